From an optimization exercise on the open Yosys and OpenROAD flow, aimed at small area; shortcuts taken in it are not production practice. Where RTL was checked, it was by simulation tests only, not by an equivalence proof against the original. Runs are listed by start time; runs that overlapped did not see each other's results, and the first one shown may already differ from the original design. Not every run is shown, and edits may drop behaviour that the tests do not exercise. For runs 2 to 4, 9, 10 and 19, only the layout was checked, not whether the RTL still works. No activity file was given, so power comes from the tool's default toggle rates.

==> flow/design.v <==
`default_nettype none
`timescale 1ns/1ns
module alu (
    input wire clk,
    input wire rst,
    input wire enable,
    input wire [7:0] operation,
    input wire [7:0] op1,
    input wire [7:0] op2,
	input wire cpu_carry,
    output wire [7:0] result_l,
    output wire [7:0] result_h,
    output wire carry,
    output wire zero,
    output wire sign
);
	reg [7:0] res_h;
	reg [7:0] res_l;
	reg ca;
	reg ze;
	reg si;
	assign carry = ca;
	assign zero = ze;
	assign sign = si;
	assign result_l = res_l;
	assign result_h = res_h;
	always @(posedge clk or posedge rst) begin
	    if (rst) begin
			res_h <= 0;
	        res_l <= 0;
	        ca <= 0;
	        ze <= 0;
	        si <= 0;
	    end else begin
			if (enable) begin
				res_h <= 0;
				case (operation[7])
					1'b1: begin  
						case (operation[6:1])
							6'b00_0100: begin  
								if ((op1 + op2 + cpu_carry) > 255) ca <= 1;
                        		res_l <= (op1 + op2 + cpu_carry);
							end
							6'b00_0101: begin  
								if ((op1 + op2 + cpu_carry) > 255) ca <= 1;
                        		res_l <= (op1 + op2 + cpu_carry);
							end
							6'b00_0110: begin  
								if ((op1 - op2) == 0) ze <= 1;
								if (op1 < op2) begin
									si <= 1;
									res_l <= (op2 - op1);
								end else begin
									res_l <= (op1 - op2);
								end
							end
							6'b00_0111: begin  
								if ((op1 - op2) == 0) ze <= 1;
								if (op1 < op2) begin
									si <= 1;
									res_l <= (op2 - op1);
								end else begin
									res_l <= (op1 - op2);
								end
							end
							6'b00_1000: begin  
								if ((op1 == 0) | (op2 == 0)) ze <= 1;
								{ res_h, res_l } <= (op1 * op2);
							end
							6'b00_1001: begin  
								if ((op1 == 0) | (op2 == 0)) ze <= 1;
								{ res_h, res_l } <= (op1 * op2);
							end
							6'b00_1010: begin  
								if ((op1 & op2) == 0) ze <= 1;
                        		res_l <= (op1 & op2);
							end
							6'b00_1011: begin  
								if ((op1 & op2) == 0) ze <= 1;
                        		res_l <= (op1 & op2);
							end
							6'b00_1100: begin  
								if ((op1 | op2) == 0) ze <= 1;
                        		res_l <= (op1 | op2);
							end
							6'b00_1101: begin  
								if ((op1 | op2) == 0) ze <= 1;
                        		res_l <= (op1 | op2);
							end
							6'b00_1110: begin  
								if ((op1 ^ op2) == 0) ze <= 1;
                        		res_l <= (op1 ^ op2);
							end
							6'b00_1111: begin  
								if ((op1 ^ op2) == 0) ze <= 1;
                        		res_l <= (op1 ^ op2);
							end
						endcase
					end
					1'b0: begin  
						if (operation[6:3] == 4'b1100) begin  
							res_l <= op1 | (8'b00000001 << operation[2:0]);
						end else if (operation[6:3] == 4'b1101) begin   
							if ((op1 & ~(8'b00000001 << operation[2:0])) == 8'b0000_0000) ze <= 1;
							res_l <= op1 & ~(8'b00000001 << operation[2:0]);
						end else begin
							case (operation)
								8'b0000_0001: begin  
									if (op1 == 8'h01) ze <= 1;
									if (op1 < 8'h01) begin
										si <= 1;
										res_l <= 8'h01;
									end else begin
										res_l <= (op1 - 1'b1);
									end
								end
								8'b0000_0010: begin  
									if (op1 == 8'hFF) begin
										ca <= 1;
										ze <= 1;
									end
									res_l <= (op1 + 1'b1);
								end
								8'b0000_0011: begin  
									if ((~op1) == 8'h00) ze <= 1;
									res_l <= ~op1;
								end
								8'b0000_0100: begin  
									ca <= 1;
								end
								8'b0000_0101: begin  
									ca <= 0;
								end
								8'b0000_0110: begin  
									if (op1 == 0) ze <= 1;
									res_l <= { op1[6:0], op1[7] };
								end
								8'b0000_0111: begin  
									if (op1 == 0) ze <= 1;
									res_l <= { op1[0], op1[7:1] };
								end
								8'b0000_1000: begin  
									if ({ op1[6:0], cpu_carry } == 0) ze <= 1;
									res_l <= { op1[6:0], cpu_carry };
									ca <= op1[7];
								end
								8'b0000_1001: begin  
									if ({ cpu_carry, op1[7:1] } == 0) ze <= 1;
									res_l <= { cpu_carry, op1[7:1] };
									ca <= op1[0];
								end
								8'b0000_1010: begin  
									if (op1 == 0) ze <= 1;
									res_l <= { op1[3:0], op1[7:4] };
								end
							endcase
						end
					end
            	endcase
			end
	    end
	end
endmodule
==> flow/run.sh <==
#!/bin/bash
# synth_recipe.tcl (not shown) runs the flow's synth.tcl, then flattens the netlist and writes it again
# the make line also repeats each setting of config.mk as NAME=value (left out here)
make -C /OpenROAD-flow-scripts/flow DESIGN_CONFIG=/design/flow/config.mk WORK_HOME=/design/flow/orfs CLKGATE_MAP_FILE= SYNTH_SCRIPT=/design/flow/synth_recipe.tcl finish
==> flow/config.mk <==
export PLATFORM = sky130hd
export DESIGN_NAME = alu
export DESIGN_NICKNAME = alu
export VERILOG_FILES = /design/flow/design.v
export SDC_FILE = /design/flow/constraint.sdc
export NUM_CORES = 4
export LEC_CHECK = 0
export CAP_MARGIN = 20
export CORE_MARGIN = 2
export CORE_UTILIZATION = 40
export SLEW_MARGIN = 20
==> flow/constraint.sdc <==
create_clock -name core_clock -period 7.0 [get_ports {clk}]
set_input_delay 1.4000 -clock core_clock [delete_from_list [all_inputs] [get_ports {clk}]]
set_output_delay 1.4000 -clock core_clock [all_outputs]
set_load 0.01 [all_outputs]
==> reports/metrics.cfg, run 1 <==
[routing]
drt_iter0_markers=729
dr_total_vias=5870
dr.pass1.iters=8
ant_nets=0
finalWirelength_um=20700
avgRoutedWirePerCell_um=21.9
post-route-drc-count=0
viasPerCell=6.20

[timing]
fmax_mhz=161
whs_ns=0.471
drv_slew=0
tightest_slew_ns=0.852
hold_viol_final=0
post-route-period-util_pct=88.6
setup-violations-final=0
min_period_ns=6.21
slew_headroom_pct=42.8
rsz0062_at_grt=false
clock_skew_ns=0
setup_tns_ns=0

[setup_path]
reg2reg_depth=2
crit_path_max_fanout=11
crit_start=op1[2]
endpoint_kind=flop
required_ns=7.13
r2r-end=ca
path_delay_family=adder cells
cp_num_cells=15
critical_path_arrival_ns=6.33
critPathMostFrequentCell=fa_1
max_stage_delay_ns=0.54
crit_chain=clkdlybuf4s50_1, clkinv_1, nor2_1, fa_1, fa_1, fa_1, inv_1, fa_1, inv_1, ha_1, or3_1, a211oi_1, o31ai_1, xnor2_1, o2bb2ai_1
worst-r2r-setup-slack_ns=6.15
cp_num_buf_inv=4
reg2reg_from=ca
critPathLaunchType=input pin
cp_slowest_cell=fa_1
path_class=input pin to flop

[finish]
seq_area_um2=475
area_growth_pct=12.9
final_util_pct=46.1
fillers=1345
most-common-layout-cells=nor2_1 (91), inv_1 (83), ha_1 (71)
mostFrequentLayoutCell=nor2_1
diodes=0
drive_above_1_share_pct=5.22
fin_nets=907
final_area_um2=6370
multi_input_area_um2=4670

[synth]
ys.flop_type=dfrtp_1
avgSynthCellArea_um2=7.68
synth_area_um2=5650
synthArstFlopShare_pct=100
synthCells=735
synth_edf_count=0
synth_warnings=1
synth-seq-cells=19
ys_types=77
yosysSeqAreaShare_pct=8.42

[clock_tree]
clock_latency_ns=0.26
numCtsBuffers=3
root_buffer=clkbuf_16
cts_resized=0
clkSlewWorstSetupHoldPaths_ns=0.05
postCtsHoldBufs=0
clock-sinks=19
tritoncts=done
cts_buffer_depth=2
htree_levels=1
post_cts_buffers=0

[power_and_ir_drop]
p_leak_nw=2.72
p_total_mw=1.02
vdd_drop_max_mv=0.179
p_per_area_nw_per_um2=161

[hold_path]
hp-start=si
min_path_type=flop to flop
hold-path-endpoint=si
hold_depth=1

[outcome]
status=no timing/DRC/antenna violations

[floorplan]
die_y_um=123
io_pins=47
dieArea_um2=15100
start_util_pct=40.8
core_area_um2=13800
die_w_um=123
placementRows=43

[placement]
place.gp.congestion=1.02
port_buffers=46
dpl_cell_area_um2=6300
hpwl_um=16300

[global_route]
grt_start_max_net_pins=43
overflow=0
antenna_found_initial=1
grt_pass1_wl_um=33100
grt_usage_pct=28.7
grt_pass1_vias=5948

[run]
maxCapViolations=0

[worst max path at each step]
stage | to | slack [ns]
after detailed placement | res_h[7] | 0.57
after global routing | res_h[7] | 0.54
after floorplan | res_h[7] | 1.27
final | res_h[4] | 0.79
after global placement | res_h[7] | 0.60
after CTS | res_h[7] | 0.82
[Yosys cell counts (all sizes together), types with 13 or more instances]
master / n / share of area [%]
a21oi: 36 / 3.3
o21ai: 32 / 2.8
nand3: 18 / 1.7
xnor2: 21 / 3.3
fa: 40 / 14
clkbuf: 19 / 1.3
nor2: 91 / 6.0
inv: 87 / 5.8
dfrtp: 19 / 8.4
a31oi: 14 / 1.6
ha: 71 / 16
nor4: 13 / 1.4
nand2: 53 / 3.6
buf: 14 / 1.4
nor3: 18 / 1.7
a211oi: 14 / 1.9
[state kept, by name, indices dropped and copies added (netlist names)]
signal / count
ca: 1
res_h: 8
res_l: 8
si: 1
ze: 1
[report_power, final]
group	leakage (nW)	total [mW]	switching (mW)	internal (mW)
logic	2.44	0.767	0.456	0.311
clock network	0.0382	0.124	0.0467	0.0778
registers	0.241	0.133	0.00916	0.124
total	2.72	1.02	0.512	0.513
[logic make-up after synthesis]
logic type / Yosys count / share of synthesized area, %
mux: 10 / 3.10
buf+inv: 126 / 8.82
simple gates: 247 / 21.0
flops: 19 / 8.42
compound gates: 196 / 24.7
fa+ha+maj: 111 / 29.9
xor+xnor: 26 / 4.03
[metrics by stage]
stage          worst slack, ns  cells
2_1_floorplan             1.27    735
3_3_place_gp             0.595    943
3_5_place_dp             0.572    943
4_1_cts                  0.824    947
5_1_grt                  0.544    947
6_report                 0.795    947
[worst register-to-register path, stage by stage, from the launching register on]
cell and delay [ns]:
dfrtp_1 0.39, nor2_1 0.06, a221oi_1 0.29
[layout make-up]
type | count | area share (%)
flip-flops and latches | 19 | 7.46
clock buffers | 4 | 1.24
well taps | 180 | 3.53
multi-input cells | 590 | 73.3
inverters | 93 | 5.48
repair buffers | 61 | 8.99
[per-layer routing]
layer | global-route usage, % | wire length, um
met1 | 38.6 | 8650
met2 | 45.3 | 9390
met3 | 6.92 | 1930
met4 | 8.98 | 731
met5 | 0 | 0
==> run 2: changes to the inputs <==
==> flow/design.v (replaced) <==
`default_nettype none
`timescale 1ns/1ns
module alu (
    input wire clk,
    input wire rst,
    input wire enable,
    input wire [7:0] operation,
    input wire [7:0] op1,
    input wire [7:0] op2,
	input wire cpu_carry,
    output wire [7:0] result_l,
    output wire [7:0] result_h,
    output wire carry,
    output wire zero,
    output wire sign
);
	reg [7:0] res_h;
	reg [7:0] res_l;
	reg ca;
	reg ze;
	reg si;
	assign carry = ca;
	assign zero = ze;
	assign sign = si;
	assign result_l = res_l;
	assign result_h = res_h;
	wire [7:0] op = operation;
	wire [7:0] a = op1;
	wire [7:0] b = op2;
	wire c = cpu_carry;
    wire [7:0] pp [0:7];
    genvar gi;
    generate for (gi = 0; gi < 8; gi = gi + 1) begin : g_pp
        assign pp[gi] = op1 & {8{op2[gi]}};
    end endgenerate
    wire mhs0 = pp[0][6] ^ pp[1][5];
    wire mhc0 = pp[0][6] & pp[1][5];
    wire mfs0 = pp[0][7] ^ pp[1][6] ^ pp[2][5];
    wire mfc0 = (pp[0][7] & pp[1][6]) | (pp[0][7] & pp[2][5]) | (pp[1][6] & pp[2][5]);
    wire mhs1 = pp[3][4] ^ pp[4][3];
    wire mhc1 = pp[3][4] & pp[4][3];
    wire mfs1 = pp[1][7] ^ pp[2][6] ^ pp[3][5];
    wire mfc1 = (pp[1][7] & pp[2][6]) | (pp[1][7] & pp[3][5]) | (pp[2][6] & pp[3][5]);
    wire mhs2 = pp[4][4] ^ pp[5][3];
    wire mhc2 = pp[4][4] & pp[5][3];
    wire mfs2 = pp[2][7] ^ pp[3][6] ^ pp[4][5];
    wire mfc2 = (pp[2][7] & pp[3][6]) | (pp[2][7] & pp[4][5]) | (pp[3][6] & pp[4][5]);
    wire mhs3 = pp[0][4] ^ pp[1][3];
    wire mhc3 = pp[0][4] & pp[1][3];
    wire mfs3 = pp[0][5] ^ pp[1][4] ^ pp[2][3];
    wire mfc3 = (pp[0][5] & pp[1][4]) | (pp[0][5] & pp[2][3]) | (pp[1][4] & pp[2][3]);
    wire mhs4 = pp[3][2] ^ pp[4][1];
    wire mhc4 = pp[3][2] & pp[4][1];
    wire mfs4 = pp[2][4] ^ pp[3][3] ^ pp[4][2];
    wire mfc4 = (pp[2][4] & pp[3][3]) | (pp[2][4] & pp[4][2]) | (pp[3][3] & pp[4][2]);
    wire mfs5 = pp[5][1] ^ pp[6][0] ^ mhs0;
    wire mfc5 = (pp[5][1] & pp[6][0]) | (pp[5][1] & mhs0) | (pp[6][0] & mhs0);
    wire mfs6 = pp[5][2] ^ pp[6][1] ^ pp[7][0];
    wire mfc6 = (pp[5][2] & pp[6][1]) | (pp[5][2] & pp[7][0]) | (pp[6][1] & pp[7][0]);
    wire mfs7 = mhc0 ^ mfs0 ^ mhs1;
    wire mfc7 = (mhc0 & mfs0) | (mhc0 & mhs1) | (mfs0 & mhs1);
    wire mfs8 = pp[6][2] ^ pp[7][1] ^ mfc0;
    wire mfc8 = (pp[6][2] & pp[7][1]) | (pp[6][2] & mfc0) | (pp[7][1] & mfc0);
    wire mfs9 = mhc1 ^ mfs1 ^ mhs2;
    wire mfc9 = (mhc1 & mfs1) | (mhc1 & mhs2) | (mfs1 & mhs2);
    wire mfs10 = pp[5][4] ^ pp[6][3] ^ pp[7][2];
    wire mfc10 = (pp[5][4] & pp[6][3]) | (pp[5][4] & pp[7][2]) | (pp[6][3] & pp[7][2]);
    wire mfs11 = mfc1 ^ mhc2 ^ mfs2;
    wire mfc11 = (mfc1 & mhc2) | (mfc1 & mfs2) | (mhc2 & mfs2);
    wire mfs12 = pp[3][7] ^ pp[4][6] ^ pp[5][5];
    wire mfc12 = (pp[3][7] & pp[4][6]) | (pp[3][7] & pp[5][5]) | (pp[4][6] & pp[5][5]);
    wire mfs13 = pp[6][4] ^ pp[7][3] ^ mfc2;
    wire mfc13 = (pp[6][4] & pp[7][3]) | (pp[6][4] & mfc2) | (pp[7][3] & mfc2);
    wire mfs14 = pp[4][7] ^ pp[5][6] ^ pp[6][5];
    wire mfc14 = (pp[4][7] & pp[5][6]) | (pp[4][7] & pp[6][5]) | (pp[5][6] & pp[6][5]);
    wire mhs5 = pp[0][3] ^ pp[1][2];
    wire mhc5 = pp[0][3] & pp[1][2];
    wire mfs15 = pp[2][2] ^ pp[3][1] ^ pp[4][0];
    wire mfc15 = (pp[2][2] & pp[3][1]) | (pp[2][2] & pp[4][0]) | (pp[3][1] & pp[4][0]);
    wire mfs16 = pp[5][0] ^ mhc3 ^ mfs3;
    wire mfc16 = (pp[5][0] & mhc3) | (pp[5][0] & mfs3) | (mhc3 & mfs3);
    wire mfs17 = mfc3 ^ mhc4 ^ mfs4;
    wire mfc17 = (mfc3 & mhc4) | (mfc3 & mfs4) | (mhc4 & mfs4);
    wire mfs18 = mfc4 ^ mfc5 ^ mfs6;
    wire mfc18 = (mfc4 & mfc5) | (mfc4 & mfs6) | (mfc5 & mfs6);
    wire mfs19 = mfc6 ^ mfc7 ^ mfs8;
    wire mfc19 = (mfc6 & mfc7) | (mfc6 & mfs8) | (mfc7 & mfs8);
    wire mfs20 = mfc8 ^ mfc9 ^ mfs10;
    wire mfc20 = (mfc8 & mfc9) | (mfc8 & mfs10) | (mfc9 & mfs10);
    wire mfs21 = mfc10 ^ mfc11 ^ mfs12;
    wire mfc21 = (mfc10 & mfc11) | (mfc10 & mfs12) | (mfc11 & mfs12);
    wire mfs22 = pp[7][4] ^ mfc12 ^ mfc13;
    wire mfc22 = (pp[7][4] & mfc12) | (pp[7][4] & mfc13) | (mfc12 & mfc13);
    wire mfs23 = pp[5][7] ^ pp[6][6] ^ pp[7][5];
    wire mfc23 = (pp[5][7] & pp[6][6]) | (pp[5][7] & pp[7][5]) | (pp[6][6] & pp[7][5]);
    wire mhs6 = pp[0][2] ^ pp[1][1];
    wire mhc6 = pp[0][2] & pp[1][1];
    wire mfs24 = pp[2][1] ^ pp[3][0] ^ mhs5;
    wire mfc24 = (pp[2][1] & pp[3][0]) | (pp[2][1] & mhs5) | (pp[3][0] & mhs5);
    wire mfs25 = mhs3 ^ mhc5 ^ mfs15;
    wire mfc25 = (mhs3 & mhc5) | (mhs3 & mfs15) | (mhc5 & mfs15);
    wire mfs26 = mhs4 ^ mfc15 ^ mfs16;
    wire mfc26 = (mhs4 & mfc15) | (mhs4 & mfs16) | (mfc15 & mfs16);
    wire mfs27 = mfs5 ^ mfc16 ^ mfs17;
    wire mfc27 = (mfs5 & mfc16) | (mfs5 & mfs17) | (mfc16 & mfs17);
    wire mfs28 = mfs7 ^ mfc17 ^ mfs18;
    wire mfc28 = (mfs7 & mfc17) | (mfs7 & mfs18) | (mfc17 & mfs18);
    wire mfs29 = mfs9 ^ mfc18 ^ mfs19;
    wire mfc29 = (mfs9 & mfc18) | (mfs9 & mfs19) | (mfc18 & mfs19);
    wire mfs30 = mfs11 ^ mfc19 ^ mfs20;
    wire mfc30 = (mfs11 & mfc19) | (mfs11 & mfs20) | (mfc19 & mfs20);
    wire mfs31 = mfs13 ^ mfc20 ^ mfs21;
    wire mfc31 = (mfs13 & mfc20) | (mfs13 & mfs21) | (mfc20 & mfs21);
    wire mfs32 = mfs14 ^ mfc21 ^ mfs22;
    wire mfc32 = (mfs14 & mfc21) | (mfs14 & mfs22) | (mfc21 & mfs22);
    wire mfs33 = mfc14 ^ mfc22 ^ mfs23;
    wire mfc33 = (mfc14 & mfc22) | (mfc14 & mfs23) | (mfc22 & mfs23);
    wire mfs34 = pp[6][7] ^ pp[7][6] ^ mfc23;
    wire mfc34 = (pp[6][7] & pp[7][6]) | (pp[6][7] & mfc23) | (pp[7][6] & mfc23);
    wire mhs7 = pp[0][1] ^ pp[1][0];
    wire mhc7 = pp[0][1] & pp[1][0];
    wire mfs35 = pp[2][0] ^ mhs6 ^ mhc7;
    wire mfc35 = (pp[2][0] & mhs6) | (pp[2][0] & mhc7) | (mhs6 & mhc7);
    wire mfs36 = mhc6 ^ mfs24 ^ mfc35;
    wire mfc36 = (mhc6 & mfs24) | (mhc6 & mfc35) | (mfs24 & mfc35);
    wire mfs37 = mfc24 ^ mfs25 ^ mfc36;
    wire mfc37 = (mfc24 & mfs25) | (mfc24 & mfc36) | (mfs25 & mfc36);
    wire mfs38 = mfc25 ^ mfs26 ^ mfc37;
    wire mfc38 = (mfc25 & mfs26) | (mfc25 & mfc37) | (mfs26 & mfc37);
    wire mfs39 = mfc26 ^ mfs27 ^ mfc38;
    wire mfc39 = (mfc26 & mfs27) | (mfc26 & mfc38) | (mfs27 & mfc38);
    wire mfs40 = mfc27 ^ mfs28 ^ mfc39;
    wire mfc40 = (mfc27 & mfs28) | (mfc27 & mfc39) | (mfs28 & mfc39);
    wire mfs41 = mfc28 ^ mfs29 ^ mfc40;
    wire mfc41 = (mfc28 & mfs29) | (mfc28 & mfc40) | (mfs29 & mfc40);
    wire mfs42 = mfc29 ^ mfs30 ^ mfc41;
    wire mfc42 = (mfc29 & mfs30) | (mfc29 & mfc41) | (mfs30 & mfc41);
    wire mfs43 = mfc30 ^ mfs31 ^ mfc42;
    wire mfc43 = (mfc30 & mfs31) | (mfc30 & mfc42) | (mfs31 & mfc42);
    wire mfs44 = mfc31 ^ mfs32 ^ mfc43;
    wire mfc44 = (mfc31 & mfs32) | (mfc31 & mfc43) | (mfs32 & mfc43);
    wire mfs45 = mfc32 ^ mfs33 ^ mfc44;
    wire mfc45 = (mfc32 & mfs33) | (mfc32 & mfc44) | (mfs33 & mfc44);
    wire mfs46 = mfc33 ^ mfs34 ^ mfc45;
    wire mfc46 = (mfc33 & mfs34) | (mfc33 & mfc45) | (mfs34 & mfc45);
    wire mfs47 = pp[7][7] ^ mfc34 ^ mfc46;
    wire mfc47 = (pp[7][7] & mfc34) | (pp[7][7] & mfc46) | (mfc34 & mfc46);
    wire [15:0] prod = {mfc47, mfs47, mfs46, mfs45, mfs44, mfs43, mfs42, mfs41, mfs40, mfs39, mfs38, mfs37, mfs36, mfs35, mhs7, pp[0][0]};
	wire two    = op[7];
	wire is_add = two & (op[6:2] == 5'd2);
	wire is_sub = two & (op[6:2] == 5'd3);
	wire is_mul = two & (op[6:2] == 5'd4);
	wire is_and = two & (op[6:2] == 5'd5);
	wire is_or  = two & (op[6:2] == 5'd6);
	wire is_xor = two & (op[6:2] == 5'd7);
	wire is_setb = (op[7:3] == 5'b01100);
	wire is_clrb = (op[7:3] == 5'b01101);
	wire is_dec  = (op == 8'h01);
	wire is_inc  = (op == 8'h02);
	wire is_not  = (op == 8'h03);
	wire is_setc = (op == 8'h04);
	wire is_clrc = (op == 8'h05);
	wire is_rl   = (op == 8'h06);
	wire is_rr   = (op == 8'h07);
	wire is_rlc  = (op == 8'h08);
	wire is_rrc  = (op == 8'h09);
	wire is_swap = (op == 8'h0A);
	wire diff = is_sub | is_dec;
	wire [7:0] ycmp = is_dec ? 8'd1 : b;
	wire [8:0] bw;
	assign bw[0] = 1'b0;
	genvar k;
	generate for (k = 0; k < 8; k = k + 1) begin : g_cmp
		assign bw[k+1] = (~a[k] & ycmp[k]) | (~a[k] & bw[k]) | (ycmp[k] & bw[k]);
	end endgenerate
	wire lt = bw[8];
	wire [7:0] y = ({8{is_add}} & b) | ({8{diff}} & ~ycmp);
	wire [8:0] cc;
	assign cc[0] = (is_add & c) | (diff & ~lt) | is_inc;
	wire [7:0] s;
	generate for (k = 0; k < 8; k = k + 1) begin : g_add
		assign s[k] = a[k] ^ y[k] ^ cc[k];
		assign cc[k+1] = (a[k] & y[k]) | (a[k] & cc[k]) | (y[k] & cc[k]);
	end endgenerate
	wire inv = diff & lt;
	wire [7:0] mask = 8'd1 << op[2:0];
	wire [7:0] lg = ({8{is_and}} & a & b) | ({8{is_or}} & (a | b)) | ({8{is_xor}} & (a ^ b))
	              | ({8{is_not}} & ~a) | ({8{is_setb}} & (a | mask)) | ({8{is_clrb}} & a & ~mask);
	wire [7:0] rot = ({8{is_rl}} & {a[6:0], a[7]}) | ({8{is_rr}} & {a[0], a[7:1]})
	               | ({8{is_rlc}} & {a[6:0], c}) | ({8{is_rrc}} & {c, a[7:1]})
	               | ({8{is_swap}} & {a[3:0], a[7:4]});
	wire arith_op = is_add | diff | is_inc;
	wire [7:0] vnm = ({8{arith_op & ~inv}} & s) | ({8{inv}} & ~s) | lg | rot;
	wire [7:0] val = vnm | ({8{is_mul}} & prod[7:0]);
	wire wl = arith_op | is_mul | is_and | is_or | is_xor | is_not | is_setb | is_clrb
	        | is_rl | is_rr | is_rlc | is_rrc | is_swap;
	wire zop = wl & ~is_add & ~is_setb & ~is_mul;
	wire az = (a == 8'd0);
	wire bz = (b == 8'd0);
	wire zset = (zop & (vnm == 8'd0)) | (is_mul & (az | bz));
	wire ca_set = ((is_add | is_inc) & cc[8]) | is_setc;
	always @(posedge clk or posedge rst) begin
		if (rst) begin
			res_h <= 0;
			res_l <= 0;
			ca <= 0;
			ze <= 0;
			si <= 0;
		end else if (enable) begin
			res_h <= {8{is_mul}} & prod[15:8];
			if (wl) res_l <= val;
			if (zset) ze <= 1'b1;
			if (inv) si <= 1'b1;
			if (is_clrc) ca <= 1'b0;
			else if (is_rlc) ca <= a[7];
			else if (is_rrc) ca <= a[0];
			else if (ca_set) ca <= 1'b1;
		end
	end
endmodule
==> run 2 against run 1 <==
  * Utilization grew 8.1 points
  * Register-to-register slack gained 0.11 ns
  * Worst hold slack gained 0.0014 ns
  * Count of clock-buffer cells in the layout shrank 1
  * Final area shrank 12%
  * Power shrank 30%
  * Synthesized area shrank 24%
  * Clock power shrank 29%
  * Synthesized cell count shrank 25%
  * Flip-flop and latch count is the same
  * Fmax shrank 8.0%
  * Largest cell class unchanged
==> reports/metrics.cfg, run 2 <==
[clock_tree]
root_buffer=clkbuf_8
clock-sinks=19
numCtsBuffers=3
htree_levels=1
clock_latency_ns=0.28
postCtsHoldBufs=0
tritoncts=done
clkSlewWorstSetupHoldPaths_ns=0.08
cts_buffer_depth=2

[setup_path]
reg2reg_from=ca
endpoint_kind=flop
crit_path_max_fanout=4
reg2reg_depth=2
worst-r2r-setup-slack_ns=6.26
path_class=input pin to flop
required_ns=7.20
r2r-end=ca
critPathLaunchType=input pin
critical_path_arrival_ns=6.94

[synth]
synth_top_area_cell=fa_1
yosysSeqAreaShare_pct=11.1
synthTopCellsByCount=nor2_1 (73), inv_1 (72), fa_1 (56), nand2_1 (51), o21ai_0 (38)
ys_types=62
avgSynthCellArea_um2=7.82
ys.flop_type=dfrtp_1
synth_warnings=1
synthCells=550
synth_area_leaders=fa_1 (26%), dfrtp_1 (11%), ha_1 (7.0%), nor2_1 (6.4%), inv_1 (6.3%)
synth-seq-cells=19
synth_area_um2=4300
synthArstFlopShare_pct=100
synth_edf_count=0
synth_top_area_share_pct=26.1
synth.most_common_cell=nor2_1

[global_route]
grt_pass1_vias=4523
antenna_found_initial=0
grt_start_max_net_pins=41
grt_pass1_wl_um=24700
grt_usage_pct=28.0
overflow=0

[floorplan]
dieArea_um2=11600
io_pins=47
die_w_um=108
die_y_um=108
start_util_pct=41.5
placementRows=37
core_area_um2=10400

[power_and_ir_drop]
p_seq_share_pct=19.7
p_sw_mw=0.321
p_leak_nw=2.59
cellInternalPower_mw=0.393
clkPwrFrac_pct=12.4
p_per_area_nw_per_um2=127
switching_share_pct=45.0
p_comb_share_pct=67.9
vdd_drop_max_mv=0.0973

[timing]
rsz0062_at_grt=false
setup-violations-final=0
slew_headroom_pct=39.6
fmax_mhz=148
min_period_ns=6.75
setup_tns_ns=0
clock_skew_ns=0
hold_viol_final=0
setup_ws_ns=0.255
post-route-period-util_pct=96.4
drv_slew=0
tightest_slew_ns=0.899

[hold_path]
hold_depth=1
hp-start=si
min_path_type=flop to flop
hold-path-endpoint=si

[finish]
diodes=0
most-common-layout-cells=buf_4 (92), nor2_1 (72), inv_1 (67)
top_regs=res_h: 8 flops, res_l: 8 flops
mostFrequentLayoutCell=buf_4
drive_above_1_share_pct=21.8
fin_nets=769
area_growth_pct=30.7

[run]
maxCapViolations=0

[placement]
dpl_worst_slack_ns=-0.690
place.gp.congestion=0.979
hpwl_um=12500
port_buffers=46

[outcome]
status=no timing/DRC/antenna violations

[routing]
post-route-drc-count=0
finalWirelength_um=15800
drt_iter0_markers=450
dr.pass1.iters=6
avgRoutedWirePerCell_um=19.9
viasPerCell=5.71
ant_nets=0
dr_total_vias=4544

## run 2: worst max path at each step
stage / from / endpoint / slack [ns] / cells past startpoint
5_1_grt: operation[0] / ze / 0.0007 / 21
2_1_floorplan: op1[3] / res_h[6] / 0.002 / 24
3_3_place_gp: op1[3] / res_h[6] / -0.62 / 23
6_report: operation[0] / ze / 0.25 / 21
3_5_place_dp: op1[3] / res_h[6] / -0.69 / 23
4_1_cts: op1[4] / res_h[6] / 0.002 / 24
## run 2: metal layers
layer | GRT usage, % | wire length, um | vias to the layer above
met3 | 3.09 | 942 | 23
li1 | - | - | 2090
met1 | 38.6 | 7100 | 2248
met4 | 6.78 | 312 | 0
met2 | 47.1 | 7470 | 183
met5 | 0 | 0 | -
## run 2: worst max-delay path, stage by stage
cell             delay, ns
clkdlybuf4s50_1       0.43
or4b_4                0.25
o21ai_1               0.10
o22ai_2               0.23
a21oi_1               0.10
o211a_1               0.24
nor2_1                0.11
nor3_1                0.06
a211o_1               0.35
fa_2                  0.39
fa_2                  0.38
fa_2                  0.38
fa_2                  0.38
fa_2                  0.37
fa_2                  0.38
fa_2                  0.37
fa_1                  0.54
o21ai_0               0.09
o21ai_1               0.14
nand4_1               0.10
o21ai_1               0.14
## run 2: layout make-up
cell class	count	area, um^2
clock buffers	3	41.3
flip-flops and latches	19	475
well taps	136	170
repair buffers	142	1200
multi-input cells	415	3420
inverters	80	309
fillers	1010	4750
clock inverters	1	5.00
## run 2: power groups by stage
stage	Clock [mW]	Combinational [mW]	Sequential, mW
after floorplan	0	0.280	0.151
after global placement	0	0.473	0.142
after detailed placement	0	0.477	0.143
after CTS	0.0913	0.482	0.141
after global routing	0.0956	0.553	0.143
final	0.0886	0.485	0.141
## run 2: timing repair
| item | CTS | global route |
|---|---|---|
| endpoints found under the setup margin | 7 | 6 |
| setup buffers | 5 | 8 |
| pin swaps | 8 | 15 |
| resized for setup | 21 | 23 |
## run 2: kinds of logic after synthesis
logic type,share of synthesized area [%]
and+or+nand+nor,21.0
buffers and inverters,10.8
adders and majority gates,33.1
muxes,0.233
DFF,11.1
xor gates and xnor gates,1.63
AOI/OAI and AO/OA,22.2
## run 2: stage by stage
stage	instances	power [mW]	util [%]	hold slack, ns	cell area (um^2)
final	796	0.714	54.2	0.472	5620
after global routing	796	0.791	54.2	0.490	5620
after CTS	788	0.715	53.0	0.470	5500
after detailed placement	779	0.620	52.2	0.447	5410
after global placement	779	0.616	52.2	0.439	5410
after floorplan	550	0.431	-	0.493	4330
==> run 3: changes to the inputs <==
--- a/flow/design.v
+++ b/flow/design.v
@@ -135,17 +135,23 @@
     wire mfc41 = (mfc28 & mfs29) | (mfc28 & mfc40) | (mfs29 & mfc40);
     wire mfs42 = mfc29 ^ mfs30 ^ mfc41;
     wire mfc42 = (mfc29 & mfs30) | (mfc29 & mfc41) | (mfs30 & mfc41);
-    wire mfs43 = mfc30 ^ mfs31 ^ mfc42;
-    wire mfc43 = (mfc30 & mfs31) | (mfc30 & mfc42) | (mfs31 & mfc42);
-    wire mfs44 = mfc31 ^ mfs32 ^ mfc43;
-    wire mfc44 = (mfc31 & mfs32) | (mfc31 & mfc43) | (mfs32 & mfc43);
-    wire mfs45 = mfc32 ^ mfs33 ^ mfc44;
-    wire mfc45 = (mfc32 & mfs33) | (mfc32 & mfc44) | (mfs33 & mfc44);
-    wire mfs46 = mfc33 ^ mfs34 ^ mfc45;
-    wire mfc46 = (mfc33 & mfs34) | (mfc33 & mfc45) | (mfs34 & mfc45);
-    wire mfs47 = pp[7][7] ^ mfc34 ^ mfc46;
-    wire mfc47 = (pp[7][7] & mfc34) | (pp[7][7] & mfc46) | (mfc34 & mfc46);
-    wire [15:0] prod = {mfc47, mfs47, mfs46, mfs45, mfs44, mfs43, mfs42, mfs41, mfs40, mfs39, mfs38, mfs37, mfs36, mfs35, mhs7, pp[0][0]};
+    wire mhs8 = mfc30 ^ mfs31;
+    wire mhc8 = mfc30 & mfs31;
+    wire mfs43 = mfc31 ^ mfs32 ^ mhc8;
+    wire mfc43 = (mfc31 & mfs32) | (mfc31 & mhc8) | (mfs32 & mhc8);
+    wire mfs44 = mfc32 ^ mfs33 ^ mfc43;
+    wire mfc44 = (mfc32 & mfs33) | (mfc32 & mfc43) | (mfs33 & mfc43);
+    wire mfs45 = mfc33 ^ mfs34 ^ mfc44;
+    wire mfc45 = (mfc33 & mfs34) | (mfc33 & mfc44) | (mfs34 & mfc44);
+    wire mfs46 = pp[7][7] ^ mfc34 ^ mfc45;
+    wire mfc46 = (pp[7][7] & mfc34) | (pp[7][7] & mfc45) | (mfc34 & mfc45);
+    wire inc0 = mfc42 & mhs8;
+    wire inc1 = inc0 & mfs43;
+    wire inc2 = inc1 & mfs44;
+    wire inc3 = inc2 & mfs45;
+    wire inc4 = inc3 & mfs46;
+    wire inc5 = inc4 & mfc46;
+    wire [15:0] prod = {(mfc46 ^ inc4), (mfs46 ^ inc3), (mfs45 ^ inc2), (mfs44 ^ inc1), (mfs43 ^ inc0), (mhs8 ^ mfc42), mfs42, mfs41, mfs40, mfs39, mfs38, mfs37, mfs36, mfs35, mhs7, pp[0][0]};
 	wire two    = op[7];
 	wire is_add = two & (op[6:2] == 5'd2);
 	wire is_sub = two & (op[6:2] == 5'd3);
@@ -166,23 +172,22 @@
 	wire is_rrc  = (op == 8'h09);
 	wire is_swap = (op == 8'h0A);
 	wire diff = is_sub | is_dec;
-	wire [7:0] ycmp = is_dec ? 8'd1 : b;
-	wire [8:0] bw;
-	assign bw[0] = 1'b0;
+	wire [7:0] y = two ? (b ^ {8{op[2]}}) : {{7{op[0]}}, 1'b0};
+	wire [8:0] cc;
+	assign cc[0] = ~two | op[2] | c;
+	wire [7:0] s;
 	genvar k;
-	generate for (k = 0; k < 8; k = k + 1) begin : g_cmp
-		assign bw[k+1] = (~a[k] & ycmp[k]) | (~a[k] & bw[k]) | (ycmp[k] & bw[k]);
-	end endgenerate
-	wire lt = bw[8];
-	wire [7:0] y = ({8{is_add}} & b) | ({8{diff}} & ~ycmp);
-	wire [8:0] cc;
-	assign cc[0] = (is_add & c) | (diff & ~lt) | is_inc;
-	wire [7:0] s;
 	generate for (k = 0; k < 8; k = k + 1) begin : g_add
 		assign s[k] = a[k] ^ y[k] ^ cc[k];
 		assign cc[k+1] = (a[k] & y[k]) | (a[k] & cc[k]) | (y[k] & cc[k]);
 	end endgenerate
-	wire inv = diff & lt;
+	wire [8:0] orp;
+	assign orp[0] = 1'b0;
+	generate for (k = 0; k < 8; k = k + 1) begin : g_orp
+		assign orp[k+1] = orp[k] | s[k];
+	end endgenerate
+	wire inv = diff & ~cc[8];
+	wire [7:0] arith = s ^ ({8{inv}} & orp[7:0]);
 	wire [7:0] mask = 8'd1 << op[2:0];
 	wire [7:0] lg = ({8{is_and}} & a & b) | ({8{is_or}} & (a | b)) | ({8{is_xor}} & (a ^ b))
 	              | ({8{is_not}} & ~a) | ({8{is_setb}} & (a | mask)) | ({8{is_clrb}} & a & ~mask);
@@ -190,14 +195,15 @@
 	               | ({8{is_rlc}} & {a[6:0], c}) | ({8{is_rrc}} & {c, a[7:1]})
 	               | ({8{is_swap}} & {a[3:0], a[7:4]});
 	wire arith_op = is_add | diff | is_inc;
-	wire [7:0] vnm = ({8{arith_op & ~inv}} & s) | ({8{inv}} & ~s) | lg | rot;
+	wire [7:0] lr = lg | rot;
+	wire [7:0] vnm = ({8{arith_op}} & arith) | lr;
 	wire [7:0] val = vnm | ({8{is_mul}} & prod[7:0]);
 	wire wl = arith_op | is_mul | is_and | is_or | is_xor | is_not | is_setb | is_clrb
 	        | is_rl | is_rr | is_rlc | is_rrc | is_swap;
 	wire zop = wl & ~is_add & ~is_setb & ~is_mul;
 	wire az = (a == 8'd0);
 	wire bz = (b == 8'd0);
-	wire zset = (zop & (vnm == 8'd0)) | (is_mul & (az | bz));
+	wire zset = (zop & ~arith_op & (lr == 8'd0)) | ((diff | is_inc) & ~orp[8]) | (is_mul & (az | bz));
 	wire ca_set = ((is_add | is_inc) & cc[8]) | is_setc;
 	always @(posedge clk or posedge rst) begin
 		if (rst) begin
--- a/flow/config.mk
+++ b/flow/config.mk
@@ -7,5 +7,6 @@
 export LEC_CHECK = 0
 export CAP_MARGIN = 20
 export CORE_MARGIN = 2
-export CORE_UTILIZATION = 40
+export CORE_UTILIZATION = 60
+export CTS_BUF_LIST = sky130_fd_sc_hd__clkbuf_4
 export SLEW_MARGIN = 20
==> run 3 against run 2 <==
  * Global-route usage increased by 4.0 points
  * Clock power down 36%
  * Cell count down 15%
  * Fmax is 0.20% lower
  * Synthesized cell count decreased by 4.0%
  * Critical path type unchanged
  * Critical endpoint is now res_h[7]
==> reports/metrics.cfg, run 3 <==
[global_route]
grt_pass1_wl_um=19300
grt_pass1_vias=3803
use_met1_pct=45.8
grt_util_met3_pct=5.82
top_usage_layer=met2
grt_usage_pct=32.0
overflow=0
antenna_found_initial=0
grt_start_max_net_pins=36
met2_usage_pct=48.9

[synth]
synth_area_leaders=fa_1 (25%), dfrtp_1 (11%), ha_1 (8.6%), inv_1 (7.2%), nor2_1 (5.0%)
avgSynthCellArea_um2=8.25
synthTopCellsByCount=inv_1 (84), nor2_1 (58), fa_1 (55), nand2_1 (41), ha_1 (30)
synth_warnings=1
synth_top_area_cell=fa_1
synth-seq-cells=19
synth_edf_count=0
synth.most_common_cell=inv_1
synthArstFlopShare_pct=100
synthCells=528
synth_area_um2=4360
synth_top_area_share_pct=25.3
ys_types=74
yosysSeqAreaShare_pct=10.9
ys.flop_type=dfrtp_1

[setup_path]
path_class=input pin to flop
critPathLaunchType=input pin
endpoint_kind=flop
required_ns=7.15
crit_path_max_fanout=4
critical_path_arrival_ns=6.91

[clock_tree]
htree_levels=1
postCtsHoldBufs=0
numCtsBuffers=3
clock_latency_ns=0.28
clock-sinks=19
tritoncts=done
root_buffer=clkbuf_4
clkSlewWorstSetupHoldPaths_ns=0.10
cts_buffer_depth=2

[placement]
hpwl_um=9840
place_inst=673
dpl_cell_area_um2=5030
port_buffers=46
place.gp.congestion=0.948
dpl_worst_slack_ns=-0.214

[timing]
hold_viol_final=0
setup_tns_ns=0
setup-violations-final=0
fmax_mhz=148
min_period_ns=6.76
drv_slew=0
setup_ws_ns=0.241
clock_skew_ns=0
rsz0062_at_grt=false
post-route-period-util_pct=96.6
slew_headroom_pct=35.1
tightest_slew_ns=0.968

[floorplan]
io_pins=47
die_y_um=89.2
start_util_pct=61.0
die_w_um=89.2
dieArea_um2=7960
placementRows=31
core_area_um2=7140

[finish]
final_area_um2=5080
final_util_pct=71.1
fin_nets=694
drive_above_1_share_pct=12.9
mostFrequentLayoutCell=inv_1
diodes=0
top_regs=res_h: 8 flops, res_l: 8 flops
stdcell_count=679
most-common-layout-cells=inv_1 (83), nor2_1 (58), fa_1 (54)
area_growth_pct=16.5

[routing]
viasPerCell=5.85
avgRoutedWirePerCell_um=18.0
ant_nets=0
dr_total_vias=3974
dr.pass1.iters=5
post-route-drc-count=0
finalWirelength_um=12200
drt_iter0_markers=306

[power_and_ir_drop]
p_per_area_nw_per_um2=128
p_leak_nw=2.32
vdd_drop_max_mv=0.0693

[outcome]
status=no timing/DRC/antenna violations

[hold_path]
min_path_type=flop to flop

[run]
maxCapViolations=0

## run 3: cell families after synthesis
logic type	after synthesis	share of synthesized area, %
flip-flops	19	10.9
buffers and inverters	125	11.8
AND/OR/NAND/NOR	170	20.2
XOR/XNOR	17	3.42
adder cells (fa/ha/maj)	85	33.9
AO/OA/AOI/OAI	99	16.6
multiplexers	13	3.10
## run 3: final timing paths
kind / start / end / slack [ns] / cells after the start
max in group asynchronous: rst / res_l[6] / 5.06 / 2
min in group asynchronous: rst / res_h[2] / 1.50 / 2
setup reg to reg: res_l[3] / res_l[3] / 6.22 / 1
hold / removal: si / si / 0.46 / 1
hold reg to reg: si / si / 0.46 / 1
setup / recovery: op2[1] / res_h[7] / 0.24 / 23
## run 3: what timing repair did
action	4_1_cts	5_1_grt
buffers inserted	0	2
resized for setup	0	5
endpoints found under the setup margin	0	2
## run 3: final cells by class
class / count / area (um^2)
multi-input combinational: 384 / 3370
fill: 636 / 2060
timing repair buffer: 83 / 741
sequential: 19 / 475
inverter: 90 / 338
tap: 99 / 124
clock buffer: 4 / 30.0
## run 3: report_power, final
| part | switching, mW | total, mW | internal (mW) |
|---|---|---|---|
| clock | 0.0310 | 0.0570 | 0.0260 |
| sequential | 0.00597 | 0.127 | 0.121 |
| combinational | 0.259 | 0.464 | 0.205 |
## run 3: per-layer routing
metal / wire [um] / share of wire [%]
met1: 5340 / 44
met2: 5380 / 44
met3: 1210 / 9.9
met4: 287 / 2.3
met5: 0 / 0
## run 3: stage by stage
stage               power, mW  hold slack (ns)
floorplan               0.435            0.493
CTS                     0.649            0.468
detailed placement      0.588            0.447
global route            0.724            0.499
global placement        0.583            0.442
finish                  0.648            0.462
## run 3: critical path, cell delays in order
cell,delay (ns)
clkdlybuf4s50_1,0.46
inv_2,0.12
nor2_1,0.06
fa_1,0.49
inv_1,0.05
fa_1,0.50
fa_1,0.54
inv_1,0.05
fa_1,0.42
fa_2,0.41
fa_1,0.45
fa_1,0.42
inv_1,0.08
fa_1,0.17
inv_1,0.04
ha_1,0.17
ha_1,0.18
ha_1,0.18
ha_1,0.18
ha_1,0.20
xor2_1,0.14
nand3_1,0.07
o21ai_0,0.10
==> run 4: changes to the inputs <==
--- a/flow/config.mk
+++ b/flow/config.mk
@@ -7,6 +7,5 @@
 export LEC_CHECK = 0
 export CAP_MARGIN = 20
 export CORE_MARGIN = 2
-export CORE_UTILIZATION = 60
-export CTS_BUF_LIST = sky130_fd_sc_hd__clkbuf_4
+export CORE_UTILIZATION = 40
 export SLEW_MARGIN = 20
==> run 4 against run 3 <==
  * Utilization decreased by 23 points
  * Fmax increased by 0.81%
  * Worst hold slack is essentially flat
  * First-iteration DRC count is 34% lower
  * Register-to-register slack about the same
  * Sequential power hardly changed
  * Still clean
  * Highest routed layer unchanged
  * Synthesized area unchanged
  * Routed wire length up 8.9%
==> reports/metrics.cfg, run 4 <==
[synth]
synthTopCellsByCount=inv_1 (84), nor2_1 (58), fa_1 (55), nand2_1 (41), ha_1 (30)
synth_top_area_cell=fa_1
synth_area_um2=4360
synth_warnings=1
synthArstFlopShare_pct=100
synth_top_area_share_pct=25.3
ys_types=74
synth-seq-cells=19
avgSynthCellArea_um2=8.25
synth_edf_count=0
synth.most_common_cell=inv_1
synth_area_leaders=fa_1 (25%), dfrtp_1 (11%), ha_1 (8.6%), inv_1 (7.2%), nor2_1 (5.0%)
yosysSeqAreaShare_pct=10.9
ys.flop_type=dfrtp_1
synthCells=528

[power_and_ir_drop]
switching_share_pct=46.2
p_sw_mw=0.315
cellInternalPower_mw=0.367
p_per_area_nw_per_um2=133
p_seq_share_pct=18.7
p_total_mw=0.683
clkPwrFrac_pct=12.2
p_comb_share_pct=69.1
p_leak_nw=2.31
vdd_drop_max_mv=0.0703

[timing]
min_period_ns=6.70
setup-violations-final=0
clock_skew_ns=0
tightest_slew_ns=0.938
drv_slew=0
fmax_mhz=149
post-route-period-util_pct=95.8
setup_tns_ns=0
rsz0062_at_grt=false
whs_ns=0.462
hold_viol_final=0
slew_headroom_pct=37.3

[routing]
viasPerCell=5.41
dr_total_vias=3882
ant_nets=0
finalWirelength_um=13300
post-route-drc-count=0
avgRoutedWirePerCell_um=18.6
wl_met3_um=779
drt_iter0_markers=203
routed-wl-met2_um=6110
highest_layer=met4
dr.pass1.iters=5
m1WireLength_um=6300

[clock_tree]
tritoncts=done
clkSlewWorstSetupHoldPaths_ns=0.09
htree_levels=1
clock-sinks=19
post_cts_buffers=0
numCtsBuffers=3
clock_latency_ns=0.26
root_buffer=clkbuf_8
cts_buffer_depth=2
postCtsHoldBufs=0

[setup_path]
crit_start=op1[3]
endpoint_kind=flop
crit_path_max_fanout=10
critical_path_arrival_ns=6.81
worst-r2r-setup-slack_ns=6.21
path_class=input pin to flop
critPathLaunchType=input pin
r2r-end=res_l[3]
required_ns=7.10
reg2reg_from=res_l[3]
reg2reg_depth=1

[finish]
area_growth_pct=18.0
drive_above_1_share_pct=13.2
mostFrequentLayoutCell=inv_1
final_util_pct=47.8
stdcell_count=717
top_regs=res_h: 8 flops, res_l: 8 flops
fin_nets=691
fillers=1075
diodes=0
most-common-layout-cells=inv_1 (83), nor2_1 (56), fa_1 (52)

[global_route]
grt_pass1_vias=4025
grt_start_max_net_pins=42
overflow=0
grt_pass1_wl_um=21500
grt_usage_pct=23.8
antenna_found_initial=0

[hold_path]
hold-path-endpoint=si
min_path_type=flop to flop
hp-start=si
hold_depth=1

[outcome]
status=no timing/DRC/antenna violations

[placement]
place.gp.congestion=0.934
port_buffers=46
hpwl_um=10800
place_inst=713

[floorplan]
die_w_um=108
start_util_pct=40.5
placementRows=38
core_area_um2=10700
die_y_um=108
io_pins=47
dieArea_um2=11700

[run]
maxCapViolations=0

## run 4: cell count changes in the layout (fill, tap and decap cells not counted)
| cell | before | now |
|---|---|---|
| buf_4 | 37 | 34 |
| clkbuf_4 | 4 | 0 |
| clkbuf_8 | 0 | 3 |
| clkinv_2 | 0 | 1 |
| fa_1 | 54 | 52 |
| fa_2 | 1 | 3 |
| nor2_1 | 58 | 56 |
| nor2_2 | 0 | 2 |
| o31ai_2 | 1 | 0 |
| o31ai_4 | 0 | 1 |
## run 4: cell type report
| class | instances | area (um^2) | area share, % |
|---|---|---|---|
| multi-input cells | 384 | 3390 | 65.9 |
| flip-flops and latches | 19 | 475 | 9.25 |
| well taps | 140 | 175 | 3.41 |
| repair buffers | 80 | 718 | 14.0 |
| clock buffers | 3 | 41.3 | 0.803 |
| inverters | 90 | 338 | 6.57 |
| clock inverters | 1 | 5.00 | 0.0974 |
## run 4: power groups by stage
stage	Sequential, mW	Clock [mW]	Combinational (mW)
2_1_floorplan	0.135	0	0.301
3_3_place_gp	0.130	0	0.461
3_5_place_dp	0.130	0	0.469
4_1_cts	0.128	0.0837	0.473
5_1_grt	0.129	0.0890	0.540
6_report	0.128	0.0833	0.472
## run 4: how the worst max path moves through the flow
stage,slack (ns),to
after floorplan,0.27,res_h[7]
after detailed placement,-0.32,res_h[7]
after global routing,0.04,res_h[7]
after global placement,-0.17,res_h[7]
final,0.30,res_h[7]
after CTS,0.01,res_h[7]
## run 4: cells by family (layout without fill, tap and decap cells)
family	Yosys count	after routing	synth area share, %
AOI/OAI and AO/OA	99	99	16.6
xor gates and xnor gates	17	17	3.42
adders and majority gates	85	85	33.9
buffers and inverters	125	174	11.8
DFF	19	19	10.9
muxes	13	13	3.10
and+or+nand+nor	170	170	20.2
## run 4: per-stage QoR
step                      instance area, um^2  setup WS [ns]
after CTS                                5120         0.0140
after floorplan                          4360          0.267
after global placement                   5070         -0.166
final                                    5140          0.295
after detailed placement                 5070         -0.316
after global routing                     5140         0.0414
## run 4: repair_timing
item,CTS,global route
endpoints found under the hold margin,0,0
pin swaps,0,1
endpoints found under the setup margin,1,3
gates resized for setup,1,8
## run 4: metal layers
metal / vias to the layer above / GRT usage [%]
met5: - / 0
met4: 0 / 4.58
met3: 8 / 2.17
met2: 125 / 37.8
met1: 1919 / 35.5
li1: 1830 / -
## run 4: worst max-delay path, stage by stage
cell and delay [ns]:
clkdlybuf4s50_1 0.54, buf_4 0.23, ha_1 0.18, inv_1 0.06
fa_1 0.49, inv_1 0.05, fa_1 0.53, inv_1 0.06
fa_1 0.53, inv_1 0.06, fa_2 0.36, fa_2 0.40
fa_1 0.41, inv_1 0.08, fa_1 0.17, inv_1 0.04
ha_1 0.17, ha_1 0.18, ha_1 0.18, ha_1 0.18
ha_1 0.20, xor2_1 0.14, nand3_1 0.07, o21ai_0 0.10
==> run 5: changes to the inputs <==
==> flow/design.v (replaced) <==
`default_nettype none
`timescale 1ns/1ns
module alu (
    input wire clk,
    input wire rst,
    input wire enable,
    input wire [7:0] operation,
    input wire [7:0] op1,
    input wire [7:0] op2,
	input wire cpu_carry,
    output wire [7:0] result_l,
    output wire [7:0] result_h,
    output wire carry,
    output wire zero,
    output wire sign
);
	reg [7:0] res_h;
	reg [7:0] res_l;
	reg ca;
	reg ze;
	reg si;
	assign carry = ca;
	assign zero = ze;
	assign sign = si;
	assign result_l = res_l;
	assign result_h = res_h;
	wire [7:0] op = operation;
	wire [7:0] a = op1;
	wire [7:0] b = op2;
	wire c = cpu_carry;
    wire [7:0] npp [0:7];
    genvar gi;
    generate for (gi = 0; gi < 8; gi = gi + 1) begin : g_pp
        assign npp[gi] = ~(op1 & {8{op2[gi]}});
    end endgenerate
    wire mhs0, mhc0;
    alu_nha u_mha0 (.a(npp[0][6]), .b(npp[1][5]), .s(mhs0), .co(mhc0));
    wire mfs0, mfc0;
    alu_fa u_mfa0 (.a(npp[0][7]), .b(npp[1][6]), .c(npp[2][5]), .s(mfs0), .co(mfc0));
    wire mhs1, mhc1;
    alu_nha u_mha1 (.a(npp[3][4]), .b(npp[4][3]), .s(mhs1), .co(mhc1));
    wire mfs1, mfc1;
    alu_fa u_mfa1 (.a(npp[1][7]), .b(npp[2][6]), .c(npp[3][5]), .s(mfs1), .co(mfc1));
    wire mhs2, mhc2;
    alu_nha u_mha2 (.a(npp[4][4]), .b(npp[5][3]), .s(mhs2), .co(mhc2));
    wire mfs2, mfc2;
    alu_fa u_mfa2 (.a(npp[2][7]), .b(npp[3][6]), .c(npp[4][5]), .s(mfs2), .co(mfc2));
    wire mhs3, mhc3;
    alu_nha u_mha3 (.a(npp[0][4]), .b(npp[1][3]), .s(mhs3), .co(mhc3));
    wire mfs3, mfc3;
    alu_fa u_mfa3 (.a(npp[0][5]), .b(npp[1][4]), .c(npp[2][3]), .s(mfs3), .co(mfc3));
    wire mhs4, mhc4;
    alu_nha u_mha4 (.a(npp[3][2]), .b(npp[4][1]), .s(mhs4), .co(mhc4));
    wire mfs4, mfc4;
    alu_fa u_mfa4 (.a(npp[2][4]), .b(npp[3][3]), .c(npp[4][2]), .s(mfs4), .co(mfc4));
    wire mfs5, mfc5;
    alu_fa u_mfa5 (.a(npp[5][1]), .b(npp[6][0]), .c(mhs0), .s(mfs5), .co(mfc5));
    wire mfs6, mfc6;
    alu_fa u_mfa6 (.a(npp[5][2]), .b(npp[6][1]), .c(npp[7][0]), .s(mfs6), .co(mfc6));
    wire mfs7, mfc7;
    alu_fa u_mfa7 (.a(mhc0), .b(mfs0), .c(mhs1), .s(mfs7), .co(mfc7));
    wire mfs8, mfc8;
    alu_fa u_mfa8 (.a(npp[6][2]), .b(npp[7][1]), .c(mfc0), .s(mfs8), .co(mfc8));
    wire mfs9, mfc9;
    alu_fa u_mfa9 (.a(mhc1), .b(mfs1), .c(mhs2), .s(mfs9), .co(mfc9));
    wire mfs10, mfc10;
    alu_fa u_mfa10 (.a(npp[5][4]), .b(npp[6][3]), .c(npp[7][2]), .s(mfs10), .co(mfc10));
    wire mfs11, mfc11;
    alu_fa u_mfa11 (.a(mfc1), .b(mhc2), .c(mfs2), .s(mfs11), .co(mfc11));
    wire mfs12, mfc12;
    alu_fa u_mfa12 (.a(npp[3][7]), .b(npp[4][6]), .c(npp[5][5]), .s(mfs12), .co(mfc12));
    wire mfs13, mfc13;
    alu_fa u_mfa13 (.a(npp[6][4]), .b(npp[7][3]), .c(mfc2), .s(mfs13), .co(mfc13));
    wire mfs14, mfc14;
    alu_fa u_mfa14 (.a(npp[4][7]), .b(npp[5][6]), .c(npp[6][5]), .s(mfs14), .co(mfc14));
    wire mhs5, mhc5;
    alu_nha u_mha5 (.a(npp[0][3]), .b(npp[1][2]), .s(mhs5), .co(mhc5));
    wire mfs15, mfc15;
    alu_fa u_mfa15 (.a(npp[2][2]), .b(npp[3][1]), .c(npp[4][0]), .s(mfs15), .co(mfc15));
    wire mfs16, mfc16;
    alu_fa u_mfa16 (.a(npp[5][0]), .b(mhc3), .c(mfs3), .s(mfs16), .co(mfc16));
    wire mfs17, mfc17;
    alu_fa u_mfa17 (.a(mfc3), .b(mhc4), .c(mfs4), .s(mfs17), .co(mfc17));
    wire mfs18, mfc18;
    alu_fa u_mfa18 (.a(mfc4), .b(mfc5), .c(mfs6), .s(mfs18), .co(mfc18));
    wire mfs19, mfc19;
    alu_fa u_mfa19 (.a(mfc6), .b(mfc7), .c(mfs8), .s(mfs19), .co(mfc19));
    wire mfs20, mfc20;
    alu_fa u_mfa20 (.a(mfc8), .b(mfc9), .c(mfs10), .s(mfs20), .co(mfc20));
    wire mfs21, mfc21;
    alu_fa u_mfa21 (.a(mfc10), .b(mfc11), .c(mfs12), .s(mfs21), .co(mfc21));
    wire mfs22, mfc22;
    alu_fa u_mfa22 (.a(npp[7][4]), .b(mfc12), .c(mfc13), .s(mfs22), .co(mfc22));
    wire mfs23, mfc23;
    alu_fa u_mfa23 (.a(npp[5][7]), .b(npp[6][6]), .c(npp[7][5]), .s(mfs23), .co(mfc23));
    wire mhs6, mhc6;
    alu_nha u_mha6 (.a(npp[0][2]), .b(npp[1][1]), .s(mhs6), .co(mhc6));
    wire mfs24, mfc24;
    alu_fa u_mfa24 (.a(npp[2][1]), .b(npp[3][0]), .c(mhs5), .s(mfs24), .co(mfc24));
    wire mfs25, mfc25;
    alu_fa u_mfa25 (.a(mhs3), .b(mhc5), .c(mfs15), .s(mfs25), .co(mfc25));
    wire mfs26, mfc26;
    alu_fa u_mfa26 (.a(mhs4), .b(mfc15), .c(mfs16), .s(mfs26), .co(mfc26));
    wire mfs27, mfc27;
    alu_fa u_mfa27 (.a(mfs5), .b(mfc16), .c(mfs17), .s(mfs27), .co(mfc27));
    wire mfs28, mfc28;
    alu_fa u_mfa28 (.a(mfs7), .b(mfc17), .c(mfs18), .s(mfs28), .co(mfc28));
    wire mfs29, mfc29;
    alu_fa u_mfa29 (.a(mfs9), .b(mfc18), .c(mfs19), .s(mfs29), .co(mfc29));
    wire mfs30, mfc30;
    alu_fa u_mfa30 (.a(mfs11), .b(mfc19), .c(mfs20), .s(mfs30), .co(mfc30));
    wire mfs31, mfc31;
    alu_fa u_mfa31 (.a(mfs13), .b(mfc20), .c(mfs21), .s(mfs31), .co(mfc31));
    wire mfs32, mfc32;
    alu_fa u_mfa32 (.a(mfs14), .b(mfc21), .c(mfs22), .s(mfs32), .co(mfc32));
    wire mfs33, mfc33;
    alu_fa u_mfa33 (.a(mfc14), .b(mfc22), .c(mfs23), .s(mfs33), .co(mfc33));
    wire mfs34, mfc34;
    alu_fa u_mfa34 (.a(npp[6][7]), .b(npp[7][6]), .c(mfc23), .s(mfs34), .co(mfc34));
    wire mhs7, mhc7;
    alu_nha u_mha7 (.a(npp[0][1]), .b(npp[1][0]), .s(mhs7), .co(mhc7));
    wire mfs35, mfc35;
    alu_fa u_mfa35 (.a(npp[2][0]), .b(mhs6), .c(mhc7), .s(mfs35), .co(mfc35));
    wire mfs36, mfc36;
    alu_fa u_mfa36 (.a(mhc6), .b(mfs24), .c(mfc35), .s(mfs36), .co(mfc36));
    wire mfs37, mfc37;
    alu_fa u_mfa37 (.a(mfc24), .b(mfs25), .c(mfc36), .s(mfs37), .co(mfc37));
    wire mfs38, mfc38;
    alu_fa u_mfa38 (.a(mfc25), .b(mfs26), .c(mfc37), .s(mfs38), .co(mfc38));
    wire mfs39, mfc39;
    alu_fa u_mfa39 (.a(mfc26), .b(mfs27), .c(mfc38), .s(mfs39), .co(mfc39));
    wire mfs40, mfc40;
    alu_fa u_mfa40 (.a(mfc27), .b(mfs28), .c(mfc39), .s(mfs40), .co(mfc40));
    wire mfs41, mfc41;
    alu_fa u_mfa41 (.a(mfc28), .b(mfs29), .c(mfc40), .s(mfs41), .co(mfc41));
    wire mfs42, mfc42;
    alu_fa u_mfa42 (.a(mfc29), .b(mfs30), .c(mfc41), .s(mfs42), .co(mfc42));
    wire mhs8, mhc8;
    alu_nha u_mha8 (.a(mfc30), .b(mfs31), .s(mhs8), .co(mhc8));
    wire mfs43, mfc43;
    alu_fa u_mfa43 (.a(mfc31), .b(mfs32), .c(mhc8), .s(mfs43), .co(mfc43));
    wire mfs44, mfc44;
    alu_fa u_mfa44 (.a(mfc32), .b(mfs33), .c(mfc43), .s(mfs44), .co(mfc44));
    wire mfs45, mfc45;
    alu_fa u_mfa45 (.a(mfc33), .b(mfs34), .c(mfc44), .s(mfs45), .co(mfc45));
    wire mfs46, mfc46;
    alu_fa u_mfa46 (.a(npp[7][7]), .b(mfc34), .c(mfc45), .s(mfs46), .co(mfc46));
    wire inc0 = ~mfc42 & ~mhs8;
    wire inc1 = inc0 & ~mfs43;
    wire inc2 = inc1 & ~mfs44;
    wire inc3 = inc2 & ~mfs45;
    wire inc4 = inc3 & ~mfs46;
    wire inc5 = inc4 & ~mfc46;
    wire [15:0] prod = {(~mfc46 ^ inc4), (~mfs46 ^ inc3), (~mfs45 ^ inc2), (~mfs44 ^ inc1), (~mfs43 ^ inc0), (~mhs8 ^ ~mfc42), ~mfs42, ~mfs41, ~mfs40, ~mfs39, ~mfs38, ~mfs37, ~mfs36, ~mfs35, ~mhs7, ~npp[0][0]};
	wire two    = op[7];
	wire is_add = two & (op[6:2] == 5'd2);
	wire is_sub = two & (op[6:2] == 5'd3);
	wire is_mul = two & (op[6:2] == 5'd4);
	wire is_and = two & (op[6:2] == 5'd5);
	wire is_or  = two & (op[6:2] == 5'd6);
	wire is_xor = two & (op[6:2] == 5'd7);
	wire is_setb = (op[7:3] == 5'b01100);
	wire is_clrb = (op[7:3] == 5'b01101);
	wire is_dec  = (op == 8'h01);
	wire is_inc  = (op == 8'h02);
	wire is_not  = (op == 8'h03);
	wire is_setc = (op == 8'h04);
	wire is_clrc = (op == 8'h05);
	wire is_rl   = (op == 8'h06);
	wire is_rr   = (op == 8'h07);
	wire is_rlc  = (op == 8'h08);
	wire is_rrc  = (op == 8'h09);
	wire is_swap = (op == 8'h0A);
	wire diff = is_sub | is_dec;
	wire [7:0] y = two ? (b ^ {8{op[2]}}) : {{7{op[0]}}, 1'b0};
	wire [8:0] cc;
	assign cc[0] = ~two | op[2] | c;
	wire [7:0] s;
	genvar k;
	generate for (k = 0; k < 8; k = k + 1) begin : g_add
		alu_fa u_fa (.a(a[k]), .b(y[k]), .c(cc[k]), .s(s[k]), .co(cc[k+1]));
	end endgenerate
	wire [8:0] orp;
	assign orp[0] = 1'b0;
	generate for (k = 0; k < 8; k = k + 1) begin : g_orp
		assign orp[k+1] = orp[k] | s[k];
	end endgenerate
	wire inv = diff & ~cc[8];
	wire [7:0] arith = s ^ ({8{inv}} & orp[7:0]);
	wire [7:0] mask = 8'd1 << op[2:0];
	wire [7:0] lg = ({8{is_and}} & a & b) | ({8{is_or}} & (a | b)) | ({8{is_xor}} & (a ^ b))
	              | ({8{is_not}} & ~a) | ({8{is_setb}} & (a | mask)) | ({8{is_clrb}} & a & ~mask);
	wire [7:0] rot = ({8{is_rl}} & {a[6:0], a[7]}) | ({8{is_rr}} & {a[0], a[7:1]})
	               | ({8{is_rlc}} & {a[6:0], c}) | ({8{is_rrc}} & {c, a[7:1]})
	               | ({8{is_swap}} & {a[3:0], a[7:4]});
	wire arith_op = is_add | diff | is_inc;
	wire [7:0] lr = lg | rot;
	wire [7:0] vnm = ({8{arith_op}} & arith) | lr;
	wire [7:0] val = vnm | ({8{is_mul}} & prod[7:0]);
	wire wl = arith_op | is_mul | is_and | is_or | is_xor | is_not | is_setb | is_clrb
	        | is_rl | is_rr | is_rlc | is_rrc | is_swap;
	wire zop = wl & ~is_add & ~is_setb & ~is_mul;
	wire az = (a == 8'd0);
	wire bz = (b == 8'd0);
	wire zset = (zop & ~arith_op & (lr == 8'd0)) | ((diff | is_inc) & ~orp[8]) | (is_mul & (az | bz));
	wire ca_set = ((is_add | is_inc) & cc[8]) | is_setc;
	always @(posedge clk or posedge rst) begin
		if (rst) begin
			res_h <= 0;
			res_l <= 0;
			ca <= 0;
			ze <= 0;
			si <= 0;
		end else if (enable) begin
			res_h <= {8{is_mul}} & prod[15:8];
			if (wl) res_l <= val;
			if (zset) ze <= 1'b1;
			if (inv) si <= 1'b1;
			if (is_clrc) ca <= 1'b0;
			else if (is_rlc) ca <= a[7];
			else if (is_rrc) ca <= a[0];
			else if (ca_set) ca <= 1'b1;
		end
	end
endmodule
module alu_fa (
	input wire a,
	input wire b,
	input wire c,
	output wire s,
	output wire co
);
	assign s = a ^ b ^ c;
	assign co = (a & b) | (a & c) | (b & c);
endmodule
module alu_nha (
	input wire a,
	input wire b,
	output wire s,
	output wire co
);
	assign s = ~(a ^ b);
	assign co = a | b;
endmodule
==> run 5 against run 4 <==
  * Highest routed layer unchanged
  * Sequential power about the same
  * Final area decreased by 4.5%
  * Still clean
  * Critical path depth decreased by 3
==> reports/metrics.cfg, run 5 <==
[finish]
top_regs=res_h: 8 flops, res_l: 8 flops
fillers=1002
drive_above_1_share_pct=9.86
diodes=0
area_growth_pct=19.6
fin_nets=672
final_util_pct=49.8
most-common-layout-cells=inv_1 (70), nor2_1 (69), fa_1 (55)
mostFrequentLayoutCell=inv_1

[synth]
synth_area_leaders=fa_1 (27%), dfrtp_1 (12%), ha_1 (9.1%), inv_1 (6.4%), nor2_1 (6.4%)
synth_top_area_share_pct=26.8
synthCells=503
synth_area_um2=4100
synthTopCellsByCount=inv_1 (70), nor2_1 (70), fa_1 (55), ha_1 (30), nand2_1 (30)
synthArstFlopShare_pct=100
yosysSeqAreaShare_pct=11.6
synth_top_area_cell=fa_1
avgSynthCellArea_um2=8.16
synth-seq-cells=19
synth_warnings=1
ys.flop_type=dfrtp_1
ys_types=64
synth_edf_count=0

[floorplan]
dieArea_um2=11100
core_area_um2=9860
placementRows=36
io_pins=47
die_y_um=105
die_w_um=105
start_util_pct=41.6

[setup_path]
crit_path_max_fanout=2
path_class=input pin to flop
endpoint_kind=flop
required_ns=7.17
critPathLaunchType=input pin
critical_path_arrival_ns=6.77

[clock_tree]
clock_latency_ns=0.26
clkSlewWorstSetupHoldPaths_ns=0.07
clock-sinks=19
htree_levels=1
tritoncts=done
cts_buffer_depth=2
root_buffer=clkbuf_8
post_cts_buffers=0
numCtsBuffers=3

[power_and_ir_drop]
p_seq_share_pct=19.5
p_sw_mw=0.289
p_per_area_nw_per_um2=132
p_leak_nw=2.13
cellInternalPower_mw=0.358
switching_share_pct=44.7
p_comb_share_pct=68.6
p_total_mw=0.646
clkPwrFrac_pct=11.9
vdd_drop_max_mv=0.0615

[timing]
whs_ns=0.482
post-route-period-util_pct=94.2
slew_headroom_pct=28.2
setup-violations-final=0
clock_skew_ns=0
setup_ws_ns=0.406
min_period_ns=6.59
hold_viol_final=0
drv_slew=0
fmax_mhz=152
rsz0062_at_grt=false
tightest_slew_ns=1.05

[placement]
port_buffers=46
place.gp.congestion=0.961
hpwl_um=9460
dpl_worst_slack_ns=-0.0318

[routing]
viasPerCell=5.41
ant_nets=0
post-route-drc-count=0
dr_total_vias=3739
avgRoutedWirePerCell_um=17.0
drt_iter0_markers=321
dr.pass1.iters=4
finalWirelength_um=11700

[global_route]
grt_start_max_net_pins=46
overflow=0
grt_pass1_vias=3734
antenna_found_initial=0
grt_usage_pct=22.5
grt_pass1_wl_um=19800

[outcome]
status=no timing/DRC/antenna violations

[hold_path]
min_path_type=flop to flop

[run]
maxCapViolations=0

-- run 5: cell count changes in the layout (fill, tap and decap cells not counted), sizes merged, moves of 6 or more --
cell	delta
inv	-14
nand2	-11
nor2	+11
xnor2	-7
xor2	+6
-- run 5: cells by family (layout without fill, tap and decap cells) --
kind of cell / after synthesis / after routing / synth area share [%]
buffers and inverters: 108 / 163 / 10.5
XOR/XNOR: 16 / 16 / 3.42
adder cells (fa/ha/maj): 85 / 85 / 36.0
multiplexers: 9 / 9 / 2.26
AO/OA/AOI/OAI: 100 / 100 / 16.5
flip-flops: 19 / 19 / 11.6
AND/OR/NAND/NOR: 166 / 166 / 19.8
-- run 5: worst paths after layout --
path                                  to  startpoint  depth (start not counted)  slack, ns
worst min register to register  res_l[3]    res_l[3]                          2       0.48
worst max register to register        ze          ze                          3       5.87
worst min-delay path            res_l[3]    res_l[3]                          2       0.48
worst max-delay path            res_h[7]      op1[4]                         21       0.41
max in group asynchronous             ca         rst                          2       4.99
min in group asynchronous       res_h[1]         rst                          2       1.56
-- run 5: final cells by class --
class                           instances  area (um^2)  area share, %
Clock buffer                            3         41.3          0.841
Inverter                               78          297           6.04
Sequential cell                        19          475           9.69
Multi-Input combinational cell        376         3200           65.2
Clock inverter                          1         5.00          0.102
Tap cell                              133          166           3.39
Timing Repair Buffer                   81          723           14.7
-- run 5: worst max-delay path, stage by stage --
cell	delay (ns)
clkdlybuf4s50_1	0.53
inv_1	0.08
nor2_2	0.13
fa_1	0.45
fa_1	0.54
inv_1	0.05
fa_1	0.50
fa_1	0.43
fa_1	0.46
fa_1	0.46
fa_1	0.42
inv_1	0.08
fa_1	0.17
ha_1	0.14
ha_1	0.14
ha_1	0.14
ha_1	0.14
ha_1	0.16
xor2_1	0.17
nand3_1	0.09
o21ai_0	0.10
-- run 5: layer usage --
metal	up-vias	GRT usage (%)	part of all wire, %
met1	1814	34.5	48
met5	-	0	0
li1	1788	-	-
met3	17	1.61	5.1
met2	120	33.6	45
met4	0	6.67	2.0
-- run 5: stage by stage --
stage,area (um^2),setup TNS (ns),cells
2_1_floorplan,4100,0,503
3_3_place_gp,4860,0,687
3_5_place_dp,4860,-0.0318,687
4_1_cts,4900,0,691
5_1_grt,4910,0,691
6_report,4910,0,691
-- run 5: power groups by stage --
stage | combinational [mW] | clock, mW | sequential [mW]
after CTS | 0.448 | 0.0795 | 0.126
after detailed placement | 0.443 | 0 | 0.129
after floorplan | 0.275 | 0 | 0.134
after global routing | 0.506 | 0.0811 | 0.128
final | 0.443 | 0.0770 | 0.126
after global placement | 0.439 | 0 | 0.128
-- run 5: timing repair --
item,4_1_cts,5_1_grt
hold buffers,0,0
resized for setup,0,5
setup endpoints to repair,0,1
==> run 6: changes to the inputs <==
==> flow/flow/run.sh (new file) <==
#!/bin/bash
# Own layout flow: the standard ORFS flow (standard.sh) with two changes.
#  1. Synthesis is synth_recipe.tcl on a copy of ORFS's synth.tcl that maps the
#     design's alu_fa full adders straight to the fa_1 cell, skips extract_fa,
#     and maps the rest with an area-oriented ABC script (area.abc).
#     Registers, flattening and renaming are as in the standard synthesis.
#  2. Ports are buffered with buf_1 (BUFFER_PORTS_ARGS) instead of the
#     default pick; every input and output port still gets its buffer.
# Each tool's output goes to a log in this folder (ORFS keeps per-step logs
# under orfs/logs).
set -euo pipefail
W=$(pwd)
F=$W/flow
python3 "$F/patch_synth.py" "$FLOW_HOME/scripts/synth.tcl" "$W/cust_core.tcl" \
    "$F/cellmap.v" "$F/area.abc" > "$W/patch_synth.log" 2>&1
sed "s#source \$::env(SCRIPTS_DIR)/synth.tcl#source {$W/cust_core.tcl}#" \
    "$W/synth_recipe.tcl" > "$W/cust_synth.tcl"
grep -q cust_core "$W/cust_synth.tcl"
bash "$W/standard.sh" "SYNTH_SCRIPT=$W/cust_synth.tcl" \
    "BUFFER_PORTS_ARGS=-buffer_cell sky130_fd_sc_hd__buf_1" finish \
    > "$W/standard.log" 2>&1
==> flow/flow/area.abc (new file) <==
strash
dc2
dch -f
map -a
strash
dch -f
map -a
topo
==> flow/flow/cellmap.v (new file) <==
(* techmap_celltype = "alu_fa" *)
module _map_alu_fa (input a, input b, input c, output s, output co);
  sky130_fd_sc_hd__fa_1 _TECHMAP_REPLACE_ (.A(a), .B(b), .CIN(c), .SUM(s), .COUT(co));
endmodule
==> flow/flow/patch_synth.py (new file) <==
#!/usr/bin/env python3
"""Write a copy of ORFS's synth.tcl with three changes:
 - instances of the design's alu_fa module become the library's fa_1 cell
   (techmap with cellmap.v) before the design is flattened;
 - extract_fa is skipped (the adders are already cells);
 - the final ABC mapping uses the area-oriented script area.abc.
usage: patch_synth.py synth.tcl out.tcl cellmap.v area.abc"""
import sys
src_path, out_path, cellmap, abc = sys.argv[1:5]
src = open(src_path).read()

def sub(old, new):
    global src
    if src.count(old) != 1:
        sys.exit(f"patch_synth: expected one {old!r} in {src_path}")
    src = src.replace(old, new)

a = 'hierarchy -check -top $::env(DESIGN_NAME)\n'
sub(a, a + f'techmap -map {{{cellmap}}}\n')
sub('  extract_fa {*}[dont_use_extract_fa_args]\n', '')
b = '  log_cmd abc {*}$abc_args\n'
sub(b, f'  set abc_args [lreplace $abc_args 1 1 {{{abc}}}]\n' + b)
open(out_path, 'w').write(src)
print("patched", src_path, "->", out_path)
==> flow/standard.sh (new file) <==
#!/bin/bash
# synth_recipe.tcl (not shown) runs the flow's synth.tcl, then flattens the netlist and writes it again
# the make line also repeats each setting of config.mk as NAME=value (left out here)
make -C /OpenROAD-flow-scripts/flow DESIGN_CONFIG=/design/flow/config.mk WORK_HOME=/design/flow/orfs CLKGATE_MAP_FILE= SYNTH_SCRIPT=/design/flow/synth_recipe.tcl "${@:-finish}"
removed: flow/run.sh
==> run 6 against run 5 <==
  * Synthesized cell count fell by 9.7%
  * Clock skew unchanged
  * Fmax fell by 0.91%
  * Setup slack worse by 0.060 ns
  * Cell count decreased by 8.4%
  * Die area down 17%
  * Non-clock buffer count shrank 11
  * Critical endpoint unchanged
  * Combinational power decreased by 17%
  * Power decreased by 9.6%
  * Flip-flop and latch count unchanged
==> reports/metrics.cfg, run 6 <==
[setup_path]
path_class=input pin to flop
reg2reg_from=res_h[3]
required_ns=7.16
critPathLaunchType=input pin
reg2reg_depth=1
crit_path_max_fanout=9
worst-r2r-setup-slack_ns=6.29
endpoint_kind=flop
r2r-end=res_h[3]
critical_path_arrival_ns=6.81

[global_route]
grt_pass1_wl_um=18900
overflow=0
met2_usage_pct=40.7
antenna_found_initial=0
use_met1_pct=42.6
grt_start_max_net_pins=20
grt_usage_pct=27.5
top_usage_layer=met1
grt_util_met3_pct=4.43
grt_pass1_vias=3519

[finish]
final_area_um2=3890
most-common-layout-cells=nand2_1 (84), nor2_1 (71), clkinv_1 (65)
mostFrequentLayoutCell=nand2_1
area_growth_pct=15.7
diodes=0
top_regs=res_h: 8 flops, res_l: 8 flops
drive_above_1_share_pct=5.87
fin_nets=612

[outcome]
status=no timing/DRC/antenna violations

[floorplan]
die_w_um=95.7
core_area_um2=8180
dieArea_um2=9150
io_pins=47
start_util_pct=41.1
die_y_um=95.7
placementRows=33

[power_and_ir_drop]
vdd_drop_max_mv=0.0763
p_leak_nw=1.37
p_per_area_nw_per_um2=150

[routing]
dr.pass1.iters=5
drt_iter0_markers=353
dr_total_vias=3669
finalWirelength_um=11800
avgRoutedWirePerCell_um=18.7
viasPerCell=5.80
post-route-drc-count=0
ant_nets=0

[synth]
ys_types=31
synth_top_area_share_pct=32.8
ys.flop_type=dfrtp_1
synth_area_leaders=fa_1 (33%), dfrtp_1 (14%), nand2_1 (9.4%), nor2_1 (7.9%), clkinv_1 (7.3%)
synthCells=454
synthTopCellsByCount=nand2_1 (84), nor2_1 (71), clkinv_1 (65), fa_1 (55), o21ai_0 (40)
synth_top_area_cell=fa_1
synth.most_common_cell=nand2_1
synth_edf_count=0
synth_warnings=1
avgSynthCellArea_um2=7.40
synth-seq-cells=19
synthArstFlopShare_pct=100
yosysSeqAreaShare_pct=14.1
synth_area_um2=3360

[timing]
post-route-period-util_pct=95.1
slew_headroom_pct=24.9
rsz0062_at_grt=false
hold_viol_final=0
tightest_slew_ns=1.10
whs_ns=0.481
setup_tns_ns=0
setup-violations-final=0
clock_skew_ns=0
fmax_mhz=150
setup_ws_ns=0.346
drv_slew=0
min_period_ns=6.65

[clock_tree]
clock_latency_ns=0.26
clock-sinks=19
post_cts_buffers=0
root_buffer=clkbuf_8
cts_resized=0
numCtsBuffers=3
postCtsHoldBufs=0
htree_levels=1
tritoncts=done
cts_buffer_depth=2
clkSlewWorstSetupHoldPaths_ns=0.08

[hold_path]
hold-path-endpoint=res_h[7]
hold_depth=2
hp-start=res_h[7]
min_path_type=flop to flop

[run]
maxCapViolations=0

[placement]
port_buffers=46
dpl_cell_area_um2=3840
hpwl_um=9810
dpl_worst_slack_ns=0.122
place.gp.congestion=1.02

-- run 6: logic make-up after synthesis --
family	count (synthesis)	share of synthesized area, %
xor gates and xnor gates	1	0.261
AOI/OAI and AO/OA	120	21.7
buffers and inverters	65	7.26
DFF	19	14.1
adders and majority gates	55	32.8
and+or+nand+nor	194	23.9
-- run 6: area by class of cell --
| type | instances | area, um^2 |
|---|---|---|
| Tap cell | 105 | 131 |
| Timing Repair Buffer | 70 | 353 |
| Multi-Input combinational cell | 370 | 2640 |
| Clock buffer | 4 | 45.0 |
| Inverter | 65 | 244 |
| Fill cell | 855 | 4290 |
| Sequential cell | 19 | 475 |
-- run 6: where the power goes --
part	internal [mW]	switching [mW]	total [mW]
Clock	0.0407	0.0426	0.0833
Combinational	0.146	0.220	0.366
Sequential	0.127	0.00848	0.136
Total	0.314	0.271	0.585
-- run 6: how the worst max path moves through the flow --
| stage | endpoint | cells past startpoint | startpoint |
|---|---|---|---|
| 2_1_floorplan | res_h[6] | 20 | op2[1] |
| 3_3_place_gp | res_h[7] | 22 | op2[0] |
| 3_5_place_dp | res_h[7] | 22 | op2[0] |
| 4_1_cts | res_h[7] | 22 | op2[0] |
| 5_1_grt | res_h[7] | 22 | op1[2] |
| 6_report | res_h[7] | 22 | op2[0] |
-- run 6: through the flow --
| stage | total power, mW | utilization [%] | instances |
|---|---|---|---|
| 5_1_grt | 0.647 | 47.6 | 633 |
| 3_5_place_dp | 0.503 | 47.0 | 629 |
| 4_1_cts | 0.589 | 47.6 | 633 |
| 6_report | 0.585 | 47.6 | 633 |
| 3_3_place_gp | 0.497 | 47.0 | 629 |
| 2_1_floorplan | 0.380 | - | 454 |
-- run 6: routing by layer --
metal | share of wire (%) | vias to the layer above
met5 | 0 | -
met4 | 0.91 | 0
met3 | 10 | 10
met2 | 44 | 207
met1 | 46 | 1743
li1 | - | 1709
-- run 6: worst max-delay path, stage by stage --
cell,delay (ns)
buf_1,0.37
clkinv_1,0.24
o22ai_1,0.17
nand2_1,0.09
fa_1,0.46
fa_1,0.43
fa_1,0.40
fa_1,0.39
fa_1,0.39
fa_1,0.38
fa_1,0.38
fa_1,0.39
nor3_1,0.20
clkinv_1,0.13
nor2_1,0.16
clkinv_1,0.12
nor2_1,0.15
nand2_1,0.11
nor2_1,0.11
clkinv_1,0.10
o21ai_0,0.16
nand2_1,0.06
==> run 7: changes to the inputs <==
==> flow/run.sh (new file) <==
#!/bin/bash
# synth_recipe.tcl (not shown) runs the flow's synth.tcl, then flattens the netlist and writes it again
# the make line also repeats each setting of config.mk as NAME=value (left out here)
make -C /OpenROAD-flow-scripts/flow DESIGN_CONFIG=/design/flow/config.mk WORK_HOME=/design/flow/orfs CLKGATE_MAP_FILE= SYNTH_SCRIPT=/design/flow/synth_recipe.tcl finish
--- a/flow/config.mk
+++ b/flow/config.mk
@@ -8,4 +8,5 @@
 export CAP_MARGIN = 20
 export CORE_MARGIN = 2
 export CORE_UTILIZATION = 40
+export GPL_TIMING_DRIVEN = 0
 export SLEW_MARGIN = 20
removed: flow/flow/run.sh
removed: flow/flow/area.abc
removed: flow/flow/cellmap.v
removed: flow/flow/patch_synth.py
removed: flow/standard.sh
==> run 7 against run 6 <==
  * Register-to-register slack got worse by 0.40 ns
  * Final area increased by 24%
  * Synthesized area increased by 22%
  * Routed wire length increased by 5.1%
  * Highest routed layer unchanged
  * Flip-flop and latch count unchanged
  * Utilization increased by 1.5 points
  * Largest cell class unchanged
  * Setup slack got worse by 0.084 ns
  * Sequential power decreased by 7%
  * Worst hold slack got worse by 0.0050 ns
  * Count of clock-buffer cells in the layout unchanged
  * Clock power decreased by 6.1%
  * Still clean on timing, DRC and antenna
  * First-iteration DRC count decreased by 24%
==> reports/metrics.cfg, run 7 <==
[floorplan]
dieArea_um2=11100
core_area_um2=9860
io_pins=47
die_y_um=105
start_util_pct=41.6
placementRows=36
die_w_um=105

[synth]
avgSynthCellArea_um2=8.16
synth_edf_count=0
ys.flop_type=dfrtp_1
synth_top_area_share_pct=26.8
synthTopCellsByCount=inv_1 (70), nor2_1 (70), fa_1 (55), ha_1 (30), nand2_1 (30)
synth-seq-cells=19
synth_top_area_cell=fa_1
yosysSeqAreaShare_pct=11.6
synth_area_leaders=fa_1 (27%), dfrtp_1 (12%), ha_1 (9.1%), inv_1 (6.4%), nor2_1 (6.4%)
ys_types=64
synthCells=503
synthArstFlopShare_pct=100
synth_warnings=1
synth_area_um2=4100

[timing]
setup-violations-final=0
drv_slew=0
hold_viol_final=0
fmax_mhz=148
tightest_slew_ns=1.14
rsz0062_at_grt=false
slew_headroom_pct=22.4
whs_ns=0.476
min_period_ns=6.74
clock_skew_ns=0
post-route-period-util_pct=96.3

[routing]
post-route-drc-count=0
dr_total_vias=3820
drt_iter0_markers=267
highest_layer=met4
viasPerCell=5.58
avgRoutedWirePerCell_um=18.1
routed-wl-met2_um=5650
ant_nets=0
finalWirelength_um=12400
wl_met3_um=781
dr.pass1.iters=6
m1WireLength_um=5830

[clock_tree]
clkSlewWorstSetupHoldPaths_ns=0.06
root_buffer=clkbuf_8
cts_buffer_depth=2
tritoncts=done
clock_latency_ns=0.26
htree_levels=1
numCtsBuffers=3
clock-sinks=19
postCtsHoldBufs=0

[power_and_ir_drop]
switching_share_pct=45.8
p_per_area_nw_per_um2=134
p_leak_nw=2.15
cellInternalPower_mw=0.351
vdd_drop_max_mv=0.0622
p_comb_share_pct=68.4
p_sw_mw=0.296
p_total_mw=0.648
clkPwrFrac_pct=12.1
p_seq_share_pct=19.5

[global_route]
grt_usage_pct=23.4
antenna_found_initial=0
grt_pass1_vias=3771
overflow=0
grt_pass1_wl_um=20500
grt_start_max_net_pins=20

[hold_path]
hold_depth=2
hold-path-endpoint=res_l[4]
min_path_type=flop to flop
hp-start=res_l[4]

[placement]
hpwl_um=9930
port_buffers=44
dpl_cell_area_um2=4710
place.gp.congestion=0.916

[setup_path]
max_stage_delay_ns=0.48
cp_slowest_cell=fa_1
critPathMostFrequentCell=fa_1
worst-r2r-setup-slack_ns=5.89
path_delay_family=adder cells
crit_path_max_fanout=19
reg2reg_depth=3
r2r-end=ze
required_ns=7.15
reg2reg_from=ze
endpoint_kind=flop
path_class=input pin to flop
cp_num_buf_inv=4
critical_path_arrival_ns=6.88
critPathLaunchType=input pin
crit_chain=clkdlybuf4s50_1, buf_6, clkbuf_2, nor3b_1, fa_1, inv_1, fa_1, fa_1, fa_1, fa_1, fa_1, fa_1, fa_1, nor2_4, nand3b_1, xor2_1, o211ai_1, mux2_2

[finish]
diodes=0
drive_above_1_share_pct=9.60
top_regs=res_h: 8 flops, res_l: 8 flops
area_growth_pct=18.0
most-common-layout-cells=inv_1 (69), nor2_1 (68), fa_1 (55)
fillers=990
fin_nets=666
mostFrequentLayoutCell=inv_1
final_area_um2=4840

[run]
maxCapViolations=0

[outcome]
status=no timing/DRC/antenna violations

run 7: worst register-to-register path, delay by kind of cell, from the launching register on:
family | cells | cell delay, ns
AO/OA/AOI/OAI | 1 | 0.25
AND/OR/NAND/NOR | 2 | 0.39
flip-flops | 1 | 0.38
run 7: final cells by class:
type                       count  area [um^2]  area share (%)
timing repair buffer          47          470            9.72
clock buffer                   4         45.0           0.930
multi-input combinational    376         3210            66.3
tap                          133          166            3.44
inverter                      78          313            6.46
buffer                        28          164            3.39
sequential                    19          475            9.82
run 7: per-stage QoR:
step | setup slack [ns] | instances | TNS [ns] | util [%]
finish | 0.262 | 685 | 0 | 49.1
global route | 0.00586 | 685 | 0 | 49.1
CTS | 0.00431 | 684 | 0 | 48.6
detailed placement | -0.776 | 680 | -8.90 | 47.7
global placement | -0.752 | 680 | -8.45 | 47.7
floorplan | 0.438 | 503 | 0 | -
run 7: worst max-delay path by stage:
stage / start / endpoint / cells after the start
after floorplan: operation[2] / res_l[1] / 19
after global placement: operation[2] / res_l[1] / 20
after detailed placement: operation[2] / res_l[1] / 20
after CTS: op1[6] / res_h[7] / 21
after global routing: op1[0] / res_h[7] / 22
final: operation[2] / res_l[1] / 18
run 7: repair_timing:
| item | CTS | global route |
|---|---|---|
| gates resized for setup | 24 | 33 |
| setup endpoints to repair | 13 | 10 |
| buffers inserted | 1 | 2 |
run 7: kinds of logic after synthesis:
kind of cell,after synthesis,share of synthesized area [%]
simple gates,166,19.8
mux,9,2.26
xor+xnor,16,3.42
buf+inv,108,10.5
fa+ha+maj,85,36.0
compound gates,100,16.5
flops,19,11.6
run 7: power by group through the flow:
stage / registers, mW / clock network, mW / logic [mW]
after floorplan: 0.134 / 0 / 0.275
after global placement: 0.128 / 0 / 0.433
after detailed placement: 0.129 / 0 / 0.438
after CTS: 0.127 / 0.0807 / 0.445
after global routing: 0.128 / 0.0856 / 0.508
final: 0.126 / 0.0782 / 0.443
run 7: routing by layer:
layer / vias up / global-route usage (%)
li1: 1787 / -
met3: 10 / 1.67
met4: 0 / 4.95
met1: 1875 / 35.8
met5: - / 0
met2: 148 / 36.1
==> run 8: changes to the inputs <==
==> flow/flow/run.sh (new file) <==
#!/bin/bash
# Own layout flow: the standard ORFS flow (standard.sh) with two changes.
#  1. Synthesis is synth_recipe.tcl on a copy of ORFS's synth.tcl that maps the
#     design's alu_fa full adders straight to the fa_1 cell, skips extract_fa,
#     and maps the rest with an area-oriented ABC script (area.abc).
#     Registers, flattening and renaming are as in the standard synthesis.
#  2. Ports are buffered with buf_1 (BUFFER_PORTS_ARGS) instead of the
#     default pick; every input and output port still gets its buffer.
# Each tool's output goes to a log in this folder (ORFS keeps per-step logs
# under orfs/logs).
set -euo pipefail
W=$(pwd)
F=$W/flow
python3 "$F/patch_synth.py" "$FLOW_HOME/scripts/synth.tcl" "$W/cust_core.tcl" \
    "$F/cellmap.v" "$F/area.abc" > "$W/patch_synth.log" 2>&1
sed "s#source \$::env(SCRIPTS_DIR)/synth.tcl#source {$W/cust_core.tcl}#" \
    "$W/synth_recipe.tcl" > "$W/cust_synth.tcl"
grep -q cust_core "$W/cust_synth.tcl"
bash "$W/standard.sh" "SYNTH_SCRIPT=$W/cust_synth.tcl" \
    "BUFFER_PORTS_ARGS=-buffer_cell sky130_fd_sc_hd__buf_1" finish \
    > "$W/standard.log" 2>&1
==> flow/flow/area.abc (new file) <==
strash
dc2
dch -f
map -a
strash
dch -f
map -a
topo
==> flow/flow/cellmap.v (new file) <==
(* techmap_celltype = "alu_fa" *)
module _map_alu_fa (input a, input b, input c, output s, output co);
  sky130_fd_sc_hd__fa_1 _TECHMAP_REPLACE_ (.A(a), .B(b), .CIN(c), .SUM(s), .COUT(co));
endmodule
==> flow/flow/patch_synth.py (new file) <==
#!/usr/bin/env python3
"""Write a copy of ORFS's synth.tcl with three changes:
 - instances of the design's alu_fa module become the library's fa_1 cell
   (techmap with cellmap.v) before the design is flattened;
 - extract_fa is skipped (the adders are already cells);
 - the final ABC mapping uses the area-oriented script area.abc.
usage: patch_synth.py synth.tcl out.tcl cellmap.v area.abc"""
import sys
src_path, out_path, cellmap, abc = sys.argv[1:5]
src = open(src_path).read()

def sub(old, new):
    global src
    if src.count(old) != 1:
        sys.exit(f"patch_synth: expected one {old!r} in {src_path}")
    src = src.replace(old, new)

a = 'hierarchy -check -top $::env(DESIGN_NAME)\n'
sub(a, a + f'techmap -map {{{cellmap}}}\n')
sub('  extract_fa {*}[dont_use_extract_fa_args]\n', '')
b = '  log_cmd abc {*}$abc_args\n'
sub(b, f'  set abc_args [lreplace $abc_args 1 1 {{{abc}}}]\n' + b)
open(out_path, 'w').write(src)
print("patched", src_path, "->", out_path)
==> flow/standard.sh (new file) <==
#!/bin/bash
# synth_recipe.tcl (not shown) runs the flow's synth.tcl, then flattens the netlist and writes it again
# the make line also repeats each setting of config.mk as NAME=value (left out here)
make -C /OpenROAD-flow-scripts/flow DESIGN_CONFIG=/design/flow/config.mk WORK_HOME=/design/flow/orfs CLKGATE_MAP_FILE= SYNTH_SCRIPT=/design/flow/synth_recipe.tcl "${@:-finish}"
removed: flow/run.sh
==> run 8 against run 7 <==
  * Global-route usage rose by 2.3 points
  * Fmax increased by 1.1%
  * Via count fell by 7.4%
  * Synthesized area shrank 18%
  * Sequential power increased by 7%
  * Largest cell class unchanged
  * Worst hold slack gained 0.0030 ns
==> reports/metrics.cfg, run 8 <==
[synth]
ys_types=31
yosysSeqAreaShare_pct=14.1
synthTopCellsByCount=nand2_1 (84), nor2_1 (71), clkinv_1 (65), fa_1 (55), o21ai_0 (40)
synth_top_area_cell=fa_1
synthArstFlopShare_pct=100
synth_edf_count=0
synth_xor_area_share_pct=0.261
synth_top_family_by_area=adder cells
synth.most_common_cell=nand2_1
synth_warnings=1
synth_area_leaders=fa_1 (33%), dfrtp_1 (14%), nand2_1 (9.4%), nor2_1 (7.9%), clkinv_1 (7.3%)
synth_area_um2=3360
ys.flop_type=dfrtp_1
synth_top_area_share_pct=32.8
synth_compound_area_share_pct=21.7
synthCells=454
synthAdderAreaFrac_pct=32.8
avgSynthCellArea_um2=7.40
synth-seq-cells=19
synthSimpleGateAreaFrac_pct=23.9
synthMuxAreaShare_pct=0

[timing]
setup-violations-final=0
setup_tns_ns=0
clock_skew_ns=0
fmax_mhz=150
tightest_slew_ns=1.08
post-route-period-util_pct=95.2
whs_ns=0.479
hold_viol_final=0
slew_headroom_pct=27.0
min_period_ns=6.66
drv_slew=0

[routing]
dr.pass1.iters=5
finalWirelength_um=11100
post-route-drc-count=0
viasPerCell=5.79
dr_total_vias=3539
drt_iter0_markers=296
avgRoutedWirePerCell_um=18.2
ant_nets=0

[finish]
final_util_pct=46.2
most-common-layout-cells=nand2_1 (84), nor2_1 (69), clkinv_1 (60)
area_growth_pct=12.4
stdcell_count=611
mostFrequentLayoutCell=nand2_1
diodes=0
final_area_um2=3780
drive_above_1_share_pct=4.94
top_regs=res_h: 8 flops, res_l: 8 flops
fin_nets=590

[clock_tree]
clkSlewWorstSetupHoldPaths_ns=0.08
numCtsBuffers=3
tritoncts=done
cts_buffer_depth=2
htree_levels=1
clock_latency_ns=0.26
clock-sinks=19
postCtsHoldBufs=0
root_buffer=clkbuf_8

[global_route]
grt_pass1_vias=3426
overflow=0
use_met1_pct=38.2
grt_pass1_wl_um=17900
grt_util_met3_pct=2.92
met2_usage_pct=40.2
grt_start_max_net_pins=20
top_usage_layer=met2
antenna_found_initial=0
grt_usage_pct=25.7

[setup_path]
critical_path.endpoint=res_h[7]
worst-r2r-setup-slack_ns=6.30
crit_chain=buf_2, clkinv_1, nor2_2, nand2_1, fa_1, fa_1, fa_1, fa_1, fa_1, fa_1, fa_1, fa_1, nor3_1, clkinv_1, nor2_1, clkinv_1, nor2_1, nand2_1, nor2_1, clkinv_1, o21ai_0, nand2_1
critPathMostFrequentCell=fa_1
crit_start=op2[1]
required_ns=7.16
path_class=input pin to flop
crit_path_max_fanout=9
endpoint_kind=flop
critPathLaunchType=input pin
cp_slowest_cell=fa_1
reg2reg_from=res_h[2]
reg2reg_depth=1
r2r-end=res_h[2]
cp_num_buf_inv=5
max_stage_delay_ns=0.42
critical_path_arrival_ns=6.82
path_delay_family=adder cells
cp_num_cells=22

[placement]
port_buffers=46
dpl_cell_area_um2=3660
place.gp.congestion=0.965
hpwl_um=8790
place_inst=605

[floorplan]
die_w_um=95.7
die_y_um=95.7
start_util_pct=41.1
core_area_um2=8180
placementRows=33
dieArea_um2=9150
io_pins=47

[power_and_ir_drop]
vdd_drop_max_mv=0.0784
p_leak_nw=1.29
p_per_area_nw_per_um2=149

[outcome]
status=no timing/DRC/antenna violations

[hold_path]
hp-start=ze
min_path_type=flop to flop

[run]
maxCapViolations=0

==> run 8: cell types whose count changed in the layout (fill, tap and decap cells not counted), sizes merged, moves of 9 or more <==
cell and change:
inv -72, clkinv +57, nand2 +53, clkdlybuf4s50 -32, ha -30, buf +15, o21ai +15, dlymetal6s2s -9
nand4 +9, xor2 -9
==> run 8: layer usage <==
metal  wire (um)  vias to the layer above
met1        5180                     1718
met4         185                        0
li1            -                     1655
met2        5020                      148
met5           0                        -
met3         729                       18
==> run 8: per-stage QoR <==
step,power (mW),setup slack [ns]
detailed placement,0.482,-0.547
CTS,0.566,0.0169
global route,0.625,-0.00604
global placement,0.476,-0.510
floorplan,0.380,0.856
finish,0.562,0.336
==> run 8: cell families after synthesis <==
group                    Yosys count
AND/OR/NAND/NOR                  194
AO/OA/AOI/OAI                    120
buffers and inverters             65
adder cells (fa/ha/maj)           55
flip-flops                        19
XOR/XNOR                           1
==> run 8: where the power goes <==
part / internal, mW / switching [mW] / total (mW)
Combinational: 0.135 / 0.207 / 0.343
Sequential: 0.127 / 0.00819 / 0.135
Clock: 0.0407 / 0.0434 / 0.0841
Total: 0.303 / 0.259 / 0.562
==> run 8: worst min path at each step <==
stage               slack, ns  depth (start not counted)  end
CTS                      0.49                          1   ze
finish                   0.48                          1   ze
floorplan                0.51                          1   si
global route             0.50                          1   si
global placement         0.46                          1   si
detailed placement       0.46                          1   si
==> run 8: timing repair <==
item / 4_1_cts / 5_1_grt
endpoints found under the setup margin: 3 / 4
buffers inserted: 0 / 2
endpoints found under the hold margin: 0 / 0
gates resized for setup: 5 / 16
==> run 8: final cells by class <==
type	count	area, um^2
Fill cell	869	4400
Multi-Input combinational cell	370	2650
Sequential cell	19	475
Inverter	65	260
Timing Repair Buffer	48	213
Tap cell	105	131
Clock buffer	4	45.0
==> run 9: changes to the inputs <==
--- a/flow/design.v
+++ b/flow/design.v
@@ -153,28 +153,33 @@
     wire inc5 = inc4 & ~mfc46;
     wire [15:0] prod = {(~mfc46 ^ inc4), (~mfs46 ^ inc3), (~mfs45 ^ inc2), (~mfs44 ^ inc1), (~mfs43 ^ inc0), (~mhs8 ^ ~mfc42), ~mfs42, ~mfs41, ~mfs40, ~mfs39, ~mfs38, ~mfs37, ~mfs36, ~mfs35, ~mhs7, ~npp[0][0]};
 	wire two    = op[7];
-	wire is_add = two & (op[6:2] == 5'd2);
-	wire is_sub = two & (op[6:2] == 5'd3);
-	wire is_mul = two & (op[6:2] == 5'd4);
-	wire is_and = two & (op[6:2] == 5'd5);
-	wire is_or  = two & (op[6:2] == 5'd6);
-	wire is_xor = two & (op[6:2] == 5'd7);
-	wire is_setb = (op[7:3] == 5'b01100);
-	wire is_clrb = (op[7:3] == 5'b01101);
-	wire is_dec  = (op == 8'h01);
-	wire is_inc  = (op == 8'h02);
-	wire is_not  = (op == 8'h03);
-	wire is_setc = (op == 8'h04);
-	wire is_clrc = (op == 8'h05);
-	wire is_rl   = (op == 8'h06);
-	wire is_rr   = (op == 8'h07);
-	wire is_rlc  = (op == 8'h08);
-	wire is_rrc  = (op == 8'h09);
-	wire is_swap = (op == 8'h0A);
-	wire diff = is_sub | is_dec;
-	wire [7:0] y = two ? (b ^ {8{op[2]}}) : {{7{op[0]}}, 1'b0};
+	wire g2 = two & ~op[6] & ~op[5];
+	wire g1 = ~op[7] & ~op[6] & ~op[5] & ~op[4];
+	wire [7:0] d2 = 8'd1 << op[4:2];
+	wire [15:0] d1 = 16'd1 << op[3:0];
+	wire is_add = g2 & d2[2];
+	wire is_sub = g2 & d2[3];
+	wire is_mul = g2 & d2[4];
+	wire is_and = g2 & d2[5];
+	wire is_or  = g2 & d2[6];
+	wire is_xor = g2 & d2[7];
+	wire g6 = ~op[7] & op[6] & op[5] & ~op[4];
+	wire is_setb = g6 & ~op[3];
+	wire is_clrb = g6 & op[3];
+	wire is_dec  = g1 & d1[1];
+	wire is_inc  = g1 & d1[2];
+	wire is_not  = g1 & d1[3];
+	wire is_setc = g1 & d1[4];
+	wire is_clrc = g1 & d1[5];
+	wire is_rl   = g1 & d1[6];
+	wire is_rr   = g1 & d1[7];
+	wire is_rlc  = g1 & d1[8];
+	wire is_rrc  = g1 & d1[9];
+	wire is_swap = g1 & d1[10];
+	wire is_rot_l = is_rl | is_rlc;
+	wire [7:0] y = two ? (b ^ {8{op[2]}}) : (is_rot_l ? a : {{7{is_dec}}, 1'b0});
 	wire [8:0] cc;
-	assign cc[0] = ~two | op[2] | c;
+	assign cc[0] = two ? (op[2] | c) : (is_rl ? a[7] : (is_rlc ? c : 1'b1));
 	wire [7:0] s;
 	genvar k;
 	generate for (k = 0; k < 8; k = k + 1) begin : g_add
@@ -185,39 +190,51 @@
 	generate for (k = 0; k < 8; k = k + 1) begin : g_orp
 		assign orp[k+1] = orp[k] | s[k];
 	end endgenerate
-	wire inv = diff & ~cc[8];
-	wire [7:0] arith = s ^ ({8{inv}} & orp[7:0]);
+	wire diff = is_sub | is_dec;
+	wire neg = (diff | is_not) & ~cc[8];
 	wire [7:0] mask = 8'd1 << op[2:0];
-	wire [7:0] lg = ({8{is_and}} & a & b) | ({8{is_or}} & (a | b)) | ({8{is_xor}} & (a ^ b))
-	              | ({8{is_not}} & ~a) | ({8{is_setb}} & (a | mask)) | ({8{is_clrb}} & a & ~mask);
-	wire [7:0] rot = ({8{is_rl}} & {a[6:0], a[7]}) | ({8{is_rr}} & {a[0], a[7:1]})
-	               | ({8{is_rlc}} & {a[6:0], c}) | ({8{is_rrc}} & {c, a[7:1]})
-	               | ({8{is_swap}} & {a[3:0], a[7:4]});
-	wire arith_op = is_add | diff | is_inc;
-	wire [7:0] lr = lg | rot;
-	wire [7:0] vnm = ({8{arith_op}} & arith) | lr;
-	wire [7:0] val = vnm | ({8{is_mul}} & prod[7:0]);
-	wire wl = arith_op | is_mul | is_and | is_or | is_xor | is_not | is_setb | is_clrb
-	        | is_rl | is_rr | is_rlc | is_rrc | is_swap;
-	wire zop = wl & ~is_add & ~is_setb & ~is_mul;
+	wire arith_op = is_add | diff | is_inc | is_not | is_rot_l;
+	wire wl = arith_op | is_mul | is_and | is_or | is_xor | is_setb | is_clrb
+	        | is_rr | is_rrc | is_swap;
+	wire hold = ~(enable & wl);
+	wire bitop = is_setb | is_clrb;
+	wire k_and = is_and | is_or | is_setb;
+	wire k_xor = is_or | is_xor | is_setb;
+	wire k_r1 = is_rr | is_rrc;
+	wire [7:0] r1 = {(is_rr & a[0]) | (is_rrc & c), a[7:1]};
+	wire [7:0] r2 = {a[3:0], a[7:4]};
+	wire [7:0] lr, dl;
+	wire [7:0] x = bitop ? mask : b;
+	wire [7:0] lg = ({8{k_and}} & a & x) | ({8{k_xor}} & (a ^ x)) | ({8{is_clrb}} & a & ~x);
+	assign lr = lg | ({8{k_r1}} & r1) | ({8{is_swap}} & r2);
+	assign dl = hold ? res_l : (({8{arith_op}} & (s ^ ({8{neg}} & orp[7:0]))) | ({8{is_mul}} & prod[7:0]) | lr);
 	wire az = (a == 8'd0);
 	wire bz = (b == 8'd0);
-	wire zset = (zop & ~arith_op & (lr == 8'd0)) | ((diff | is_inc) & ~orp[8]) | (is_mul & (az | bz));
+	wire lr_z = is_and | is_or | is_xor | is_clrb | is_rr | is_rrc | is_swap;
+	wire zset = (lr_z & (lr == 8'd0)) | ((arith_op & ~is_add) & ~orp[8]) | (is_mul & (az | bz));
 	wire ca_set = ((is_add | is_inc) & cc[8]) | is_setc;
 	always @(posedge clk or posedge rst) begin
 		if (rst) begin
+			res_l <= 0;
+			ca <= 0;
+			ze <= 0;
+			si <= 0;
+		end else begin
+			res_l <= dl;
+		end
+	end
+	always @(posedge clk or posedge rst) begin
+		if (rst) begin
 			res_h <= 0;
-			res_l <= 0;
 			ca <= 0;
 			ze <= 0;
 			si <= 0;
 		end else if (enable) begin
 			res_h <= {8{is_mul}} & prod[15:8];
-			if (wl) res_l <= val;
 			if (zset) ze <= 1'b1;
-			if (inv) si <= 1'b1;
+			if (diff & ~cc[8]) si <= 1'b1;
 			if (is_clrc) ca <= 1'b0;
-			else if (is_rlc) ca <= a[7];
+			else if (is_rlc) ca <= cc[8];
 			else if (is_rrc) ca <= a[0];
 			else if (ca_set) ca <= 1'b1;
 		end
==> run 9 against run 8 <==
  * Utilization is 0.17 points lower
  * Clock power is 18% lower
  * Critical path depth is 1 higher
  * Routed wire length is 14% lower
  * Count of clock-buffer cells in the layout is 1 lower
  * Flip-flop and latch count is 3 lower
  * Clock skew stayed put
  * Critical endpoint is now res_l[7]
  * Largest power group unchanged
==> reports/metrics.cfg, run 9 <==
[clock_tree]
clock-sinks=16
cts_buffer_depth=2
root_buffer=clkbuf_8
htree_levels=1
postCtsHoldBufs=0
clkSlewWorstSetupHoldPaths_ns=0.06
clock_latency_ns=0.25
tritoncts=done
numCtsBuffers=3

[finish]
most-common-layout-cells=nand2_1 (93), fa_1 (55), nor2_1 (48)
top_regs=res_h: 8 flops, res_l: 8 flops
mostFrequentLayoutCell=nand2_1
final_util_pct=46.0
final_area_um2=3520
drive_above_1_share_pct=7.19
fin_nets=544
diodes=0
stdcell_count=561
fillers=821
area_growth_pct=13.2

[synth]
synth_edf_count=0
ys_types=30
avgSynthCellArea_um2=7.64
synthArstFlopShare_pct=100
synth_top_area_share_pct=35.4
synth.most_common_cell=nand2_1
synth_warnings=7
synth_top_area_cell=fa_1
ys.flop_type=dfrtp_1
yosysSeqAreaShare_pct=12.9
synthTopCellsByCount=nand2_1 (93), fa_1 (55), clkinv_1 (49), nor2_1 (49), a21oi_1 (32)
synth-seq-cells=16
synthCells=407
synth_area_um2=3110
synth_area_leaders=fa_1 (35%), dfrtp_1 (13%), nand2_1 (11%), clkinv_1 (5.9%), nor2_1 (5.9%)

[timing]
setup-violations-final=0
min_period_ns=6.62
fmax_mhz=151
rsz0062_at_grt=false
setup_ws_ns=0.385
setup_tns_ns=0
drv_slew=0
slew_headroom_pct=37.0
tightest_slew_ns=0.937
hold_viol_final=0
post-route-period-util_pct=94.5
whs_ns=0.488
clock_skew_ns=0

[setup_path]
path_class=input pin to flop
critPathLaunchType=input pin
required_ns=7.16
critical_path_arrival_ns=6.78
crit_path_max_fanout=10
reg2reg_depth=1
endpoint_kind=flop

[placement]
dpl_worst_slack_ns=-0.685
port_buffers=43
place_inst=554
hpwl_um=7500
dpl_cell_area_um2=3410
place.gp.congestion=0.944

[routing]
dr_total_vias=3223
post-route-drc-count=0
ant_nets=0
avgRoutedWirePerCell_um=17.1
finalWirelength_um=9620
highest_layer=met4
m1WireLength_um=3970
routed-wl-met2_um=4680
wl_met3_um=617
viasPerCell=5.75
dr.pass1.iters=6
drt_iter0_markers=200

[hold_path]
min_path_type=flop to flop
hold_depth=2

[global_route]
grt_pass1_wl_um=16300
antenna_found_initial=0
grt_pass1_vias=3311
grt_start_max_net_pins=20
overflow=0
grt_usage_pct=24.5

[floorplan]
dieArea_um2=8500
core_area_um2=7650
start_util_pct=40.7
die_w_um=92.2
placementRows=32
io_pins=47
die_y_um=92.2

[power_and_ir_drop]
p_sw_mw=0.250
p_total_mw=0.541
p_leak_nw=1.24
clkPwrFrac_pct=12.7
p_comb_share_pct=66.0
vdd_drop_max_mv=0.0795
p_seq_share_pct=21.3
switching_share_pct=46.3
cellInternalPower_mw=0.291
p_per_area_nw_per_um2=154

[outcome]
status=no timing/DRC/antenna violations

[run]
maxCapViolations=0

## run 9: cell count changes in the layout (fill, tap and decap cells not counted), sizes merged, moves of 4 or more
cell | before | now
a221oi | 7 | 3
a22oi | 3 | 8
clkinv | 61 | 45
nand2 | 84 | 93
nand3 | 12 | 8
nor2 | 71 | 49
nor4 | 1 | 5
o21ai | 40 | 25
o22ai | 17 | 11
## run 9: per-layer routing
layer	GRT usage, %	up-vias
met1	32.9	1544
met5	0	-
met4	9.33	0
met3	3.20	28
met2	40.7	145
li1	-	1506
## run 9: worst max-delay path, cell delays in order
cell and delay, ns:
clkbuf_2 0.21, nor2_1 0.10, nand2_1 0.11, nor2_1 0.09
nand3_1 0.11, nand2_1 0.23, nand2_1 0.12, o21ai_0 0.12
fa_1 0.43, fa_1 0.40, fa_1 0.39, fa_1 0.39
fa_1 0.39, fa_1 0.39, fa_1 0.39, fa_1 0.41
nor2_2 0.24, clkinv_1 0.17, nor2_1 0.19, a21oi_1 0.07
xnor2_1 0.18, nand2_1 0.08, a41oi_1 0.17
## run 9: final cells by class
cell class                 count  area (um^2)  share of cell area (%)
tap                          102          128                    3.63
sequential                    16          400                    11.4
buffer                         3         22.5                   0.640
multi-input combinational    341         2510                    71.4
clock buffer                   3         41.3                    1.17
timing repair buffer          47          218                    6.19
inverter                      49          196                    5.58
## run 9: repair_timing
| action | 4_1_cts | 5_1_grt |
|---|---|---|
| setup buffers | 0 | 4 |
| setup endpoints to repair | 9 | 8 |
| gates resized for setup | 7 | 22 |
## run 9: cell families (layout without fill, tap and decap cells)
family                     count (synthesis)  after routing  synth area share, %
DFF                                       16             16                 12.9
buffers and inverters                     52            102                 6.64
other                                      1              3                0.121
xor gates and xnor gates                   5              5                 1.41
AOI/OAI and AO/OA                        101            101                 20.1
and+or+nand+nor                          177            177                 23.5
adders and majority gates                 55             55                 35.4
## run 9: power groups by stage
stage               sequential, mW  clock (mW)  combinational [mW]
detailed placement           0.117           0               0.354
finish                       0.115      0.0687               0.357
global placement             0.116           0               0.347
CTS                          0.116      0.0710               0.357
floorplan                    0.124           0               0.231
global route                 0.117      0.0742               0.411
## run 9: worst paths after layout
check,endpoint,slack [ns],startpoint
setup / recovery,res_l[7],0.38,operation[7]
hold / removal,res_h[0],0.49,res_h[0]
setup reg to reg,res_h[6],6.26,res_h[6]
hold reg to reg,res_h[0],0.49,res_h[0]
max in group asynchronous,res_h[0],5.61,rst
min in group asynchronous,res_l[5],1.10,rst
==> run 10: changes to the inputs <==
--- a/flow/config.mk
+++ b/flow/config.mk
@@ -8,5 +8,6 @@
 export CAP_MARGIN = 20
 export CORE_MARGIN = 2
 export CORE_UTILIZATION = 40
+export CTS_BUF_LIST = sky130_fd_sc_hd__clkbuf_4
 export GPL_TIMING_DRIVEN = 0
 export SLEW_MARGIN = 20
==> run 10 against run 9 <==
  * Highest routed layer unchanged
  * Worst hold slack improved by 0.0055 ns
  * First-iteration DRC count decreased by 1.0%
  * Synthesized area is the same
  * Power decreased by 3.9%
  * Final area decreased by 0.71%
  * Flip-flop and latch count is the same
  * Still clean
  * Synthesized cell count stayed put
  * Combinational power hardly changed
  * Count of clock-buffer cells in the layout unchanged
  * Fmax about the same
  * Die area unchanged
==> reports/metrics.cfg, run 10 <==
[outcome]
status=no timing/DRC/antenna violations

[timing]
post-route-period-util_pct=94.5
setup-violations-final=0
clock_skew_ns=0
hold_viol_final=0
slew_headroom_pct=35.9
min_period_ns=6.61
rsz0062_at_grt=false
tightest_slew_ns=0.952
drv_slew=0
fmax_mhz=151

[routing]
dr.pass1.iters=5
finalWirelength_um=9640
post-route-drc-count=0
avgRoutedWirePerCell_um=17.2
viasPerCell=5.73
dr_total_vias=3212
drt_iter0_markers=198
ant_nets=0

[clock_tree]
numCtsBuffers=3
clock_latency_ns=0.28
tritoncts=done
clkSlewWorstSetupHoldPaths_ns=0.09
postCtsHoldBufs=0
clock-sinks=16
root_buffer=clkbuf_4
cts_buffer_depth=2
htree_levels=1

[placement]
port_buffers=43
dpl_cell_area_um2=3410
hpwl_um=7500
place.gp.congestion=0.944

[synth]
synthArstFlopShare_pct=100
synth.most_common_cell=nand2_1
avgSynthCellArea_um2=7.64
ys.flop_type=dfrtp_1
synth-seq-cells=16
synth_area_leaders=fa_1 (35%), dfrtp_1 (13%), nand2_1 (11%), clkinv_1 (5.9%), nor2_1 (5.9%)
yosysSeqAreaShare_pct=12.9
synth_area_um2=3110
synth_top_area_cell=fa_1
synthCells=407
synth_warnings=7
synth_edf_count=0
synth_top_area_share_pct=35.4
synthTopCellsByCount=nand2_1 (93), fa_1 (55), clkinv_1 (49), nor2_1 (49), a21oi_1 (32)
ys_types=30

[setup_path]
cp_slowest_cell=fa_1
reg2reg_depth=1
max_stage_delay_ns=0.44
worst-r2r-setup-slack_ns=6.26
critPathMostFrequentCell=fa_1
critPathLaunchType=input pin
critical_path_arrival_ns=6.79
crit_chain=buf_2, nand4_1, nand2_1, fa_1, fa_1, fa_1, fa_1, fa_1, fa_1, fa_1, fa_1, nor3_1, clkinv_1, nor2_1, clkinv_1, nor2_1, clkinv_1, nor2_1, clkinv_1, nor2_1, nor2_1, a22o_2
required_ns=7.18
r2r-end=res_h[6]
path_class=input pin to flop
cp_num_buf_inv=5
path_delay_family=adder cells
crit_path_max_fanout=19
reg2reg_from=res_h[6]
endpoint_kind=flop

[finish]
final_util_pct=45.7
most-common-layout-cells=nand2_1 (93), fa_1 (55), nor2_1 (48)
top_regs=res_h: 8 flops, res_l: 8 flops
multi_input_area_um2=2510
fin_nets=544
mostFrequentLayoutCell=nand2_1
drive_above_1_share_pct=6.97
seq_area_um2=400
area_growth_pct=12.3
final_area_um2=3490
fillers=829
diodes=0

[hold_path]
hold_depth=2
hold-path-endpoint=res_h[0]
min_path_type=flop to flop
hp-start=res_h[0]

[floorplan]
die_w_um=92.2
dieArea_um2=8500
io_pins=47
placementRows=32
core_area_um2=7650
die_y_um=92.2
start_util_pct=40.7

[power_and_ir_drop]
p_leak_nw=1.23
p_per_area_nw_per_um2=149
vdd_drop_max_mv=0.0793

[global_route]
grt_usage_pct=24.5
antenna_found_initial=0
grt_pass1_wl_um=16300
overflow=0
grt_start_max_net_pins=20
grt_pass1_vias=3303

[run]
maxCapViolations=0

[run 10: changes by cell type in the layout (fill, tap and decap cells not counted), sizes merged]
cell,previous run,this run
buf,39,41
clkbuf,14,12
[run 10: area by class of cell]
type / count / share of cell area (%)
Multi-Input combinational cell: 341 / 71.9
Sequential cell: 16 / 11.5
Timing Repair Buffer: 47 / 6.05
Inverter: 49 / 5.62
Tap cell: 102 / 3.65
Clock buffer: 3 / 0.644
Buffer: 3 / 0.644
[run 10: cells by family (layout without fill, tap and decap cells)]
logic type      after synthesis  after routing  synth area share (%)
compound gates              101            101                  20.1
fa+ha+maj                    55             55                  35.4
simple gates                177            177                  23.5
buf+inv                      52            102                  6.64
xor+xnor                      5              5                  1.41
other cells                   1              3                 0.121
flops                        16             16                  12.9
[run 10: worst max-delay path by stage]
stage / startpoint / to / cells after the start
after detailed placement: op1[2] / res_h[7] / 23
after global routing: op2[1] / res_h[7] / 23
final: op1[3] / res_h[6] / 22
after floorplan: op1[2] / res_h[6] / 22
after CTS: op1[5] / res_h[6] / 21
after global placement: op1[2] / res_h[6] / 23
[run 10: where the power goes]
part	total (mW)	switching, mW	internal, mW
clock network	0.0481	0.0281	0.0200
registers	0.115	0.00765	0.107
logic	0.357	0.212	0.144
total	0.520	0.248	0.272
[run 10: layer usage]
| metal | vias up | GRT usage (%) | part of all wire (%) |
|---|---|---|---|
| met5 | - | 0 | 0 |
| met4 | 0 | 8.96 | 3.9 |
| met3 | 31 | 3.20 | 5.0 |
| met2 | 130 | 40.3 | 48 |
| met1 | 1550 | 33.1 | 43 |
| li1 | 1501 | - | - |
[run 10: repair_timing]
| item | 4_1_cts | 5_1_grt |
|---|---|---|
| buffers inserted | 0 | 4 |
| endpoints found under the setup margin | 6 | 7 |
| gates resized for setup | 7 | 18 |
[run 10: metrics by stage]
step                      setup TNS [ns]  hold WS, ns  total power, mW  setup WS (ns)  cells
final                                  0        0.494            0.520          0.388    561
after global routing                   0        0.538            0.582         0.0188    561
after CTS                              0        0.504            0.522         0.0790    557
after detailed placement           -4.30        0.486            0.472         -0.685    554
after global placement             -3.37        0.478            0.464         -0.584    554
after floorplan                        0        0.519            0.355          0.765    409
==> run 11: changes to the inputs <==
--- a/flow/design.v
+++ b/flow/design.v
@@ -153,29 +153,24 @@
     wire inc5 = inc4 & ~mfc46;
     wire [15:0] prod = {(~mfc46 ^ inc4), (~mfs46 ^ inc3), (~mfs45 ^ inc2), (~mfs44 ^ inc1), (~mfs43 ^ inc0), (~mhs8 ^ ~mfc42), ~mfs42, ~mfs41, ~mfs40, ~mfs39, ~mfs38, ~mfs37, ~mfs36, ~mfs35, ~mhs7, ~npp[0][0]};
 	wire two    = op[7];
-	wire g2 = two & ~op[6] & ~op[5];
-	wire g1 = ~op[7] & ~op[6] & ~op[5] & ~op[4];
-	wire [7:0] d2 = 8'd1 << op[4:2];
-	wire [15:0] d1 = 16'd1 << op[3:0];
-	wire is_add = g2 & d2[2];
-	wire is_sub = g2 & d2[3];
-	wire is_mul = g2 & d2[4];
-	wire is_and = g2 & d2[5];
-	wire is_or  = g2 & d2[6];
-	wire is_xor = g2 & d2[7];
-	wire g6 = ~op[7] & op[6] & op[5] & ~op[4];
-	wire is_setb = g6 & ~op[3];
-	wire is_clrb = g6 & op[3];
-	wire is_dec  = g1 & d1[1];
-	wire is_inc  = g1 & d1[2];
-	wire is_not  = g1 & d1[3];
-	wire is_setc = g1 & d1[4];
-	wire is_clrc = g1 & d1[5];
-	wire is_rl   = g1 & d1[6];
-	wire is_rr   = g1 & d1[7];
-	wire is_rlc  = g1 & d1[8];
-	wire is_rrc  = g1 & d1[9];
-	wire is_swap = g1 & d1[10];
+	wire is_add = two & (op[6:2] == 5'd2);
+	wire is_sub = two & (op[6:2] == 5'd3);
+	wire is_mul = two & (op[6:2] == 5'd4);
+	wire is_and = two & (op[6:2] == 5'd5);
+	wire is_or  = two & (op[6:2] == 5'd6);
+	wire is_xor = two & (op[6:2] == 5'd7);
+	wire is_setb = (op[7:3] == 5'b01100);
+	wire is_clrb = (op[7:3] == 5'b01101);
+	wire is_dec  = (op == 8'h01);
+	wire is_inc  = (op == 8'h02);
+	wire is_not  = (op == 8'h03);
+	wire is_setc = (op == 8'h04);
+	wire is_clrc = (op == 8'h05);
+	wire is_rl   = (op == 8'h06);
+	wire is_rr   = (op == 8'h07);
+	wire is_rlc  = (op == 8'h08);
+	wire is_rrc  = (op == 8'h09);
+	wire is_swap = (op == 8'h0A);
 	wire is_rot_l = is_rl | is_rlc;
 	wire [7:0] y = two ? (b ^ {8{op[2]}}) : (is_rot_l ? a : {{7{is_dec}}, 1'b0});
 	wire [8:0] cc;
@@ -192,22 +187,18 @@
 	end endgenerate
 	wire diff = is_sub | is_dec;
 	wire neg = (diff | is_not) & ~cc[8];
+	wire [7:0] arith = s ^ ({8{neg}} & orp[7:0]);
 	wire [7:0] mask = 8'd1 << op[2:0];
+	wire [7:0] lg = ({8{is_and}} & a & b) | ({8{is_or}} & (a | b)) | ({8{is_xor}} & (a ^ b))
+	              | ({8{is_setb}} & (a | mask)) | ({8{is_clrb}} & a & ~mask);
+	wire [7:0] rot = ({8{is_rr}} & {a[0], a[7:1]}) | ({8{is_rrc}} & {c, a[7:1]})
+	               | ({8{is_swap}} & {a[3:0], a[7:4]});
 	wire arith_op = is_add | diff | is_inc | is_not | is_rot_l;
+	wire [7:0] lr = lg | rot;
+	wire [7:0] vnm = ({8{arith_op}} & arith) | lr;
+	wire [7:0] val = vnm | ({8{is_mul}} & prod[7:0]);
 	wire wl = arith_op | is_mul | is_and | is_or | is_xor | is_setb | is_clrb
 	        | is_rr | is_rrc | is_swap;
-	wire hold = ~(enable & wl);
-	wire bitop = is_setb | is_clrb;
-	wire k_and = is_and | is_or | is_setb;
-	wire k_xor = is_or | is_xor | is_setb;
-	wire k_r1 = is_rr | is_rrc;
-	wire [7:0] r1 = {(is_rr & a[0]) | (is_rrc & c), a[7:1]};
-	wire [7:0] r2 = {a[3:0], a[7:4]};
-	wire [7:0] lr, dl;
-	wire [7:0] x = bitop ? mask : b;
-	wire [7:0] lg = ({8{k_and}} & a & x) | ({8{k_xor}} & (a ^ x)) | ({8{is_clrb}} & a & ~x);
-	assign lr = lg | ({8{k_r1}} & r1) | ({8{is_swap}} & r2);
-	assign dl = hold ? res_l : (({8{arith_op}} & (s ^ ({8{neg}} & orp[7:0]))) | ({8{is_mul}} & prod[7:0]) | lr);
 	wire az = (a == 8'd0);
 	wire bz = (b == 8'd0);
 	wire lr_z = is_and | is_or | is_xor | is_clrb | is_rr | is_rrc | is_swap;
@@ -215,22 +206,14 @@
 	wire ca_set = ((is_add | is_inc) & cc[8]) | is_setc;
 	always @(posedge clk or posedge rst) begin
 		if (rst) begin
+			res_h <= 0;
 			res_l <= 0;
-			ca <= 0;
-			ze <= 0;
-			si <= 0;
-		end else begin
-			res_l <= dl;
-		end
-	end
-	always @(posedge clk or posedge rst) begin
-		if (rst) begin
-			res_h <= 0;
 			ca <= 0;
 			ze <= 0;
 			si <= 0;
 		end else if (enable) begin
 			res_h <= {8{is_mul}} & prod[15:8];
+			if (wl) res_l <= val;
 			if (zset) ze <= 1'b1;
 			if (diff & ~cc[8]) si <= 1'b1;
 			if (is_clrc) ca <= 1'b0;
--- a/flow/config.mk
+++ b/flow/config.mk
@@ -8,6 +8,6 @@
 export CAP_MARGIN = 20
 export CORE_MARGIN = 2
 export CORE_UTILIZATION = 40
-export CTS_BUF_LIST = sky130_fd_sc_hd__clkbuf_4
+export CTS_BUF_LIST = sky130_fd_sc_hd__clkbuf_4 sky130_fd_sc_hd__clkbuf_8
 export GPL_TIMING_DRIVEN = 0
 export SLEW_MARGIN = 20
==> run 11 against run 10 <==
  * Still clean
  * Utilization up 0.82 points
  * Combinational power about the same
  * Register-to-register slack about the same
  * Via count increased by 9.4%
==> reports/metrics.cfg, run 11 <==
[setup_path]
path_class=input pin to flop
critPathLaunchType=input pin
required_ns=7.15
endpoint_kind=flop
max_stage_delay_ns=0.46
critical_path_arrival_ns=6.81
path_delay_family=adder cells
cp_num_buf_inv=5
critPathMostFrequentCell=fa_1
crit_chain=clkbuf_4, clkinvlp_4, o21ai_1, nand2_1, fa_1, fa_1, fa_1, fa_1, fa_1, fa_1, fa_1, fa_1, nor3_2, clkinv_1, or2_2, nor2_1, clkinv_1, nor2_1, clkinv_1, nor2_2, xor2_1, o21ai_0
cp_slowest_cell=fa_1
crit_path_max_fanout=14

[finish]
drive_above_1_share_pct=8.18
mostFrequentLayoutCell=nand2_1
top_regs=res_h: 8 flops, res_l: 8 flops
fin_nets=573
area_growth_pct=14.1
final_area_um2=3760
final_util_pct=46.5
diodes=0
most-common-layout-cells=nand2_1 (94), fa_1 (55), nor2_1 (54)

[timing]
min_period_ns=6.66
fmax_mhz=150
clock_skew_ns=0
drv_slew=0
setup_tns_ns=0
tightest_slew_ns=1.04
slew_headroom_pct=30.2
post-route-period-util_pct=95.1
setup-violations-final=0
hold_viol_final=0

[global_route]
overflow=0
grt_usage_pct=25.7
grt_start_max_net_pins=20
antenna_found_initial=0
grt_pass1_vias=3353
grt_pass1_wl_um=17800

[clock_tree]
htree_levels=1
clkSlewWorstSetupHoldPaths_ns=0.08
clock-sinks=19
numCtsBuffers=3
cts_buffer_depth=2
root_buffer=clkbuf_8
clock_latency_ns=0.27
tritoncts=done

[synth]
synthArstFlopShare_pct=100
synth_edf_count=0
synth_top_area_cell=fa_1
synth_area_um2=3300
synth.most_common_cell=nand2_1
synth_compound_area_share_pct=22.4
synth-seq-cells=19
synthMuxAreaShare_pct=0
synthTopCellsByCount=nand2_1 (96), nor2_1 (58), clkinv_1 (55), fa_1 (55), a21oi_1 (34)
synth_top_family_by_area=adder cells
avgSynthCellArea_um2=7.57
synthSimpleGateAreaFrac_pct=22.8
ys.flop_type=dfrtp_1
synth_warnings=1
synthCells=436
synthAdderAreaFrac_pct=33.4
synth_area_leaders=fa_1 (33%), dfrtp_1 (14%), nand2_1 (11%), nor2_1 (6.6%), clkinv_1 (6.3%)
synth_top_area_share_pct=33.4
yosysSeqAreaShare_pct=14.4
synth_xor_area_share_pct=0.796
ys_types=34

[power_and_ir_drop]
p_leak_nw=1.31
p_per_area_nw_per_um2=155
p_total_mw=0.582
vdd_drop_max_mv=0.0722

[placement]
dpl_cell_area_um2=3610
place.gp.congestion=0.964
port_buffers=46
hpwl_um=8460

[floorplan]
core_area_um2=8090
start_util_pct=40.8
placementRows=33
die_w_um=94.8
io_pins=47
dieArea_um2=8990
die_y_um=94.8

[routing]
finalWirelength_um=10900
dr_total_vias=3514
dr.pass1.iters=5
m1WireLength_um=4920
wl_met3_um=821
drt_iter0_markers=331
viasPerCell=5.92
ant_nets=0
highest_layer=met4
post-route-drc-count=0
avgRoutedWirePerCell_um=18.3
routed-wl-met2_um=4860

[run]
maxCapViolations=0

[hold_path]
min_path_type=flop to flop

[outcome]
status=no timing/DRC/antenna violations

## run 11: cell types whose count changed after synthesis, sizes merged, moves of 3 or more
cell     before  now
o2111ai       0    4
nand3         8   13
nand4         9    5
nor2         49   58
clkinv       49   55
nand2        93   96
buf           3    0
dfrtp        16   19
o21ai        25   30
a31oi         5    9
o211ai        0    3
## run 11: layout make-up
cell class | count | area [um^2]
Clock buffer | 3 | 41.3
Multi-Input combinational cell | 362 | 2660
Tap cell | 105 | 131
Timing Repair Buffer | 49 | 226
Inverter | 55 | 229
Sequential cell | 19 | 475
Fill cell | 847 | 4330
Clock inverter | 1 | 5.00
## run 11: cell families (layout without fill, tap and decap cells)
logic type               count (synthesis)  count (layout)
AO/OA/AOI/OAI                          118             118
XOR/XNOR                                 3               3
adder cells (fa/ha/maj)                 55              55
buffers and inverters                   55             108
flip-flops                              19              19
AND/OR/NAND/NOR                        186             186
## run 11: timing repair
item,4_1_cts,5_1_grt
pin swaps,0,0
gates resized for setup,9,34
hold buffers,0,0
buffers inserted,0,3
setup endpoints to repair,12,11
## run 11: worst paths after layout
kind	start	endpoint	slack, ns	cells after the start
min	res_h[3]	res_h[3]	0.49	1
min in group asynchronous	rst	ze	1.14	2
max in group asynchronous	rst	res_h[1]	5.47	2
max	op1[3]	res_h[7]	0.34	22
min reg2reg	res_h[3]	res_h[3]	0.49	1
max reg2reg	res_h[6]	res_h[6]	6.26	1
## run 11: layer usage
layer	global-route usage, %	vias up
li1	-	1607
met1	37.8	1691
met5	0	-
met2	40.1	188
met4	6.16	0
met3	3.43	28
## run 11: power by group
part / switching, mW / internal (mW) / total [mW] / leakage [nW]
registers: 0.0107 / 0.131 / 0.142 / 0.242
clock network: 0.0442 / 0.0398 / 0.0840 / 0.0255
logic: 0.213 / 0.143 / 0.357 / 1.04
## run 11: metrics by stage
stage	worst slack [ns]	cells	hold WS, ns
6_report	0.341	594	0.493
5_1_grt	-0.00946	594	0.508
4_1_cts	0.0115	591	0.492
3_5_place_dp	-0.791	587	0.471
3_3_place_gp	-0.764	587	0.454
2_1_floorplan	0.567	436	0.512
==> run 12: changes to the inputs <==
--- a/flow/config.mk
+++ b/flow/config.mk
@@ -8,6 +8,8 @@
 export CAP_MARGIN = 20
 export CORE_MARGIN = 2
 export CORE_UTILIZATION = 40
-export CTS_BUF_LIST = sky130_fd_sc_hd__clkbuf_4 sky130_fd_sc_hd__clkbuf_8
+export CTS_BUF_LIST = sky130_fd_sc_hd__clkbuf_8
+export CTS_CLUSTER_DIAMETER = 500
+export CTS_CLUSTER_SIZE = 30
 export GPL_TIMING_DRIVEN = 0
 export SLEW_MARGIN = 20
==> run 12 against run 11 <==
  * Synthesized area unchanged
  * Combinational power about the same
  * Critical path depth unchanged
  * Register-to-register slack about the same
  * Clock skew unchanged
  * Count of clock-buffer cells in the layout unchanged
==> reports/metrics.cfg, run 12 <==
[synth]
synthArstFlopShare_pct=100
synth_edf_count=0
synth_top_area_share_pct=33.4
synth_area_leaders=fa_1 (33%), dfrtp_1 (14%), nand2_1 (11%), nor2_1 (6.6%), clkinv_1 (6.3%)
ys_types=34
synth_warnings=1
synth-seq-cells=19
synthCells=436
synth_area_um2=3300
synth.most_common_cell=nand2_1
synthTopCellsByCount=nand2_1 (96), nor2_1 (58), clkinv_1 (55), fa_1 (55), a21oi_1 (34)
yosysSeqAreaShare_pct=14.4
avgSynthCellArea_um2=7.57
ys.flop_type=dfrtp_1
synth_top_area_cell=fa_1

[clock_tree]
numCtsBuffers=3
root_buffer=clkbuf_8
clkSlewWorstSetupHoldPaths_ns=0.08
clock_latency_ns=0.27
htree_levels=1
tritoncts=done
cts_buffer_depth=2
clock-sinks=19

[timing]
min_period_ns=6.66
slew_headroom_pct=30.2
hold_viol_final=0
fmax_mhz=150
tightest_slew_ns=1.04
clock_skew_ns=0
post-route-period-util_pct=95.1
setup-violations-final=0
drv_slew=0

[setup_path]
max_stage_delay_ns=0.46
crit_chain=clkbuf_4, clkinvlp_4, o21ai_1, nand2_1, fa_1, fa_1, fa_1, fa_1, fa_1, fa_1, fa_1, fa_1, nor3_2, clkinv_1, or2_2, nor2_1, clkinv_1, nor2_1, clkinv_1, nor2_2, xor2_1, o21ai_0
critical_path_arrival_ns=6.81
required_ns=7.15
reg2reg_depth=1
critPathMostFrequentCell=fa_1
cp_num_buf_inv=5
cp_num_cells=22
endpoint_kind=flop
critPathLaunchType=input pin
cp_slowest_cell=fa_1
crit_path_max_fanout=14
path_delay_family=adder cells
reg2reg_from=res_h[6]
path_class=input pin to flop
crit_start=op1[3]

[run]
maxCapViolations=0

[power_and_ir_drop]
vdd_drop_max_mv=0.0722
p_total_mw=0.582
clkPwrFrac_pct=14.4
p_per_area_nw_per_um2=155
cellInternalPower_mw=0.314
p_sw_mw=0.268
switching_share_pct=46.1
p_leak_nw=1.31
p_seq_share_pct=24.3
p_comb_share_pct=61.3

[floorplan]
placementRows=33
start_util_pct=40.8
core_area_um2=8090
die_y_um=94.8
dieArea_um2=8990
die_w_um=94.8
io_pins=47

[hold_path]
hold_depth=1
hp-start=res_h[3]
min_path_type=flop to flop

[routing]
avgRoutedWirePerCell_um=18.3
ant_nets=0
drt_iter0_markers=331
dr_total_vias=3514
dr.pass1.iters=5
post-route-drc-count=0
finalWirelength_um=10900
viasPerCell=5.92

[placement]
port_buffers=46
dpl_cell_area_um2=3610
hpwl_um=8460
place.gp.congestion=0.964

[finish]
top_regs=res_h: 8 flops, res_l: 8 flops
mostFrequentLayoutCell=nand2_1
final_area_um2=3760
final_util_pct=46.5
area_growth_pct=14.1
diodes=0
drive_above_1_share_pct=8.18
fin_nets=573
most-common-layout-cells=nand2_1 (94), fa_1 (55), nor2_1 (54)

[outcome]
status=no timing/DRC/antenna violations

[global_route]
antenna_found_initial=0
grt_pass1_vias=3353
grt_start_max_net_pins=20
grt_pass1_wl_um=17800
grt_usage_pct=25.7
overflow=0

[run 12: cell counts after synthesis]
No cell type changed its count.
[run 12: repair_timing]
item,in CTS,in global routing
setup endpoints to repair,12,11
buffers inserted,0,3
hold buffers,0,0
endpoints found under the hold margin,0,0
pin swaps,0,0
gates resized for setup,9,34
[run 12: final cells by class]
cell class              count  area (um^2)
fillers                   847         4330
multi-input cells         362         2660
flip-flops and latches     19          475
inverters                  55          229
repair buffers             49          226
well taps                 105          131
clock buffers               3         41.3
clock inverters             1         5.00
[run 12: path summary, 6_finish.rpt]
path	end	slack [ns]
max in group asynchronous	res_h[1]	5.47
max reg2reg	res_h[6]	6.26
min	res_h[3]	0.49
min reg2reg	res_h[3]	0.49
min in group asynchronous	ze	1.14
max	res_h[7]	0.34
[run 12: routing by layer]
layer  GRT usage (%)  routed length (um)  share of wire (%)
met2            40.1                4860                 45
met3            3.43                 821                7.6
met4            6.16                 266                2.4
met5               0                   0                  0
met1            37.8                4920                 45
[run 12: kinds of logic (layout without fill, tap and decap cells)]
| logic type | count (synthesis) | count (layout) | synth area share [%] |
|---|---|---|---|
| and+or+nand+nor | 186 | 186 | 22.8 |
| AOI/OAI and AO/OA | 118 | 118 | 22.4 |
| adders and majority gates | 55 | 55 | 33.4 |
| buffers and inverters | 55 | 108 | 6.25 |
| xor gates and xnor gates | 3 | 3 | 0.796 |
| DFF | 19 | 19 | 14.4 |
[run 12: power groups by stage]
stage          Sequential (mW)  Clock, mW  Combinational, mW
2_1_floorplan            0.154          0              0.234
3_3_place_gp             0.143          0              0.345
3_5_place_dp             0.144          0              0.351
4_1_cts                  0.142     0.0872              0.353
5_1_grt                  0.144     0.0927              0.419
6_report                 0.142     0.0840              0.357
[run 12: per-stage QoR]
stage	std cells	hold WS (ns)	TNS, ns	worst slack, ns
floorplan	436	0.512	0	0.567
global placement	587	0.454	-5.47	-0.764
detailed placement	587	0.471	-5.87	-0.791
CTS	591	0.492	0	0.0115
global route	594	0.508	-0.00946	-0.00946
finish	594	0.493	0	0.341
==> run 13: changes to the inputs <==
==> flow/config.mk (replaced) <==
export PLATFORM = sky130hd
export DESIGN_NAME = alu
export DESIGN_NICKNAME = alu
export VERILOG_FILES = /design/flow/design.v
export SDC_FILE = /design/flow/constraint.sdc
export NUM_CORES = 4
export LEC_CHECK = 0
export CAP_MARGIN = 0
export CORE_MARGIN = 2
export CORE_UTILIZATION = 60
export CTS_BUF_LIST = sky130_fd_sc_hd__clkbuf_8
export GPL_TIMING_DRIVEN = 0
export SLEW_MARGIN = 0
==> run 13 against run 12 <==
  * Largest power group unchanged
  * Synthesized area stayed put
  * Critical endpoint unchanged
  * Fmax is 1.2% lower
  * Synthesized cell count stayed put
  * Global-route usage is 8.7 points higher
  * Non-clock buffer count is 1 higher
  * First-iteration DRC count is 54% higher
  * Cell count is 5.4% lower
  * Combinational power is 4% higher
  * Clock power is 9.0% lower
==> reports/metrics.cfg, run 13 <==
[power_and_ir_drop]
p_sw_mw=0.271
p_per_area_nw_per_um2=160
vdd_drop_max_mv=0.102
cellInternalPower_mw=0.319
p_comb_share_pct=63.1
p_leak_nw=1.30
p_seq_share_pct=24.0
switching_share_pct=45.9
clkPwrFrac_pct=12.9
p_total_mw=0.590

[routing]
finalWirelength_um=10100
dr.pass1.iters=6
post-route-drc-count=0
ant_nets=0
drt_iter0_markers=509
dr_total_vias=3591
avgRoutedWirePerCell_um=17.9
viasPerCell=6.39

[finish]
most-common-layout-cells=nand2_1 (96), nor2_1 (55), fa_1 (55)
mostFrequentLayoutCell=nand2_1
stdcell_count=562
area_growth_pct=11.8
diodes=0
seq_area_um2=475
top_regs=res_h: 8 flops, res_l: 8 flops
multi_input_area_um2=2630
final_area_um2=3690
drive_above_1_share_pct=6.53
fin_nets=574
fillers=488

[timing]
rsz0062_at_grt=false
clock_skew_ns=0
post-route-period-util_pct=96.3
tightest_slew_ns=1.19
min_period_ns=6.74
setup_tns_ns=0
setup-violations-final=0
fmax_mhz=148
hold_viol_final=0
slew_headroom_pct=20.6
drv_slew=0

[setup_path]
r2r-end=res_l[1]
critical_path_arrival_ns=6.88
endpoint_kind=flop
crit_chain=buf_2, clkinv_1, o21ai_1, nand2_1, fa_1, fa_1, fa_1, fa_1, fa_1, fa_1, fa_1, fa_1, nor3_1, clkinv_1, or2_2, nor2_1, clkinv_1, nor2_1, clkinv_1, nor2_1, xor2_1, o21ai_0
reg2reg_depth=2
crit_path_max_fanout=12
max_stage_delay_ns=0.48
worst-r2r-setup-slack_ns=6.23
required_ns=7.14
path_class=input pin to flop
reg2reg_from=res_l[1]
cp_slowest_cell=fa_1
critPathLaunchType=input pin
critPathMostFrequentCell=fa_1

[clock_tree]
clock_latency_ns=0.26
numCtsBuffers=3
cts_buffer_depth=2
tritoncts=done
htree_levels=1
root_buffer=clkbuf_8
clkSlewWorstSetupHoldPaths_ns=0.07
clock-sinks=19
postCtsHoldBufs=0

[global_route]
grt_usage_pct=34.4
antenna_found_initial=0
grt_start_max_net_pins=20
grt_pass1_vias=3366
grt_pass1_wl_um=16500
overflow=0

[floorplan]
io_pins=47
start_util_pct=61.1
die_y_um=78.2
core_area_um2=5410
placementRows=27
dieArea_um2=6110
die_w_um=78.2

[synth]
synth.most_common_cell=nand2_1
synth-seq-cells=19
synth_top_area_cell=fa_1
synthTopCellsByCount=nand2_1 (96), nor2_1 (58), clkinv_1 (55), fa_1 (55), a21oi_1 (34)
synth_top_area_share_pct=33.4
synth_area_um2=3300
synthArstFlopShare_pct=100
ys_types=34
synth_area_leaders=fa_1 (33%), dfrtp_1 (14%), nand2_1 (11%), nor2_1 (6.6%), clkinv_1 (6.3%)
synthCells=436
avgSynthCellArea_um2=7.57
yosysSeqAreaShare_pct=14.4
synth_edf_count=0
ys.flop_type=dfrtp_1
synth_warnings=1

[placement]
place.gp.congestion=1.01
place_inst=554
dpl_cell_area_um2=3560
hpwl_um=7970
port_buffers=46

[hold_path]
hp-start=ze
min_path_type=flop to flop
hold-path-endpoint=ze
hold_depth=1

[outcome]
status=no timing/DRC/antenna violations

[run]
maxCapViolations=0

## run 13: worst max-delay path by stage
stage                  from        to  slack [ns]  cells past startpoint
4_1_cts        operation[2]  res_l[7]       0.003                     21
5_1_grt              op2[0]  res_h[7]       0.004                     22
2_1_floorplan        op1[1]  res_h[6]        0.57                     23
3_3_place_gp         op1[1]  res_h[6]       -0.58                     24
6_report             op2[0]  res_h[7]        0.26                     22
3_5_place_dp         op1[1]  res_h[7]       -0.65                     24
## run 13: worst max-delay path, delay by kind of cell
kind	cells	cell delay (ns)
compound gates	2	0.29
xor+xnor	1	0.16
fa+ha+maj	8	3.26
buf+inv	5	0.78
simple gates	6	0.99
## run 13: cells by family (layout without fill, tap and decap cells)
logic type,after synthesis,in the layout,share of synthesized area (%)
AO/OA/AOI/OAI,118,118,22.4
flip-flops,19,19,14.4
XOR/XNOR,3,3,0.796
adder cells (fa/ha/maj),55,55,33.4
AND/OR/NAND/NOR,186,186,22.8
buffers and inverters,55,109,6.25
## run 13: through the flow
step	hold WS, ns	utilization [%]	worst slack [ns]
after detailed placement	0.465	65.9	-0.646
after global routing	0.516	68.2	0.00363
after CTS	0.485	67.0	0.00262
final	0.476	68.2	0.259
after global placement	0.454	65.9	-0.576
after floorplan	0.512	-	0.567
## run 13: power groups by stage
stage / Combinational, mW / Sequential (mW) / Clock [mW]
4_1_cts: 0.366 / 0.142 / 0.0776
6_report: 0.372 / 0.141 / 0.0764
3_3_place_gp: 0.349 / 0.142 / 0
2_1_floorplan: 0.234 / 0.154 / 0
5_1_grt: 0.418 / 0.144 / 0.0808
3_5_place_dp: 0.364 / 0.144 / 0
## run 13: area by class of cell
type | instances | share of cell area, %
sequential | 19 | 12.9
tap | 72 | 2.44
inverter | 55 | 6.11
clock buffer | 3 | 1.12
timing repair buffer | 50 | 6.11
multi-input combinational | 362 | 71.2
clock inverter | 1 | 0.102
## run 13: what timing repair did
item	CTS	global route
endpoints found under the setup margin	3	11
gates resized for setup	7	21
buffers inserted	0	4
## run 13: routing by layer
layer | track usage [%] | routed length (um) | up-vias
li1 | - | - | 1599
met1 | 50.5 | 4070 | 1661
met2 | 53.4 | 4470 | 280
met3 | 5.40 | 1230 | 51
met4 | 10.0 | 315 | 0
met5 | 0 | 0 | -
==> run 14: changes to the inputs <==
--- a/flow/config.mk
+++ b/flow/config.mk
@@ -7,7 +7,7 @@
 export LEC_CHECK = 0
 export CAP_MARGIN = 0
 export CORE_MARGIN = 2
-export CORE_UTILIZATION = 60
+export CORE_UTILIZATION = 40
 export CTS_BUF_LIST = sky130_fd_sc_hd__clkbuf_8
 export GPL_TIMING_DRIVEN = 0
 export SLEW_MARGIN = 0
==> run 14 against run 13 <==
  * Still clean on timing, DRC and antenna
  * First-iteration DRC count fell by 41%
  * Routed wire length rose by 7.4%
  * Synthesized area did not move
  * Sequential share of layout area fell by 0.23 points
  * Combinational power fell by 4%
  * Setup slack improved by 0.12 ns
  * Die area rose by 47%
  * Power fell by 1.5%
  * Critical endpoint unchanged
==> reports/metrics.cfg, run 14 <==
[floorplan]
placementRows=33
core_area_um2=8090
dieArea_um2=8990
start_util_pct=40.8
io_pins=47
die_w_um=94.8
die_y_um=94.8

[hold_path]
min_path_type=flop to flop
hold_depth=2
hp-start=res_h[7]
hold-path-endpoint=res_h[7]

[timing]
setup_tns_ns=0
tightest_slew_ns=1.21
clock_skew_ns=0
fmax_mhz=151
drv_slew=0
slew_headroom_pct=18.8
post-route-period-util_pct=94.7
min_period_ns=6.63
hold_viol_final=0
setup-violations-final=0

[global_route]
grt_usage_pct=26.1
grt_start_max_net_pins=20
grt_pass1_vias=3341
grt_pass1_wl_um=17900
overflow=0
antenna_found_initial=0

[placement]
hpwl_um=8450
port_buffers=46
place.gp.congestion=0.964

[synth]
avgSynthCellArea_um2=7.57
synth_warnings=1
synth_top_area_share_pct=33.4
synth_edf_count=0
synth_top_area_cell=fa_1
synthArstFlopShare_pct=100
ys.flop_type=dfrtp_1
synth_area_leaders=fa_1 (33%), dfrtp_1 (14%), nand2_1 (11%), nor2_1 (6.6%), clkinv_1 (6.3%)
ys_types=34
synth-seq-cells=19
yosysSeqAreaShare_pct=14.4
synth_area_um2=3300
synthTopCellsByCount=nand2_1 (96), nor2_1 (58), clkinv_1 (55), fa_1 (55), a21oi_1 (34)
synth.most_common_cell=nand2_1
synthCells=436

[setup_path]
reg2reg_from=res_l[7]
required_ns=7.15
max_stage_delay_ns=0.60
r2r-end=res_l[7]
critPathMostFrequentCell=fa_1
endpoint_kind=flop
crit_chain=clkbuf_4, nand2_1, fa_1, fa_1, fa_1, fa_1, fa_1, fa_1, fa_1, fa_1, nor3_2, clkinv_1, or2_2, nor2_1, clkinv_1, nor2_1, clkinv_1, nor2_2, xor2_1, o21ai_0
crit_path_max_fanout=19
path_class=input pin to flop
worst-r2r-setup-slack_ns=6.25
critical_path_arrival_ns=6.77
critPathLaunchType=input pin
cp_slowest_cell=fa_1
reg2reg_depth=2

[routing]
viasPerCell=5.84
dr_total_vias=3470
drt_iter0_markers=300
ant_nets=0
dr.pass1.iters=6
avgRoutedWirePerCell_um=18.2
post-route-drc-count=0
finalWirelength_um=10800

[power_and_ir_drop]
p_per_area_nw_per_um2=155
p_leak_nw=1.31
p_total_mw=0.581
vdd_drop_max_mv=0.0725

[finish]
top_regs=res_h: 8 flops, res_l: 8 flops
area_growth_pct=13.8
mostFrequentLayoutCell=nand2_1
multi_input_area_um2=2650
fin_nets=573
seq_area_um2=475
drive_above_1_share_pct=8.18
diodes=0
final_util_pct=46.4
fillers=867
most-common-layout-cells=nand2_1 (94), fa_1 (55), nor2_1 (54)

[clock_tree]
clkSlewWorstSetupHoldPaths_ns=0.07
root_buffer=clkbuf_8
numCtsBuffers=3
postCtsHoldBufs=0
cts_buffer_depth=2
tritoncts=done
clock_latency_ns=0.28
htree_levels=1
clock-sinks=19

[outcome]
status=no timing/DRC/antenna violations

[run]
maxCapViolations=0

-- run 14: cell counts after synthesis --
Identical to the previous run, type by type.
-- run 14: cells by family (layout without fill, tap and decap cells) --
kind of cell,after synthesis,count (layout),share of synthesized area [%]
adders and majority gates,55,55,33.4
and+or+nand+nor,186,186,22.8
buffers and inverters,55,108,6.25
AOI/OAI and AO/OA,118,118,22.4
xor gates and xnor gates,3,3,0.796
DFF,19,19,14.4
-- run 14: critical path, delay by kind of cell --
family          cells  cell delay, ns
simple gates        6            1.06
xor+xnor            1            0.19
fa+ha+maj           8            3.44
compound gates      1            0.09
buf+inv             4            0.60
-- run 14: per-layer routing --
layer  track usage, %  vias up  part of all wire [%]
li1                 -     1608                     -
met1             38.1     1672                    45
met2             40.8      166                    46
met3             4.15       24                   7.3
met4             5.56        0                   1.7
met5                0        -                     0
-- run 14: timing repair --
action,4_1_cts,5_1_grt
gates resized for setup,9,37
setup endpoints to repair,12,11
cloned,0,0
setup buffers,0,3
-- run 14: area by class of cell --
| cell class | count | share of cell area, % |
|---|---|---|
| Clock buffer | 3 | 1.10 |
| Multi-Input combinational cell | 362 | 70.6 |
| Timing Repair Buffer | 49 | 6.03 |
| Sequential cell | 19 | 12.7 |
| Tap cell | 105 | 3.50 |
| Clock inverter | 1 | 0.133 |
| Inverter | 55 | 6.03 |
-- run 14: worst max-delay path by stage --
stage	from	to	slack (ns)
final	op1[2]	res_h[7]	0.37
after CTS	op1[5]	res_h[7]	0.01
after global placement	op1[1]	res_h[7]	-0.76
after floorplan	op1[1]	res_h[6]	0.57
after global routing	op2[1]	res_h[7]	-0.004
after detailed placement	op1[1]	res_h[7]	-0.79
-- run 14: power breakdown --
group | leakage, nW | internal (mW) | switching (mW)
clock network | 0.0255 | 0.0398 | 0.0443
logic | 1.04 | 0.143 | 0.213
registers | 0.242 | 0.131 | 0.0103
-- run 14: metrics by stage --
stage	setup WS [ns]	hold WS, ns	instance area, um^2	std cells
2_1_floorplan	0.567	0.512	3300	436
3_3_place_gp	-0.764	0.454	3600	587
3_5_place_dp	-0.786	0.471	3600	587
4_1_cts	0.0111	0.492	3670	591
5_1_grt	-0.00405	0.508	3760	594
6_report	0.374	0.491	3760	594
==> run 15: changes to the inputs <==
--- a/flow/flow/run.sh
+++ b/flow/flow/run.sh
@@ -2,7 +2,7 @@
 # Own layout flow: the standard ORFS flow (standard.sh) with two changes.
 #  1. Synthesis is synth_recipe.tcl on a copy of ORFS's synth.tcl that maps the
 #     design's alu_fa full adders straight to the fa_1 cell, skips extract_fa,
-#     and maps the rest with an area-oriented ABC script (area.abc).
+#     and maps the rest with an area-oriented ABC script (area.abc: deepsyn, then area mapping).
 #     Registers, flattening and renaming are as in the standard synthesis.
 #  2. Ports are buffered with buf_1 (BUFFER_PORTS_ARGS) instead of the
 #     default pick; every input and output port still gets its buffer.
==> flow/flow/area.abc (replaced) <==
strash
&get -n
&deepsyn -T 120
&put
dch -f
map -a
topo
--- a/flow/config.mk
+++ b/flow/config.mk
@@ -7,7 +7,7 @@
 export LEC_CHECK = 0
 export CAP_MARGIN = 0
 export CORE_MARGIN = 2
-export CORE_UTILIZATION = 40
+export CORE_UTILIZATION = 60
 export CTS_BUF_LIST = sky130_fd_sc_hd__clkbuf_8
 export GPL_TIMING_DRIVEN = 0
 export SLEW_MARGIN = 0
==> run 15 against run 14 <==
  * Largest cell class unchanged
  * First-iteration DRC count is 53% higher
  * Via count is 2.0% higher
  * Synthesized area is 1.4% lower
  * Register-to-register slack worse by 0.08 ns
  * Cell count is 7.6% lower
  * Non-clock buffer count is 2 lower
  * Still clean
  * Flip-flop and latch count stayed put
  * Synthesized cell count is 1.8% lower
  * Setup slack worse by 0.093 ns
==> reports/metrics.cfg, run 15 <==
[finish]
drive_above_1_share_pct=5.85
stdcell_count=549
most-common-layout-cells=nand2_1 (101), clkinv_1 (56), fa_1 (55)
mostFrequentLayoutCell=nand2_1
multi_input_area_um2=2580
area_growth_pct=11.0
fin_nets=563
seq_area_um2=475
final_area_um2=3610
fillers=446
diodes=0
top_regs=res_h: 8 flops, res_l: 8 flops

[setup_path]
reg2reg_depth=2
required_ns=7.18
max_stage_delay_ns=0.45
path_class=input pin to flop
critPathMostFrequentCell=fa_1
endpoint_kind=flop
worst-r2r-setup-slack_ns=6.17
reg2reg_from=res_l[3]
critPathLaunchType=input pin
r2r-end=res_l[3]
critical_path_arrival_ns=6.89
cp_slowest_cell=fa_1
crit_path_max_fanout=8

[synth]
synth_warnings=1
synth_top_area_cell=fa_1
avgSynthCellArea_um2=7.61
synth_top_area_share_pct=33.8
ys_types=29
synth_area_leaders=fa_1 (34%), dfrtp_1 (15%), nand2_1 (12%), clkinv_1 (6.9%), nor2_1 (5.5%)
synth_area_um2=3260
synthArstFlopShare_pct=100
ys.flop_type=dfrtp_1
synth.most_common_cell=nand2_1
synth-seq-cells=19
synth_edf_count=0
synthCells=428
yosysSeqAreaShare_pct=14.6
synthTopCellsByCount=nand2_1 (102), clkinv_1 (60), fa_1 (55), nor2_1 (48), o21ai_0 (29)

[placement]
dpl_cell_area_um2=3520
place.gp.congestion=0.986
hpwl_um=8030
place_inst=544
dpl_worst_slack_ns=-0.664
port_buffers=46

[power_and_ir_drop]
p_per_area_nw_per_um2=164
vdd_drop_max_mv=0.154
p_leak_nw=1.23

[timing]
clock_skew_ns=0
slew_headroom_pct=14.9
tightest_slew_ns=1.26
setup_tns_ns=0
whs_ns=0.480
setup_ws_ns=0.281
post-route-period-util_pct=96.0
setup-violations-final=0
min_period_ns=6.72
drv_slew=0
fmax_mhz=149
hold_viol_final=0

[hold_path]
hold-path-endpoint=ze
hold_depth=1
min_path_type=flop to flop
hp-start=ze

[floorplan]
die_y_um=77.7
dieArea_um2=6030
start_util_pct=62.9
core_area_um2=5170
die_w_um=77.7
io_pins=47
placementRows=26

[clock_tree]
postCtsHoldBufs=0
clock-sinks=19
cts_buffer_depth=2
clock_latency_ns=0.26
clkSlewWorstSetupHoldPaths_ns=0.07
numCtsBuffers=3
root_buffer=clkbuf_8
tritoncts=done
htree_levels=1

[routing]
dr_total_vias=3539
drt_iter0_markers=458
ant_nets=0
dr.pass1.iters=6
viasPerCell=6.45
avgRoutedWirePerCell_um=18.5
post-route-drc-count=0
finalWirelength_um=10100

[global_route]
grt_pass1_wl_um=16800
grt_pass1_vias=3411
grt_start_max_net_pins=20
overflow=0
antenna_found_initial=0
grt_usage_pct=35.5

[outcome]
status=no timing/DRC/antenna violations

[run]
maxCapViolations=0

## run 15: cell types whose count changed after synthesis, moves of 3 or more
| cell | previous run | this run |
|---|---|---|
| nor2_1 | 58 | 48 |
| nand3_1 | 13 | 16 |
| o211ai_1 | 3 | 10 |
| nor3_1 | 8 | 19 |
| nand2_1 | 96 | 102 |
| a31oi_1 | 9 | 1 |
| a21oi_1 | 34 | 16 |
| a22oi_1 | 7 | 0 |
| clkinv_1 | 55 | 60 |
| o22ai_1 | 9 | 14 |
| o221ai_1 | 2 | 10 |
## run 15: metal layers
metal  GRT usage, %  part of all wire (%)  vias to the layer above
met1           52.2                    39                     1654
met3           4.07                    11                       38
li1               -                     -                     1581
met5              0                     0                        -
met2           56.7                    46                      266
met4           8.39                   3.1                        0
## run 15: where the power goes
part	switching, mW	internal, mW	total [mW]
combinational	0.234	0.147	0.380
sequential	0.00899	0.128	0.137
clock	0.0376	0.0396	0.0772
total	0.280	0.314	0.594
## run 15: cell families after synthesis
group / Yosys count / synth area share, %
adder cells (fa/ha/maj): 55 / 33.8
flip-flops: 19 / 14.6
AO/OA/AOI/OAI: 99 / 19.9
XOR/XNOR: 1 / 0.269
buffers and inverters: 60 / 6.92
AND/OR/NAND/NOR: 194 / 24.4
## run 15: cell type report
type / count / share of cell area (%)
repair buffers: 47 / 5.50
clock inverters: 1 / 0.138
clock buffers: 3 / 1.14
well taps: 70 / 2.42
flip-flops and latches: 19 / 13.2
multi-input cells: 349 / 71.3
inverters: 60 / 6.33
## run 15: metrics by stage
step	power, mW	util [%]
after detailed placement	0.507	68.0
final	0.594	69.9
after CTS	0.583	69.1
after global routing	0.648	69.9
after global placement	0.493	68.0
after floorplan	0.384	-
## run 15: worst max-delay path by stage
stage | startpoint | end | slack [ns] | cells past startpoint
detailed placement | operation[2] | res_l[7] | -0.66 | 24
CTS | operation[2] | res_l[7] | 0.008 | 24
finish | operation[0] | res_l[2] | 0.28 | 27
floorplan | operation[6] | res_l[3] | 0.62 | 22
global route | operation[0] | res_l[2] | -0.05 | 27
global placement | operation[2] | res_l[7] | -0.59 | 24
## run 15: critical path: cells and delay by family
family | cells | cell delay [ns]
adders and majority gates | 8 | 3.22
AOI/OAI and AO/OA | 6 | 0.94
and+or+nand+nor | 7 | 0.67
buffers and inverters | 6 | 0.65
## run 15: timing repair
| action | CTS | global route |
|---|---|---|
| cloned | 0 | 0 |
| pin swaps | 0 | 0 |
| setup endpoints to repair | 11 | 12 |
| endpoints found under the hold margin | 0 | 0 |
| resized for setup | 3 | 23 |
| buffers inserted | 1 | 0 |
==> run 16: changes to the inputs <==
--- a/flow/flow/run.sh
+++ b/flow/flow/run.sh
@@ -2,7 +2,7 @@
 # Own layout flow: the standard ORFS flow (standard.sh) with two changes.
 #  1. Synthesis is synth_recipe.tcl on a copy of ORFS's synth.tcl that maps the
 #     design's alu_fa full adders straight to the fa_1 cell, skips extract_fa,
-#     and maps the rest with an area-oriented ABC script (area.abc: deepsyn, then area mapping).
+#     and maps the rest with an area-oriented ABC script (area.abc).
 #     Registers, flattening and renaming are as in the standard synthesis.
 #  2. Ports are buffered with buf_1 (BUFFER_PORTS_ARGS) instead of the
 #     default pick; every input and output port still gets its buffer.
==> flow/flow/area.abc (replaced) <==
strash
dc2
dch -f
map -a
strash
dch -f
map -a
topo
--- a/flow/config.mk
+++ b/flow/config.mk
@@ -7,7 +7,7 @@
 export LEC_CHECK = 0
 export CAP_MARGIN = 0
 export CORE_MARGIN = 2
-export CORE_UTILIZATION = 60
+export CORE_UTILIZATION = 75
 export CTS_BUF_LIST = sky130_fd_sc_hd__clkbuf_8
 export GPL_TIMING_DRIVEN = 0
 export SLEW_MARGIN = 0
==> run 16 against run 15 <==
  * Highest routed layer unchanged
  * Worst hold slack got worse by 0.0025 ns
  * Critical endpoint is now res_h[6]
  * Die area decreased by 18%
  * Power increased by 3.6%
  * Global-route usage increased by 7.9 points
  * Routed wire length increased by 2.5%
  * Sequential share of layout area decreased by 0.21 points
  * Register-to-register slack improved by 0.02 ns
  * Clock power decreased by 3.0%
  * Sequential power increased by 3%
  * Critical path depth decreased by 5
==> reports/metrics.cfg, run 16 <==
[synth]
synth_edf_count=0
synth_warnings=1
synthCells=436
synth_top_area_share_pct=33.4
synth_area_um2=3300
synth_area_leaders=fa_1 (33%), dfrtp_1 (14%), nand2_1 (11%), nor2_1 (6.6%), clkinv_1 (6.3%)
synth_top_area_cell=fa_1
synthArstFlopShare_pct=100
avgSynthCellArea_um2=7.57
synth.most_common_cell=nand2_1
synthTopCellsByCount=nand2_1 (96), nor2_1 (58), clkinv_1 (55), fa_1 (55), a21oi_1 (34)
yosysSeqAreaShare_pct=14.4
synth-seq-cells=19
ys.flop_type=dfrtp_1
ys_types=34

[routing]
finalWirelength_um=10400
ant_nets=0
avgRoutedWirePerCell_um=19.2
dr.pass1.iters=14
post-route-drc-count=0
drt_iter0_markers=628
dr_total_vias=3804
viasPerCell=7.03

[setup_path]
critPathMostFrequentCell=fa_1
critical_path_arrival_ns=7.00
reg2reg_depth=2
reg2reg_from=res_l[1]
r2r-end=res_l[1]
crit_path_max_fanout=11
path_class=input pin to flop
max_stage_delay_ns=0.41
worst-r2r-setup-slack_ns=6.19
critPathLaunchType=input pin
crit_chain=buf_2, clkinvlp_4, nor2_2, nand2_1, fa_1, fa_1, fa_1, fa_1, fa_1, fa_1, fa_1, fa_1, nor3_2, clkinv_1, or2_2, nor2_1, clkinv_1, nor2_1, clkinv_1, nor2_2, nor2_1, a22o_2
cp_num_cells=22
endpoint_kind=flop
path_delay_family=adder cells
required_ns=7.15
cp_num_buf_inv=5
cp_slowest_cell=fa_1

[timing]
fmax_mhz=146
hold_viol_final=0
slew_headroom_pct=19.4
post-route-period-util_pct=97.9
setup_ws_ns=0.145
setup_tns_ns=0
clock_skew_ns=0
tightest_slew_ns=1.20
min_period_ns=6.85
setup-violations-final=0
whs_ns=0.477
drv_slew=0

[clock_tree]
clock-sinks=19
tritoncts=done
htree_levels=1
clock_latency_ns=0.25
cts_buffer_depth=2
clkSlewWorstSetupHoldPaths_ns=0.07
root_buffer=clkbuf_8
numCtsBuffers=3

[global_route]
grt_start_max_net_pins=20
antenna_found_initial=0
grt_pass1_vias=3671
grt_usage_pct=43.4
overflow=0
grt_pass1_wl_um=16800

[finish]
fin_nets=573
mostFrequentLayoutCell=nand2_1
top_regs=res_h: 8 flops, res_l: 8 flops
final_util_pct=85.6
drive_above_1_share_pct=7.16
stdcell_count=541
most-common-layout-cells=nand2_1 (95), fa_1 (55), nor2_1 (54)
area_growth_pct=11.3
fillers=269
diodes=0
final_area_um2=3670

[floorplan]
die_y_um=70.3
core_area_um2=4290
io_pins=47
dieArea_um2=4950
die_w_um=70.3
start_util_pct=76.9
placementRows=24

[hold_path]
hold_depth=1
min_path_type=flop to flop
hold-path-endpoint=si
hp-start=si

[placement]
dpl_worst_slack_ns=-0.618
hpwl_um=7790
place_inst=534
dpl_cell_area_um2=3540
port_buffers=46
place.gp.congestion=1.12

[power_and_ir_drop]
p_leak_nw=1.30
vdd_drop_max_mv=0.126
p_total_mw=0.615
p_per_area_nw_per_um2=167

[run]
maxCapViolations=0

[outcome]
status=no timing/DRC/antenna violations

-- run 16: worst max-delay path by stage --
stage | slack, ns | endpoint | startpoint
2_1_floorplan | 0.57 | res_h[6] | op1[1]
3_3_place_gp | -0.46 | res_h[6] | op1[1]
3_5_place_dp | -0.62 | res_h[6] | op1[1]
4_1_cts | 0.04 | res_h[6] | op1[1]
5_1_grt | -0.1 | res_h[7] | op1[0]
6_report | 0.15 | res_h[6] | op1[0]
-- run 16: cell families (layout without fill, tap and decap cells) --
logic type	Yosys count	count (layout)	share of synthesized area, %
xor gates and xnor gates	3	3	0.796
DFF	19	19	14.4
and+or+nand+nor	186	186	22.8
AOI/OAI and AO/OA	118	118	22.4
buffers and inverters	55	108	6.25
adders and majority gates	55	55	33.4
-- run 16: worst reg2reg max path: cells and delay by family (launching register included) --
kind | cells | cell delay (ns)
AOI/OAI and AO/OA | 1 | 0.08
and+or+nand+nor | 1 | 0.13
DFF | 1 | 0.39
-- run 16: repair_timing --
action / CTS / global route
setup endpoints to repair: 4 / 11
gates resized for setup: 11 / 25
hold buffers: 0 / 0
pin swaps: 0 / 0
gates cloned: 0 / 0
setup buffers: 0 / 3
-- run 16: metal layers --
metal  vias to the layer above  part of all wire, %  GRT usage (%)
met1                      1671                   35           57.4
met2                       403                   44           67.8
met4                         0                  7.0           22.0
li1                       1608                    -              -
met5                         -                    0              0
met3                       122                   14           9.24
-- run 16: power by group --
group / switching, mW / internal [mW] / total, mW / leakage, nW
Clock: 0.0359 / 0.0390 / 0.0749 / 0.0269
Combinational: 0.243 / 0.156 / 0.399 / 1.03
Sequential: 0.0103 / 0.131 / 0.141 / 0.242
-- run 16: final cells by class --
type	instances	area [um^2]	share of cell area [%]
Tap cell	52	65.1	1.77
Clock buffer	3	41.3	1.12
Multi-Input combinational cell	362	2640	71.9
Clock inverter	1	3.75	0.102
Inverter	55	228	6.20
Sequential cell	19	475	12.9
Timing Repair Buffer	49	220	5.99
==> run 17: changes to the inputs <==
--- a/flow/flow/run.sh
+++ b/flow/flow/run.sh
@@ -2,7 +2,7 @@
 # Own layout flow: the standard ORFS flow (standard.sh) with two changes.
 #  1. Synthesis is synth_recipe.tcl on a copy of ORFS's synth.tcl that maps the
 #     design's alu_fa full adders straight to the fa_1 cell, skips extract_fa,
-#     and maps the rest with an area-oriented ABC script (area.abc).
+#     and maps the rest with an area-oriented ABC script (area.abc: deepsyn, then area mapping).
 #     Registers, flattening and renaming are as in the standard synthesis.
 #  2. Ports are buffered with buf_1 (BUFFER_PORTS_ARGS) instead of the
 #     default pick; every input and output port still gets its buffer.
==> flow/flow/area.abc (replaced) <==
strash
&get -n
&deepsyn -T 120
&put
dch -f
map -a
topo
--- a/flow/config.mk
+++ b/flow/config.mk
@@ -7,7 +7,7 @@
 export LEC_CHECK = 0
 export CAP_MARGIN = 0
 export CORE_MARGIN = 2
-export CORE_UTILIZATION = 75
+export CORE_UTILIZATION = 52
 export CTS_BUF_LIST = sky130_fd_sc_hd__clkbuf_8
 export GPL_TIMING_DRIVEN = 0
 export SLEW_MARGIN = 0
==> run 17 against run 16 <==
  * Utilization fell by 25 points
  * First-iteration DRC count decreased by 59%
  * Count of clock-buffer cells in the layout unchanged
  * Clock skew stayed put
  * Combinational power fell by 4%
  * Cell count is 2.6% higher
==> reports/metrics.cfg, run 17 <==
[timing]
slew_headroom_pct=37.4
fmax_mhz=149
tightest_slew_ns=0.915
drv_slew=0
setup_tns_ns=0
setup-violations-final=0
post-route-period-util_pct=95.9
hold_viol_final=0
min_period_ns=6.71
whs_ns=0.478
clock_skew_ns=0
rsz0062_at_grt=false

[routing]
avgRoutedWirePerCell_um=18.1
drt_iter0_markers=258
dr_total_vias=3401
post-route-drc-count=0
viasPerCell=6.13
finalWirelength_um=10000
ant_nets=0
dr.pass1.iters=5

[floorplan]
die_w_um=83.1
core_area_um2=5990
die_y_um=83.1
dieArea_um2=6910
start_util_pct=54.3
io_pins=47
placementRows=28

[finish]
final_area_um2=3630
fillers=604
top_regs=res_h: 8 flops, res_l: 8 flops
most-common-layout-cells=nand2_1 (101), clkinv_1 (57), fa_1 (55)
drive_above_1_share_pct=5.63
fin_nets=564
diodes=0
area_growth_pct=11.5
final_util_pct=60.6
mostFrequentLayoutCell=nand2_1

[global_route]
grt_start_max_net_pins=20
antenna_found_initial=0
grt_usage_pct=29.8
overflow=0
grt_pass1_wl_um=16600
grt_pass1_vias=3343

[synth]
synth_area_um2=3260
synth_top_area_share_pct=33.8
synth_edf_count=0
synthCells=428
ys.flop_type=dfrtp_1
synthArstFlopShare_pct=100
yosysSeqAreaShare_pct=14.6
synthTopCellsByCount=nand2_1 (102), clkinv_1 (60), fa_1 (55), nor2_1 (48), o21ai_0 (29)
synth_warnings=1
synth.most_common_cell=nand2_1
avgSynthCellArea_um2=7.61
synth_top_area_cell=fa_1
synth_area_leaders=fa_1 (34%), dfrtp_1 (15%), nand2_1 (12%), clkinv_1 (6.9%), nor2_1 (5.5%)
synth-seq-cells=19
ys_types=29

[power_and_ir_drop]
p_per_area_nw_per_um2=164
p_total_mw=0.596
p_leak_nw=1.23
vdd_drop_max_mv=0.150

[setup_path]
endpoint_kind=flop
reg2reg_depth=2
critical_path_arrival_ns=6.89
r2r-end=res_l[3]
max_stage_delay_ns=0.44
crit_start=operation[0]
required_ns=7.17
path_class=input pin to flop
crit_path_max_fanout=8
worst-r2r-setup-slack_ns=6.25
critPathLaunchType=input pin
cp_slowest_cell=fa_1
critical_path.endpoint=res_l[2]
critPathMostFrequentCell=fa_1
reg2reg_from=res_l[3]

[clock_tree]
clkSlewWorstSetupHoldPaths_ns=0.07
numCtsBuffers=3
htree_levels=1
tritoncts=done
clock_latency_ns=0.25
root_buffer=clkbuf_8
postCtsHoldBufs=0
cts_buffer_depth=2
clock-sinks=19

[run]
maxCapViolations=0

[hold_path]
hold_depth=1
min_path_type=flop to flop

[placement]
port_buffers=46
hpwl_um=8040
place.gp.congestion=0.957
dpl_cell_area_um2=3520

[outcome]
status=no timing/DRC/antenna violations

## run 17: how the worst min path moves through the flow
stage,startpoint,endpoint,slack [ns]
finish,ze,ze,0.48
global route,ze,ze,0.49
CTS,ze,ze,0.48
detailed placement,ze,ze,0.46
global placement,ze,ze,0.46
floorplan,ze,ze,0.51
## run 17: worst max-delay path: cells and delay by family
kind	cells	cell delay, ns
compound gates	6	0.94
simple gates	7	0.65
buf+inv	6	0.69
fa+ha+maj	8	3.21
## run 17: through the flow
step                setup slack, ns  instances
CTS                         0.00842        554
detailed placement           -0.679        549
finish                        0.285        555
global route                 0.0121        555
global placement             -0.586        549
floorplan                     0.619        428
## run 17: cell families after synthesis
| logic type | after synthesis | share of synthesized area [%] |
|---|---|---|
| fa+ha+maj | 55 | 33.8 |
| buf+inv | 60 | 6.92 |
| flops | 19 | 14.6 |
| compound gates | 99 | 19.9 |
| simple gates | 194 | 24.4 |
| xor+xnor | 1 | 0.269 |
## run 17: power by group
group | internal (mW) | switching [mW] | total, mW
clock network | 0.0395 | 0.0375 | 0.0770
logic | 0.149 | 0.234 | 0.383
registers | 0.128 | 0.00850 | 0.136
total | 0.316 | 0.280 | 0.596
## run 17: cell type report
cell class	count	area, um^2	share of cell area (%)
Sequential cell	19	475	13.1
Timing Repair Buffer	48	204	5.62
Inverter	60	233	6.41
Clock buffer	3	41.3	1.14
Clock inverter	1	5.00	0.138
Multi-Input combinational cell	349	2580	71.0
Tap cell	75	93.8	2.59
## run 17: routing by layer
metal | vias to the layer above | GRT usage [%] | part of all wire (%)
met2 | 195 | 47.5 | 46
met3 | 10 | 5.67 | 8.6
met5 | - | 0 | 0
met4 | 0 | 6.41 | 0.84
li1 | 1580 | - | -
met1 | 1616 | 42.7 | 45
## run 17: repair_timing
action	4_1_cts	5_1_grt
pin swaps	0	0
hold endpoints to repair	0	0
endpoints found under the setup margin	10	11
buffers inserted	1	0
gates resized for setup	6	18
==> run 18: changes to the inputs <==
--- a/flow/config.mk
+++ b/flow/config.mk
@@ -7,7 +7,7 @@
 export LEC_CHECK = 0
 export CAP_MARGIN = 0
 export CORE_MARGIN = 2
-export CORE_UTILIZATION = 52
+export CORE_UTILIZATION = 66
 export CTS_BUF_LIST = sky130_fd_sc_hd__clkbuf_8
 export GPL_TIMING_DRIVEN = 0
 export SLEW_MARGIN = 0
==> run 18 against run 17 <==
  * Cell count is 0.90% lower
  * Clock skew did not move
  * Register-to-register slack got worse by 0.07 ns
  * Sequential power about the same
  * Count of clock-buffer cells in the layout unchanged
  * Synthesized cell count unchanged
  * Global-route usage grew 9.1 points
  * First-iteration DRC count grew 89%
  * Utilization rose by 16 points
  * Power fell by 0.66%
  * Flip-flop and latch count unchanged
  * Critical endpoint unchanged
  * Largest power group unchanged
  * Highest routed layer unchanged
==> reports/metrics.cfg, run 18 <==
[finish]
most-common-layout-cells=nand2_1 (101), clkinv_1 (57), fa_1 (55)
top_regs=res_h: 8 flops, res_l: 8 flops
fillers=385
area_growth_pct=11.8
diodes=0
final_util_pct=76.5
fin_nets=567
mostFrequentLayoutCell=nand2_1
drive_above_1_share_pct=6.21

[timing]
clock_skew_ns=0
setup_tns_ns=0
fmax_mhz=148
setup_ws_ns=0.251
hold_viol_final=0
whs_ns=0.487
min_period_ns=6.75
tightest_slew_ns=1.23
slew_headroom_pct=16.8
drv_slew=0
post-route-period-util_pct=96.4
setup-violations-final=0

[floorplan]
core_area_um2=4750
io_pins=47
placementRows=25
die_y_um=74.2
start_util_pct=68.5
die_w_um=74.2
dieArea_um2=5510

[synth]
ys.flop_type=dfrtp_1
synth-seq-cells=19
synth_warnings=1
synth_area_um2=3260
synthArstFlopShare_pct=100
synth_top_area_cell=fa_1
synth_edf_count=0
synth.most_common_cell=nand2_1
synth_top_area_share_pct=33.8
ys_types=29
avgSynthCellArea_um2=7.61
synthCells=428
synthTopCellsByCount=nand2_1 (102), clkinv_1 (60), fa_1 (55), nor2_1 (48), o21ai_0 (29)
yosysSeqAreaShare_pct=14.6
synth_area_leaders=fa_1 (34%), dfrtp_1 (15%), nand2_1 (12%), clkinv_1 (6.9%), nor2_1 (5.5%)

[placement]
dpl_worst_slack_ns=-0.644
port_buffers=46
place.gp.congestion=0.991
hpwl_um=7850

[setup_path]
crit_path_max_fanout=8
critical_path_arrival_ns=6.92
endpoint_kind=flop
required_ns=7.17
critPathLaunchType=input pin
path_class=input pin to flop

[run]
maxCapViolations=0

[routing]
ant_nets=0
dr_total_vias=3611
finalWirelength_um=10000
drt_iter0_markers=487
avgRoutedWirePerCell_um=18.2
dr.pass1.iters=5
viasPerCell=6.57
post-route-drc-count=0

[global_route]
grt_usage_pct=38.9
grt_start_max_net_pins=20
grt_pass1_vias=3441
antenna_found_initial=0
overflow=0
grt_pass1_wl_um=16200

[clock_tree]
clkSlewWorstSetupHoldPaths_ns=0.07
clock-sinks=19
root_buffer=clkbuf_8
tritoncts=done
cts_buffer_depth=2
clock_latency_ns=0.26
postCtsHoldBufs=0
numCtsBuffers=3
htree_levels=1

[hold_path]
min_path_type=flop to flop

[power_and_ir_drop]
p_per_area_nw_per_um2=163
p_leak_nw=1.25
vdd_drop_max_mv=0.109

[outcome]
status=no timing/DRC/antenna violations

==> run 18: per-stage QoR <==
| step | total power, mW | instance area (um^2) | cells |
|---|---|---|---|
| floorplan | 0.384 | 3260 | 428 |
| global placement | 0.488 | 3510 | 541 |
| detailed placement | 0.508 | 3510 | 541 |
| CTS | 0.582 | 3570 | 546 |
| global route | 0.646 | 3640 | 550 |
| finish | 0.592 | 3640 | 550 |
==> run 18: worst max-delay path, cell delays in order <==
cell      delay, ns
buf_1          0.11
clkinv_1       0.16
nor2_1         0.20
nor2_2         0.08
clkinv_1       0.07
nor2_2         0.04
o21ai_0        0.26
o21ai_2        0.15
clkinv_1       0.09
nor2_1         0.06
clkinv_1       0.14
o21ai_0        0.13
fa_1           0.42
fa_1           0.42
fa_1           0.40
fa_1           0.39
fa_1           0.38
fa_1           0.39
fa_1           0.41
fa_1           0.38
clkinv_1       0.07
nand2_2        0.13
a21oi_1        0.25
nand2_1        0.09
a21oi_1        0.15
nor2_1         0.08
o211ai_1       0.08
==> run 18: path summary, 6_finish.rpt <==
| path | from | end | slack [ns] | cells past startpoint |
|---|---|---|---|---|
| max reg2reg | res_l[3] | res_l[3] | 6.18 | 2 |
| min in group asynchronous | rst | res_l[7] | 1.12 | 2 |
| max | operation[0] | res_l[2] | 0.25 | 27 |
| min reg2reg | ze | ze | 0.49 | 1 |
| max in group asynchronous | rst | res_l[5] | 5.57 | 2 |
| min | ze | ze | 0.49 | 1 |
==> run 18: metal layers <==
layer,routed length (um),share of wire [%],up-vias,GRT usage [%]
li1,-,-,1585,-
met1,3770,38,1679,54.4
met2,4660,47,294,62.9
met3,1230,12,53,5.42
met4,360,3.6,0,13.3
met5,0,0,-,0
==> run 18: cells by family (layout without fill, tap and decap cells) <==
family          after synthesis  after routing  share of synthesized area (%)
xor+xnor                      1              1                          0.269
simple gates                194            194                           24.4
compound gates               99             99                           19.9
flops                        19             19                           14.6
fa+ha+maj                    55             55                           33.8
buf+inv                      60            115                           6.92
==> run 18: where the power goes <==
group,total (mW),leakage [nW],internal (mW),switching (mW)
Sequential,0.136,0.243,0.128,0.00884
Clock,0.0749,0.0255,0.0396,0.0353
Combinational,0.381,0.977,0.147,0.234
Total,0.592,1.25,0.314,0.278
==> run 18: timing repair <==
item	4_1_cts	5_1_grt
endpoints found under the hold margin	0	0
resized for setup	4	19
pin swaps	0	2
setup buffers	1	4
endpoints found under the setup margin	10	12
==> run 18: cell type report <==
| class | count | area, um^2 | area share, % |
|---|---|---|---|
| Multi-Input combinational cell | 349 | 2570 | 70.7 |
| Sequential cell | 19 | 475 | 13.1 |
| Inverter | 60 | 233 | 6.40 |
| Timing Repair Buffer | 51 | 226 | 6.22 |
| Tap cell | 67 | 83.8 | 2.30 |
| Clock buffer | 3 | 41.3 | 1.13 |
| Clock inverter | 1 | 5.00 | 0.138 |
==> run 19: changes to the inputs <==
--- a/flow/design.v
+++ b/flow/design.v
@@ -217,7 +217,7 @@
 			if (zset) ze <= 1'b1;
 			if (diff & ~cc[8]) si <= 1'b1;
 			if (is_clrc) ca <= 1'b0;
-			else if (is_rlc) ca <= cc[8];
+			else if (is_rlc) ca <= a[7];
 			else if (is_rrc) ca <= a[0];
 			else if (ca_set) ca <= 1'b1;
 		end
--- a/flow/config.mk
+++ b/flow/config.mk
@@ -7,7 +7,7 @@
 export LEC_CHECK = 0
 export CAP_MARGIN = 0
 export CORE_MARGIN = 2
-export CORE_UTILIZATION = 66
+export CORE_UTILIZATION = 60
 export CTS_BUF_LIST = sky130_fd_sc_hd__clkbuf_8
 export GPL_TIMING_DRIVEN = 0
 export SLEW_MARGIN = 0
==> run 19 against run 18 <==
  * Sequential power grew 3%
  * Die area grew 8.5%
  * Combinational power grew 5.2%
  * Cell count shrank 0.55%
  * Utilization shrank 5.2 points
  * Critical path depth shrank 3
  * Synthesized area shrank 0.88%
  * Synthesized cell count shrank 1.9%
  * Highest routed layer unchanged
==> reports/metrics.cfg, run 19 <==
[outcome]
status=no timing/DRC/antenna violations

[floorplan]
placementRows=26
die_y_um=77.3
start_util_pct=62.8
io_pins=47
dieArea_um2=5980
die_w_um=77.3
core_area_um2=5140

[power_and_ir_drop]
p_leak_nw=1.28
vdd_drop_max_mv=0.128
p_per_area_nw_per_um2=168

[finish]
area_growth_pct=13.6
mostFrequentLayoutCell=nand2_1
most-common-layout-cells=nand2_1 (103), fa_1 (54), clkinv_1 (46)
final_area_um2=3660
drive_above_1_share_pct=8.39
final_util_pct=71.3
diodes=0
fin_nets=561
top_regs=res_h: 8 flops, res_l: 8 flops

[global_route]
grt_pass1_vias=3406
grt_start_max_net_pins=20
overflow=0
grt_usage_pct=35.4
grt_pass1_wl_um=16500
antenna_found_initial=0

[setup_path]
required_ns=7.14
endpoint_kind=flop
critical_path_arrival_ns=6.94
reg2reg_from=res_l[0]
crit_path_max_fanout=10
path_class=input pin to flop
worst-r2r-setup-slack_ns=6.25
critPathLaunchType=input pin
reg2reg_depth=2
r2r-end=res_l[0]

[synth]
avgSynthCellArea_um2=7.68
synth_area_leaders=fa_1 (34%), dfrtp_1 (15%), nand2_1 (12%), clkinv_1 (6.2%), o21ai_0 (5.9%)
synthArstFlopShare_pct=100
synth-seq-cells=19
synth.most_common_cell=nand2_1
ys_types=30
synthCells=420
synth_edf_count=0
synth_top_area_cell=fa_1
ys.flop_type=dfrtp_1
synthTopCellsByCount=nand2_1 (103), fa_1 (55), clkinv_1 (53), nor2_1 (39), o21ai_0 (38)
yosysSeqAreaShare_pct=14.7
synthMuxAreaShare_pct=0
synth_area_um2=3230
synth_warnings=1
synthAdderAreaFrac_pct=34.1
synth_compound_area_share_pct=20.2
synth_top_family_by_area=adder cells
synthSimpleGateAreaFrac_pct=24.5
synth_xor_area_share_pct=0.271
synth_top_area_share_pct=34.1

[clock_tree]
clkSlewWorstSetupHoldPaths_ns=0.07
tritoncts=done
numCtsBuffers=3
clock_latency_ns=0.26
clock-sinks=19
cts_buffer_depth=2
htree_levels=1
root_buffer=clkbuf_8

[placement]
place.gp.congestion=1.02
hpwl_um=7820
dpl_worst_slack_ns=-1.31
port_buffers=46
dpl_cell_area_um2=3490

[run]
maxCapViolations=0

[timing]
fmax_mhz=147
drv_slew=0
setup_ws_ns=0.202
tightest_slew_ns=1.06
clock_skew_ns=0
setup-violations-final=0
rsz0062_at_grt=false
post-route-period-util_pct=97.1
hold_viol_final=0
slew_headroom_pct=27.3
setup_tns_ns=0
min_period_ns=6.80

[routing]
post-route-drc-count=0
dr_total_vias=3593
dr.pass1.iters=5
ant_nets=0
drt_iter0_markers=341
finalWirelength_um=10000
avgRoutedWirePerCell_um=18.4
viasPerCell=6.57

[hold_path]
hold-path-endpoint=res_h[7]
min_path_type=flop to flop
hp-start=res_h[7]
hold_depth=2

==> run 19: logic make-up (layout without fill, tap and decap cells) <==
family / after synthesis / after routing
adder cells (fa/ha/maj): 55 / 55
AO/OA/AOI/OAI: 103 / 103
XOR/XNOR: 1 / 1
flip-flops: 19 / 19
buffers and inverters: 53 / 110
AND/OR/NAND/NOR: 189 / 189
==> run 19: repair_timing <==
action,4_1_cts,5_1_grt
gates resized for setup,10,23
hold buffers,0,0
buffers inserted,2,5
setup endpoints to repair,11,10
pin swaps,1,5
==> run 19: layout make-up <==
cell class / count / area [um^2]
clock inverter: 1 / 5.00
tap: 70 / 87.6
clock buffer: 3 / 41.3
timing repair buffer: 53 / 236
sequential: 19 / 475
fill: 433 / 1480
inverter: 53 / 213
multi-input combinational: 348 / 2610
==> run 19: power breakdown <==
| group | total (mW) | internal, mW | leakage (nW) | switching [mW] |
|---|---|---|---|---|
| sequential | 0.140 | 0.130 | 0.245 | 0.0106 |
| combinational | 0.401 | 0.154 | 1.01 | 0.246 |
| clock | 0.0767 | 0.0396 | 0.0255 | 0.0370 |
| total | 0.618 | 0.324 | 1.28 | 0.294 |
==> run 19: per-stage QoR <==
step / hold WS, ns / total power, mW / instances
6_report: 0.486 / 0.618 / 547
5_1_grt: 0.515 / 0.677 / 547
4_1_cts: 0.489 / 0.606 / 542
3_5_place_dp: 0.472 / 0.529 / 536
3_3_place_gp: 0.456 / 0.514 / 536
2_1_floorplan: 0.512 / 0.398 / 420
==> run 19: worst max-delay path by stage <==
| stage | endpoint | start | cells after the start |
|---|---|---|---|
| finish | res_l[7] | operation[5] | 24 |
| global route | res_h[7] | op1[4] | 19 |
| CTS | res_l[7] | operation[1] | 26 |
| detailed placement | res_l[7] | operation[2] | 25 |
| global placement | res_l[7] | operation[2] | 25 |
| floorplan | res_l[2] | operation[1] | 25 |
==> run 19: critical path, cell delays in order <==
cell and delay (ns):
clkbuf_2 0.19, nor2_2 0.17, clkinv_1 0.16, nor3_2 0.21, o21ai_2 0.11, buf_4 0.16
nor2_4 0.14, o221ai_1 0.14, fa_1 0.41, fa_1 0.40, fa_1 0.39, fa_1 0.40
fa_1 0.40, fa_1 0.39, fa_1 0.40, fa_2 0.39, nor3_2 0.24, o21ai_4 0.13
clkinv_1 0.10, o21ai_0 0.11, nand3_1 0.10, o21ai_0 0.10, nor3_1 0.22, o22ai_1 0.10
==> run 19: layer usage <==
layer	wire, um	vias up	track usage (%)
li1	-	1583	-
met5	0	-	0
met4	340	0	14.1
met3	1170	39	4.53
met2	4450	296	54.2
met1	4080	1675	51.8
==> run 20: changes to the inputs <==
--- a/flow/design.v
+++ b/flow/design.v
@@ -217,7 +217,7 @@
 			if (zset) ze <= 1'b1;
 			if (diff & ~cc[8]) si <= 1'b1;
 			if (is_clrc) ca <= 1'b0;
-			else if (is_rlc) ca <= a[7];
+			else if (is_rlc) ca <= cc[8];
 			else if (is_rrc) ca <= a[0];
 			else if (ca_set) ca <= 1'b1;
 		end
--- a/flow/config.mk
+++ b/flow/config.mk
@@ -8,6 +8,7 @@
 export CAP_MARGIN = 0
 export CORE_MARGIN = 2
 export CORE_UTILIZATION = 60
-export CTS_BUF_LIST = sky130_fd_sc_hd__clkbuf_8
+export CTS_BUF_LIST = sky130_fd_sc_hd__clkbuf_4
+export CTS_CLUSTER_SIZE = 7
 export GPL_TIMING_DRIVEN = 0
 export SLEW_MARGIN = 0
==> run 20 against run 19 <==
  * Power is 7.2% lower
  * Synthesized cell count up 1.9%
  * Combinational power down 5.5%
  * Utilization fell by 2.0 points
  * Largest power group unchanged
  * Final area down 2.2%
  * Critical path depth increased by 2
==> reports/metrics.cfg, run 20 <==
[timing]
setup-violations-final=0
rsz0062_at_grt=false
slew_headroom_pct=16.4
hold_viol_final=0
tightest_slew_ns=1.24
setup_tns_ns=0
drv_slew=0
fmax_mhz=151
min_period_ns=6.64
clock_skew_ns=0
post-route-period-util_pct=94.8

[floorplan]
die_y_um=77.7
core_area_um2=5170
dieArea_um2=6030
io_pins=47
die_w_um=77.7
start_util_pct=62.9
placementRows=26

[setup_path]
required_ns=7.14
endpoint_kind=flop
max_stage_delay_ns=0.44
critPathLaunchType=input pin
path_delay_family=adder cells
critical_path_arrival_ns=6.78
critPathMostFrequentCell=fa_1
cp_slowest_cell=fa_1
path_class=input pin to flop
crit_path_max_fanout=8
reg2reg_from=res_l[3]
crit_start=operation[1]
cp_num_buf_inv=6

[power_and_ir_drop]
vdd_drop_max_mv=0.154
p_per_area_nw_per_um2=160
p_leak_nw=1.22
p_total_mw=0.573

[global_route]
grt_pass1_wl_um=16800
grt_pass1_vias=3404
met2_usage_pct=56.6
overflow=0
grt_start_max_net_pins=20
grt_util_met3_pct=4.77
use_met1_pct=52.1
antenna_found_initial=0
grt_usage_pct=35.6
top_usage_layer=met2

[placement]
hpwl_um=8030
place.gp.congestion=0.986
place_inst=544
dpl_cell_area_um2=3520
port_buffers=46

[synth]
ys.flop_type=dfrtp_1
synthCells=428
synthArstFlopShare_pct=100
synth-seq-cells=19
ys_types=29
synth.most_common_cell=nand2_1
synth_top_area_cell=fa_1
synth_area_leaders=fa_1 (34%), dfrtp_1 (15%), nand2_1 (12%), clkinv_1 (6.9%), nor2_1 (5.5%)
synthTopCellsByCount=nand2_1 (102), clkinv_1 (60), fa_1 (55), nor2_1 (48), o21ai_0 (29)
synth_edf_count=0
synth_area_um2=3260
synth_top_area_share_pct=33.8
yosysSeqAreaShare_pct=14.6
avgSynthCellArea_um2=7.61
synth_warnings=1

[routing]
avgRoutedWirePerCell_um=18.3
finalWirelength_um=10100
dr_total_vias=3501
ant_nets=0
post-route-drc-count=0
dr.pass1.iters=6
viasPerCell=6.39
drt_iter0_markers=396

[finish]
mostFrequentLayoutCell=nand2_1
fin_nets=562
area_growth_pct=10.1
diodes=0
drive_above_1_share_pct=5.65
stdcell_count=548
most-common-layout-cells=nand2_1 (101), clkinv_1 (55), fa_1 (55)
final_area_um2=3580
final_util_pct=69.3
top_regs=res_h: 8 flops, res_l: 8 flops

[run]
maxCapViolations=0

[clock_tree]
clkSlewWorstSetupHoldPaths_ns=0.11
root_buffer=clkbuf_4
clock-sinks=19
post_cts_buffers=0
cts_buffer_depth=2
clock_latency_ns=0.31
numCtsBuffers=3
htree_levels=1
tritoncts=done

[outcome]
status=no timing/DRC/antenna violations

[hold_path]
min_path_type=flop to flop
hp-start=ze

## run 20: cell type report
cell class,instances,area (um^2)
fill,458,1590
clock inverter,1,5.00
timing repair buffer,46,188
tap,70,87.6
multi-input combinational,349,2580
clock buffer,3,22.5
sequential,19,475
inverter,60,229
## run 20: kinds of logic (layout without fill, tap and decap cells)
| family | after synthesis | in the layout | synth area share (%) |
|---|---|---|---|
| xor gates and xnor gates | 1 | 1 | 0.269 |
| AOI/OAI and AO/OA | 99 | 99 | 19.9 |
| buffers and inverters | 60 | 110 | 6.92 |
| adders and majority gates | 55 | 55 | 33.8 |
| and+or+nand+nor | 194 | 194 | 24.4 |
| DFF | 19 | 19 | 14.6 |
## run 20: path summary, 6_finish.rpt
check	to	slack, ns	depth (start not counted)
hold reg to reg	ze	0.49	1
min in group asynchronous	res_l[7]	1.06	2
hold / removal	ze	0.49	1
max in group asynchronous	res_l[0]	5.62	2
setup / recovery	res_l[3]	0.36	26
setup reg to reg	res_l[3]	6.17	2
## run 20: power breakdown
part | total (mW) | switching, mW | internal, mW
registers | 0.136 | 0.00880 | 0.127
clock network | 0.0577 | 0.0363 | 0.0214
logic | 0.379 | 0.233 | 0.146
total | 0.573 | 0.278 | 0.295
## run 20: repair_timing
action | CTS | global route
hold buffers | 0 | 0
resized for setup | 4 | 21
setup endpoints to repair | 10 | 11
## run 20: metal layers
layer,vias up,wire length (um)
li1,1575,-
met2,246,4700
met5,-,0
met4,0,293
met3,32,1090
met1,1648,3970
## run 20: metrics by stage
step | setup WS [ns] | hold slack, ns
floorplan | 0.619 | 0.513
detailed placement | -0.664 | 0.469
global route | 0.0133 | 0.533
global placement | -0.588 | 0.456
CTS | 0.00462 | 0.496
finish | 0.363 | 0.488
==> run 21: changes to the inputs <==
==> flow/flow/run.sh (replaced) <==
#!/bin/bash
set -euo pipefail
W=$(pwd)
F=$W/flow
python3 "$F/patch_synth.py" "$FLOW_HOME/scripts/synth.tcl" "$W/cust_core.tcl" \
    "$F/cellmap.v" "$F/area.abc" > "$W/patch_synth.log" 2>&1
sed "s#source \$::env(SCRIPTS_DIR)/synth.tcl#source {$W/cust_core.tcl}#" \
    "$W/synth_recipe.tcl" > "$W/cust_synth.tcl"
grep -q cust_core "$W/cust_synth.tcl"
bash "$W/standard.sh" "SYNTH_SCRIPT=$W/cust_synth.tcl" \
    "BUFFER_PORTS_ARGS=-buffer_cell sky130_fd_sc_hd__buf_1" \
    "CTS_ARGS=-sink_clustering_enable -repair_clock_nets -buf_list sky130_fd_sc_hd__clkbuf_4 -sink_clustering_size 7 -dont_use_dummy_load" finish \
    > "$W/standard.log" 2>&1
==> run 21 against run 20 <==
  * Still clean
  * Die area is the same
  * Sequential share of layout area barely moved
  * Register-to-register slack hardly changed
  * Fmax decreased by 0.19%
  * Non-clock buffer count unchanged
  * Flip-flop and latch count stayed put
  * Critical path depth is 1 higher
  * First-iteration DRC count increased by 0.51%
  * Worst hold slack lost 0.0035 ns
  * Via count decreased by 0.63%
  * Critical path type unchanged
  * Highest routed layer unchanged
==> reports/metrics.cfg, run 21 <==
[setup_path]
reg2reg_depth=2
reg2reg_from=res_l[3]
r2r-end=res_l[3]
worst-r2r-setup-slack_ns=6.16
critPathLaunchType=input pin
path_class=input pin to flop
crit_path_max_fanout=8
endpoint_kind=flop
critical_path_arrival_ns=6.86
required_ns=7.21
crit_start=operation[0]

[routing]
viasPerCell=6.36
ant_nets=0
drt_iter0_markers=398
finalWirelength_um=10000
post-route-drc-count=0
dr_total_vias=3479
avgRoutedWirePerCell_um=18.3
dr.pass1.iters=5

[timing]
drv_slew=0
clock_skew_ns=0
fmax_mhz=150
setup-violations-final=0
setup_ws_ns=0.350
tightest_slew_ns=1.27
rsz0062_at_grt=false
post-route-period-util_pct=95.0
setup_tns_ns=0
slew_headroom_pct=14.6
min_period_ns=6.65
hold_viol_final=0

[floorplan]
die_w_um=77.7
io_pins=47
dieArea_um2=6030
placementRows=26
die_y_um=77.7
core_area_um2=5170
start_util_pct=62.9

[hold_path]
hold_depth=1
min_path_type=flop to flop
hold-path-endpoint=ze
hp-start=ze

[synth]
synthTopCellsByCount=nand2_1 (102), clkinv_1 (60), fa_1 (55), nor2_1 (48), o21ai_0 (29)
synth_area_leaders=fa_1 (34%), dfrtp_1 (15%), nand2_1 (12%), clkinv_1 (6.9%), nor2_1 (5.5%)
ys_types=29
avgSynthCellArea_um2=7.61
synth-seq-cells=19
synth_edf_count=0
synth.most_common_cell=nand2_1
ys.flop_type=dfrtp_1
yosysSeqAreaShare_pct=14.6
synth_area_um2=3260
synth_top_area_share_pct=33.8
synth_warnings=1
synthCells=428
synth_top_area_cell=fa_1
synthArstFlopShare_pct=100

[finish]
diodes=0
fin_nets=562
drive_above_1_share_pct=5.45
most-common-layout-cells=nand2_1 (101), clkinv_1 (55), fa_1 (55)
mostFrequentLayoutCell=nand2_1
top_regs=res_h: 8 flops, res_l: 8 flops
area_growth_pct=9.95
stdcell_count=547

[clock_tree]
htree_levels=1
postCtsHoldBufs=0
tritoncts=done
clock-sinks=19
cts_buffer_depth=2
numCtsBuffers=3
root_buffer=clkbuf_4
cts_resized=4
clock_latency_ns=0.29
post_cts_buffers=0
clkSlewWorstSetupHoldPaths_ns=0.09

[global_route]
grt_pass1_vias=3413
overflow=0
antenna_found_initial=0
grt_usage_pct=35.5
grt_pass1_wl_um=16800
grt_start_max_net_pins=20

[outcome]
status=no timing/DRC/antenna violations

[placement]
hpwl_um=8030
place_inst=544
port_buffers=46
place.gp.congestion=0.986
dpl_worst_slack_ns=-0.664

[power_and_ir_drop]
p_total_mw=0.569
p_per_area_nw_per_um2=159
p_leak_nw=1.21
vdd_drop_max_mv=0.154

[run]
maxCapViolations=0

-- run 21: cell count changes in the layout (fill, tap and decap cells not counted), sizes merged --
cell    before  now
clkinv      56   55
-- run 21: worst max-delay path: stages --
cell and delay [ns]:
buf_1 0.12, clkinv_1 0.17, nor2_2 0.16, nor2_2 0.08
clkinv_1 0.06, nor2_1 0.06, o21ai_0 0.22, o21ai_2 0.13
inv_2 0.10, nor2_1 0.06, clkinv_1 0.14, o21ai_0 0.16
fa_1 0.44, fa_1 0.41, fa_1 0.40, fa_1 0.39
fa_1 0.40, fa_1 0.41, fa_1 0.40, fa_1 0.38
clkinv_1 0.07, nand2_2 0.13, a21oi_2 0.20, nand2_1 0.07
a21oi_1 0.16, nor2_1 0.08, o211ai_1 0.07
-- run 21: metrics by stage --
| step | hold slack [ns] | util, % | instance area (um^2) |
|---|---|---|---|
| 2_1_floorplan | 0.513 | - | 3260 |
| 3_3_place_gp | 0.456 | 68.0 | 3520 |
| 3_5_place_dp | 0.469 | 68.0 | 3520 |
| 4_1_cts | 0.492 | 68.5 | 3540 |
| 5_1_grt | 0.529 | 69.2 | 3580 |
| 6_report | 0.485 | 69.2 | 3580 |
-- run 21: per-layer routing --
layer / global-route usage, % / up-vias / wire [um]
li1: - / 1574 / -
met1: 52.2 / 1644 / 4080
met2: 56.6 / 235 / 4670
met3: 4.07 / 26 / 1010
met4: 8.39 / 0 / 257
met5: 0 / - / 0
-- run 21: cell type report --
cell class	instances	area, um^2
tap	70	87.6
inverter	60	229
sequential	19	475
multi-input combinational	349	2580
timing repair buffer	46	188
clock buffer	3	22.5
fill	460	1590
-- run 21: power breakdown --
part / switching [mW] / internal, mW
registers: 0.00883 / 0.127
clock network: 0.0330 / 0.0201
logic: 0.233 / 0.147
-- run 21: how the worst max path moves through the flow --
stage                     to  slack (ns)  cells after the start
global route        res_h[7]       0.002                     21
detailed placement  res_l[7]       -0.66                     24
finish              res_l[2]        0.35                     27
floorplan           res_l[3]        0.62                     22
global placement    res_l[7]       -0.59                     24
CTS                 res_h[6]       0.002                     21
-- run 21: cells by family (layout without fill, tap and decap cells) --
| logic type | after synthesis | in the layout | synth area share, % |
|---|---|---|---|
| simple gates | 194 | 194 | 24.4 |
| compound gates | 99 | 99 | 19.9 |
| flops | 19 | 19 | 14.6 |
| fa+ha+maj | 55 | 55 | 33.8 |
| xor+xnor | 1 | 1 | 0.269 |
| buf+inv | 60 | 109 | 6.92 |

static timing again, ports no longer ideal:
How much do the figures lean on ideal ports? The routed layouts below were timed once more, with nothing changed but the port constraints. Step 1 sets driving cells, clkbuf_16 on the clock port and buf_2 on the other inputs (assumed; they add their load-dependent delay and slew). Step 2 adds t to the input delays and takes it off the output delays; t is the mean of the earliest and latest rising clock arrival at the registers after step 1. Input paths then give back, and output paths get back, about the clock's delay inside the block. Three values: no drivers, after step 1, after step 2; two values: the first two.
run	t (ns)	setup slack, ns	worst slew at a driven data input, ns
run 1	0.301	0.795 / 0.810 / 0.509	0.06
run 2	0.299	0.255 / 0.256 / -0.043	0.04
run 3	0.309	0.241 / 0.238 / -0.072	0.04
run 4	0.290	0.295 / 0.300 / 0.010	0.04
run 5	0.285	0.406 / 0.403 / 0.118	0.04
run 6	0.295	0.346 / 0.350 / 0.054	0.05
run 7	0.289	0.262 / 0.269 / -0.020	0.04
run 8	0.296	0.336 / 0.346 / 0.050	0.04
run 9	0.272	0.385 / 0.386 / 0.114	0.03
run 10	0.304	0.388 / 0.382 / 0.077	0.03
run 11	0.294	0.341 / 0.347 / 0.053	0.04
run 12	0.294	0.341 / 0.347 / 0.053	0.04
run 13	0.283	0.259 / 0.262 / -0.022	0.04
run 14	0.300	0.374 / 0.371 / 0.071	0.04
run 15	0.283	0.281 / 0.285 / 0.002	0.03
run 16	0.279	0.145 / 0.148 / -0.131	0.04
run 17	0.280	0.285 / 0.291 / 0.011	0.03
run 18	0.280	0.251 / 0.254 / -0.025	0.04
run 19	0.284	0.202 / 0.207 / -0.077	0.04
run 20	0.330	0.363 / 0.363 / 0.033	0.04
run 21	0.320	0.350 / 0.352 / 0.032	0.03
Met with ideal ports but missed after step 2: setup timing in 7 of these runs. The setup slack of run 20, which loses most, moves by 0.000 ns with the drivers and by -0.330 ns with both steps.
